Source: an optimization exercise on an open RTL-to-GDS flow (aim: small area). Production flows keep margins and buffers that such runs may drop.
RTL that was checked went through simulation tests only; none was proved equivalent to the original.
Runs are listed by start time; runs that overlapped did not see each other's results, and the first one shown may already differ from the original design.
Some runs may be left out. An edit can pass the tests and still lose a function that they never use.
Only the layout flow was run in runs 6, 7, 20 and 21; the RTL was not checked for function there.
Power figures rest on the tool's default switching activity, not on a simulated workload.

<file path="flow/design.v">
`timescale 1ns / 1ps
module CPU(
	input clock,						
	input[15:0] d_datain,			 
	input enable,						
	input[15:0] i_datain,			 
	input reset,						
	input start,						
	output [7:0] d_addr,			
	output [15:0] d_dataout,	 
	output d_we,					
	output [7:0] i_addr			
    );
	parameter idle = 1'b0;
	parameter exec = 1'b1;
	reg[1:0]	state, next_state;
	parameter NOP = 5'b00000;
	parameter HALT = 5'b00001;
	parameter LOAD = 5'b00010;
	parameter STORE = 5'b00011;
	parameter LDIH = 5'b10000;
	parameter ADD = 5'b01000;
	parameter ADDI = 5'b01001;
	parameter ADDC = 5'b10001;
	parameter SUB = 5'b10010;
	parameter SUBI = 5'b10011;
	parameter SUBC = 5'b10100;
	parameter CMP = 5'b01100;
	parameter AND = 5'b01101;
	parameter OR = 5'b01110;
	parameter NOT = 5'b10111;
	parameter XOR = 5'b01111;
	parameter SLL = 5'b00100;
	parameter SRL = 5'b00110;
	parameter SLA = 5'b00101;
	parameter SRA = 5'b00111;
	parameter SLR = 5'b01010;
	parameter SRR = 5'b01011;
	parameter JUMP = 5'b11000;
	parameter JMPR = 5'b11001;
	parameter BZ = 5'b11010;
	parameter BNZ = 5'b11011;
	parameter BN = 5'b11100;
	parameter BNN = 5'b11101;
	parameter BC = 5'b11110;
	parameter BNC = 5'b11111;
	parameter INC = 5'b10101;
	parameter DEC = 5'b10110;
	reg[15:0] id_ir;
	reg[15:0] ex_ir;
	reg[15:0] mem_ir;
	reg[15:0] wb_ir;
	reg[15:0] reg_A;
	reg[15:0] reg_B;
	reg[15:0] reg_C;
	reg[15:0] reg_C1;
	reg[15:0] smdr;
	reg[15:0] smdr1;
	reg[2:0] flag;						 
	reg dw;
	reg[15:0] gr[0:7];
	reg[7:0] pc;
	assign i_addr = pc;
	assign d_we = dw;
	assign d_dataout = smdr1;
	assign d_addr = ((mem_ir[15:11] == LOAD)||(mem_ir[15:11] == STORE)) ? reg_C[7:0] : 8'b0000_0000;
	wire[15:0] mem_fwd = (mem_ir[15:11] == LOAD) ? d_datain : reg_C;
	wire[15:0] result;
	wire carry;
	reg[4:0] operation;
	always@(*)
	begin
		case(ex_ir[15:11])
			LOAD:operation <= 5'b00100;	 
			STORE:operation <= 5'b00000;	 
			LDIH:operation <= 5'b00000;	 
			ADD:operation <= 5'b00000;		 
			ADDI:operation <= 5'b00000;	 
			ADDC:operation <= 5'b00001;	 
			SUB:operation <= 5'b00010;		 
			SUBI:operation <= 5'b00010;	 
			SUBC:operation <= 5'b00011;	 
			INC:operation <= 5'b10000;		 
			DEC:operation <= 5'b10001;		 
			JUMP:operation <= 5'b00000;	 
			JMPR:operation <= 5'b00000;	 
			BZ:operation <= 5'b00000;		 
			BNZ:operation <= 5'b00000;		 
			BN:operation <= 5'b00000;		 
			BNN:operation <= 5'b00000;		 
			BC:operation <= 5'b00001;		 
			BNC:operation <= 5'b00001;		 
			CMP:operation <= 5'b00101;		 
			AND:operation <= 5'b00110;		 
			OR:operation <= 5'b00111;		 
			XOR:operation <= 5'b01000;		 
			NOT:operation <= 5'b01001;		 
			SLL:operation <= 5'b01010;		 
			SRL:operation <= 5'b01100;		 
			SLA:operation <= 5'b01011;		 
			SRA:operation <= 5'b01101;		 
			SLR:operation <= 5'b01110;		 
			SRR:operation <= 5'b01111;		 
			default: operation <= 5'b11111;
		endcase
	end
	ALU op(operation,reg_A,reg_B,flag[0],result,carry);
	always@(posedge clock or negedge reset)
	begin
		if(!reset)	state <= idle;
		else	state <= next_state;
	end
	always@(*)
	case(state)
		idle:
			if((enable == 1'b1)&&(start == 1'b1))	next_state <= exec;
			else	next_state <= idle;
		exec:
			if((enable == 1'b0)||(wb_ir[15:11] == HALT))	next_state <= idle;
			else	next_state <= exec;
		default:	next_state <= idle;
	endcase
	always@(posedge clock or negedge reset)
	begin
		if(!reset)
		begin
			id_ir <= 16'b0000_0000_0000_0000;
			pc <= 8'b0000_0000;
		end
		else if(state == exec)
		begin
			if((id_ir[15:11] == LOAD && i_datain[15:11] == ADD &&  (id_ir[10:8] == i_datain[2:0] || id_ir[10:8] == i_datain[6:4]))||
				(id_ir[15:11] == LOAD && i_datain[15:11] == ADDC && (id_ir[10:8] == i_datain[2:0] || id_ir[10:8] == i_datain[6:4]))||
				(id_ir[15:11] == LOAD && i_datain[15:11] == SUB && (id_ir[10:8] == i_datain[2:0] || id_ir[10:8] == i_datain[6:4]))||
				(id_ir[15:11] == LOAD && i_datain[15:11] == SUBC && (id_ir[10:8] == i_datain[2:0] || id_ir[10:8] == i_datain[6:4]))||
				(id_ir[15:11] == LOAD && i_datain[15:11] == OR && (id_ir[10:8] == i_datain[2:0] || id_ir[10:8] == i_datain[6:4]))||
				(id_ir[15:11] == LOAD && i_datain[15:11] == XOR && (id_ir[10:8] == i_datain[2:0] || id_ir[10:8] == i_datain[6:4]))||
				(id_ir[15:11] == LOAD && i_datain[15:11] == AND && (id_ir[10:8] == i_datain[2:0] || id_ir[10:8] == i_datain[6:4])))
			begin
				id_ir <= 16'b0000_0000_0000_0000;
				pc <= pc;
			end
			else if((id_ir[15:11] == LOAD && i_datain[15:11] == 	LOAD && id_ir[10:8] == i_datain[6:4])||
				(id_ir[15:11] == LOAD && i_datain[15:11] == STORE && id_ir[10:8] == i_datain[6:4])||
				(id_ir[15:11] == LOAD && i_datain[15:11] == INC && id_ir[10:8] == i_datain[6:4])||
				(id_ir[15:11] == LOAD && i_datain[15:11] == DEC && id_ir[10:8] == i_datain[6:4])||
				(id_ir[15:11] == LOAD && i_datain[15:11] == NOT && id_ir[10:8] == i_datain[6:4])||
				(id_ir[15:11] == LOAD && i_datain[15:11] == SLL && id_ir[10:8] == i_datain[6:4])||
				(id_ir[15:11] == LOAD && i_datain[15:11] == SRL && id_ir[10:8] == i_datain[6:4])||
				(id_ir[15:11] == LOAD && i_datain[15:11] == SLA && id_ir[10:8] == i_datain[6:4])||
				(id_ir[15:11] == LOAD && i_datain[15:11] == SRA && id_ir[10:8] == i_datain[6:4])||
				(id_ir[15:11] == LOAD && i_datain[15:11] == SLR && id_ir[10:8] == i_datain[6:4])||
				(id_ir[15:11] == LOAD && i_datain[15:11] == SRR && id_ir[10:8] == i_datain[6:4]))
				begin
				id_ir <= 16'b0000_0000_0000_0000;
				pc <= pc;
				end
			else if((id_ir[15:11] == LOAD && i_datain[15:11] == LDIH && id_ir[10:8] == i_datain[10:8])||
				(id_ir[15:11] == LOAD && i_datain[15:11] == ADDI && id_ir[10:8] == i_datain[10:8])||
				(id_ir[15:11] == LOAD && i_datain[15:11] == SUBI && id_ir[10:8] == i_datain[10:8]))
				begin
				id_ir <= 16'b0000_0000_0000_0000;
				pc <= pc;
				end
			else if(((mem_ir[15:11] == BZ) && (flag[1] == 1'b1))||
				((mem_ir[15:11] == BNZ) && (flag[1] == 1'b0))||
				((mem_ir[15:11] == BN) && (flag[2] == 1'b1))||
				((mem_ir[15:11] == BNN) && (flag[2] == 1'b0))||
				((mem_ir[15:11] == BC) && (flag[0] == 1'b1))||
				((mem_ir[15:11] == BNC) && (flag[0] == 1'b0))||
				(mem_ir[15:11] == JMPR)||(mem_ir[15:11] == JUMP))
				begin
				pc <= reg_C[7:0];
				id_ir <= i_datain;
				end
			else
				begin
				pc <= pc+1;
				id_ir <= i_datain;
				end
		end
	end
	always@(posedge clock or negedge reset)
	begin
		if(!reset)
		begin
			ex_ir <= 16'b0000_0000_0000_0000;
			reg_B <= 16'b0000_0000_0000_0000;
			reg_A <= 16'b0000_0000_0000_0000;
			smdr <= 16'b0000_0000_0000_0000;
		end
		else if(state == exec)
		begin
			ex_ir <= id_ir;
			if((id_ir[15:11] == BZ)||
				(id_ir[15:11] == BNZ)||
				(id_ir[15:11] == BC)||
				(id_ir[15:11] == BNC)||
				(id_ir[15:11] == BN)||
				(id_ir[15:11] == BNN)||
				(id_ir[15:11] == JMPR)||
				(id_ir[15:11] == LDIH)||
				(id_ir[15:11] == ADDI)||
				(id_ir[15:11] == SUBI))
				reg_A <= gr[id_ir[10:8]];
			else if(id_ir[15:11] == JUMP)
				reg_A <= 16'b0000_0000_0000_0000;
			else
				reg_A <= gr[id_ir[6:4]];
			if((id_ir[15:11] == LOAD)||
				(id_ir[15:11] == STORE)||
				(id_ir[15:11] == SLL)||
				(id_ir[15:11] == SRL)||
				(id_ir[15:11] == SLA)||
				(id_ir[15:11] == SRA)||
				(id_ir[15:11] == SLR)||
				(id_ir[15:11] == SRR))
				reg_B <= {12'b0000_0000_0000, id_ir[3:0]};
			else if((id_ir[15:11] == ADDI)||
				(id_ir[15:11] == SUBI)||
				(id_ir[15:11] == JUMP)||
				(id_ir[15:11] == JMPR)||
				(id_ir[15:11] == BZ)||
				(id_ir[15:11] == BNZ)||
				(id_ir[15:11] == BN)||
				(id_ir[15:11] == BNN)||
				(id_ir[15:11] == BC)||
				(id_ir[15:11] == BNC))
				reg_B <= {8'b0000_0000, id_ir[7:0]};
			else if(id_ir[15:11] == LDIH)
				reg_B <= {id_ir[7:0],8'b0000_0000};
			else if((id_ir[15:11] == ADD)||
				(id_ir[15:11] == ADDC)||
				(id_ir[15:11] == SUB)||
				(id_ir[15:11] == SUBC)||
				(id_ir[15:11] == CMP)||
				(id_ir[15:11] == AND)||
				(id_ir[15:11] == OR)||
				(id_ir[15:11] == XOR))
				reg_B <= gr[id_ir[2:0]];
			else
				reg_B <= 16'b0000_0000_0000_0000;
			if((id_ir[15:11] == ADD)||
				(id_ir[15:11] == ADDC)||
				(id_ir[15:11] == SUB)||
				(id_ir[15:11] == SUBC)||
				(id_ir[15:11] == CMP)||
				(id_ir[15:11] == AND)||
				(id_ir[15:11] == OR)||
				(id_ir[15:11] == NOT)||
				(id_ir[15:11] == XOR)||
				(id_ir[15:11] == INC)||
				(id_ir[15:11] == DEC)||
				(id_ir[15:11] == SLL)||
				(id_ir[15:11] == SRL)||
				(id_ir[15:11] == SLA)||
				(id_ir[15:11] == SRA)||
				(id_ir[15:11] == SLR)||
				(id_ir[15:11] == SRR))
				begin
					if(id_ir[6:4] == ex_ir[10:8])
						reg_A <= result;
					if(id_ir[6:4] == mem_ir[10:8])
						reg_A <= mem_fwd;
					if(id_ir[6:4] == wb_ir[10:8])
						reg_A <= reg_C1;
				end
			if((id_ir[15:11] == LDIH)||
				(id_ir[15:11] == SUBI)||
				(id_ir[15:11] == ADDI))
				begin
					if(id_ir[10:8] == ex_ir[10:8])
						reg_A <= result;
				end
			if((id_ir[15:11] == ADD)||
				(id_ir[15:11] == ADDC)||
				(id_ir[15:11] == SUB)||
				(id_ir[15:11] == SUBC)||
				(id_ir[15:11] == CMP)||
				(id_ir[15:11] == AND)||
				(id_ir[15:11] == OR)||
				(id_ir[15:11] == XOR))
				begin
					if(id_ir[3:0] == ex_ir[10:8])
						reg_B <= result;
					if(id_ir[3:0] == mem_ir[10:8])
						reg_B <= mem_fwd;
					if(id_ir[3:0] == wb_ir[10:8])
						reg_B <= reg_C1;
				end
			if(id_ir[15:11] == STORE)
				smdr <= gr[id_ir[10:8]];
			else
				smdr <= 16'b0000_0000_0000_0000;
		end
	end
	always@(posedge clock or negedge reset)
	begin
		if(!reset)
		begin
			mem_ir <= 16'b0000_0000_0000_0000;
			flag  <= 3'b000;
			reg_C <= 16'b0000_0000_0000_0000;
			dw <= 1'b0;
			smdr1 <= 16'b0000_0000_0000_0000;
		end
		else if(state == exec)
		begin
			mem_ir <= ex_ir;
			reg_C <= result;
			if(result == 16'b0000_0000_0000_0000)
				flag[1] <= 1'b1;
			else
				flag[1] <= 1'b0;
			if(result[15] == 1'b1)
				flag[2] <= 1'b1;
			else
				flag[2] <= 1'b0;
			if(ex_ir[15:11] == STORE)
				dw <= 1'b1;
			else
				dw <= 1'b0;
			if(ex_ir[15:11] == STORE)
				smdr1 <= smdr;
			else
				smdr1 <= 16'b0000_0000_0000_0000;
			if((ex_ir[15:11] == ADDC)||
				(ex_ir[15:11] == SUBC)||
				(ex_ir[15:11] == BC)||
				(ex_ir[15:11] == BNC)||
				(ex_ir[15:11] == CMP))
				flag[0] <= carry;
			else
				flag[0] <= 1'b0;
		end
	end
	always@(posedge clock or negedge reset)
	begin
		if(!reset)
		begin
			wb_ir <= 16'b0000_0000_0000_0000;
			reg_C1 <= 16'b0000_0000_0000_0000;
		end
		else if(state == exec)
		begin
			wb_ir <= mem_ir;
			if(mem_ir[15:11] == LOAD)
				reg_C1 <= d_datain;
			else
				reg_C1 <= reg_C;	
		end
	end
	always@(posedge clock)
	begin
		if(state == exec)
		begin
			if((wb_ir[15:11] == LOAD)||
				(wb_ir[15:11] == LDIH)||
				(wb_ir[15:11] == ADD)||
				(wb_ir[15:11] == ADDI)||
				(wb_ir[15:11] == ADDC)||
				(wb_ir[15:11] == SUB)||
				(wb_ir[15:11] == SUBI)||
				(wb_ir[15:11] == SUBC)||
				(wb_ir[15:11] == INC)||
				(wb_ir[15:11] == DEC)||
				(wb_ir[15:11] == AND)||
				(wb_ir[15:11] == OR)||
				(wb_ir[15:11] == NOT)||
				(wb_ir[15:11] == XOR)||
				(wb_ir[15:11] == SLL)||
				(wb_ir[15:11] == SRL)||
				(wb_ir[15:11] == SLA)||
				(wb_ir[15:11] == SRA)||
				(wb_ir[15:11] == SLR)||
				(wb_ir[15:11] == SRR))
				gr[wb_ir[10:8]] <= reg_C1;
			else;
		end
		else;
	end
endmodule
module ALU(
	input[4:0] select,
	input[15:0] in1,
	input[15:0] in2,
	input flag,									 
	output reg[15:0] out,
	output reg carry							 
	);
	reg[16:0] test;
	always@(*)
	begin
		carry = 1'b0;
		test = 17'b0;
		case(select)
			5'b00000:out = in1 + in2;		 
			5'b00001:							 
			begin
				test = in1 + in2 + flag;
				out = in1 + in2 + flag;
				if(test[16] == 1'b1)
					carry = 1'b1;
				else
					carry = 1'b0;
			end
			5'b00010:out = in1 - in2;		 
			5'b00011:							 
			begin
				if(in1 >= in2)
				begin
					out = in1 - in2;
					carry = 1'b0;
				end
				else
				begin
					out = in1 - in2;
					carry = 1'b1;
				end
			end
			5'b00100:out = in1;				 
			5'b00101:							 
			begin
				out = in1 - in2;
				if(in1 >= in2) carry = 1'b0;
				else carry = 1'b1;
			end
			5'b00110:out = in1 & in2;		 
			5'b00111:out = in1 | in2;		 
			5'b01000:out = in1 ^ in2;		 
			5'b01001:out = ~in1;				 
			5'b01010:out = in1 << in2;		 
			5'b01011:out = in1 << in2;		 
			5'b01100:out = in1 >> in2;		 
			5'b01101:							 
			begin
				if(in1[15] == 1'b0)
					out = in1 >> in2;
				else
					out = ~(~in1>>in2);
			end
			5'b01110:out = (in1 << in2) + (in1 >> (16 - in2)); 
			5'b01111:out = (in1 >> in2) + (in1 << (16 - in2)); 
			5'b10000:out = in1 + 1;		 
			5'b10001:out = in1 - 1;		 
			default:out = 0;
		endcase
	end
endmodule
</file>
<file path="flow/run.sh">
#!/bin/bash
# synth_recipe.tcl (not shown) runs the flow's synth.tcl, then flattens the netlist and writes it again
# the make line also repeats each setting of config.mk as NAME=value (left out here)
make -C /OpenROAD-flow-scripts/flow DESIGN_CONFIG=/design/flow/config.mk WORK_HOME=/design/flow/orfs CLKGATE_MAP_FILE= SYNTH_SCRIPT=/design/flow/synth_recipe.tcl finish
</file>
<file path="flow/config.mk">
export PLATFORM = sky130hd
export DESIGN_NAME = CPU
export DESIGN_NICKNAME = CPU
export VERILOG_FILES = /design/flow/design.v
export SDC_FILE = /design/flow/constraint.sdc
export NUM_CORES = 4
export LEC_CHECK = 0
export CAP_MARGIN = 20
export CORE_MARGIN = 2
export CORE_UTILIZATION = 40
export SLEW_MARGIN = 20
</file>
<file path="flow/constraint.sdc">
create_clock -name core_clock -period 10.0 [get_ports {clock}]
set_input_delay 2.0000 -clock core_clock [delete_from_list [all_inputs] [get_ports {clock}]]
set_output_delay 2.0000 -clock core_clock [all_outputs]
set_load 0.01 [all_outputs]
</file>
==> impl_metrics.yaml, run 1 <==
pwr:
  switching_share: 0.5351
  p_leak_nw: 10.05
  p_int_mw: 4.201
  ir_drop_uv: 199.9
  powerDensity_nw_per_um2: 339.2
  p_clk_frac: 0.114
  net-switching-power_mw: 4.835
  power_frac_seq: 0.221
  pwr-share-comb: 0.665
routing:
  viasPerCell: 6.690
  routed_wl_mm: 98.58
  routedWlPerCell_um: 29.64
  drc_errors: 0
  drt_iter0_markers: 2767
  dr.pass1.iters: 7
  via_count: 22252
  ant_nets: 0
clock_network:
  clkSlewWorstSetupHoldPaths_ns: 0.07
  cts_tree: "yes"
  htreeDepth: 1
  post_cts_buffers: 0
  cts.sinks: 276
  clk_latency_ns: 0.56
  clockRootBuffer: "clkbuf_16"
  numCtsBuffers: 27
  cts-hold-fix-buffers: 0
  clock_path_buffers: 3
  ctsResizeCount: 0
floorplan:
  dieArea_um2: 62760
  io_pins: 69
  rows: 90
  start_util: 0.4035
  core-area_um2: 60250
  fp.dieW_um: 250.5
  die_h_um: 250.5
logic_synthesis:
  syn_area_per_cell_um2: 9.484
  async_flop_share: 0.5362
  synthDistinctLibCells: 94
  yosys_warnings: 2
  synth_top_cell_by_area: "edfxtp_1"
  synth-edff-count: 128
  yosysSeqAreaShare: 0.3105
  ys_ff_latch: 276
  syn_area_um2: 24310
  postSynthCellCount: 2563
  synthTopCellsByArea: "edfxtp_1 16%, dfrtp_1 15%, mux4_2 13%"
  synth_commonest_cells: "233 x nor2_1, 200 x nand2_1, 153 x o21ai_0, 148 x dfrtp_1, 142 x a21oi_1"
  synthMostInstantiatedCell: "nor2_1"
  yosysTopAreaCellShare: 0.1581
  ys.flop_type: "dfrtp_1"
  synth_fp_nets: 2705
timing:
  setup_viol: 0
  finalClockSkew_ns: 0.02366
  final-hold-violation-count: 0
  fin_setup_tns_ns: 0
  finalCriticalPeriod_ns: 7.289
  worst_pin_slew_ns: 1.304
  max-slew-margin-rel: 0.1304
  drv_slew: 0
  timing.fmax_ghz: 0.1372
  rsz0062_at_grt: "no"
  fin_crit_sh: 0.7289
grt:
  grt_pass1_wl_mm: 144.2
  antenna_found_initial: 1
  first_global_vias: 21273
  grt_overflow_total: 0
  grt_max_degree: 76
  grtUsageTotal: 0.3059
setup_path:
  path_max_fanout: 33
  critPathCaptureType: "flop"
  cp.arrival_ns: 7.69
  required_ns: 10.40
  startpoint_type: "flop"
  r2r_cells: 22
  path_class: "reg -> reg"
placed_design:
  gp_congestion: 1.031
  port_buffers: 68
  hpwl_mm: 74.34
layout:
  postLayoutCoreUtil: 0.4422
  area_growth_pct: 9.595
  drive_gt1_frac: 0.1329
  finalNetCount: 2666
  antenna_cells: 0
  area.sequential_um2: 7557
  multi_input_area_um2: 15760
  num-fill-cells: 5762
hold_path:
  hp-class: "reg -> reg"
  hold_depth: 1
run:
  maxCapViolCount: 0
outcome:
  outcome: "finished clean"
-- critical path, stage by stage (launching register included) --
cell and delay (ns):
dfrtp_2 0.41, inv_1 0.06, buf_4 0.36, ha_1 0.38, nor3b_1 0.36, nor2_1 0.09
or3_1 0.58, or2_2 0.49, o32ai_1 0.36, ha_1 0.24, inv_1 0.06, fa_1 0.45
nor2b_1 0.16, o31a_1 0.25, o2111ai_1 0.22, nand3_1 0.18, nor4_1 0.06, a2111oi_0 0.56
nand3_1 0.13, a221oi_1 1.03, a221oi_1 0.25, a221oi_1 0.29, o221ai_1 0.14
-- power by group through the flow --
stage	Combinational, mW	Clock, mW	Sequential (mW)
after global routing	6.30	1.09	2.03
after CTS	5.82	1.05	1.98
after global placement	5.80	0	1.98
final	6.01	1.03	2.00
after floorplan	3.99	0	1.77
after detailed placement	5.80	0	2.00
-- path summary, 6_finish.rpt --
path	start	to	slack (ns)
max	reg_B[0]$_DFFE_PN0P_	reg_B[12]$_DFFE_PN0P_	2.71
min	smdr[3]$_DFFE_PN0P_	smdr[3]$_DFFE_PN0P_	0.49
max reg2reg	reg_B[0]$_DFFE_PN0P_	reg_B[12]$_DFFE_PN0P_	2.71
min reg2reg	smdr[3]$_DFFE_PN0P_	smdr[3]$_DFFE_PN0P_	0.49
max in group asynchronous	reset	reg_B[0]$_DFFE_PN0P_	6.74
min in group asynchronous	reset	id_ir[9]$_DFFE_PN0P_	1.38
-- per-stage QoR --
stage	power [mW]	setup slack (ns)	instances	cell area [µm²]	hold slack, ns
global placement	7.771	3.216	3276	25730	0.4711
floorplan	5.755	3.710	2563	24310	0.4556
global route	9.423	2.394	3326	26640	0.5113
detailed placement	7.796	3.047	3277	25760	0.4741
CTS	8.846	3.032	3326	26630	0.4975
finish	9.036	2.712	3326	26640	0.4945
-- cell families (layout without fill, tap and decap cells) --
kind of cell / after synthesis / after routing / share of synthesized area
muxes: 272 / 272 / 0.1835
adders and majority gates: 106 / 106 / 0.05641
buffers and inverters: 280 / 261 / 0.04499
AOI/OAI and AO/OA: 757 / 757 / 0.2128
and+or+nand+nor: 774 / 774 / 0.1564
xor gates and xnor gates: 98 / 98 / 0.03531
DFF: 276 / 276 / 0.3105
-- layout make-up --
| type | count | area share |
|---|---|---|
| multi-input combinational | 2007 | 0.5917 |
| clock buffer | 31 | 0.02593 |
| sequential | 276 | 0.2837 |
| inverter | 81 | 0.01141 |
| clock inverter | 18 | 0.006904 |
| tap | 782 | 0.03673 |
| timing repair buffer | 131 | 0.04363 |
-- layout by cell type, fill, tap and decap left out, drive strengths merged, types with 22 or more instances in the layout --
cell type / Yosys / final
xnor2: 47 / 47
nand2: 200 / 200
nand2b: 28 / 28
buf: 59 / 64
nor2: 235 / 235
nor3: 68 / 68
dfrtp: 148 / 148
mux2i: 106 / 106
clkdlybuf4s50: 0 / 67
o211ai: 38 / 38
o22ai: 43 / 43
a22o: 38 / 38
edfxtp: 128 / 128
a211oi: 51 / 51
nand3: 39 / 39
a21oi: 142 / 142
a31oi: 27 / 27
o21a: 22 / 22
mux4: 136 / 136
o21ai: 173 / 173
and2: 25 / 25
mux2: 30 / 30
ha: 100 / 100
xor2: 51 / 51
clkbuf: 140 / 31
inv: 80 / 84
nor4: 32 / 32
and3: 24 / 24
o2bb2ai: 24 / 24
-- flip-flops by register name, indices dropped and copies added, names as in the netlist --
signal and flops:
dw 1, ex_ir 8, flag 2, gr 128, id_ir 16, mem_ir 8
pc 8, reg_A 16, reg_B 16, reg_C 16, reg_C1 16, smdr 16
smdr1 16, state 1, wb_ir 8
-- per-layer routing --
metal,wire [µm],track usage
met5,11,0
met3,6694,0.02910
met2,46890,0.5121
met1,38650,0.3911
met4,6336,0.1672
==> run 2: changes to the inputs <==
==> flow/design.v (replaced) <==
`timescale 1ns / 1ps
module CPU(
	input clock,
	input [15:0] d_datain,
	input enable,
	input [15:0] i_datain,
	input reset,
	input start,
	output [7:0] d_addr,
	output [15:0] d_dataout,
	output d_we,
	output [7:0] i_addr
	);
	localparam [4:0] NOP = 5'b00000, HALT = 5'b00001, LOAD = 5'b00010, STORE = 5'b00011,
		LDIH = 5'b10000, ADD = 5'b01000, ADDI = 5'b01001, ADDC = 5'b10001, SUB = 5'b10010,
		SUBI = 5'b10011, SUBC = 5'b10100, CMP = 5'b01100, AND = 5'b01101, OR = 5'b01110,
		NOT = 5'b10111, XOR = 5'b01111, SLL = 5'b00100, SRL = 5'b00110, SLA = 5'b00101,
		SRA = 5'b00111, SLR = 5'b01010, SRR = 5'b01011, JUMP = 5'b11000, JMPR = 5'b11001,
		BZ = 5'b11010, BNZ = 5'b11011, BN = 5'b11100, BNN = 5'b11101, BC = 5'b11110,
		BNC = 5'b11111, INC = 5'b10101, DEC = 5'b10110;
	reg run;
	reg [7:0] pc;
	reg [7:0] id_hi, id_lo;
	reg [7:0] ex_hi, ex_lo;
	wire [15:0] id_ir = {id_hi, id_lo};
	wire [15:0] ex_ir = {ex_hi, ex_lo};
	reg [4:0] mem_op;
	reg [2:0] mem_r1;
	reg [15:0] reg_C;
	reg cf;
	reg [15:0] smdr1;
	reg wb_wr, wb_halt;
	reg [2:0] wb_r1;
	reg [15:0] reg_C1;
	reg p_wr;
	reg [2:0] p_r1;
	reg [15:0] reg_C2;
	reg [15:0] gr [0:7];
	wire mem_load  = (mem_op == LOAD);
	wire mem_store = (mem_op == STORE);
	wire zf = (reg_C == 16'd0);
	wire nf = reg_C[15];
	wire taken = (mem_op == JUMP) || (mem_op == JMPR) ||
		((mem_op == BZ) && zf) || ((mem_op == BNZ) && !zf) ||
		((mem_op == BN) && nf) || ((mem_op == BNN) && !nf) ||
		((mem_op == BC) && cf) || ((mem_op == BNC) && !cf);
	assign i_addr = pc;
	assign d_we = mem_store;
	assign d_addr = (mem_load || mem_store) ? reg_C[7:0] : 8'd0;
	assign d_dataout = mem_store ? smdr1 : 16'd0;
	wire mem_wr = (mem_op == LOAD) || (mem_op == LDIH) || (mem_op == ADD) ||
		(mem_op == ADDI) || (mem_op == ADDC) || (mem_op == SUB) || (mem_op == SUBI) ||
		(mem_op == SUBC) || (mem_op == INC) || (mem_op == DEC) || (mem_op == AND) ||
		(mem_op == OR) || (mem_op == NOT) || (mem_op == XOR) || (mem_op == SLL) ||
		(mem_op == SRL) || (mem_op == SLA) || (mem_op == SRA) || (mem_op == SLR) ||
		(mem_op == SRR);
	wire [4:0] iop = i_datain[15:11];
	wire [2:0] ld_r = id_ir[10:8];
	wire stall = (id_ir[15:11] == LOAD) && (
		(((iop == ADD) || (iop == ADDC) || (iop == SUB) || (iop == SUBC) ||
		  (iop == OR) || (iop == XOR) || (iop == AND)) &&
		 ((ld_r == i_datain[2:0]) || (ld_r == i_datain[6:4]))) ||
		(((iop == LOAD) || (iop == STORE) || (iop == INC) || (iop == DEC) ||
		  (iop == NOT) || (iop == SLL) || (iop == SRL) || (iop == SLA) ||
		  (iop == SRA) || (iop == SLR) || (iop == SRR)) &&
		 (ld_r == i_datain[6:4])) ||
		(((iop == LDIH) || (iop == ADDI) || (iop == SUBI)) &&
		 (ld_r == i_datain[10:8])));
	wire [4:0] op = ex_ir[15:11];
	wire [2:0] r1 = ex_ir[10:8];
	wire [2:0] r2 = ex_ir[6:4];
	wire [2:0] r3 = ex_ir[2:0];
	wire [3:0] f4 = ex_ir[3:0];
	wire [7:0] imm8 = ex_ir[7:0];
	wire op_br = (op == BZ) || (op == BNZ) || (op == BN) || (op == BNN) ||
		(op == BC) || (op == BNC) || (op == JMPR);
	wire op_imm = (op == LDIH) || (op == ADDI) || (op == SUBI);
	wire op_fwdA = (op == ADD) || (op == ADDC) || (op == SUB) || (op == SUBC) ||
		(op == CMP) || (op == AND) || (op == OR) || (op == NOT) || (op == XOR) ||
		(op == INC) || (op == DEC) || (op == SLL) || (op == SRL) || (op == SLA) ||
		(op == SRA) || (op == SLR) || (op == SRR);
	wire op_fwdB = (op == ADD) || (op == ADDC) || (op == SUB) || (op == SUBC) ||
		(op == CMP) || (op == AND) || (op == OR) || (op == XOR);
	wire [2:0] ra = (op_br || op_imm) ? r1 : r2;
	wire [2:0] rb = (op == STORE) ? r1 : r3;
	wire [15:0] gA = gr[ra];
	wire [15:0] gB = gr[rb];
	wire a_p = op_fwdA && (r2 == p_r1);
	wire a_w = op_fwdA && (r2 == wb_r1);
	wire a_m = (op_fwdA && (r2 == mem_r1)) || (op_imm && (r1 == mem_r1));
	wire [15:0] in1 = (op == JUMP) ? 16'd0 : a_p ? reg_C2 : a_w ? reg_C1 : a_m ? reg_C : gA;
	wire b_p = (f4 == {1'b0, p_r1});
	wire b_w = (f4 == {1'b0, wb_r1});
	wire b_m = (f4 == {1'b0, mem_r1});
	wire [15:0] fB = b_p ? reg_C2 : b_w ? reg_C1 : b_m ? reg_C : gB;
	reg [15:0] in2;
	always @(*) begin
		case (op)
			ADD, ADDC, SUB, SUBC, CMP, AND, OR, XOR: in2 = fB;
			STORE: in2 = {12'd0, f4};
			ADDI, SUBI, JUMP, JMPR, BZ, BNZ, BN, BNN, BC, BNC: in2 = {8'd0, imm8};
			LDIH: in2 = {imm8, 8'd0};
			INC, DEC: in2 = 16'd1;
			NOT: in2 = 16'hffff;
			default: in2 = 16'd0;
		endcase
	end
	wire op_sub = (op == SUB) || (op == SUBI) || (op == SUBC) || (op == CMP) || (op == DEC);
	wire op_addc = (op == ADDC) || (op == BC) || (op == BNC);
	wire [15:0] bx = op_sub ? ~in2 : in2;
	wire cin = op_sub | (op_addc & cf);
	wire [16:0] sum = {1'b0, in1} + {1'b0, bx} + {16'd0, cin};
	wire cf_next = op_addc ? sum[16] : ((op == SUBC) || (op == CMP)) ? !sum[16] : 1'b0;
	wire [3:0] k = f4;
	wire left = (op == SLL) || (op == SLA) || (op == SLR);
	wire [3:0] amt = left ? (4'd0 - k) : k;
	wire [31:0] rr = {in1, in1} >> amt;
	wire [15:0] rot = rr[15:0];
	reg [15:0] ge;
	integer i;
	always @(*)
		for (i = 0; i < 16; i = i + 1)
			ge[i] = (i >= k);
	wire [15:0] ger;
	genvar gi;
	generate
		for (gi = 0; gi < 16; gi = gi + 1) begin : g_rev
			assign ger[gi] = ge[15 - gi];
		end
	endgenerate
	reg [15:0] result;
	always @(*) begin
		case (op)
			LOAD, STORE, LDIH, ADD, ADDI, ADDC, SUB, SUBI, SUBC, CMP, INC, DEC,
			JUMP, JMPR, BZ, BNZ, BN, BNN, BC, BNC: result = sum[15:0];
			AND: result = in1 & in2;
			OR: result = in1 | in2;
			XOR, NOT: result = in1 ^ in2;
			SLL, SLA: result = rot & ge;
			SLR, SRR: result = rot;
			SRL: result = rot & ger;
			SRA: result = (rot & ger) | (~ger & {16{in1[15]}});
			default: result = 16'd0;
		endcase
	end
	always @(posedge clock or negedge reset) begin
		if (!reset)
			run <= 1'b0;
		else if (run)
			run <= enable && !wb_halt;
		else
			run <= enable && start;
	end
	always @(posedge clock or negedge reset) begin
		if (!reset) begin
			pc <= 8'd0;
			id_hi <= 8'd0;
			ex_hi <= 8'd0;
			mem_op <= 5'd0;
			mem_r1 <= 3'd0;
			reg_C <= 16'd0;
			wb_wr <= 1'b0;
			wb_halt <= 1'b0;
			wb_r1 <= 3'd0;
		end else if (run) begin
			if (stall)
				id_hi <= 8'd0;
			else begin
				id_hi <= i_datain[15:8];
				pc <= taken ? reg_C[7:0] : pc + 8'd1;
			end
			ex_hi <= id_hi;
			mem_op <= op;
			mem_r1 <= r1;
			reg_C <= result;
			wb_wr <= mem_wr;
			wb_halt <= (mem_op == HALT);
			wb_r1 <= mem_r1;
		end
	end
	always @(posedge clock) begin
		if (run) begin
			id_lo <= i_datain[7:0];
			ex_lo <= id_lo;
			cf <= cf_next;
			smdr1 <= gB;
			reg_C1 <= mem_load ? d_datain : reg_C;
			p_wr <= wb_wr;
			p_r1 <= wb_r1;
			reg_C2 <= reg_C1;
			if (p_wr)
				gr[p_r1] <= reg_C2;
		end
	end
endmodule
==> impl_metrics.yaml, run 2 <==
floorplan:
  dieArea_um2: 43120
  core-area_um2: 40920
  die_h_um: 207.7
  io_pins: 69
  fp.dieW_um: 207.7
  start_util: 0.4054
  rows: 74
layout:
  num-fill-cells: 3880
  final_common_cell: "nand2_1"
  fin_cells: 2292
  antenna_cells: 0
  largest_register_ff_count: 128
  drive_gt1_frac: 0.1256
  finalNetCount: 1826
  area_growth_pct: 13.80
  final_cell_mix: "273 x nand2_1, 197 x edfxtp_1, 129 x nand3_1"
pwr:
  switching_share: 0.4626
  p_clk_frac: 0.186
  net-switching-power_mw: 2.796
  power_frac_seq: 0.252
  total_power_mw: 6.044
  pwr-share-comb: 0.562
  p_leak_nw: 7.105
  powerDensity_nw_per_um2: 320.1
  p_int_mw: 3.248
  ir_drop_uv: 169.1
clock_network:
  clock_path_buffers: 3
  cts_tree: "yes"
  clk_latency_ns: 0.60
  ctsResizeCount: 0
  cts-hold-fix-buffers: 0
  post_cts_buffers: 0
  clockRootBuffer: "clkbuf_16"
  clkSlewWorstSetupHoldPaths_ns: 0.06
  cts.sinks: 251
  numCtsBuffers: 30
  htreeDepth: 1
setup_path:
  startpoint_type: "flop"
  r2r_slack_ns: 2.45
  critPathCaptureType: "flop"
  path_max_fanout: 35
  required_ns: 10.32
  reg2reg_to: "cf$_DFFE_PP_"
  r2r_cells: 26
  worstReg2RegStart: "ex_hi[5]$_DFFE_PN0P_"
  cp.arrival_ns: 7.88
  path_class: "reg -> reg"
  cp-startpoint: "ex_hi[5]$_DFFE_PN0P_"
timing:
  worst_pin_slew_ns: 1.310
  timing.fmax_ghz: 0.1324
  fin_setup_tns_ns: 0
  finalClockSkew_ns: 0.04669
  finalCriticalPeriod_ns: 7.555
  drv_slew: 0
  rsz0062_at_grt: "no"
  fin_ws_ns: 2.445
  max-slew-margin-rel: 0.1247
  fin_crit_sh: 0.7555
  setup_viol: 0
  final-hold-violation-count: 0
logic_synthesis:
  yosysSeqAreaShare: 0.4380
  synth_commonest_cells: "273 x nand2_1, 197 x edfxtp_1, 129 x nand3_1, 115 x o21ai_0, 90 x clkbuf_1"
  synth-edff-count: 197
  ys.flop_type: "edfxtp_1"
  syn_area_per_cell_um2: 9.702
  synth_top_cell_by_area: "edfxtp_1"
  synthDistinctLibCells: 95
  postSynthCellCount: 1710
  yosys_warnings: 1
  ys_ff_latch: 251
  syn_area_um2: 16590
  synthTopCellsByArea: "edfxtp_1 36%, dfrtp_1 8.1%, nand2_1 6.2%"
  yosysTopAreaCellShare: 0.3566
  synthMostInstantiatedCell: "nand2_1"
  async_flop_share: 0.2151
  synth_fp_nets: 1799
run:
  maxCapViolCount: 0
grt:
  grtUsageTotal: 0.2688
  grt_overflow_total: 0
  grt_max_degree: 58
  grt_pass1_wl_mm: 88.09
  first_global_vias: 13667
  antenna_found_initial: 2
hold_path:
  min_to: "ex_lo[2]$_DFFE_PP_"
  hold_depth: 0
  hold_path.startpoint: "id_lo[2]$_DFFE_PP_"
  hp-class: "reg -> reg"
routing:
  via_count: 14549
  viasPerCell: 6.348
  routedWlPerCell_um: 25.88
  routed_wl_mm: 59.31
  drt_iter0_markers: 1870
  ant_nets: 0
  drc_errors: 0
  dr.pass1.iters: 7
placed_design:
  dpl_worst_slack_ns: 2.585
  hpwl_mm: 41.49
  dp_cells: 2237
  port_buffers: 68
  gp_congestion: 0.9669
outcome:
  outcome: "finished clean"
[run 2: power by group through the flow]
stage	sequential [mW]	combinational (mW)	clock, mW
2_1_floorplan	1.42	2.34	0
3_3_place_gp	1.53	3.26	0
3_5_place_dp	1.53	3.29	0
4_1_cts	1.52	3.31	1.14
5_1_grt	1.54	3.64	1.18
6_report	1.52	3.39	1.13
[run 2: per-stage QoR]
stage	cell area (µm²)	util	hold slack, ns
2_1_floorplan	16590	-	0.4003
4_1_cts	18880	0.4613	0.4195
5_1_grt	18880	0.4613	0.4244
6_report	18880	0.4613	0.4204
3_5_place_dp	17870	0.4367	0.4045
3_3_place_gp	17870	0.4367	0.4047
[run 2: cell type report]
class / count / area (µm²) / area share
sequential: 251 / 7271 / 0.3851
tap: 532 / 665.6 / 0.03526
timing repair buffer: 116 / 1036 / 0.05487
clock inverter: 18 / 212.7 / 0.01127
clock buffer: 37 / 797.0 / 0.04222
inverter: 67 / 251.5 / 0.01332
multi-input combinational: 1271 / 8646 / 0.4579
[run 2: kinds of logic (layout without fill, tap and decap cells)]
kind of cell / count (synthesis) / after routing / share of synthesized area
AND/OR/NAND/NOR: 604 / 604 / 0.1698
multiplexers: 128 / 128 / 0.08975
flip-flops: 251 / 251 / 0.4380
adder cells (fa/ha/maj): 53 / 53 / 0.04088
AO/OA/AOI/OAI: 416 / 416 / 0.1769
buffers and inverters: 188 / 238 / 0.04759
XOR/XNOR: 70 / 70 / 0.03696
[run 2: how the worst max path moves through the flow]
stage / endpoint
after floorplan: cf$_DFFE_PP_
after global placement: cf$_DFFE_PP_
after detailed placement: cf$_DFFE_PP_
after CTS: cf$_DFFE_PP_
after global routing: cf$_DFFE_PP_
final: cf$_DFFE_PP_
[run 2: per-layer routing]
metal  global-route usage  vias up  routed length, µm
li1                     -     6406                  -
met1               0.3831     7140              24990
met2               0.4038      859              25720
met3              0.04629      144               5957
met5                    0        -                  0
met4               0.1130        0               2647
[run 2: critical path, stage by stage (launching register included)]
cell and delay [ns]:
dfrtp_1 0.98, or2_1 0.32, or3_1 0.52, mux2i_4 0.78, buf_4 0.47, nand2_1 0.11, nand3_1 0.09, nand2_1 0.05
o21ai_0 0.30, mux2i_1 0.12, o21ai_0 0.17, mux2_2 0.17, a221o_1 0.24, xor2_1 0.12, fa_1 0.46, inv_1 0.08
a21oi_1 0.09, o21bai_1 0.20, a21o_1 0.17, a31o_2 0.18, a41oi_1 0.15, a21oi_1 0.25, a31oi_1 0.15, o21ai_0 0.65
a211o_1 0.19, nand2_1 0.05, a32o_1 0.21
==> run 3: changes to the inputs <==
--- a/flow/config.mk
+++ b/flow/config.mk
@@ -9,3 +9,5 @@
 export CORE_MARGIN = 2
 export CORE_UTILIZATION = 40
+export CTS_BUF_LIST = sky130_fd_sc_hd__clkbuf_4
+export CTS_CLUSTER_SIZE = 30
 export SLEW_MARGIN = 20
==> impl_metrics.yaml, run 3 <==
pwr:
  powerDensity_nw_per_um2: 314.7
  ir_drop_uv: 147.7
  p_leak_nw: 7.181
  total_power_mw: 5.919
routing:
  routedWlPerCell_um: 25.17
  ant_nets: 0
  drt_iter0_markers: 1805
  routed_wl_mm: 59.55
  viasPerCell: 6.269
  dr.pass1.iters: 6
  via_count: 14832
  drc_errors: 0
clock_network:
  htreeDepth: 3
  clkSlewWorstSetupHoldPaths_ns: 0.06
  cts_tree: "yes"
  ctsResizeCount: 0
  cts-hold-fix-buffers: 0
  clockRootBuffer: "clkbuf_4"
  clk_latency_ns: 0.79
  clock_path_buffers: 3
  numCtsBuffers: 73
  cts.sinks: 251
  post_cts_buffers: 0
timing:
  final-hold-violation-count: 0
  fin_ws_ns: 2.445
  rsz0062_at_grt: "no"
  fin_hold_ws_ns: 0.3652
  setup_viol: 0
  finalCriticalPeriod_ns: 7.555
  timing.fmax_ghz: 0.1324
  worst_pin_slew_ns: 1.229
  fin_crit_sh: 0.7555
  max-slew-margin-rel: 0.1787
  drv_slew: 0
  finalClockSkew_ns: 0.07988
  fin_setup_tns_ns: 0
floorplan:
  io_pins: 69
  start_util: 0.4054
  fp.dieW_um: 207.7
  rows: 74
  die_h_um: 207.7
  dieArea_um2: 43120
  core-area_um2: 40920
logic_synthesis:
  async_flop_share: 0.2151
  ys.flop_type: "edfxtp_1"
  synthTopCellsByArea: "edfxtp_1 36%, dfrtp_1 8.1%, nand2_1 6.2%"
  syn_area_um2: 16590
  yosysSeqAreaShare: 0.4380
  syn_area_per_cell_um2: 9.702
  ys_ff_latch: 251
  postSynthCellCount: 1710
  synth-edff-count: 197
  yosysTopAreaCellShare: 0.3566
  synth_top_cell_by_area: "edfxtp_1"
  yosys_warnings: 1
  synth_commonest_cells: "273 x nand2_1, 197 x edfxtp_1, 129 x nand3_1, 115 x o21ai_0, 90 x clkbuf_1"
  synth_fp_nets: 1799
  synthDistinctLibCells: 95
  synthMostInstantiatedCell: "nand2_1"
setup_path:
  worstReg2RegStart: "ex_hi[5]$_DFFE_PN0P_"
  path_max_fanout: 35
  startpoint_type: "flop"
  cp_slowest_cell: "dfrtp_1"
  cp_top_family: "compound AO/OA/AOI/OAI gates"
  slowest_delay_ns: 0.99
  crit_buf_inv: 2
  required_ns: 10.53
  cp.arrival_ns: 8.08
  r2r_cells: 26
  path_class: "reg -> reg"
  reg2reg_to: "cf$_DFFE_PP_"
  critPathCaptureType: "flop"
  r2r_slack_ns: 2.44
outcome:
  outcome: "finished clean"
placed_design:
  port_buffers: 68
  place_area_um2: 17870
  dp_cells: 2237
  dpl_worst_slack_ns: 2.585
  gp_congestion: 0.9669
  hpwl_mm: 41.49
grt:
  grt_pass1_wl_mm: 88.42
  first_global_vias: 13937
  grt_busiest_layer: "met2"
  gr-usage-met1: 0.3789
  globalRouteMet2Util: 0.4030
  grt_max_degree: 58
  grtUsageTotal: 0.2716
  grt_overflow_total: 0
  grt_util_met3: 0.05915
  antenna_found_initial: 4
layout:
  final_cell_mix: "273 x nand2_1, 197 x edfxtp_1, 129 x nand3_1"
  postLayoutCoreUtil: 0.4596
  final_common_cell: "nand2_1"
  fin_area_um2: 18810
  drive_gt1_frac: 0.1578
  area_growth_pct: 13.38
  fin_cells: 2366
  largest_register_ff_count: 128
  finalNetCount: 1869
hold_path:
  hp-class: "reg -> reg"
  hold_depth: 0
  hold_path.startpoint: "id_lo[7]$_DFFE_PP_"
  min_to: "ex_lo[7]$_DFFE_PP_"
run:
  maxCapViolCount: 0
run 3: cell counts after synthesis:
Identical to the previous run, type by type.
run 3: report_power, final:
part	switching (mW)	internal [mW]
Sequential	0.234	1.29
Combinational	2.11	1.29
Clock	0.463	0.533
run 3: logic make-up (layout without fill, tap and decap cells):
family,after synthesis,count (layout),synth area share
mux,128,128,0.08975
buf+inv,188,310,0.04759
simple gates,604,604,0.1698
xor+xnor,70,70,0.03696
fa+ha+maj,53,53,0.04088
other cells,0,2,0
flops,251,251,0.4380
compound gates,416,416,0.1769
run 3: cell type report:
type | instances | area (µm²)
fillers | 3930 | 22120
multi-input cells | 1271 | 8646
flip-flops and latches | 251 | 7271
repair buffers | 116 | 1036
clock buffers | 105 | 788.3
well taps | 532 | 665.6
inverters | 67 | 251.5
clock inverters | 22 | 146.4
diodes | 2 | 5.005
run 3: worst max-delay path by stage:
stage	end	depth (start not counted)	slack (ns)	startpoint
global placement	cf$_DFFE_PP_	27	2.85	ex_hi[5]$_DFFE_PN0P_
detailed placement	cf$_DFFE_PP_	27	2.58	ex_hi[5]$_DFFE_PN0P_
finish	cf$_DFFE_PP_	26	2.44	ex_hi[5]$_DFFE_PN0P_
CTS	cf$_DFFE_PP_	26	2.62	ex_hi[5]$_DFFE_PN0P_
floorplan	cf$_DFFE_PP_	30	4.09	ex_hi[4]$_DFFE_PN0P_
global route	cf$_DFFE_PP_	26	1.88	ex_hi[5]$_DFFE_PN0P_
run 3: per-layer routing:
layer,wire (µm),vias to the layer above
li1,-,6535
met1,24530,7132
met3,6787,168
met5,13,-
met4,2578,2
met2,25640,995
run 3: worst reg2reg max path: stages, from the launching register on:
cell and delay (ns):
dfrtp_1 0.99, or2_1 0.33, or3_1 0.52, mux2i_4 0.80
buf_4 0.48, nand2_1 0.14, nand3_1 0.09, nand2_1 0.05
o21ai_0 0.34, mux2i_1 0.12, o21ai_0 0.16, mux2_2 0.17
a221o_1 0.24, xor2_1 0.11, fa_1 0.46, inv_1 0.09
a21oi_1 0.09, o21bai_1 0.20, a21o_1 0.16, a31o_2 0.18
a41oi_1 0.17, a21oi_1 0.25, a31oi_1 0.15, o21ai_0 0.61
a211o_1 0.19, nand2_1 0.05, a32o_1 0.21
==> run 4: changes to the inputs <==
--- a/flow/config.mk
+++ b/flow/config.mk
@@ -9,5 +9,6 @@
 export CORE_MARGIN = 2
 export CORE_UTILIZATION = 40
-export CTS_BUF_LIST = sky130_fd_sc_hd__clkbuf_4
+export CTS_BUF_LIST = sky130_fd_sc_hd__clkbuf_16
+export CTS_CLUSTER_DIAMETER = 60
 export CTS_CLUSTER_SIZE = 30
 export SLEW_MARGIN = 20
==> impl_metrics.yaml, run 4 <==
setup_path:
  reg2reg_to: "cf$_DFFE_PP_"
  required_ns: 10.34
  worstReg2RegStart: "ex_hi[5]$_DFFE_PN0P_"
  cp.arrival_ns: 7.94
  r2r_slack_ns: 2.40
  r2r_cells: 26
  critPathCaptureType: "flop"
  startpoint_type: "flop"
  path_class: "reg -> reg"
  path_max_fanout: 35
logic_synthesis:
  synthTopCellsByArea: "edfxtp_1 36%, dfrtp_1 8.1%, nand2_1 6.2%"
  synth_top_family_by_area: "compound AO/OA/AOI/OAI gates"
  yosys_warnings: 1
  ys_ff_latch: 251
  synth-edff-count: 197
  synth_compound_area_frac: 0.1769
  synth_top_cell_by_area: "edfxtp_1"
  syn_area_um2: 16590
  synth-adder-area-share: 0.04088
  synth_commonest_cells: "273 x nand2_1, 197 x edfxtp_1, 129 x nand3_1, 115 x o21ai_0, 90 x clkbuf_1"
  async_flop_share: 0.2151
  synth-xor-area-share: 0.03696
  yosys-mux-area-fraction: 0.08975
  synthDistinctLibCells: 95
  syn_area_per_cell_um2: 9.702
  yosysTopAreaCellShare: 0.3566
  synth_fp_nets: 1799
  synthMostInstantiatedCell: "nand2_1"
  ys.flop_type: "edfxtp_1"
  postSynthCellCount: 1710
  synth_simple_gate_area_frac: 0.1698
  yosysSeqAreaShare: 0.4380
grt:
  antenna_found_initial: 1
  grt_pass1_wl_mm: 87.14
  grt_overflow_total: 0
  grtUsageTotal: 0.2670
  first_global_vias: 13500
  grt_max_degree: 58
routing:
  viasPerCell: 6.268
  routedWlPerCell_um: 25.68
  top_layer_used: "met4"
  dr.pass1.iters: 7
  routed_wl_mm: 58.78
  via_count: 14348
  drc_errors: 0
  wl_met2_mm: 25.21
  wl_met1_mm: 24.62
  met3RoutedLength_mm: 6.087
  ant_nets: 0
  drt_iter0_markers: 1658
clock_network:
  cts_tree: "yes"
  htreeDepth: 1
  numCtsBuffers: 28
  clock_path_buffers: 3
  cts-hold-fix-buffers: 0
  cts.sinks: 251
  clockRootBuffer: "clkbuf_16"
  clk_latency_ns: 0.59
  post_cts_buffers: 0
  clkSlewWorstSetupHoldPaths_ns: 0.08
  ctsResizeCount: 0
timing:
  final-hold-violation-count: 0
  timing.fmax_ghz: 0.1316
  fin_setup_tns_ns: 0
  fin_ws_ns: 2.400
  finalClockSkew_ns: 0.02637
  setup_viol: 0
  finalCriticalPeriod_ns: 7.600
  max-slew-margin-rel: 0.1849
  worst_pin_slew_ns: 1.220
  fin_crit_sh: 0.7600
  drv_slew: 0
  rsz0062_at_grt: "no"
floorplan:
  rows: 74
  io_pins: 69
  start_util: 0.4054
  fp.dieW_um: 207.7
  dieArea_um2: 43120
  core-area_um2: 40920
  die_h_um: 207.7
layout:
  area.sequential_um2: 7271
  largest_register_ff_count: 128
  area_growth_pct: 14.15
  antenna_cells: 0
  final_common_cell: "nand2_1"
  drive_gt1_frac: 0.1281
  finalNetCount: 1824
  fin_area_um2: 18940
  num-fill-cells: 3860
  final_cell_mix: "273 x nand2_1, 197 x edfxtp_1, 129 x nand3_1"
  fin_cells: 2289
  multi_input_area_um2: 8646
placed_design:
  hpwl_mm: 41.49
  port_buffers: 68
  gp_congestion: 0.9669
  dp_cells: 2237
  dpl_worst_slack_ns: 2.585
  place_area_um2: 17870
hold_path:
  min_to: "ex_lo[3]$_DFFE_PP_"
  hp-class: "reg -> reg"
  hold_path.startpoint: "id_lo[3]$_DFFE_PP_"
  hold_depth: 0
pwr:
  ir_drop_uv: 149.4
  net-switching-power_mw: 2.875
  total_power_mw: 6.060
  pwr-share-comb: 0.558
  p_leak_nw: 7.129
  powerDensity_nw_per_um2: 320.0
  p_int_mw: 3.185
  switching_share: 0.4744
  power_frac_seq: 0.251
  p_clk_frac: 0.191
outcome:
  outcome: "finished clean"
run:
  maxCapViolCount: 0
-- run 4: cell counts after synthesis --
Identical to the previous run, type by type.
-- run 4: power groups by stage --
stage | logic [mW] | clock network (mW) | registers (mW)
CTS | 3.31 | 1.17 | 1.51
detailed placement | 3.29 | 0 | 1.53
floorplan | 2.34 | 0 | 1.42
global route | 3.64 | 1.20 | 1.54
finish | 3.38 | 1.16 | 1.52
global placement | 3.26 | 0 | 1.53
-- run 4: cells by family (layout without fill, tap and decap cells) --
family | after synthesis | after routing
compound gates | 416 | 416
xor+xnor | 70 | 70
fa+ha+maj | 53 | 53
buf+inv | 188 | 235
flops | 251 | 251
mux | 128 | 128
simple gates | 604 | 604
-- run 4: through the flow --
stage	hold slack [ns]	utilization
2_1_floorplan	0.4003	-
4_1_cts	0.4256	0.4627
3_5_place_dp	0.4045	0.4367
5_1_grt	0.4284	0.4627
6_report	0.4239	0.4627
3_3_place_gp	0.4047	0.4367
-- run 4: final cells by class --
cell class / count / share of cell area
Multi-Input combinational cell: 1271 / 0.4566
Clock inverter: 23 / 0.01804
Inverter: 67 / 0.01328
Timing Repair Buffer: 116 / 0.05471
Clock buffer: 29 / 0.03832
Sequential cell: 251 / 0.3839
Tap cell: 532 / 0.03515
-- run 4: metal layers --
layer,up-vias,GRT usage
met2,832,0.3987
met1,6977,0.3783
met4,0,0.1189
met3,137,0.04841
met5,-,0
li1,6402,-
-- run 4: worst max-delay path: stages, from the launching register on --
cell and delay [ns]:
dfrtp_1 0.99, or2_1 0.32, or3_1 0.52, mux2i_4 0.78, buf_4 0.47, nand2_1 0.10
nand3_1 0.09, nand2_1 0.05, o21ai_0 0.32, mux2i_1 0.12, o21ai_0 0.16, mux2_2 0.17
a221o_1 0.24, xor2_1 0.12, fa_1 0.46, inv_1 0.09, a21oi_1 0.09, o21bai_1 0.20
a21o_1 0.16, a31o_2 0.18, a41oi_1 0.16, a21oi_1 0.25, a31oi_1 0.15, o21ai_0 0.65
a211o_1 0.19, nand2_1 0.05, a32o_1 0.20
-- run 4: worst max-delay path by stage --
| stage | startpoint | to | cells after the start | slack (ns) |
|---|---|---|---|---|
| 6_report | ex_hi[5]$_DFFE_PN0P_ | cf$_DFFE_PP_ | 26 | 2.40 |
| 5_1_grt | ex_hi[5]$_DFFE_PN0P_ | cf$_DFFE_PP_ | 26 | 1.79 |
| 4_1_cts | ex_hi[5]$_DFFE_PN0P_ | cf$_DFFE_PP_ | 26 | 2.56 |
| 3_5_place_dp | ex_hi[5]$_DFFE_PN0P_ | cf$_DFFE_PP_ | 27 | 2.58 |
| 3_3_place_gp | ex_hi[5]$_DFFE_PN0P_ | cf$_DFFE_PP_ | 27 | 2.85 |
| 2_1_floorplan | ex_hi[4]$_DFFE_PN0P_ | cf$_DFFE_PP_ | 30 | 4.09 |
==> run 5: changes to the inputs <==
--- a/flow/config.mk
+++ b/flow/config.mk
@@ -9,6 +9,6 @@
 export CORE_MARGIN = 2
 export CORE_UTILIZATION = 40
-export CTS_BUF_LIST = sky130_fd_sc_hd__clkbuf_16
-export CTS_CLUSTER_DIAMETER = 60
-export CTS_CLUSTER_SIZE = 30
+export CTS_BUF_LIST = sky130_fd_sc_hd__clkbuf_8
+export CTS_CLUSTER_DIAMETER = 50
+export CTS_CLUSTER_SIZE = 20
 export SLEW_MARGIN = 20
==> impl_metrics.yaml, run 5 <==
grt:
  grt_overflow_total: 0
  grt_pass1_wl_mm: 88.18
  grtUsageTotal: 0.2707
  antenna_found_initial: 2
  grt_max_degree: 58
  first_global_vias: 13629
layout:
  final_common_cell: "nand2_1"
  area_growth_pct: 12.66
  antenna_cells: 0
  num-fill-cells: 3900
  drive_gt1_frac: 0.1335
  fin_area_um2: 18690
  fin_cells: 2300
  final_cell_mix: "273 x nand2_1, 197 x edfxtp_1, 129 x nand3_1"
  largest_register_ff_count: 128
  finalNetCount: 1831
  postLayoutCoreUtil: 0.4567
routing:
  wl_met1_mm: 25.14
  viasPerCell: 6.320
  ant_nets: 0
  routed_wl_mm: 59.47
  drt_iter0_markers: 1783
  routedWlPerCell_um: 25.86
  via_count: 14536
  wl_met2_mm: 25.61
  dr.pass1.iters: 6
  top_layer_used: "met5"
  met3RoutedLength_mm: 5.909
  drc_errors: 0
floorplan:
  io_pins: 69
  dieArea_um2: 43120
  fp.dieW_um: 207.7
  rows: 74
  die_h_um: 207.7
  core-area_um2: 40920
  start_util: 0.4054
timing:
  rsz0062_at_grt: "no"
  final-hold-violation-count: 0
  finalClockSkew_ns: 0.06494
  fin_setup_tns_ns: 0
  worst_pin_slew_ns: 1.213
  fin_crit_sh: 0.7595
  timing.fmax_ghz: 0.1317
  drv_slew: 0
  finalCriticalPeriod_ns: 7.595
  max-slew-margin-rel: 0.1894
  setup_viol: 0
clock_network:
  clk_latency_ns: 0.66
  htreeDepth: 2
  cts.sinks: 251
  cts-hold-fix-buffers: 0
  clock_path_buffers: 3
  clockRootBuffer: "clkbuf_8"
  post_cts_buffers: 0
  clkSlewWorstSetupHoldPaths_ns: 0.09
  cts_tree: "yes"
  ctsResizeCount: 0
  numCtsBuffers: 35
placed_design:
  place_area_um2: 17870
  dp_cells: 2237
  gp_congestion: 0.9669
  port_buffers: 68
  hpwl_mm: 41.49
setup_path:
  path_max_fanout: 35
  cp.arrival_ns: 7.98
  path_class: "reg -> reg"
  required_ns: 10.39
  slowest_delay_ns: 0.99
  cp-startpoint: "ex_hi[5]$_DFFE_PN0P_"
  endpoint: "cf$_DFFE_PP_"
  cp_slowest_cell: "dfrtp_1"
  startpoint_type: "flop"
  critPathCaptureType: "flop"
  reg2reg_to: "cf$_DFFE_PP_"
  r2r_slack_ns: 2.41
  worstReg2RegStart: "ex_hi[5]$_DFFE_PN0P_"
  r2r_cells: 26
logic_synthesis:
  syn_area_um2: 16590
  yosysTopAreaCellShare: 0.3566
  ys.flop_type: "edfxtp_1"
  postSynthCellCount: 1710
  synthMostInstantiatedCell: "nand2_1"
  synthDistinctLibCells: 95
  yosysSeqAreaShare: 0.4380
  synth-edff-count: 197
  synthTopCellsByArea: "edfxtp_1 36%, dfrtp_1 8.1%, nand2_1 6.2%"
  synth_commonest_cells: "273 x nand2_1, 197 x edfxtp_1, 129 x nand3_1, 115 x o21ai_0, 90 x clkbuf_1"
  synth_top_cell_by_area: "edfxtp_1"
  yosys_warnings: 1
  synth_fp_nets: 1799
  ys_ff_latch: 251
  syn_area_per_cell_um2: 9.702
  async_flop_share: 0.2151
pwr:
  p_clk_frac: 0.163
  ir_drop_uv: 146.6
  p_int_mw: 3.023
  power_frac_seq: 0.259
  powerDensity_nw_per_um2: 314.3
  p_leak_nw: 7.026
  switching_share: 0.4855
  net-switching-power_mw: 2.853
  pwr-share-comb: 0.579
run:
  maxCapViolCount: 0
hold_path:
  hp-class: "reg -> reg"
outcome:
  outcome: "finished clean"
run 5: cell counts after synthesis:
No cell type changed its count.
run 5: per-stage QoR:
| step | worst slack, ns | total power [mW] | hold WS (ns) |
|---|---|---|---|
| after floorplan | 4.088 | 3.758 | 0.4003 |
| after global placement | 2.854 | 4.789 | 0.4047 |
| after detailed placement | 2.585 | 4.827 | 0.4045 |
| after CTS | 2.546 | 5.797 | 0.4223 |
| after global routing | 1.789 | 6.186 | 0.4283 |
| final | 2.405 | 5.875 | 0.4231 |
run 5: layout make-up:
cell class                 count  area [µm²]  share of cell area
clock inverter                28       339.1             0.01814
clock buffer                  35       481.7             0.02577
sequential                   251        7271              0.3890
timing repair buffer         116        1036             0.05543
tap                          532       665.6             0.03561
multi-input combinational   1271        8646              0.4626
inverter                      67       251.5             0.01346
run 5: critical path: cells and delay by family, from the launching register on:
family / cells / cell delay, ns
adder cells (fa/ha/maj): 1 / 0.46
multiplexers: 3 / 1.09
AO/OA/AOI/OAI: 13 / 2.93
flip-flops: 1 / 0.99
XOR/XNOR: 1 / 0.12
buffers and inverters: 2 / 0.56
AND/OR/NAND/NOR: 6 / 1.14
run 5: worst min-delay path by stage:
stage          slack [ns]               start  cells past startpoint            endpoint
5_1_grt              0.43  id_lo[3]$_DFFE_PP_                      0  ex_lo[3]$_DFFE_PP_
2_1_floorplan        0.40  id_lo[0]$_DFFE_PP_                      0  ex_lo[0]$_DFFE_PP_
6_report             0.42  id_lo[3]$_DFFE_PP_                      0  ex_lo[3]$_DFFE_PP_
3_3_place_gp         0.40  id_lo[5]$_DFFE_PP_                      0  ex_lo[5]$_DFFE_PP_
3_5_place_dp         0.40  id_lo[7]$_DFFE_PP_                      0  ex_lo[7]$_DFFE_PP_
4_1_cts              0.42  id_lo[5]$_DFFE_PP_                      0  ex_lo[5]$_DFFE_PP_
run 5: layer usage:
| metal | vias up | global-route usage |
|---|---|---|
| li1 | 6412 | - |
| met5 | - | 0 |
| met2 | 863 | 0.4026 |
| met4 | 2 | 0.1235 |
| met3 | 163 | 0.05113 |
| met1 | 7096 | 0.3824 |
run 5: kinds of logic after synthesis:
family / Yosys count / share of synthesized area
simple gates: 604 / 0.1698
xor+xnor: 70 / 0.03696
buf+inv: 188 / 0.04759
compound gates: 416 / 0.1769
mux: 128 / 0.08975
fa+ha+maj: 53 / 0.04088
flops: 251 / 0.4380
run 5: power by group through the flow:
stage	combinational, mW	sequential [mW]	clock (mW)
2_1_floorplan	2.34	1.42	0
3_3_place_gp	3.26	1.53	0
3_5_place_dp	3.29	1.53	0
4_1_cts	3.31	1.51	0.973
5_1_grt	3.64	1.54	1.01
6_report	3.40	1.52	0.956
==> run 6: changes to the inputs <==
--- a/flow/design.v
+++ b/flow/design.v
@@ -82,16 +82,24 @@
 	wire op_fwdB = (op == ADD) || (op == ADDC) || (op == SUB) || (op == SUBC) ||
 		(op == CMP) || (op == AND) || (op == OR) || (op == XOR);
+	wire a_p = op_fwdA && (r2 == p_r1);
+	wire a_w = op_fwdA && (r2 == wb_r1) && !a_p;
+	wire a_m = ((op_fwdA && (r2 == mem_r1)) || (op_imm && (r1 == mem_r1))) && !a_p && !a_w;
+	wire a_g = (op != JUMP) && !a_p && !a_w && !a_m;
 	wire [2:0] ra = (op_br || op_imm) ? r1 : r2;
+	wire b_p = op_fwdB && (f4 == {1'b0, p_r1});
+	wire b_w = op_fwdB && (f4 == {1'b0, wb_r1}) && !b_p;
+	wire b_m = op_fwdB && (f4 == {1'b0, mem_r1}) && !b_p && !b_w;
+	wire b_g = !b_p && !b_w && !b_m;
 	wire [2:0] rb = (op == STORE) ? r1 : r3;
-	wire [15:0] gA = gr[ra];
-	wire [15:0] gB = gr[rb];
-	wire a_p = op_fwdA && (r2 == p_r1);
-	wire a_w = op_fwdA && (r2 == wb_r1);
-	wire a_m = (op_fwdA && (r2 == mem_r1)) || (op_imm && (r1 == mem_r1));
-	wire [15:0] in1 = (op == JUMP) ? 16'd0 : a_p ? reg_C2 : a_w ? reg_C1 : a_m ? reg_C : gA;
-	wire b_p = (f4 == {1'b0, p_r1});
-	wire b_w = (f4 == {1'b0, wb_r1});
-	wire b_m = (f4 == {1'b0, mem_r1});
-	wire [15:0] fB = b_p ? reg_C2 : b_w ? reg_C1 : b_m ? reg_C : gB;
+	reg [15:0] in1, fB;
+	integer j;
+	always @(*) begin
+		in1 = ({16{a_p}} & reg_C2) | ({16{a_w}} & reg_C1) | ({16{a_m}} & reg_C);
+		fB = ({16{b_p}} & reg_C2) | ({16{b_w}} & reg_C1) | ({16{b_m}} & reg_C);
+		for (j = 0; j < 8; j = j + 1) begin
+			in1 = in1 | ({16{a_g && (ra == j)}} & gr[j]);
+			fB = fB | ({16{b_g && (rb == j)}} & gr[j]);
+		end
+	end
 	reg [15:0] in2;
 	always @(*) begin
@@ -110,5 +118,15 @@
 	wire [15:0] bx = op_sub ? ~in2 : in2;
 	wire cin = op_sub | (op_addc & cf);
-	wire [16:0] sum = {1'b0, in1} + {1'b0, bx} + {16'd0, cin};
+	wire [15:0] pp = in1 ^ bx;
+	wire [15:0] gg = in1 & bx;
+	wire [16:0] cc;
+	assign cc[0] = cin;
+	genvar ci;
+	generate
+		for (ci = 0; ci < 16; ci = ci + 1) begin : g_rc
+			assign cc[ci + 1] = gg[ci] | (pp[ci] & cc[ci]);
+		end
+	endgenerate
+	wire [16:0] sum = {cc[16], pp ^ cc[15:0]};
 	wire cf_next = op_addc ? sum[16] : ((op == SUBC) || (op == CMP)) ? !sum[16] : 1'b0;
 	wire [3:0] k = f4;
@@ -129,4 +147,9 @@
 		end
 	endgenerate
+	wire shl = (op == SLL) || (op == SLA);
+	wire shr = (op == SRL) || (op == SRA);
+	wire [15:0] shm = shl ? ge : shr ? ger : 16'hffff;
+	wire [15:0] shf = ((op == SRA) && in1[15]) ? ~ger : 16'd0;
+	wire [15:0] shv = (rot & shm) | shf;
 	reg [15:0] result;
 	always @(*) begin
@@ -137,8 +160,5 @@
 			OR: result = in1 | in2;
 			XOR, NOT: result = in1 ^ in2;
-			SLL, SLA: result = rot & ge;
-			SLR, SRR: result = rot;
-			SRL: result = rot & ger;
-			SRA: result = (rot & ger) | (~ger & {16{in1[15]}});
+			SLL, SLA, SLR, SRR, SRL, SRA: result = shv;
 			default: result = 16'd0;
 		endcase
@@ -184,5 +204,5 @@
 			ex_lo <= id_lo;
 			cf <= cf_next;
-			smdr1 <= gB;
+			smdr1 <= fB;
 			reg_C1 <= mem_load ? d_datain : reg_C;
 			p_wr <= wb_wr;
==> flow/flow/run.sh (new file) <==
#!/bin/bash
# Own layout flow: the standard flow with three changes.
#  1. Synthesis is synth_recipe.tcl unchanged except that Yosys's abc pass runs
#     flow/abc_area.script (an area-oriented mapping). abc maps only the
#     combinational logic, after the flip-flops are mapped and named, so the
#     registers are those of the standard synthesis.
#  2. Port buffers are sky130_fd_sc_hd__buf_1 instead of the default buffer.
#  3. Clock tree: clkbuf_8 buffers, sinks clustered by 20, no dummy loads.
# Each tool's output goes to a log file in the work folder.
set -euo pipefail
W=$PWD
F=$W/flow

{
	head -n 1 "$W/synth_recipe.tcl"
	cat <<EOF
proc abc {args} {
	set i [lsearch \$args -script]
	if { \$i >= 0 } { set args [lreplace \$args \$i [expr {\$i + 1}] -script $F/abc_area.script] }
	yosys abc {*}\$args
}
EOF
	tail -n +2 "$W/synth_recipe.tcl"
} > "$W/own_synth.tcl"

make -C "$FLOW_HOME" DESIGN_CONFIG="$W/config.mk" WORK_HOME="$W/orfs" CLKGATE_MAP_FILE= \
	SYNTH_SCRIPT="$W/own_synth.tcl" synth > "$W/own_synth.log" 2>&1

bash "$W/standard.sh" \
	"BUFFER_PORTS_ARGS=-buffer_cell sky130_fd_sc_hd__buf_1" \
	"CTS_ARGS=-sink_clustering_enable -repair_clock_nets -buf_list sky130_fd_sc_hd__clkbuf_8 -sink_clustering_size 20 -sink_clustering_max_diameter 50 -dont_use_dummy_load" \
	finish > "$W/own_layout.log" 2>&1
==> flow/flow/abc_area.script (new file) <==
&get -n
&st
&dch -f
&nf -a -R 1000
&put
mfs2
strash
&get -n
&st
&dch -f
&nf -a -R 1000
&put
topo
stime -c
==> flow/standard.sh (new file) <==
#!/bin/bash
# synth_recipe.tcl (not shown) runs the flow's synth.tcl, then flattens the netlist and writes it again
# the make line also repeats each setting of config.mk as NAME=value (left out here)
make -C /OpenROAD-flow-scripts/flow DESIGN_CONFIG=/design/flow/config.mk WORK_HOME=/design/flow/orfs CLKGATE_MAP_FILE= SYNTH_SCRIPT=/design/flow/synth_recipe.tcl "${@:-finish}"
--- a/flow/config.mk
+++ b/flow/config.mk
@@ -9,6 +9,3 @@
 export CORE_MARGIN = 2
 export CORE_UTILIZATION = 40
-export CTS_BUF_LIST = sky130_fd_sc_hd__clkbuf_8
-export CTS_CLUSTER_DIAMETER = 50
-export CTS_CLUSTER_SIZE = 20
 export SLEW_MARGIN = 20
removed: flow/run.sh
==> impl_metrics.yaml, run 6 <==
setup_path:
  endpoint: "reg_C[15]$_DFFE_PN0P_"
  required_ns: 10.40
  reg2reg_to: "reg_C[15]$_DFFE_PN0P_"
  slowest_delay_ns: 0.47
  crit_buf_inv: 4
  r2r_cells: 39
  cp.arrival_ns: 10.22
  crit_top_cell: "fa_2"
  critPathCaptureType: "flop"
  startpoint_type: "flop"
  cp_slowest_cell: "dfrtp_2"
  worstReg2RegStart: "ex_hi[5]$_DFFE_PN0P_"
  cp_top_family: "adder cells"
  path_class: "reg -> reg"
  crit_cells: 39
  r2r_slack_ns: 0.19
  cp-startpoint: "ex_hi[5]$_DFFE_PN0P_"
  path_max_fanout: 17
grt:
  grt_pass1_wl_mm: 68.38
  antenna_found_initial: 0
  grt_max_degree: 61
  grt_overflow_total: 0
  first_global_vias: 11042
  grtUsageTotal: 0.2542
run:
  maxCapViolCount: 0
floorplan:
  core-area_um2: 33450
  rows: 67
  fp.dieW_um: 188.1
  io_pins: 69
  dieArea_um2: 35370
  start_util: 0.4052
  die_h_um: 188.1
layout:
  largest_register_ff_count: 128
  final_cell_mix: "197 x edfxtp_1, 136 x nand2_1, 82 x a222oi_1"
  final_common_cell: "edfxtp_1"
  area_growth_pct: 14.70
  finalNetCount: 1429
  drive_gt1_frac: 0.1173
  fin_area_um2: 15550
timing:
  timing.fmax_ghz: 0.1019
  finalClockSkew_ns: 0.1111
  fin_ws_ns: 0.1870
  max-slew-margin-rel: 0.3052
  setup_viol: 0
  final-hold-violation-count: 0
  finalCriticalPeriod_ns: 9.813
  fin_crit_sh: 0.9813
  drv_slew: 0
  fin_setup_tns_ns: 0
  fin_hold_ws_ns: 0.4003
  worst_pin_slew_ns: 1.042
  rsz0062_at_grt: "yes"
routing:
  routedWlPerCell_um: 25.39
  drt_iter0_markers: 1841
  ant_nets: 0
  via_count: 11310
  routed_wl_mm: 45.40
  drc_errors: 0
  viasPerCell: 6.326
  dr.pass1.iters: 14
logic_synthesis:
  synthTopCellsByArea: "edfxtp_1 44%, dfrtp_1 10%, a222oi_1 6.1%"
  async_flop_share: 0.2151
  yosysSeqAreaShare: 0.5361
  yosys_warnings: 1
  ys_ff_latch: 251
  synth_fp_nets: 1270
  synth_commonest_cells: "197 x edfxtp_1, 136 x nand2_1, 89 x nor2_1, 82 x a222oi_1, 73 x o21ai_0"
  ys.flop_type: "edfxtp_1"
  synth_top_cell_by_area: "edfxtp_1"
  synthMostInstantiatedCell: "edfxtp_1"
  syn_area_um2: 13550
  synthDistinctLibCells: 50
  yosysTopAreaCellShare: 0.4364
  postSynthCellCount: 1182
  synth-edff-count: 197
  syn_area_per_cell_um2: 11.47
clock_network:
  clockRootBuffer: "clkbuf_8"
  numCtsBuffers: 26
  cts-hold-fix-buffers: 0
  htreeDepth: 1
  clock_path_buffers: 3
  cts_tree: "yes"
  clk_latency_ns: 0.63
  cts.sinks: 251
  clkSlewWorstSetupHoldPaths_ns: 0.09
outcome:
  outcome: "finished clean"
placed_design:
  place_area_um2: 15120
  hpwl_mm: 30.27
  gp_congestion: 0.9123
  port_buffers: 68
  dpl_worst_slack_ns: 0.2380
pwr:
  powerDensity_nw_per_um2: 258.7
  ir_drop_uv: 126.0
  p_leak_nw: 5.512
  total_power_mw: 4.022
hold_path:
  hp-class: "reg -> reg"
[run 6: kinds of logic after synthesis]
logic type | count (synthesis) | synth area share
AOI/OAI and AO/OA | 342 | 0.1818
xor gates and xnor gates | 50 | 0.03231
adders and majority gates | 52 | 0.05686
buffers and inverters | 54 | 0.01495
DFF | 251 | 0.5361
muxes | 68 | 0.05372
and+or+nand+nor | 365 | 0.1243
[run 6: layer usage]
| layer | global-route usage | share of wire | vias to the layer above |
|---|---|---|---|
| met5 | 0 | 0 | - |
| met4 | 0.09146 | 0.037 | 0 |
| met3 | 0.05109 | 0.099 | 126 |
| met2 | 0.3940 | 0.45 | 705 |
| met1 | 0.3544 | 0.41 | 5476 |
| li1 | - | - | 5003 |
[run 6: stage by stage]
stage               cells    util
detailed placement   1753  0.4522
finish               1788  0.4648
global placement     1753  0.4522
CTS                  1779  0.4629
floorplan            1182       -
global route         1787  0.4647
[run 6: power breakdown]
part           total [mW]  switching, mW  internal, mW  leakage, nW
Sequential           1.54          0.236          1.30         2.44
Combinational        1.92           1.18         0.737         2.88
Clock               0.566          0.336         0.230        0.187
Total                4.02           1.75          2.27         5.51
[run 6: what timing repair did]
action | in CTS | in global routing
gates resized for setup | 0 | 1
setup endpoints to repair | 0 | 1
setup buffers | 0 | 8
[run 6: layout make-up]
type | instances | area [µm²]
fillers | 3088 | 17900
flip-flops and latches | 251 | 7277
clock buffers | 26 | 357.8
inverters | 54 | 211.5
diodes | 1 | 2.502
repair buffers | 131 | 726.9
multi-input cells | 877 | 6411
well taps | 448 | 560.5
[run 6: worst min-delay path by stage]
stage | from | end | cells after the start
4_1_cts | id_lo[4]$_DFFE_PP_ | ex_lo[4]$_DFFE_PP_ | 0
3_3_place_gp | id_lo[7]$_DFFE_PP_ | ex_lo[7]$_DFFE_PP_ | 0
5_1_grt | id_lo[4]$_DFFE_PP_ | ex_lo[4]$_DFFE_PP_ | 0
3_5_place_dp | id_lo[5]$_DFFE_PP_ | ex_lo[5]$_DFFE_PP_ | 0
2_1_floorplan | id_lo[0]$_DFFE_PP_ | ex_lo[0]$_DFFE_PP_ | 0
6_report | id_lo[4]$_DFFE_PP_ | ex_lo[4]$_DFFE_PP_ | 0
==> run 7: changes to the inputs <==
--- a/flow/design.v
+++ b/flow/design.v
@@ -73,31 +73,46 @@
 	wire [3:0] f4 = ex_ir[3:0];
 	wire [7:0] imm8 = ex_ir[7:0];
-	wire op_br = (op == BZ) || (op == BNZ) || (op == BN) || (op == BNN) ||
-		(op == BC) || (op == BNC) || (op == JMPR);
-	wire op_imm = (op == LDIH) || (op == ADDI) || (op == SUBI);
-	wire op_fwdA = (op == ADD) || (op == ADDC) || (op == SUB) || (op == SUBC) ||
-		(op == CMP) || (op == AND) || (op == OR) || (op == NOT) || (op == XOR) ||
-		(op == INC) || (op == DEC) || (op == SLL) || (op == SRL) || (op == SLA) ||
-		(op == SRA) || (op == SLR) || (op == SRR);
-	wire op_fwdB = (op == ADD) || (op == ADDC) || (op == SUB) || (op == SUBC) ||
-		(op == CMP) || (op == AND) || (op == OR) || (op == XOR);
-	wire a_p = op_fwdA && (r2 == p_r1);
-	wire a_w = op_fwdA && (r2 == wb_r1) && !a_p;
-	wire a_m = ((op_fwdA && (r2 == mem_r1)) || (op_imm && (r1 == mem_r1))) && !a_p && !a_w;
-	wire a_g = (op != JUMP) && !a_p && !a_w && !a_m;
-	wire [2:0] ra = (op_br || op_imm) ? r1 : r2;
-	wire b_p = op_fwdB && (f4 == {1'b0, p_r1});
-	wire b_w = op_fwdB && (f4 == {1'b0, wb_r1}) && !b_p;
-	wire b_m = op_fwdB && (f4 == {1'b0, mem_r1}) && !b_p && !b_w;
-	wire b_g = !b_p && !b_w && !b_m;
-	wire [2:0] rb = (op == STORE) ? r1 : r3;
+	wire [4:0] dop = id_ir[15:11];
+	wire [2:0] d1 = id_ir[10:8];
+	wire [2:0] d2 = id_ir[6:4];
+	wire [2:0] d3 = id_ir[2:0];
+	wire [3:0] d4 = id_ir[3:0];
+	wire d_br = (dop == BZ) || (dop == BNZ) || (dop == BN) || (dop == BNN) ||
+		(dop == BC) || (dop == BNC) || (dop == JMPR);
+	wire d_imm = (dop == LDIH) || (dop == ADDI) || (dop == SUBI);
+	wire d_fwdA = (dop == ADD) || (dop == ADDC) || (dop == SUB) || (dop == SUBC) ||
+		(dop == CMP) || (dop == AND) || (dop == OR) || (dop == NOT) || (dop == XOR) ||
+		(dop == INC) || (dop == DEC) || (dop == SLL) || (dop == SRL) || (dop == SLA) ||
+		(dop == SRA) || (dop == SLR) || (dop == SRR);
+	wire d_fwdB = (dop == ADD) || (dop == ADDC) || (dop == SUB) || (dop == SUBC) ||
+		(dop == CMP) || (dop == AND) || (dop == OR) || (dop == XOR);
+	wire na_p = d_fwdA && (d2 == wb_r1);
+	wire na_w = d_fwdA && (d2 == mem_r1) && !na_p;
+	wire na_m = ((d_fwdA && (d2 == r1)) || (d_imm && (d1 == r1))) && !na_p && !na_w;
+	wire na_g = (dop != JUMP) && !na_p && !na_w && !na_m;
+	wire [2:0] nra = (d_br || d_imm) ? d1 : d2;
+	wire nb_p = d_fwdB && (d4 == {1'b0, wb_r1});
+	wire nb_w = d_fwdB && (d4 == {1'b0, mem_r1}) && !nb_p;
+	wire nb_m = d_fwdB && (d4 == {1'b0, r1}) && !nb_p && !nb_w;
+	wire nb_g = !nb_p && !nb_w && !nb_m;
+	wire [2:0] nrb = (dop == STORE) ? d1 : d3;
+	reg [10:0] nselA, nselB;
+	integer j;
+	always @(*) begin
+		for (j = 0; j < 8; j = j + 1) begin
+			nselA[j] = na_g && (nra == j);
+			nselB[j] = nb_g && (nrb == j);
+		end
+		nselA[10:8] = {na_p, na_w, na_m};
+		nselB[10:8] = {nb_p, nb_w, nb_m};
+	end
+	reg [10:0] selA, selB;
 	reg [15:0] in1, fB;
-	integer j;
-	always @(*) begin
-		in1 = ({16{a_p}} & reg_C2) | ({16{a_w}} & reg_C1) | ({16{a_m}} & reg_C);
-		fB = ({16{b_p}} & reg_C2) | ({16{b_w}} & reg_C1) | ({16{b_m}} & reg_C);
+	always @(*) begin
+		in1 = ({16{selA[10]}} & reg_C2) | ({16{selA[9]}} & reg_C1) | ({16{selA[8]}} & reg_C);
+		fB = ({16{selB[10]}} & reg_C2) | ({16{selB[9]}} & reg_C1) | ({16{selB[8]}} & reg_C);
 		for (j = 0; j < 8; j = j + 1) begin
-			in1 = in1 | ({16{a_g && (ra == j)}} & gr[j]);
-			fB = fB | ({16{b_g && (rb == j)}} & gr[j]);
+			in1 = in1 | ({16{selA[j]}} & gr[j]);
+			fB = fB | ({16{selB[j]}} & gr[j]);
 		end
 	end
@@ -147,9 +162,4 @@
 		end
 	endgenerate
-	wire shl = (op == SLL) || (op == SLA);
-	wire shr = (op == SRL) || (op == SRA);
-	wire [15:0] shm = shl ? ge : shr ? ger : 16'hffff;
-	wire [15:0] shf = ((op == SRA) && in1[15]) ? ~ger : 16'd0;
-	wire [15:0] shv = (rot & shm) | shf;
 	reg [15:0] result;
 	always @(*) begin
@@ -160,5 +170,8 @@
 			OR: result = in1 | in2;
 			XOR, NOT: result = in1 ^ in2;
-			SLL, SLA, SLR, SRR, SRL, SRA: result = shv;
+			SLL, SLA: result = rot & ge;
+			SLR, SRR: result = rot;
+			SRL: result = rot & ger;
+			SRA: result = (rot & ger) | (~ger & {16{in1[15]}});
 			default: result = 16'd0;
 		endcase
@@ -203,4 +216,6 @@
 			id_lo <= i_datain[7:0];
 			ex_lo <= id_lo;
+			selA <= nselA;
+			selB <= nselB;
 			cf <= cf_next;
 			smdr1 <= fB;
--- a/flow/flow/run.sh
+++ b/flow/flow/run.sh
@@ -29,4 +29,4 @@
 bash "$W/standard.sh" \
 	"BUFFER_PORTS_ARGS=-buffer_cell sky130_fd_sc_hd__buf_1" \
-	"CTS_ARGS=-sink_clustering_enable -repair_clock_nets -buf_list sky130_fd_sc_hd__clkbuf_8 -sink_clustering_size 20 -sink_clustering_max_diameter 50 -dont_use_dummy_load" \
+	"CTS_ARGS=-sink_clustering_enable -repair_clock_nets -buf_list sky130_fd_sc_hd__clkbuf_8 -sink_clustering_size 16 -sink_clustering_max_diameter 40 -dont_use_dummy_load" \
 	finish > "$W/own_layout.log" 2>&1
--- a/flow/config.mk
+++ b/flow/config.mk
@@ -8,4 +8,4 @@
 export CAP_MARGIN = 20
 export CORE_MARGIN = 2
-export CORE_UTILIZATION = 40
+export CORE_UTILIZATION = 65
 export SLEW_MARGIN = 20
==> impl_metrics.yaml, run 7 <==
layout:
  final_common_cell: "edfxtp_1"
  drive_gt1_frac: 0.07732
  largest_register_ff_count: 128
  final_cell_mix: "219 x edfxtp_1, 107 x nand2_1, 85 x nor2_1"
  finalNetCount: 1448
  postLayoutCoreUtil: 0.7303
  area_growth_pct: 11.17
placed_design:
  hpwl_mm: 30.13
  gp_congestion: 0.9861
  port_buffers: 68
logic_synthesis:
  syn_area_um2: 14250
  syn_area_per_cell_um2: 11.88
  synth_commonest_cells: "219 x edfxtp_1, 107 x nand2_1, 87 x nor2_1, 76 x a22oi_1, 66 x a21oi_1"
  synth_top_cell_by_area: "edfxtp_1"
  synthMostInstantiatedCell: "edfxtp_1"
  yosysSeqAreaShare: 0.5564
  synth_fp_nets: 1287
  ys_ff_latch: 273
  yosysTopAreaCellShare: 0.4616
  postSynthCellCount: 1199
  synthTopCellsByArea: "edfxtp_1 46%, dfrtp_1 9.5%, a222oi_1 4.1%"
  async_flop_share: 0.1978
  synthDistinctLibCells: 56
  yosys_warnings: 1
  ys.flop_type: "edfxtp_1"
  synth-edff-count: 219
pwr:
  net-switching-power_mw: 1.353
  power_frac_seq: 0.456
  switching_share: 0.3782
  p_clk_frac: 0.195
  powerDensity_nw_per_um2: 225.9
  pwr-share-comb: 0.348
  ir_drop_uv: 150.2
  p_leak_nw: 5.520
  p_int_mw: 2.224
setup_path:
  cp.arrival_ns: 9.97
  critPathCaptureType: "flop"
  crit_top_cell: "fa_1"
  cp_slowest_cell: "edfxtp_1"
  path_max_fanout: 10
  startpoint_type: "flop"
  required_ns: 10.38
  path_class: "reg -> reg"
  slowest_delay_ns: 0.53
routing:
  viasPerCell: 7.237
  routedWlPerCell_um: 27.16
  drt_iter0_markers: 1868
  routed_wl_mm: 44.52
  drc_errors: 0
  dr.pass1.iters: 9
  ant_nets: 0
  via_count: 11862
timing:
  rsz0062_at_grt: "no"
  final-hold-violation-count: 0
  fin_hold_ws_ns: 0.4214
  max-slew-margin-rel: 0.2676
  fin_setup_tns_ns: 0
  timing.fmax_ghz: 0.1043
  fin_crit_sh: 0.9591
  finalCriticalPeriod_ns: 9.591
  drv_slew: 0
  finalClockSkew_ns: 0.06546
  setup_viol: 0
  worst_pin_slew_ns: 1.098
floorplan:
  die_h_um: 152.1
  io_pins: 69
  start_util: 0.6569
  rows: 54
  fp.dieW_um: 152.1
  dieArea_um2: 23120
  core-area_um2: 21690
grt:
  grtUsageTotal: 0.3778
  antenna_found_initial: 1
  first_global_vias: 11251
  grt_overflow_total: 0
  grt_pass1_wl_mm: 66.25
  grt_max_degree: 64
clock_network:
  cts-hold-fix-buffers: 0
  cts_tree: "yes"
  clk_latency_ns: 0.55
  cts.sinks: 273
  clkSlewWorstSetupHoldPaths_ns: 0.06
  clock_path_buffers: 3
  numCtsBuffers: 37
  htreeDepth: 2
  clockRootBuffer: "clkbuf_8"
run:
  maxCapViolCount: 0
outcome:
  outcome: "finished clean"
hold_path:
  hp-class: "reg -> reg"
[run 7: cell count changes in the layout (fill, tap and decap cells not counted), sizes merged, moves of 10 or more]
cell	previous run	this run
mux2i	30	19
a221o	1	14
a222oi	82	59
a22oi	30	76
nand2	136	107
nand4	3	21
o21ai	73	52
clkbuf	28	38
edfxtp	197	219
[run 7: timing repair]
action | CTS | global route
resized for setup | 0 | 6
endpoints found under the setup margin | 0 | 1
setup buffers | 0 | 1
[run 7: worst paths after layout]
kind | startpoint | end | slack [ns] | depth (start not counted)
setup / recovery | reg_C2[0]$_DFFE_PP_ | reg_C[15]$_DFFE_PN0P_ | 0.41 | 28
hold / removal | id_lo[7]$_DFFE_PP_ | ex_lo[7]$_DFFE_PP_ | 0.42 | 0
hold reg to reg | id_lo[7]$_DFFE_PP_ | ex_lo[7]$_DFFE_PP_ | 0.42 | 0
setup reg to reg | reg_C2[0]$_DFFE_PP_ | reg_C[15]$_DFFE_PN0P_ | 0.41 | 28
max in group asynchronous | reset | ex_hi[5]$_DFFE_PN0P_ | 7.63 | 2
min in group asynchronous | reset | reg_C[14]$_DFFE_PN0P_ | 1.38 | 1
[run 7: final cells by class]
class	count	area, µm²
inverter	60	225.2
antenna	1	2.502
timing repair buffer	122	661.9
fill	1531	5849
sequential	273	7934
multi-input combinational	866	6156
tap	280	350.3
clock buffer	37	509.2
[run 7: cells by family after synthesis]
group | synth area share
XOR/XNOR | 0.03258
adder cells (fa/ha/maj) | 0.05410
buffers and inverters | 0.01581
flip-flops | 0.5564
multiplexers | 0.03785
AND/OR/NAND/NOR | 0.1118
AO/OA/AOI/OAI | 0.1914
[run 7: power by group through the flow]
stage                     Clock [mW]  Combinational (mW)  Sequential (mW)
after floorplan                    0               0.757             1.61
after global placement             0                1.16             1.64
after detailed placement           0                1.20             1.65
after CTS                      0.706                1.21             1.62
after global routing           0.746                1.34             1.65
final                          0.699                1.25             1.63
[run 7: per-stage QoR]
| stage | cell area [µm²] | worst slack [ns] | total power, mW | cells |
|---|---|---|---|---|
| final | 15840 | 0.4090 | 3.577 | 1639 |
| after detailed placement | 15300 | 0.1674 | 2.848 | 1600 |
| after global routing | 15840 | 0.03634 | 3.735 | 1638 |
| after CTS | 15810 | 0.08760 | 3.539 | 1637 |
| after floorplan | 14250 | 0.3622 | 2.363 | 1199 |
| after global placement | 15290 | 0.4351 | 2.801 | 1600 |
[run 7: worst max-delay path: cells and delay by family (launching register included)]
| family | cells | cell delay, ns |
|---|---|---|
| flip-flops | 1 | 0.53 |
| AO/OA/AOI/OAI | 6 | 1.18 |
| adder cells (fa/ha/maj) | 16 | 7.02 |
| buffers and inverters | 3 | 0.26 |
| XOR/XNOR | 1 | 0.16 |
| AND/OR/NAND/NOR | 2 | 0.29 |
[run 7: layer usage]
layer  track usage  routed length [µm]
met1        0.5202               16020
met5             0                   0
met2        0.5699               19550
met4        0.2047                2741
met3       0.07958                6212
==> run 8: changes to the inputs <==
--- a/flow/design.v
+++ b/flow/design.v
@@ -73,46 +73,31 @@
 	wire [3:0] f4 = ex_ir[3:0];
 	wire [7:0] imm8 = ex_ir[7:0];
-	wire [4:0] dop = id_ir[15:11];
-	wire [2:0] d1 = id_ir[10:8];
-	wire [2:0] d2 = id_ir[6:4];
-	wire [2:0] d3 = id_ir[2:0];
-	wire [3:0] d4 = id_ir[3:0];
-	wire d_br = (dop == BZ) || (dop == BNZ) || (dop == BN) || (dop == BNN) ||
-		(dop == BC) || (dop == BNC) || (dop == JMPR);
-	wire d_imm = (dop == LDIH) || (dop == ADDI) || (dop == SUBI);
-	wire d_fwdA = (dop == ADD) || (dop == ADDC) || (dop == SUB) || (dop == SUBC) ||
-		(dop == CMP) || (dop == AND) || (dop == OR) || (dop == NOT) || (dop == XOR) ||
-		(dop == INC) || (dop == DEC) || (dop == SLL) || (dop == SRL) || (dop == SLA) ||
-		(dop == SRA) || (dop == SLR) || (dop == SRR);
-	wire d_fwdB = (dop == ADD) || (dop == ADDC) || (dop == SUB) || (dop == SUBC) ||
-		(dop == CMP) || (dop == AND) || (dop == OR) || (dop == XOR);
-	wire na_p = d_fwdA && (d2 == wb_r1);
-	wire na_w = d_fwdA && (d2 == mem_r1) && !na_p;
-	wire na_m = ((d_fwdA && (d2 == r1)) || (d_imm && (d1 == r1))) && !na_p && !na_w;
-	wire na_g = (dop != JUMP) && !na_p && !na_w && !na_m;
-	wire [2:0] nra = (d_br || d_imm) ? d1 : d2;
-	wire nb_p = d_fwdB && (d4 == {1'b0, wb_r1});
-	wire nb_w = d_fwdB && (d4 == {1'b0, mem_r1}) && !nb_p;
-	wire nb_m = d_fwdB && (d4 == {1'b0, r1}) && !nb_p && !nb_w;
-	wire nb_g = !nb_p && !nb_w && !nb_m;
-	wire [2:0] nrb = (dop == STORE) ? d1 : d3;
-	reg [10:0] nselA, nselB;
+	wire op_br = (op == BZ) || (op == BNZ) || (op == BN) || (op == BNN) ||
+		(op == BC) || (op == BNC) || (op == JMPR);
+	wire op_imm = (op == LDIH) || (op == ADDI) || (op == SUBI);
+	wire op_fwdA = (op == ADD) || (op == ADDC) || (op == SUB) || (op == SUBC) ||
+		(op == CMP) || (op == AND) || (op == OR) || (op == NOT) || (op == XOR) ||
+		(op == INC) || (op == DEC) || (op == SLL) || (op == SRL) || (op == SLA) ||
+		(op == SRA) || (op == SLR) || (op == SRR);
+	wire op_fwdB = (op == ADD) || (op == ADDC) || (op == SUB) || (op == SUBC) ||
+		(op == CMP) || (op == AND) || (op == OR) || (op == XOR);
+	wire a_p = op_fwdA && (r2 == p_r1);
+	wire a_w = op_fwdA && (r2 == wb_r1) && !a_p;
+	wire a_m = ((op_fwdA && (r2 == mem_r1)) || (op_imm && (r1 == mem_r1))) && !a_p && !a_w;
+	wire a_g = (op != JUMP) && !a_p && !a_w && !a_m;
+	wire [2:0] ra = (op_br || op_imm) ? r1 : r2;
+	wire b_p = op_fwdB && (f4 == {1'b0, p_r1});
+	wire b_w = op_fwdB && (f4 == {1'b0, wb_r1}) && !b_p;
+	wire b_m = op_fwdB && (f4 == {1'b0, mem_r1}) && !b_p && !b_w;
+	wire b_g = !b_p && !b_w && !b_m;
+	wire [2:0] rb = (op == STORE) ? r1 : r3;
+	reg [15:0] in1, fB;
 	integer j;
 	always @(*) begin
+		in1 = ({16{a_p}} & reg_C2) | ({16{a_w}} & reg_C1) | ({16{a_m}} & reg_C);
+		fB = ({16{b_p}} & reg_C2) | ({16{b_w}} & reg_C1) | ({16{b_m}} & reg_C);
 		for (j = 0; j < 8; j = j + 1) begin
-			nselA[j] = na_g && (nra == j);
-			nselB[j] = nb_g && (nrb == j);
-		end
-		nselA[10:8] = {na_p, na_w, na_m};
-		nselB[10:8] = {nb_p, nb_w, nb_m};
-	end
-	reg [10:0] selA, selB;
-	reg [15:0] in1, fB;
-	always @(*) begin
-		in1 = ({16{selA[10]}} & reg_C2) | ({16{selA[9]}} & reg_C1) | ({16{selA[8]}} & reg_C);
-		fB = ({16{selB[10]}} & reg_C2) | ({16{selB[9]}} & reg_C1) | ({16{selB[8]}} & reg_C);
-		for (j = 0; j < 8; j = j + 1) begin
-			in1 = in1 | ({16{selA[j]}} & gr[j]);
-			fB = fB | ({16{selB[j]}} & gr[j]);
+			in1 = in1 | ({16{a_g && (ra == j)}} & gr[j]);
+			fB = fB | ({16{b_g && (rb == j)}} & gr[j]);
 		end
 	end
@@ -124,6 +109,4 @@
 			ADDI, SUBI, JUMP, JMPR, BZ, BNZ, BN, BNN, BC, BNC: in2 = {8'd0, imm8};
 			LDIH: in2 = {imm8, 8'd0};
-			INC, DEC: in2 = 16'd1;
-			NOT: in2 = 16'hffff;
 			default: in2 = 16'd0;
 		endcase
@@ -132,5 +115,5 @@
 	wire op_addc = (op == ADDC) || (op == BC) || (op == BNC);
 	wire [15:0] bx = op_sub ? ~in2 : in2;
-	wire cin = op_sub | (op_addc & cf);
+	wire cin = (op_sub && (op != DEC)) || (op == INC) || (op_addc && cf);
 	wire [15:0] pp = in1 ^ bx;
 	wire [15:0] gg = in1 & bx;
@@ -162,4 +145,23 @@
 		end
 	endgenerate
+	wire shl = (op == SLL) || (op == SLA);
+	wire shr = (op == SRL) || (op == SRA);
+	wire [15:0] shm = shl ? ge : shr ? ger : 16'hffff;
+	wire [15:0] shf = ((op == SRA) && in1[15]) ? ~ger : 16'd0;
+	wire [15:0] shv = (rot & shm) | shf;
+	reg [3:0] tt;
+	always @(*) begin
+		case (op)
+			AND: tt = 4'b1000;
+			OR: tt = 4'b1110;
+			XOR: tt = 4'b0110;
+			default: tt = 4'b0011;	 
+		endcase
+	end
+	reg [15:0] lu;
+	integer li;
+	always @(*)
+		for (li = 0; li < 16; li = li + 1)
+			lu[li] = tt[{in1[li], in2[li]}];
 	reg [15:0] result;
 	always @(*) begin
@@ -167,11 +169,6 @@
 			LOAD, STORE, LDIH, ADD, ADDI, ADDC, SUB, SUBI, SUBC, CMP, INC, DEC,
 			JUMP, JMPR, BZ, BNZ, BN, BNN, BC, BNC: result = sum[15:0];
-			AND: result = in1 & in2;
-			OR: result = in1 | in2;
-			XOR, NOT: result = in1 ^ in2;
-			SLL, SLA: result = rot & ge;
-			SLR, SRR: result = rot;
-			SRL: result = rot & ger;
-			SRA: result = (rot & ger) | (~ger & {16{in1[15]}});
+			AND, OR, XOR, NOT: result = lu;
+			SLL, SLA, SLR, SRR, SRL, SRA: result = shv;
 			default: result = 16'd0;
 		endcase
@@ -216,6 +213,4 @@
 			id_lo <= i_datain[7:0];
 			ex_lo <= id_lo;
-			selA <= nselA;
-			selB <= nselB;
 			cf <= cf_next;
 			smdr1 <= fB;
--- a/flow/flow/run.sh
+++ b/flow/flow/run.sh
@@ -29,4 +29,4 @@
 bash "$W/standard.sh" \
 	"BUFFER_PORTS_ARGS=-buffer_cell sky130_fd_sc_hd__buf_1" \
-	"CTS_ARGS=-sink_clustering_enable -repair_clock_nets -buf_list sky130_fd_sc_hd__clkbuf_8 -sink_clustering_size 16 -sink_clustering_max_diameter 40 -dont_use_dummy_load" \
+	"CTS_ARGS=-sink_clustering_enable -repair_clock_nets -buf_list sky130_fd_sc_hd__clkbuf_8 -sink_clustering_size 20 -sink_clustering_max_diameter 50 -dont_use_dummy_load" \
 	finish > "$W/own_layout.log" 2>&1
--- a/flow/config.mk
+++ b/flow/config.mk
@@ -8,4 +8,5 @@
 export CAP_MARGIN = 20
 export CORE_MARGIN = 2
-export CORE_UTILIZATION = 65
+export CORE_UTILIZATION = 40
+export GPL_TIMING_DRIVEN = 0
 export SLEW_MARGIN = 20
==> impl_metrics.yaml, run 8 <==
outcome:
  outcome: "complete, but fails checks"
  so_faults: "setup timing"
logic_synthesis:
  syn_area_per_cell_um2: 11.64
  postSynthCellCount: 1138
  synthDistinctLibCells: 50
  yosys_warnings: 1
  synth_top_cell_by_area: "edfxtp_1"
  syn_area_um2: 13250
  synthTopCellsByArea: "edfxtp_1 45%, dfrtp_1 10%, a222oi_1 5.9%"
  synthMostInstantiatedCell: "edfxtp_1"
  synth-edff-count: 197
  async_flop_share: 0.2151
  synth_fp_nets: 1194
  yosysSeqAreaShare: 0.5486
  ys.flop_type: "edfxtp_1"
  ys_ff_latch: 251
  yosysTopAreaCellShare: 0.4466
  synth_commonest_cells: "197 x edfxtp_1, 117 x nor2_1, 80 x nand2_1, 78 x a222oi_1, 62 x a21oi_1"
setup_path:
  cp.arrival_ns: 10.58
  path_class: "reg -> reg"
  slowest_delay_ns: 0.52
  critPathCaptureType: "flop"
  cp_slowest_cell: "or4_4"
  startpoint_type: "flop"
  crit_top_cell: "fa_2"
  path_max_fanout: 9
  required_ns: 10.39
floorplan:
  io_pins: 69
  rows: 66
  die_h_um: 186.0
  start_util: 0.4071
  dieArea_um2: 34580
  fp.dieW_um: 186.0
  core-area_um2: 32540
layout:
  postLayoutCoreUtil: 0.4852
  area.sequential_um2: 7282
  num-fill-cells: 2942
  largest_register_ff_count: 128
  area_growth_pct: 19.18
  final_common_cell: "edfxtp_1"
  multi_input_area_um2: 6327
  antenna_cells: 0
  final_cell_mix: "197 x edfxtp_1, 94 x nor2_1, 78 x nand2_1, 78 x a222oi_1, 67 x buf_1"
  fin_area_um2: 15790
  fin_cells: 1770
  drive_gt1_frac: 0.1589
  finalNetCount: 1386
grt:
  grtUsageTotal: 0.2611
  first_global_vias: 10860
  grt_max_degree: 61
  grt_overflow_total: 0
  grt_pass1_wl_mm: 66.92
  antenna_found_initial: 0
clock_network:
  clkSlewWorstSetupHoldPaths_ns: 0.07
  clockRootBuffer: "clkbuf_8"
  cts.sinks: 251
  htreeDepth: 1
  numCtsBuffers: 29
  clk_latency_ns: 0.61
  clock_path_buffers: 3
  cts_tree: "yes"
routing:
  drc_errors: 0
  routed_wl_mm: 45.46
  via_count: 11415
  viasPerCell: 6.449
  drt_iter0_markers: 1895
  ant_nets: 0
  routedWlPerCell_um: 25.68
  dr.pass1.iters: 8
pwr:
  p_leak_nw: 5.488
  powerDensity_nw_per_um2: 263.4
  ir_drop_uv: 112.1
timing:
  final-hold-violation-count: 0
  timing.fmax_ghz: 0.09813
  finalClockSkew_ns: 0.09249
  finalCriticalPeriod_ns: 10.19
  fin_crit_sh: 1.019
  setup_viol: 1
  rsz0062_at_grt: "yes"
  drv_slew: 0
  fin_ws_ns: -0.1901
  max-slew-margin-rel: 0.2647
  worst_pin_slew_ns: 1.096
placed_design:
  dp_cells: 1678
  port_buffers: 68
  hpwl_mm: 29.63
  place_area_um2: 14780
  gp_congestion: 0.9049
hold_path:
  hp-class: "reg -> reg"
run:
  maxCapViolCount: 0
-- run 8: final timing paths --
kind	start	end	slack, ns	cells after the start
worst max-delay path	ex_hi[5]$_DFFE_PN0P_	reg_C[15]$_DFFE_PN0P_	-0.19	38
worst min-delay path	id_lo[3]$_DFFE_PP_	ex_lo[3]$_DFFE_PP_	0.42	0
worst max register to register	ex_hi[5]$_DFFE_PN0P_	reg_C[15]$_DFFE_PN0P_	-0.19	38
worst min register to register	id_lo[3]$_DFFE_PP_	ex_lo[3]$_DFFE_PP_	0.42	0
max in group asynchronous	reset	reg_C[13]$_DFFE_PN0P_	7.85	2
min in group asynchronous	reset	id_hi[1]$_DFFE_PN0P_	1.43	1
-- run 8: kinds of logic (layout without fill, tap and decap cells) --
kind of cell / after synthesis / after routing / synth area share
and+or+nand+nor: 351 / 352 / 0.1239
adders and majority gates: 20 / 20 / 0.02796
muxes: 74 / 74 / 0.05838
DFF: 251 / 251 / 0.5486
buffers and inverters: 33 / 222 / 0.009352
xor gates and xnor gates: 50 / 50 / 0.03306
AOI/OAI and AO/OA: 359 / 359 / 0.1987
-- run 8: layout make-up --
| type | count | share of cell area |
|---|---|---|
| flip-flops and latches | 251 | 0.4613 |
| inverters | 33 | 0.008164 |
| multi-input cells | 855 | 0.4008 |
| repair buffers | 160 | 0.06936 |
| well taps | 442 | 0.03503 |
| clock buffers | 29 | 0.02529 |
-- run 8: repair_timing --
action,in CTS,in global routing
setup buffers,49,12
endpoints found under the hold margin,0,0
hold buffers,0,0
resized for setup,18,12
pin swaps,38,28
cloned,1,0
endpoints found under the setup margin,8,3
-- run 8: metrics by stage --
stage          total power [mW]  hold WS (ns)  setup slack, ns   TNS, ns
4_1_cts                   4.077        0.4227         -0.07612  -0.07612
3_5_place_dp              3.370        0.4057           -2.041    -9.553
3_3_place_gp              3.300        0.4018           -3.068    -17.89
2_1_floorplan             2.706        0.4003          -0.5404   -0.9955
6_report                  4.158        0.4189          -0.1901   -0.1901
5_1_grt                   4.369        0.4306          -0.4173   -0.7574
-- run 8: worst max-delay path: cells and delay by family (launching register included) --
kind                       cells  cell delay, ns
AOI/OAI and AO/OA              7            1.26
xor gates and xnor gates       1            0.16
adders and majority gates     16            5.94
buffers and inverters          5            0.46
DFF                            1            0.45
and+or+nand+nor                9            1.67
-- run 8: power breakdown --
group / total, mW / internal, mW / switching [mW] / leakage (nW)
clock: 0.594 / 0.255 / 0.340 / 0.209
combinational: 2.02 / 0.787 / 1.24 / 2.84
sequential: 1.54 / 1.30 / 0.240 / 2.44
total: 4.16 / 2.34 / 1.82 / 5.49
-- run 8: metal layers --
layer / vias up / share of wire / GRT usage
met2: 784 / 0.44 / 0.4021
met4: 0 / 0.046 / 0.1140
met1: 5496 / 0.40 / 0.3664
met3: 132 / 0.11 / 0.04011
li1: 5003 / - / -
met5: - / 0 / 0
==> run 9: changes to the inputs <==
--- a/flow/flow/run.sh
+++ b/flow/flow/run.sh
@@ -30,3 +30,3 @@
 	"BUFFER_PORTS_ARGS=-buffer_cell sky130_fd_sc_hd__buf_1" \
 	"CTS_ARGS=-sink_clustering_enable -repair_clock_nets -buf_list sky130_fd_sc_hd__clkbuf_8 -sink_clustering_size 20 -sink_clustering_max_diameter 50 -dont_use_dummy_load" \
-	finish > "$W/own_layout.log" 2>&1
+	"REMOVE_ABC_BUFFERS=1" finish > "$W/own_layout.log" 2>&1
==> impl_metrics.yaml, run 9 <==
setup_path:
  cp.arrival_ns: 10.88
  cp-startpoint: "ex_hi[6]$_DFFE_PN0P_"
  worstReg2RegStart: "ex_hi[6]$_DFFE_PN0P_"
  path_class: "reg -> reg"
  slowest_delay_ns: 0.55
  required_ns: 10.42
  crit_top_cell: "fa_2"
  path_max_fanout: 4
  cp_slowest_cell: "or4_4"
  startpoint_type: "flop"
  critPathCaptureType: "flop"
pwr:
  powerDensity_nw_per_um2: 264.1
  p_leak_nw: 5.600
  ir_drop_uv: 122.4
logic_synthesis:
  yosysTopAreaCellShare: 0.4466
  yosys_warnings: 1
  synth_commonest_cells: "197 x edfxtp_1, 117 x nor2_1, 80 x nand2_1, 78 x a222oi_1, 62 x a21oi_1"
  synth_top_cell_by_area: "edfxtp_1"
  synthDistinctLibCells: 50
  synthTopCellsByArea: "edfxtp_1 45%, dfrtp_1 10%, a222oi_1 5.9%"
  yosysSeqAreaShare: 0.5486
  async_flop_share: 0.2151
  ys.flop_type: "edfxtp_1"
  synth-edff-count: 197
  synthMostInstantiatedCell: "edfxtp_1"
  syn_area_um2: 13250
  syn_area_per_cell_um2: 11.64
  ys_ff_latch: 251
  postSynthCellCount: 1138
floorplan:
  dieArea_um2: 34580
  die_h_um: 186.0
  start_util: 0.4071
  io_pins: 69
  fp.dieW_um: 186.0
  rows: 66
  core-area_um2: 32540
layout:
  final_cell_mix: "197 x edfxtp_1, 94 x nor2_1, 78 x a222oi_1"
  final_common_cell: "edfxtp_1"
  area_growth_pct: 20.90
  drive_gt1_frac: 0.1706
  antenna_cells: 0
  finalNetCount: 1400
  postLayoutCoreUtil: 0.4922
  largest_register_ff_count: 128
timing:
  finalCriticalPeriod_ns: 10.46
  fin_crit_sh: 1.046
  finalClockSkew_ns: 0.1128
  setup_viol: 3
  drv_slew: 0
  rsz0062_at_grt: "yes"
  max-slew-margin-rel: 0.2306
  final-hold-violation-count: 0
  fin_ws_ns: -0.4575
  timing.fmax_ghz: 0.09563
  worst_pin_slew_ns: 1.147
routing:
  routed_wl_mm: 46.53
  drt_iter0_markers: 2046
  routedWlPerCell_um: 26.08
  drc_errors: 0
  viasPerCell: 6.516
  ant_nets: 0
  via_count: 11625
  dr.pass1.iters: 10
grt:
  first_global_vias: 11171
  grtUsageTotal: 0.2719
  grt_pass1_wl_mm: 69.88
  antenna_found_initial: 0
  grt_max_degree: 54
  grt_overflow_total: 0
clock_network:
  cts.sinks: 251
  cts-hold-fix-buffers: 0
  htreeDepth: 1
  numCtsBuffers: 28
  clock_path_buffers: 3
  clockRootBuffer: "clkbuf_8"
  clk_latency_ns: 0.64
  clkSlewWorstSetupHoldPaths_ns: 0.08
  cts_tree: "yes"
outcome:
  outcome: "complete, but fails checks"
  so_faults: "setup timing"
placed_design:
  port_buffers: 68
  gp_congestion: 0.9036
  dpl_worst_slack_ns: -3.350
  hpwl_mm: 31.62
hold_path:
  hold_path.startpoint: "reg_C1[13]$_DFFE_PP_"
  hp-class: "reg -> reg"
run:
  maxCapViolCount: 0
==> run 9: what timing repair did <==
action                                  CTS  global route
setup buffers                            49             9
resized for setup                        82            11
gates cloned                              1             0
hold endpoints to repair                  0             0
endpoints found under the setup margin    9             4
pin swaps                                44            38
==> run 9: through the flow <==
stage	total power, mW	hold slack, ns	setup TNS (ns)	std cells	cell area, µm²
floorplan	2.627	0.4003	-18.29	1138	13250
global placement	3.223	0.4025	-128.46	1648	14050
detailed placement	3.356	0.4062	-19.10	1698	14850
CTS	4.138	0.4214	-0.7564	1776	15900
global route	4.451	0.4281	-1.936	1784	16010
finish	4.229	0.4130	-0.9936	1784	16010
==> run 9: worst max-delay path: cells and delay by family (launching register included) <==
family | cells | cell delay (ns)
AO/OA/AOI/OAI | 5 | 0.45
AND/OR/NAND/NOR | 14 | 2.62
buffers and inverters | 6 | 0.63
flip-flops | 1 | 0.48
adder cells (fa/ha/maj) | 16 | 6.11
==> run 9: power breakdown <==
part / internal [mW] / switching [mW]
combinational: 0.838 / 1.26
sequential: 1.30 / 0.246
clock: 0.246 / 0.341
==> run 9: cell families (layout without fill, tap and decap cells) <==
kind of cell | count (synthesis) | count (layout) | share of synthesized area
flip-flops | 251 | 251 | 0.5486
buffers and inverters | 33 | 236 | 0.009352
AO/OA/AOI/OAI | 359 | 359 | 0.1987
XOR/XNOR | 50 | 50 | 0.03306
AND/OR/NAND/NOR | 351 | 352 | 0.1239
adder cells (fa/ha/maj) | 20 | 20 | 0.02796
multiplexers | 74 | 74 | 0.05838
==> run 9: path summary, 6_finish.rpt <==
path                                          to  slack [ns]  depth (start not counted)
min in group asynchronous   reg_C[7]$_DFFE_PN0P_        1.31                          1
hold reg to reg             reg_C2[13]$_DFFE_PP_        0.41                          0
setup / recovery           reg_C[15]$_DFFE_PN0P_       -0.46                         41
hold / removal              reg_C2[13]$_DFFE_PP_        0.41                          0
setup reg to reg           reg_C[15]$_DFFE_PN0P_       -0.46                         41
max in group asynchronous      pc[5]$_DFFE_PN0P_        7.94                          3
==> run 9: per-layer routing <==
metal  track usage  part of all wire  vias up
met2        0.4268              0.45      830
met3       0.04754              0.12      174
met5             0                 0        -
li1              -                 -     5027
met1        0.3729              0.39     5594
met4        0.1134             0.047        0
==> run 9: cell type report <==
| type | instances | area, µm² |
|---|---|---|
| clock buffer | 28 | 385.4 |
| timing repair buffer | 175 | 1306 |
| tap | 442 | 553.0 |
| inverter | 33 | 127.6 |
| sequential | 251 | 7282 |
| fill | 2908 | 16520 |
| multi-input combinational | 855 | 6359 |
==> run 10: changes to the inputs <==
--- a/flow/flow/run.sh
+++ b/flow/flow/run.sh
@@ -30,3 +30,3 @@
 	"BUFFER_PORTS_ARGS=-buffer_cell sky130_fd_sc_hd__buf_1" \
 	"CTS_ARGS=-sink_clustering_enable -repair_clock_nets -buf_list sky130_fd_sc_hd__clkbuf_8 -sink_clustering_size 20 -sink_clustering_max_diameter 50 -dont_use_dummy_load" \
-	"REMOVE_ABC_BUFFERS=1" finish > "$W/own_layout.log" 2>&1
+	finish > "$W/own_layout.log" 2>&1
--- a/flow/config.mk
+++ b/flow/config.mk
@@ -9,4 +9,3 @@
 export CORE_MARGIN = 2
 export CORE_UTILIZATION = 40
-export GPL_TIMING_DRIVEN = 0
 export SLEW_MARGIN = 20
==> impl_metrics.yaml, run 10 <==
outcome:
  outcome: "finished clean"
grt:
  grt_max_degree: 74
  grt_pass1_wl_mm: 67.90
  first_global_vias: 10883
  grtUsageTotal: 0.2644
  antenna_found_initial: 3
  grt_overflow_total: 0
pwr:
  ir_drop_uv: 111.4
  p_int_mw: 2.323
  power_frac_seq: 0.369
  p_clk_frac: 0.145
  powerDensity_nw_per_um2: 267.9
  switching_share: 0.4355
  net-switching-power_mw: 1.792
  p_leak_nw: 5.339
  pwr-share-comb: 0.486
logic_synthesis:
  ys.flop_type: "edfxtp_1"
  synth_fp_nets: 1194
  ys_ff_latch: 251
  async_flop_share: 0.2151
  syn_area_per_cell_um2: 11.64
  synthTopCellsByArea: "edfxtp_1 45%, dfrtp_1 10%, a222oi_1 5.9%"
  synth-xor-area-share: 0.03306
  synthMostInstantiatedCell: "edfxtp_1"
  yosys-mux-area-fraction: 0.05838
  yosysTopAreaCellShare: 0.4466
  synth_top_family_by_area: "compound AO/OA/AOI/OAI gates"
  yosys_warnings: 1
  syn_area_um2: 13250
  synth_top_cell_by_area: "edfxtp_1"
  synth_commonest_cells: "197 x edfxtp_1, 117 x nor2_1, 80 x nand2_1, 78 x a222oi_1, 62 x a21oi_1"
  synth-edff-count: 197
  postSynthCellCount: 1138
  synthDistinctLibCells: 50
  yosysSeqAreaShare: 0.5486
  synth_compound_area_frac: 0.1987
  synth_simple_gate_area_frac: 0.1239
  synth-adder-area-share: 0.02796
timing:
  fin_ws_ns: 0.2404
  finalCriticalPeriod_ns: 9.760
  setup_viol: 0
  worst_pin_slew_ns: 1.042
  fin_crit_sh: 0.9760
  final-hold-violation-count: 0
  finalClockSkew_ns: 0.1199
  max-slew-margin-rel: 0.3007
  fin_hold_ws_ns: 0.4175
  drv_slew: 0
  rsz0062_at_grt: "yes"
  timing.fmax_ghz: 0.1025
setup_path:
  required_ns: 10.36
  path_max_fanout: 4
  cp_slowest_cell: "or4_4"
  r2r_slack_ns: 0.24
  r2r_cells: 36
  cp.arrival_ns: 10.12
  cp-startpoint: "ex_hi[5]$_DFFE_PN0P_"
  reg2reg_to: "reg_C[15]$_DFFE_PN0P_"
  critPathCaptureType: "flop"
  slowest_delay_ns: 0.55
  crit_top_cell: "fa_2"
  worstReg2RegStart: "ex_hi[5]$_DFFE_PN0P_"
  endpoint: "reg_C[15]$_DFFE_PN0P_"
  startpoint_type: "flop"
  path_class: "reg -> reg"
layout:
  final_common_cell: "edfxtp_1"
  largest_register_ff_count: 128
  area_growth_pct: 15.98
  final_cell_mix: "197 x edfxtp_1, 108 x nor2_1, 79 x nand2_1"
  finalNetCount: 1371
  drive_gt1_frac: 0.1302
placed_design:
  port_buffers: 68
  dpl_worst_slack_ns: -0.04702
  hpwl_mm: 30.16
  gp_congestion: 0.9382
routing:
  via_count: 11327
  routed_wl_mm: 45.45
  viasPerCell: 6.450
  routedWlPerCell_um: 25.88
  wl_met2_mm: 20.15
  met3RoutedLength_mm: 5.104
  drt_iter0_markers: 1910
  ant_nets: 0
  wl_met1_mm: 18.17
  top_layer_used: "met4"
  dr.pass1.iters: 8
  drc_errors: 0
floorplan:
  die_h_um: 186.0
  fp.dieW_um: 186.0
  start_util: 0.4071
  rows: 66
  io_pins: 69
  dieArea_um2: 34580
  core-area_um2: 32540
clock_network:
  htreeDepth: 1
  clkSlewWorstSetupHoldPaths_ns: 0.08
  cts.sinks: 251
  clockRootBuffer: "clkbuf_8"
  cts_tree: "yes"
  numCtsBuffers: 29
  clock_path_buffers: 3
  clk_latency_ns: 0.63
hold_path:
  hp-class: "reg -> reg"
run:
  maxCapViolCount: 0
==> run 10: cell counts after synthesis <==
Identical to the previous run, type by type.
==> run 10: per-layer routing <==
metal  track usage  vias up
met4        0.1178        0
met1        0.3644     5467
met3       0.05165      135
li1              -     4961
met5             0        -
met2        0.4055      764
==> run 10: final cells by class <==
cell class	instances	area [µm²]
flip-flops and latches	251	7277
well taps	442	553.0
diodes	1	2.502
fillers	3026	17170
clock buffers	29	399.1
inverters	33	127.6
repair buffers	146	843.3
multi-input cells	854	6160
==> run 10: critical path, delay by kind of cell (launching register included) <==
kind	cells	cell delay, ns
adder cells (fa/ha/maj)	16	5.72
AO/OA/AOI/OAI	5	0.54
AND/OR/NAND/NOR	11	2.48
flip-flops	1	0.44
buffers and inverters	4	0.36
==> run 10: metrics by stage <==
stage	setup TNS, ns	cell area, µm²	util	power (mW)	instances
3_3_place_gp	0	14830	0.4557	3.432	1715
2_1_floorplan	-0.9955	13470	-	2.706	1138
3_5_place_dp	-0.04702	14840	0.4561	3.462	1716
6_report	0	15360	0.4722	4.116	1756
4_1_cts	0	15280	0.4696	4.070	1750
5_1_grt	-0.1040	15360	0.4721	4.344	1755
==> run 10: cell families after synthesis <==
family,Yosys count
multiplexers,74
adder cells (fa/ha/maj),20
buffers and inverters,33
AND/OR/NAND/NOR,351
AO/OA/AOI/OAI,359
flip-flops,251
XOR/XNOR,50
==> run 10: timing repair <==
| action | in CTS | in global routing |
|---|---|---|
| hold buffers | 0 | 0 |
| buffers inserted | 5 | 4 |
| endpoints found under the setup margin | 1 | 3 |
| resized for setup | 1 | 6 |
| pin swaps | 17 | 8 |
| gates cloned | 0 | 0 |
==> run 10: worst min path at each step <==
stage | start | endpoint | slack [ns] | cells past startpoint
finish | id_lo[3]$_DFFE_PP_ | ex_lo[3]$_DFFE_PP_ | 0.42 | 0
detailed placement | id_lo[7]$_DFFE_PP_ | ex_lo[7]$_DFFE_PP_ | 0.41 | 0
CTS | id_lo[3]$_DFFE_PP_ | ex_lo[3]$_DFFE_PP_ | 0.42 | 0
floorplan | id_lo[0]$_DFFE_PP_ | ex_lo[0]$_DFFE_PP_ | 0.40 | 0
global route | id_lo[3]$_DFFE_PP_ | ex_lo[3]$_DFFE_PP_ | 0.42 | 0
global placement | id_lo[7]$_DFFE_PP_ | ex_lo[7]$_DFFE_PP_ | 0.40 | 0
==> run 10: power groups by stage <==
stage	clock [mW]	sequential (mW)	combinational, mW
6_report	0.597	1.52	2.00
5_1_grt	0.644	1.54	2.17
4_1_cts	0.610	1.51	1.95
3_5_place_dp	0	1.53	1.93
3_3_place_gp	0	1.53	1.90
2_1_floorplan	0	1.46	1.24
==> run 11: changes to the inputs <==
--- a/flow/flow/run.sh
+++ b/flow/flow/run.sh
@@ -29,4 +29,4 @@
 bash "$W/standard.sh" \
 	"BUFFER_PORTS_ARGS=-buffer_cell sky130_fd_sc_hd__buf_1" \
-	"CTS_ARGS=-sink_clustering_enable -repair_clock_nets -buf_list sky130_fd_sc_hd__clkbuf_8 -sink_clustering_size 20 -sink_clustering_max_diameter 50 -dont_use_dummy_load" \
+	"CTS_ARGS=-sink_clustering_enable -repair_clock_nets -buf_list sky130_fd_sc_hd__clkbuf_8 -sink_clustering_size 20 -sink_clustering_max_diameter 70 -dont_use_dummy_load" \
 	finish > "$W/own_layout.log" 2>&1
==> impl_metrics.yaml, run 11 <==
placed_design:
  hpwl_mm: 30.16
  place_area_um2: 14840
  port_buffers: 68
  gp_congestion: 0.9382
logic_synthesis:
  synth_top_family_by_area: "compound AO/OA/AOI/OAI gates"
  syn_area_per_cell_um2: 11.64
  async_flop_share: 0.2151
  synth-edff-count: 197
  yosysSeqAreaShare: 0.5486
  synth_top_cell_by_area: "edfxtp_1"
  yosys_warnings: 1
  synth_commonest_cells: "197 x edfxtp_1, 117 x nor2_1, 80 x nand2_1, 78 x a222oi_1, 62 x a21oi_1"
  synth_simple_gate_area_frac: 0.1239
  synth-adder-area-share: 0.02796
  syn_area_um2: 13250
  synthMostInstantiatedCell: "edfxtp_1"
  ys.flop_type: "edfxtp_1"
  postSynthCellCount: 1138
  synth_fp_nets: 1194
  yosysTopAreaCellShare: 0.4466
  yosys-mux-area-fraction: 0.05838
  synth_compound_area_frac: 0.1987
  synthTopCellsByArea: "edfxtp_1 45%, dfrtp_1 10%, a222oi_1 5.9%"
  ys_ff_latch: 251
  synthDistinctLibCells: 50
  synth-xor-area-share: 0.03306
setup_path:
  required_ns: 10.36
  slowest_delay_ns: 0.55
  worstReg2RegStart: "ex_hi[5]$_DFFE_PN0P_"
  crit_top_cell: "fa_2"
  cp_slowest_cell: "or4_4"
  cp.arrival_ns: 10.13
  path_max_fanout: 4
  cp-startpoint: "ex_hi[5]$_DFFE_PN0P_"
  path_class: "reg -> reg"
  crit_buf_inv: 4
  cp_top_family: "adder cells"
  critPathCaptureType: "flop"
  startpoint_type: "flop"
clock_network:
  cts_tree: "yes"
  cts-hold-fix-buffers: 0
  clockRootBuffer: "clkbuf_8"
  htreeDepth: 1
  numCtsBuffers: 20
  clkSlewWorstSetupHoldPaths_ns: 0.12
  clock_path_buffers: 3
  cts.sinks: 251
  clk_latency_ns: 0.58
grt:
  grt_util_met3: 0.04989
  first_global_vias: 10785
  gr-usage-met1: 0.3640
  antenna_found_initial: 3
  grtUsageTotal: 0.2637
  grt_overflow_total: 0
  grt_busiest_layer: "met2"
  globalRouteMet2Util: 0.4013
  grt_pass1_wl_mm: 67.66
  grt_max_degree: 74
run:
  maxCapViolCount: 0
layout:
  multi_input_area_um2: 6160
  final_cell_mix: "197 x edfxtp_1, 108 x nor2_1, 79 x nand2_1"
  fin_area_um2: 15230
  area_growth_pct: 14.99
  final_common_cell: "edfxtp_1"
  area.sequential_um2: 7277
  finalNetCount: 1361
  largest_register_ff_count: 128
  drive_gt1_frac: 0.1236
  num-fill-cells: 3032
floorplan:
  core-area_um2: 32540
  fp.dieW_um: 186.0
  io_pins: 69
  die_h_um: 186.0
  dieArea_um2: 34580
  start_util: 0.4071
  rows: 66
outcome:
  outcome: "finished clean"
routing:
  ant_nets: 0
  via_count: 11286
  drc_errors: 0
  routedWlPerCell_um: 25.96
  dr.pass1.iters: 14
  routed_wl_mm: 45.32
  drt_iter0_markers: 1847
  viasPerCell: 6.464
timing:
  final-hold-violation-count: 0
  max-slew-margin-rel: 0.2959
  fin_crit_sh: 0.9762
  finalCriticalPeriod_ns: 9.762
  timing.fmax_ghz: 0.1024
  worst_pin_slew_ns: 1.049
  drv_slew: 0
  finalClockSkew_ns: 0.05124
  rsz0062_at_grt: "yes"
  setup_viol: 0
hold_path:
  hold_path.startpoint: "id_lo[7]$_DFFE_PP_"
  hp-class: "reg -> reg"
pwr:
  powerDensity_nw_per_um2: 264.0
  total_power_mw: 4.022
  ir_drop_uv: 166.1
  p_leak_nw: 5.270
## run 11: cell count changes in the layout (fill, tap and decap cells not counted), sizes merged
| cell | previous run | this run |
|---|---|---|
| clkbuf | 30 | 21 |
| buf | 145 | 144 |
## run 11: final cells by class
class | count | share of cell area
flip-flops and latches | 251 | 0.4778
diodes | 1 | 0.0001643
repair buffers | 145 | 0.05488
clock buffers | 20 | 0.01807
well taps | 442 | 0.03631
multi-input cells | 854 | 0.4044
inverters | 33 | 0.008379
## run 11: through the flow
step / util / setup slack, ns / hold slack [ns] / cells / setup TNS, ns
after floorplan: - / -0.5404 / 0.4003 / 1138 / -0.9955
after global placement: 0.4557 / 0.09375 / 0.4009 / 1715 / 0
after detailed placement: 0.4561 / -0.04702 / 0.4065 / 1716 / -0.04702
after CTS: 0.4658 / 0.02073 / 0.4160 / 1741 / 0
after global routing: 0.4680 / -0.1422 / 0.4202 / 1745 / -0.1422
final: 0.4681 / 0.2378 / 0.4157 / 1746 / 0
## run 11: what timing repair did
action                                  CTS  global route
setup buffers                             5             3
endpoints found under the setup margin    1             3
pin swaps                                17             8
cloned                                    0             0
resized for setup                         1             6
## run 11: path summary, 6_finish.rpt
check / to / slack, ns / cells after the start
max: reg_C[15]$_DFFE_PN0P_ / 0.24 / 36
min: ex_lo[7]$_DFFE_PP_ / 0.42 / 0
max reg2reg: reg_C[15]$_DFFE_PN0P_ / 0.24 / 36
min reg2reg: ex_lo[7]$_DFFE_PP_ / 0.42 / 0
max in group asynchronous: ex_hi[4]$_DFFE_PN0P_ / 7.84 / 2
min in group asynchronous: id_hi[1]$_DFFE_PN0P_ / 1.58 / 2
## run 11: metal layers
metal / part of all wire / wire (µm)
met1: 0.40 / 18150
met4: 0.052 / 2338
met5: 0 / 0
met3: 0.11 / 5103
met2: 0.44 / 19730
## run 11: power by group
part / switching (mW) / total (mW) / internal (mW)
clock network: 0.328 / 0.508 / 0.180
registers: 0.221 / 1.52 / 1.30
logic: 1.23 / 2.00 / 0.767
## run 11: logic make-up after synthesis
kind of cell             after synthesis
flip-flops                           251
buffers and inverters                 33
adder cells (fa/ha/maj)               20
AO/OA/AOI/OAI                        359
multiplexers                          74
AND/OR/NAND/NOR                      351
XOR/XNOR                              50
==> run 12: changes to the inputs <==
--- a/flow/design.v
+++ b/flow/design.v
@@ -118,13 +118,8 @@
 	wire [15:0] pp = in1 ^ bx;
 	wire [15:0] gg = in1 & bx;
-	wire [16:0] cc;
-	assign cc[0] = cin;
-	genvar ci;
-	generate
-		for (ci = 0; ci < 16; ci = ci + 1) begin : g_rc
-			assign cc[ci + 1] = gg[ci] | (pp[ci] & cc[ci]);
-		end
-	endgenerate
-	wire [16:0] sum = {cc[16], pp ^ cc[15:0]};
+	wire [8:0] sum_lo = {1'b0, in1[7:0]} + {1'b0, bx[7:0]} + {8'd0, cin};
+	wire [8:0] sum_h0 = {1'b0, in1[15:8]} + {1'b0, bx[15:8]};
+	wire [8:0] sum_h1 = {1'b0, in1[15:8]} + {1'b0, bx[15:8]} + 9'd1;
+	wire [16:0] sum = {sum_lo[8] ? sum_h1 : sum_h0, sum_lo[7:0]};
 	wire cf_next = op_addc ? sum[16] : ((op == SUBC) || (op == CMP)) ? !sum[16] : 1'b0;
 	wire [3:0] k = f4;
--- a/flow/flow/run.sh
+++ b/flow/flow/run.sh
@@ -29,4 +29,4 @@
 bash "$W/standard.sh" \
 	"BUFFER_PORTS_ARGS=-buffer_cell sky130_fd_sc_hd__buf_1" \
-	"CTS_ARGS=-sink_clustering_enable -repair_clock_nets -buf_list sky130_fd_sc_hd__clkbuf_8 -sink_clustering_size 20 -sink_clustering_max_diameter 70 -dont_use_dummy_load" \
+	"CTS_ARGS=-sink_clustering_enable -repair_clock_nets -buf_list sky130_fd_sc_hd__clkbuf_8 -sink_clustering_size 20 -sink_clustering_max_diameter 50 -dont_use_dummy_load" \
 	finish > "$W/own_layout.log" 2>&1
==> impl_metrics.yaml, run 12 <==
layout:
  num-fill-cells: 3131
  area_growth_pct: 11.92
  final_cell_mix: "197 x edfxtp_1, 136 x nand2_1, 112 x nor2_1"
  finalNetCount: 1426
  drive_gt1_frac: 0.06520
  antenna_cells: 0
  area.sequential_um2: 7271
  fin_cells: 1813
  fin_area_um2: 15220
  largest_register_ff_count: 128
  final_common_cell: "edfxtp_1"
  multi_input_area_um2: 6315
pwr:
  p_int_mw: 2.429
  total_power_mw: 4.467
  powerDensity_nw_per_um2: 293.5
  p_clk_frac: 0.132
  net-switching-power_mw: 2.038
  switching_share: 0.4562
  p_leak_nw: 5.320
  power_frac_seq: 0.353
  ir_drop_uv: 128.3
  pwr-share-comb: 0.515
logic_synthesis:
  yosysSeqAreaShare: 0.5343
  synth_commonest_cells: "197 x edfxtp_1, 136 x nand2_1, 113 x nor2_1, 82 x a21oi_1, 81 x a222oi_1"
  ys_ff_latch: 251
  ys.flop_type: "edfxtp_1"
  yosysTopAreaCellShare: 0.4350
  syn_area_per_cell_um2: 11.08
  async_flop_share: 0.2151
  synth_fp_nets: 1286
  syn_area_um2: 13600
  yosys_warnings: 1
  synth_top_cell_by_area: "edfxtp_1"
  postSynthCellCount: 1227
  synthDistinctLibCells: 51
  synthMostInstantiatedCell: "edfxtp_1"
  synthTopCellsByArea: "edfxtp_1 43%, dfrtp_1 9.9%, a222oi_1 6.0%"
  synth-edff-count: 197
floorplan:
  die_h_um: 188.4
  io_pins: 69
  rows: 67
  fp.dieW_um: 188.4
  dieArea_um2: 35490
  start_util: 0.4056
  core-area_um2: 33530
clock_network:
  cts.sinks: 251
  ctsResizeCount: 0
  clkSlewWorstSetupHoldPaths_ns: 0.08
  post_cts_buffers: 0
  clockRootBuffer: "clkbuf_8"
  cts-hold-fix-buffers: 0
  numCtsBuffers: 29
  cts_tree: "yes"
  htreeDepth: 1
  clk_latency_ns: 0.65
  clock_path_buffers: 3
grt:
  grtUsageTotal: 0.2592
  first_global_vias: 10906
  grt_pass1_wl_mm: 69.42
  grt_overflow_total: 0
  antenna_found_initial: 0
  grt_max_degree: 72
routing:
  routedWlPerCell_um: 25.84
  dr.pass1.iters: 11
  routed_wl_mm: 46.84
  via_count: 11793
  viasPerCell: 6.505
  ant_nets: 0
  drc_errors: 0
  drt_iter0_markers: 1891
timing:
  timing.fmax_ghz: 0.1218
  max-slew-margin-rel: 0.2462
  fin_ws_ns: 1.790
  finalCriticalPeriod_ns: 8.210
  final-hold-violation-count: 0
  drv_slew: 0
  fin_setup_tns_ns: 0
  setup_viol: 0
  fin_crit_sh: 0.8210
  finalClockSkew_ns: 0.09891
  rsz0062_at_grt: "no"
  worst_pin_slew_ns: 1.125
placed_design:
  hpwl_mm: 31.93
  port_buffers: 68
  place_area_um2: 14820
  gp_congestion: 1.009
  dpl_worst_slack_ns: 2.019
  dp_cells: 1784
setup_path:
  r2r_slack_ns: 1.79
  startpoint_type: "flop"
  critPathCaptureType: "flop"
  cp.arrival_ns: 8.51
  cp_slowest_cell: "nor2_1"
  slowest_delay_ns: 0.84
  path_max_fanout: 19
  path_class: "reg -> reg"
  required_ns: 10.30
  crit_top_cell: "a21o_1"
run:
  maxCapViolCount: 0
outcome:
  outcome: "finished clean"
hold_path:
  hp-class: "reg -> reg"
run 12: cell types whose count changed after synthesis, sizes merged, moves of 11 or more:
cell   before  now
nand2      80  136
mux2i      48   32
xnor2      24   38
ha          4   20
a21oi      62   82
a21o        1   12
fa         16    3
run 12: per-layer routing:
metal	vias to the layer above	share of wire	global-route usage
li1	5175	-	-
met1	5512	0.40	0.3716
met3	161	0.13	0.04787
met2	945	0.42	0.3785
met4	0	0.053	0.1253
met5	-	0	0
run 12: final cells by class:
class | instances | area share
Inverter | 30 | 0.007398
Timing Repair Buffer | 109 | 0.03707
Multi-Input combinational cell | 946 | 0.4148
Tap cell | 448 | 0.03682
Sequential cell | 251 | 0.4776
Clock buffer | 29 | 0.02622
run 12: through the flow:
step	util	hold slack, ns
detailed placement	0.4418	0.4072
finish	0.4540	0.3971
global route	0.4540	0.4075
CTS	0.4537	0.3978
global placement	0.4415	0.4017
floorplan	-	0.4003
run 12: final timing paths:
check	startpoint	endpoint	cells past startpoint
max reg2reg	ex_hi[7]$_DFFE_PN0P_	cf$_DFFE_PP_	27
min reg2reg	id_lo[0]$_DFFE_PP_	ex_lo[0]$_DFFE_PP_	0
max	ex_hi[7]$_DFFE_PN0P_	cf$_DFFE_PP_	27
min	id_lo[0]$_DFFE_PP_	ex_lo[0]$_DFFE_PP_	0
min in group asynchronous	reset	id_hi[1]$_DFFE_PN0P_	2
max in group asynchronous	reset	reg_C[7]$_DFFE_PN0P_	2
run 12: kinds of logic after synthesis:
family / synth area share
AO/OA/AOI/OAI: 0.1998
XOR/XNOR: 0.04637
adder cells (fa/ha/maj): 0.02282
buffers and inverters: 0.008280
flip-flops: 0.5343
multiplexers: 0.05336
AND/OR/NAND/NOR: 0.1351
run 12: power by group through the flow:
stage	sequential (mW)	combinational (mW)	clock (mW)
finish	1.58	2.30	0.590
global route	1.59	2.49	0.644
CTS	1.57	2.24	0.605
detailed placement	1.59	2.23	0
global placement	1.59	2.22	0
floorplan	1.47	1.59	0
run 12: critical path: cells and delay by family, from the launching register on:
kind | cells | cell delay (ns)
adder cells (fa/ha/maj) | 2 | 0.86
AND/OR/NAND/NOR | 15 | 4.35
flip-flops | 1 | 0.59
multiplexers | 1 | 0.35
AO/OA/AOI/OAI | 6 | 0.96
buffers and inverters | 2 | 0.53
XOR/XNOR | 1 | 0.25
==> run 13: changes to the inputs <==
--- a/flow/design.v
+++ b/flow/design.v
@@ -118,8 +118,13 @@
 	wire [15:0] pp = in1 ^ bx;
 	wire [15:0] gg = in1 & bx;
-	wire [8:0] sum_lo = {1'b0, in1[7:0]} + {1'b0, bx[7:0]} + {8'd0, cin};
-	wire [8:0] sum_h0 = {1'b0, in1[15:8]} + {1'b0, bx[15:8]};
-	wire [8:0] sum_h1 = {1'b0, in1[15:8]} + {1'b0, bx[15:8]} + 9'd1;
-	wire [16:0] sum = {sum_lo[8] ? sum_h1 : sum_h0, sum_lo[7:0]};
+	wire [16:0] cc;
+	assign cc[0] = cin;
+	genvar ci;
+	generate
+		for (ci = 0; ci < 16; ci = ci + 1) begin : g_rc
+			assign cc[ci + 1] = gg[ci] | (pp[ci] & cc[ci]);
+		end
+	endgenerate
+	wire [16:0] sum = {cc[16], pp ^ cc[15:0]};
 	wire cf_next = op_addc ? sum[16] : ((op == SUBC) || (op == CMP)) ? !sum[16] : 1'b0;
 	wire [3:0] k = f4;
--- a/flow/flow/run.sh
+++ b/flow/flow/run.sh
@@ -30,3 +30,3 @@
 	"BUFFER_PORTS_ARGS=-buffer_cell sky130_fd_sc_hd__buf_1" \
 	"CTS_ARGS=-sink_clustering_enable -repair_clock_nets -buf_list sky130_fd_sc_hd__clkbuf_8 -sink_clustering_size 20 -sink_clustering_max_diameter 50 -dont_use_dummy_load" \
-	finish > "$W/own_layout.log" 2>&1
+	"RECOVER_POWER=100" finish > "$W/own_layout.log" 2>&1
==> impl_metrics.yaml, run 13 <==
setup_path:
  critPathCaptureType: "flop"
  r2r_cells: 38
  path_max_fanout: 4
  cp_slowest_cell: "or4_4"
  r2r_slack_ns: 0.26
  startpoint_type: "flop"
  cp.arrival_ns: 10.12
  slowest_delay_ns: 0.55
  path_class: "reg -> reg"
  crit_top_cell: "fa_2"
  cp-startpoint: "ex_hi[5]$_DFFE_PN0P_"
  required_ns: 10.37
  worstReg2RegStart: "ex_hi[5]$_DFFE_PN0P_"
logic_synthesis:
  synth_fp_nets: 1194
  ys_ff_latch: 251
  synthMostInstantiatedCell: "edfxtp_1"
  ys.flop_type: "edfxtp_1"
  syn_area_um2: 13250
  postSynthCellCount: 1138
  synthTopCellsByArea: "edfxtp_1 45%, dfrtp_1 10%, a222oi_1 5.9%"
  yosysSeqAreaShare: 0.5486
  synth_top_cell_by_area: "edfxtp_1"
  synthDistinctLibCells: 50
  yosys_warnings: 1
  yosysTopAreaCellShare: 0.4466
  async_flop_share: 0.2151
  synth-edff-count: 197
  synth_commonest_cells: "197 x edfxtp_1, 117 x nor2_1, 80 x nand2_1, 78 x a222oi_1, 62 x a21oi_1"
  syn_area_per_cell_um2: 11.64
floorplan:
  die_h_um: 186.0
  start_util: 0.4071
  core-area_um2: 32540
  fp.dieW_um: 186.0
  rows: 66
  dieArea_um2: 34580
  io_pins: 69
timing:
  finalCriticalPeriod_ns: 9.744
  final-hold-violation-count: 0
  fin_crit_sh: 0.9744
  setup_viol: 0
  rsz0062_at_grt: "yes"
  drv_slew: 71
  finalClockSkew_ns: 0.1171
  worst_pin_slew_ns: 3.276
  timing.fmax_ghz: 0.1026
  max-slew-margin-rel: -1.184
routing:
  drt_iter0_markers: 2014
  ant_nets: 0
  dr.pass1.iters: 10
  drc_errors: 0
  routedWlPerCell_um: 25.92
  viasPerCell: 6.459
  via_count: 11342
  routed_wl_mm: 45.52
layout:
  drive_gt1_frac: 0.1203
  num-fill-cells: 3034
  final_cell_mix: "197 x edfxtp_1, 108 x nor2_1, 79 x nand2_1"
  area_growth_pct: 15.58
  final_common_cell: "edfxtp_1"
  fin_area_um2: 15310
  finalNetCount: 1371
  largest_register_ff_count: 128
pwr:
  ir_drop_uv: 111.2
  p_leak_nw: 5.295
  powerDensity_nw_per_um2: 269.1
  total_power_mw: 4.119
grt:
  grtUsageTotal: 0.2644
  grt_overflow_total: 0
  antenna_found_initial: 3
  grt_max_degree: 74
  grt_pass1_wl_mm: 67.90
  first_global_vias: 10883
clock_network:
  clkSlewWorstSetupHoldPaths_ns: 0.08
  cts.sinks: 251
  cts_tree: "yes"
  htreeDepth: 1
  clock_path_buffers: 3
  clk_latency_ns: 0.63
  cts-hold-fix-buffers: 0
  numCtsBuffers: 29
  clockRootBuffer: "clkbuf_8"
hold_path:
  hold_path.startpoint: "id_lo[3]$_DFFE_PP_"
  hp-class: "reg -> reg"
  hold_depth: 0
outcome:
  so_faults: "capacitance limit, slew limit"
  outcome: "complete, but fails checks"
placed_design:
  hpwl_mm: 30.16
  place_area_um2: 14840
  port_buffers: 68
  gp_congestion: 0.9382
run:
  maxCapViolCount: 3
==> run 13: where the power goes <==
| part | switching [mW] | internal, mW |
|---|---|---|
| clock | 0.344 | 0.255 |
| sequential | 0.218 | 1.30 |
| combinational | 1.23 | 0.768 |
| total | 1.80 | 2.32 |
==> run 13: final timing paths <==
path                                    endpoint
max in group asynchronous          run$_DFF_PN0_
max reg2reg                reg_C[15]$_DFFE_PN0P_
min in group asynchronous   reg_C[1]$_DFFE_PN0P_
max                        reg_C[15]$_DFFE_PN0P_
min reg2reg                   ex_lo[3]$_DFFE_PP_
min                           ex_lo[3]$_DFFE_PP_
==> run 13: critical path, delay by kind of cell (launching register included) <==
family,cells,cell delay (ns)
AO/OA/AOI/OAI,5,0.50
adder cells (fa/ha/maj),16,5.71
buffers and inverters,4,0.36
flip-flops,1,0.44
AND/OR/NAND/NOR,13,2.51
==> run 13: layer usage <==
| layer | global-route usage | routed length, µm |
|---|---|---|
| met1 | 0.3644 | 18030 |
| met5 | 0 | 0 |
| met2 | 0.4055 | 20170 |
| met3 | 0.05165 | 5330 |
| met4 | 0.1178 | 1996 |
==> run 13: stage by stage <==
| step | util | setup WS, ns | TNS [ns] | hold slack (ns) | cells |
|---|---|---|---|---|---|
| after global routing | 0.4704 | -0.1040 | -0.1040 | 0.4247 | 1755 |
| after detailed placement | 0.4561 | -0.04702 | -0.04702 | 0.4065 | 1716 |
| after floorplan | - | -0.5404 | -0.9955 | 0.4003 | 1138 |
| after CTS | 0.4696 | 0.04234 | 0 | 0.4200 | 1750 |
| after global placement | 0.4557 | 0.09375 | 0 | 0.4009 | 1715 |
| final | 0.4705 | 0.2561 | 0 | 0.4175 | 1756 |
==> run 13: what timing repair did <==
item / 4_1_cts / 5_1_grt
endpoints found under the setup margin: 1 / 3
setup buffers: 5 / 4
pin swaps: 17 / 8
resized for setup: 1 / 6
==> run 13: logic make-up (layout without fill, tap and decap cells) <==
family / after synthesis / in the layout / synth area share
adder cells (fa/ha/maj): 20 / 20 / 0.02796
AND/OR/NAND/NOR: 351 / 351 / 0.1239
flip-flops: 251 / 251 / 0.5486
AO/OA/AOI/OAI: 359 / 359 / 0.1987
buffers and inverters: 33 / 208 / 0.009352
other: 0 / 1 / 0
XOR/XNOR: 50 / 50 / 0.03306
multiplexers: 74 / 74 / 0.05838
==> run 13: layout make-up <==
| cell class | instances | area [µm²] | share of cell area |
|---|---|---|---|
| Clock buffer | 29 | 399.1 | 0.02607 |
| Inverter | 33 | 127.6 | 0.008337 |
| Sequential cell | 251 | 7277 | 0.4754 |
| Timing Repair Buffer | 146 | 805.8 | 0.05264 |
| Antenna cell | 1 | 2.502 | 0.0001635 |
| Multi-Input combinational cell | 854 | 6143 | 0.4013 |
| Tap cell | 442 | 553.0 | 0.03613 |
==> run 14: changes to the inputs <==
--- a/flow/flow/run.sh
+++ b/flow/flow/run.sh
@@ -30,3 +30,3 @@
 	"BUFFER_PORTS_ARGS=-buffer_cell sky130_fd_sc_hd__buf_1" \
 	"CTS_ARGS=-sink_clustering_enable -repair_clock_nets -buf_list sky130_fd_sc_hd__clkbuf_8 -sink_clustering_size 20 -sink_clustering_max_diameter 50 -dont_use_dummy_load" \
-	"RECOVER_POWER=100" finish > "$W/own_layout.log" 2>&1
+	finish > "$W/own_layout.log" 2>&1
--- a/flow/config.mk
+++ b/flow/config.mk
@@ -6,6 +6,6 @@
 export NUM_CORES = 4
 export LEC_CHECK = 0
-export CAP_MARGIN = 20
+export CAP_MARGIN = 0
 export CORE_MARGIN = 2
 export CORE_UTILIZATION = 40
-export SLEW_MARGIN = 20
+export SLEW_MARGIN = 0
==> impl_metrics.yaml, run 14 <==
logic_synthesis:
  synthTopCellsByArea: "edfxtp_1 45%, dfrtp_1 10%, a222oi_1 5.9%"
  syn_area_um2: 13250
  yosysTopAreaCellShare: 0.4466
  synthMostInstantiatedCell: "edfxtp_1"
  postSynthCellCount: 1138
  synth_commonest_cells: "197 x edfxtp_1, 117 x nor2_1, 80 x nand2_1, 78 x a222oi_1, 62 x a21oi_1"
  synth_top_cell_by_area: "edfxtp_1"
  synth_fp_nets: 1194
  async_flop_share: 0.2151
  yosys_warnings: 1
  synth-edff-count: 197
  syn_area_per_cell_um2: 11.64
  synthDistinctLibCells: 50
  ys.flop_type: "edfxtp_1"
  ys_ff_latch: 251
  yosysSeqAreaShare: 0.5486
timing:
  max-slew-margin-rel: 0.1111
  fin_crit_sh: 0.9750
  fin_setup_tns_ns: 0
  finalClockSkew_ns: 0.1223
  drv_slew: 0
  final-hold-violation-count: 0
  setup_viol: 0
  finalCriticalPeriod_ns: 9.750
  worst_pin_slew_ns: 1.324
  rsz0062_at_grt: "yes"
  timing.fmax_ghz: 0.1026
clock_network:
  cts_tree: "yes"
  clock_path_buffers: 3
  htreeDepth: 1
  clk_latency_ns: 0.63
  cts.sinks: 251
  clockRootBuffer: "clkbuf_8"
  numCtsBuffers: 27
  clkSlewWorstSetupHoldPaths_ns: 0.08
layout:
  finalNetCount: 1365
  num-fill-cells: 3028
  largest_register_ff_count: 128
  final_common_cell: "edfxtp_1"
  postLayoutCoreUtil: 0.4700
  area_growth_pct: 15.45
  drive_gt1_frac: 0.1262
  final_cell_mix: "197 x edfxtp_1, 108 x nor2_1, 79 x nand2_1"
  fin_cells: 1750
placed_design:
  dp_cells: 1715
  port_buffers: 68
  hpwl_mm: 30.19
  gp_congestion: 0.9382
grt:
  gr-usage-met1: 0.3596
  first_global_vias: 10813
  grt_max_degree: 74
  antenna_found_initial: 1
  grt_busiest_layer: "met2"
  grt_pass1_wl_mm: 67.21
  grtUsageTotal: 0.2623
  grt_util_met3: 0.05400
  globalRouteMet2Util: 0.4012
  grt_overflow_total: 0
setup_path:
  crit_top_cell: "fa_2"
  reg2reg_to: "reg_C[15]$_DFFE_PN0P_"
  required_ns: 10.36
  crit_cells: 37
  cp_top_family: "adder cells"
  startpoint_type: "flop"
  path_class: "reg -> reg"
  cp_slowest_cell: "dfrtp_2"
  cp.arrival_ns: 10.11
  path_max_fanout: 5
  r2r_cells: 37
  r2r_slack_ns: 0.25
  crit_buf_inv: 3
  endpoint: "reg_C[15]$_DFFE_PN0P_"
  cp-startpoint: "ex_hi[6]$_DFFE_PN0P_"
  worstReg2RegStart: "ex_hi[6]$_DFFE_PN0P_"
  critPathCaptureType: "flop"
  slowest_delay_ns: 0.46
floorplan:
  rows: 66
  io_pins: 69
  core-area_um2: 32540
  dieArea_um2: 34580
  start_util: 0.4071
  die_h_um: 186.0
  fp.dieW_um: 186.0
pwr:
  powerDensity_nw_per_um2: 266.8
  ir_drop_uv: 155.2
  total_power_mw: 4.080
  p_leak_nw: 5.304
routing:
  routed_wl_mm: 45.27
  dr.pass1.iters: 10
  routedWlPerCell_um: 25.87
  ant_nets: 0
  drc_errors: 0
  viasPerCell: 6.458
  drt_iter0_markers: 1712
  via_count: 11302
outcome:
  outcome: "finished clean"
run:
  maxCapViolCount: 0
hold_path:
  hp-class: "reg -> reg"
==> run 14: what timing repair did <==
item                                    in CTS  in global routing
pin swaps                                   16                 12
endpoints found under the setup margin       1                  3
buffers inserted                             5                  2
gates cloned                                 0                  0
hold buffers                                 0                  0
resized for setup                            1                  8
==> run 14: worst min path at each step <==
stage                             from                  to  slack, ns  depth (start not counted)
global route        id_lo[3]$_DFFE_PP_  ex_lo[3]$_DFFE_PP_       0.42                          0
global placement    id_lo[7]$_DFFE_PP_  ex_lo[7]$_DFFE_PP_       0.40                          0
CTS                 id_lo[7]$_DFFE_PP_  ex_lo[7]$_DFFE_PP_       0.42                          0
detailed placement  id_lo[1]$_DFFE_PP_  ex_lo[1]$_DFFE_PP_       0.41                          0
finish              id_lo[1]$_DFFE_PP_  ex_lo[1]$_DFFE_PP_       0.42                          0
floorplan           id_lo[0]$_DFFE_PP_  ex_lo[0]$_DFFE_PP_       0.40                          0
==> run 14: metrics by stage <==
stage	instance area, µm²	hold WS, ns	setup WS [ns]
6_report	15290	0.4153	0.2497
2_1_floorplan	13470	0.4003	-0.5404
5_1_grt	15290	0.4246	-0.07121
3_5_place_dp	14830	0.4080	-0.05858
4_1_cts	15240	0.4171	0.004507
3_3_place_gp	14830	0.4009	0.09375
==> run 14: layout make-up <==
type	count	area (µm²)	share of cell area
tap	442	553.0	0.03616
timing repair buffer	142	812.0	0.05310
inverter	33	127.6	0.008346
sequential	251	7277	0.4759
antenna	1	2.502	0.0001636
multi-input combinational	854	6148	0.4021
clock buffer	27	371.6	0.02430
==> run 14: logic make-up after synthesis <==
| group | Yosys count | synth area share |
|---|---|---|
| simple gates | 351 | 0.1239 |
| fa+ha+maj | 20 | 0.02796 |
| buf+inv | 33 | 0.009352 |
| flops | 251 | 0.5486 |
| xor+xnor | 50 | 0.03306 |
| compound gates | 359 | 0.1987 |
| mux | 74 | 0.05838 |
==> run 14: metal layers <==
| layer | share of wire | vias up | wire length (µm) |
|---|---|---|---|
| li1 | - | 4949 | - |
| met1 | 0.40 | 5438 | 18290 |
| met2 | 0.44 | 777 | 19820 |
| met3 | 0.11 | 138 | 5032 |
| met4 | 0.047 | 0 | 2135 |
| met5 | 0 | - | 0 |
==> run 14: power by group <==
| group | internal, mW | switching (mW) | total, mW |
|---|---|---|---|
| sequential | 1.30 | 0.220 | 1.52 |
| combinational | 0.765 | 1.22 | 1.99 |
| clock | 0.238 | 0.333 | 0.571 |
==> run 15: changes to the inputs <==
--- a/flow/design.v
+++ b/flow/design.v
@@ -118,13 +118,8 @@
 	wire [15:0] pp = in1 ^ bx;
 	wire [15:0] gg = in1 & bx;
-	wire [16:0] cc;
-	assign cc[0] = cin;
-	genvar ci;
-	generate
-		for (ci = 0; ci < 16; ci = ci + 1) begin : g_rc
-			assign cc[ci + 1] = gg[ci] | (pp[ci] & cc[ci]);
-		end
-	endgenerate
-	wire [16:0] sum = {cc[16], pp ^ cc[15:0]};
+	wire [8:0] sum_lo = {1'b0, in1[7:0]} + {1'b0, bx[7:0]} + {8'd0, cin};
+	wire [8:0] sum_h0 = {1'b0, in1[15:8]} + {1'b0, bx[15:8]};
+	wire [8:0] sum_h1 = {1'b0, in1[15:8]} + {1'b0, bx[15:8]} + 9'd1;
+	wire [16:0] sum = {sum_lo[8] ? sum_h1 : sum_h0, sum_lo[7:0]};
 	wire cf_next = op_addc ? sum[16] : ((op == SUBC) || (op == CMP)) ? !sum[16] : 1'b0;
 	wire [3:0] k = f4;
--- a/flow/flow/run.sh
+++ b/flow/flow/run.sh
@@ -29,4 +29,4 @@
 bash "$W/standard.sh" \
 	"BUFFER_PORTS_ARGS=-buffer_cell sky130_fd_sc_hd__buf_1" \
-	"CTS_ARGS=-sink_clustering_enable -repair_clock_nets -buf_list sky130_fd_sc_hd__clkbuf_8 -sink_clustering_size 20 -sink_clustering_max_diameter 50 -dont_use_dummy_load" \
+	"CTS_ARGS=-sink_clustering_enable -repair_clock_nets -buf_list sky130_fd_sc_hd__clkbuf_8 -sink_clustering_size 20 -sink_clustering_max_diameter 70 -dont_use_dummy_load" \
 	finish > "$W/own_layout.log" 2>&1
--- a/flow/config.mk
+++ b/flow/config.mk
@@ -8,4 +8,4 @@
 export CAP_MARGIN = 0
 export CORE_MARGIN = 2
-export CORE_UTILIZATION = 40
+export CORE_UTILIZATION = 50
 export SLEW_MARGIN = 0
==> impl_metrics.yaml, run 15 <==
placed_design:
  gp_congestion: 0.9793
  dpl_worst_slack_ns: 2.224
  place_area_um2: 14690
  hpwl_mm: 32.26
  port_buffers: 68
logic_synthesis:
  synth_top_cell_by_area: "edfxtp_1"
  ys_ff_latch: 251
  synth_commonest_cells: "197 x edfxtp_1, 136 x nand2_1, 113 x nor2_1, 82 x a21oi_1, 81 x a222oi_1"
  synthTopCellsByArea: "edfxtp_1 43%, dfrtp_1 9.9%, a222oi_1 6.0%"
  synthDistinctLibCells: 51
  yosysTopAreaCellShare: 0.4350
  synth_fp_nets: 1286
  yosysSeqAreaShare: 0.5343
  yosys-mux-area-fraction: 0.05336
  synth-edff-count: 197
  synth_simple_gate_area_frac: 0.1351
  syn_area_per_cell_um2: 11.08
  ys.flop_type: "edfxtp_1"
  postSynthCellCount: 1227
  async_flop_share: 0.2151
  synth_top_family_by_area: "compound AO/OA/AOI/OAI gates"
  synth-xor-area-share: 0.04637
  yosys_warnings: 1
  synth_compound_area_frac: 0.1998
  synth-adder-area-share: 0.02282
  synthMostInstantiatedCell: "edfxtp_1"
  syn_area_um2: 13600
timing:
  finalClockSkew_ns: 0.1091
  drv_slew: 0
  fin_setup_tns_ns: 0
  rsz0062_at_grt: "no"
  fin_hold_ws_ns: 0.4263
  final-hold-violation-count: 0
  max-slew-margin-rel: 0.1701
  fin_crit_sh: 0.8067
  fin_ws_ns: 1.933
  timing.fmax_ghz: 0.1240
  finalCriticalPeriod_ns: 8.067
  setup_viol: 0
  worst_pin_slew_ns: 1.237
layout:
  multi_input_area_um2: 6296
  postLayoutCoreUtil: 0.5582
  finalNetCount: 1419
  area_growth_pct: 10.00
  drive_gt1_frac: 0.05817
  num-fill-cells: 2398
  largest_register_ff_count: 128
  area.sequential_um2: 7271
  final_common_cell: "edfxtp_1"
  final_cell_mix: "197 x edfxtp_1, 136 x nand2_1, 112 x nor2_1"
  fin_area_um2: 14960
  antenna_cells: 0
floorplan:
  dieArea_um2: 28540
  die_h_um: 168.9
  io_pins: 69
  core-area_um2: 26800
  start_util: 0.5075
  fp.dieW_um: 168.9
  rows: 60
hold_path:
  min_to: "ex_lo[0]$_DFFE_PP_"
  hold_path.startpoint: "id_lo[0]$_DFFE_PP_"
  hold_depth: 0
  hp-class: "reg -> reg"
setup_path:
  path_class: "reg -> reg"
  required_ns: 10.25
  crit_buf_inv: 2
  r2r_slack_ns: 1.93
  slowest_delay_ns: 0.85
  cp_slowest_cell: "nor2_1"
  reg2reg_to: "cf$_DFFE_PP_"
  cp_top_family: "simple AND/OR/NAND/NOR gates"
  path_max_fanout: 19
  critPathCaptureType: "flop"
  crit_top_cell: "a21o_1"
  cp.arrival_ns: 8.31
  r2r_cells: 28
  worstReg2RegStart: "ex_hi[4]$_DFFE_PN0P_"
  startpoint_type: "flop"
clock_network:
  clockRootBuffer: "clkbuf_8"
  clk_latency_ns: 0.59
  cts_tree: "yes"
  cts.sinks: 251
  clock_path_buffers: 3
  clkSlewWorstSetupHoldPaths_ns: 0.11
  htreeDepth: 1
  ctsResizeCount: 0
  numCtsBuffers: 20
  cts-hold-fix-buffers: 0
  post_cts_buffers: 0
routing:
  dr.pass1.iters: 9
  viasPerCell: 6.892
  drt_iter0_markers: 2257
  via_count: 11709
  drc_errors: 0
  ant_nets: 0
  routed_wl_mm: 47.47
  routedWlPerCell_um: 27.94
grt:
  grt_max_degree: 70
  grt_pass1_wl_mm: 69.96
  grtUsageTotal: 0.3302
  antenna_found_initial: 0
  first_global_vias: 10750
  grt_overflow_total: 0
pwr:
  p_leak_nw: 5.253
  powerDensity_nw_per_um2: 295.0
  ir_drop_uv: 167.4
run:
  maxCapViolCount: 0
outcome:
  outcome: "finished clean"
[run 15: cell types whose count changed after synthesis, moves of 5 or more]
cell and change:
nand2_1 +56, a22o_1 -10, a221oi_1 -8, a21oi_1 +20
nand2b_1 -6, xor2_1 +8, xnor2_1 +14, mux2i_1 -16
ha_1 +16, o32ai_1 -5, a21o_1 +11, o21ai_0 +8
fa_1 -13, mux2_1 +10
[run 15: worst register-to-register path: cells and delay by family (launching register included)]
family                     cells  cell delay [ns]
AOI/OAI and AO/OA              7             1.42
xor gates and xnor gates       2             0.31
adders and majority gates      2             0.82
buffers and inverters          2             0.48
DFF                            1             0.68
muxes                          1             0.33
and+or+nand+nor               14             3.73
[run 15: area by class of cell]
type                       instances  share of cell area
sequential                       251              0.4860
multi-input combinational        946              0.4208
timing repair buffer             111             0.03872
tap                              341             0.02852
clock buffer                      20             0.01840
inverter                          30            0.007527
[run 15: power breakdown]
group          leakage (nW)  switching (mW)  internal (mW)
clock                 0.144           0.326          0.179
sequential             2.44           0.259           1.30
combinational          2.67            1.47          0.875
total                  5.25            2.06           2.36
[run 15: kinds of logic after synthesis]
family / after synthesis
adders and majority gates: 23
and+or+nand+nor: 401
muxes: 68
xor gates and xnor gates: 72
AOI/OAI and AO/OA: 382
DFF: 251
buffers and inverters: 30
[run 15: per-stage QoR]
step	power, mW	cells
global placement	3.834	1679
global route	4.654	1699
finish	4.413	1699
floorplan	3.056	1227
detailed placement	3.840	1679
CTS	4.347	1699
[run 15: worst max path at each step]
stage                         start           end  slack (ns)  cells past startpoint
2_1_floorplan  ex_hi[7]$_DFFE_PN0P_  cf$_DFFE_PP_        1.50                     26
3_3_place_gp   ex_hi[7]$_DFFE_PN0P_  cf$_DFFE_PP_        2.42                     28
3_5_place_dp   ex_hi[4]$_DFFE_PN0P_  cf$_DFFE_PP_        2.22                     28
4_1_cts        ex_hi[4]$_DFFE_PN0P_  cf$_DFFE_PP_        2.13                     28
5_1_grt        ex_hi[4]$_DFFE_PN0P_  cf$_DFFE_PP_        1.26                     28
6_report       ex_hi[4]$_DFFE_PN0P_  cf$_DFFE_PP_        1.93                     28
[run 15: metal layers]
| layer | vias up | share of wire | global-route usage |
|---|---|---|---|
| met3 | 114 | 0.12 | 0.05752 |
| met4 | 0 | 0.044 | 0.1428 |
| met1 | 5550 | 0.42 | 0.4890 |
| li1 | 5159 | - | - |
| met2 | 886 | 0.42 | 0.4779 |
| met5 | - | 0 | 0 |
==> run 16: changes to the inputs <==
--- a/flow/config.mk
+++ b/flow/config.mk
@@ -6,6 +6,6 @@
 export NUM_CORES = 4
 export LEC_CHECK = 0
-export CAP_MARGIN = 0
+export CAP_MARGIN = 20
 export CORE_MARGIN = 2
-export CORE_UTILIZATION = 50
-export SLEW_MARGIN = 0
+export CORE_UTILIZATION = 40
+export SLEW_MARGIN = 20
==> impl_metrics.yaml, run 16 <==
grt:
  grt_overflow_total: 0
  grtUsageTotal: 0.2592
  grt_max_degree: 72
  first_global_vias: 10863
  antenna_found_initial: 0
  grt_pass1_wl_mm: 69.55
routing:
  routed_wl_mm: 46.82
  dr.pass1.iters: 14
  via_count: 11688
  drt_iter0_markers: 2131
  routedWlPerCell_um: 25.92
  ant_nets: 0
  viasPerCell: 6.472
  drc_errors: 0
timing:
  fin_setup_tns_ns: 0
  finalCriticalPeriod_ns: 8.227
  worst_pin_slew_ns: 1.110
  max-slew-margin-rel: 0.2565
  fin_crit_sh: 0.8227
  rsz0062_at_grt: "no"
  finalClockSkew_ns: 0.08055
  setup_viol: 0
  drv_slew: 0
  final-hold-violation-count: 0
  timing.fmax_ghz: 0.1215
logic_synthesis:
  postSynthCellCount: 1227
  async_flop_share: 0.2151
  syn_area_per_cell_um2: 11.08
  yosys_warnings: 1
  synth-adder-area-share: 0.02282
  synthTopCellsByArea: "edfxtp_1 43%, dfrtp_1 9.9%, a222oi_1 6.0%"
  yosysSeqAreaShare: 0.5343
  ys.flop_type: "edfxtp_1"
  synth-xor-area-share: 0.04637
  synth-edff-count: 197
  synth_top_cell_by_area: "edfxtp_1"
  synthMostInstantiatedCell: "edfxtp_1"
  ys_ff_latch: 251
  synth_compound_area_frac: 0.1998
  synth_top_family_by_area: "compound AO/OA/AOI/OAI gates"
  syn_area_um2: 13600
  yosysTopAreaCellShare: 0.4350
  synth_commonest_cells: "197 x edfxtp_1, 136 x nand2_1, 113 x nor2_1, 82 x a21oi_1, 81 x a222oi_1"
  yosys-mux-area-fraction: 0.05336
  synthDistinctLibCells: 51
  synth_simple_gate_area_frac: 0.1351
  synth_fp_nets: 1286
floorplan:
  io_pins: 69
  rows: 67
  start_util: 0.4056
  dieArea_um2: 35490
  core-area_um2: 33530
  die_h_um: 188.4
  fp.dieW_um: 188.4
clock_network:
  clockRootBuffer: "clkbuf_8"
  cts-hold-fix-buffers: 0
  post_cts_buffers: 0
  clkSlewWorstSetupHoldPaths_ns: 0.08
  cts.sinks: 251
  clk_latency_ns: 0.59
  ctsResizeCount: 0
  htreeDepth: 1
  clock_path_buffers: 3
  numCtsBuffers: 22
  cts_tree: "yes"
placed_design:
  place_area_um2: 14820
  port_buffers: 68
  gp_congestion: 1.009
  hpwl_mm: 31.93
  dp_cells: 1784
setup_path:
  path_max_fanout: 19
  cp.arrival_ns: 8.49
  critPathCaptureType: "flop"
  path_class: "reg -> reg"
  required_ns: 10.26
  startpoint_type: "flop"
layout:
  area_growth_pct: 11.21
  final_cell_mix: "197 x edfxtp_1, 136 x nand2_1, 112 x nor2_1"
  fin_area_um2: 15130
  final_common_cell: "edfxtp_1"
  drive_gt1_frac: 0.06038
  largest_register_ff_count: 128
  fin_cells: 1806
  postLayoutCoreUtil: 0.4511
  antenna_cells: 0
  finalNetCount: 1419
pwr:
  total_power_mw: 4.393
  powerDensity_nw_per_um2: 290.4
  p_leak_nw: 5.269
  ir_drop_uv: 125.1
outcome:
  outcome: "finished clean"
run:
  maxCapViolCount: 0
hold_path:
  hp-class: "reg -> reg"
-- run 16: cell type report --
cell class	count	area (µm²)
clock buffers	22	302.8
fillers	3123	18410
inverters	30	112.6
multi-input cells	946	6315
flip-flops and latches	251	7271
well taps	448	560.5
repair buffers	109	564.3
-- run 16: where the power goes --
part	switching, mW	leakage [nW]	internal (mW)
registers	0.271	2.44	1.30
logic	1.43	2.67	0.871
clock network	0.324	0.158	0.196
-- run 16: stage by stage --
step,setup WS [ns],hold slack [ns]
final,1.773,0.4242
after detailed placement,2.019,0.4072
after floorplan,1.501,0.4003
after global routing,1.197,0.4353
after CTS,1.920,0.4282
after global placement,2.325,0.4017
-- run 16: worst max-delay path: stages, from the launching register on --
cell      delay (ns)
dfrtp_1         0.59
nand2b_1        0.30
nor2_1          0.82
nand2_1         0.20
and4_1          0.29
nor4_2          0.27
buf_4           0.31
nor3_2          0.09
buf_4           0.22
nor4_1          0.37
nand2b_1        0.19
nor2_1          0.58
a222oi_1        0.21
and3_1          0.31
fa_1            0.48
fa_1            0.39
nor2b_1         0.16
o21ai_0         0.09
nand2b_1        0.13
a21o_1          0.14
a21o_1          0.16
a21o_1          0.13
a21o_1          0.23
nand3_1         0.16
nor3_1          0.34
nand4_1         0.17
xor2_1          0.25
mux2_1          0.36
-- run 16: layer usage --
metal / track usage / share of wire / vias up
met3: 0.05010 / 0.12 / 144
met4: 0.1166 / 0.054 / 0
met2: 0.3823 / 0.42 / 834
li1: - / - / 5160
met1: 0.3705 / 0.41 / 5550
met5: 0 / 0 / -
-- run 16: final timing paths --
kind | start | endpoint | slack (ns) | cells past startpoint
min reg2reg | id_lo[3]$_DFFE_PP_ | ex_lo[3]$_DFFE_PP_ | 0.42 | 0
min | id_lo[3]$_DFFE_PP_ | ex_lo[3]$_DFFE_PP_ | 0.42 | 0
max reg2reg | ex_hi[7]$_DFFE_PN0P_ | cf$_DFFE_PP_ | 1.77 | 27
max | ex_hi[7]$_DFFE_PN0P_ | cf$_DFFE_PP_ | 1.77 | 27
max in group asynchronous | reset | reg_C[7]$_DFFE_PN0P_ | 7.87 | 2
min in group asynchronous | reset | id_hi[2]$_DFFE_PN0P_ | 1.56 | 2
-- run 16: kinds of logic after synthesis --
kind of cell,count (synthesis)
XOR/XNOR,72
adder cells (fa/ha/maj),23
buffers and inverters,30
flip-flops,251
multiplexers,68
AND/OR/NAND/NOR,401
AO/OA/AOI/OAI,382
==> run 17: changes to the inputs <==
--- a/flow/config.mk
+++ b/flow/config.mk
@@ -6,6 +6,6 @@
 export NUM_CORES = 4
 export LEC_CHECK = 0
-export CAP_MARGIN = 20
+export CAP_MARGIN = 0
 export CORE_MARGIN = 2
 export CORE_UTILIZATION = 40
-export SLEW_MARGIN = 20
+export SLEW_MARGIN = 0
==> impl_metrics.yaml, run 17 <==
pwr:
  p_int_mw: 2.362
  pwr-share-comb: 0.526
  switching_share: 0.4629
  p_clk_frac: 0.116
  power_frac_seq: 0.358
  ir_drop_uv: 145.6
  powerDensity_nw_per_um2: 291.4
  p_leak_nw: 5.251
  net-switching-power_mw: 2.036
setup_path:
  path_max_fanout: 19
  r2r_slack_ns: 1.74
  r2r_cells: 27
  startpoint_type: "flop"
  reg2reg_to: "cf$_DFFE_PP_"
  critPathCaptureType: "flop"
  cp-startpoint: "ex_hi[4]$_DFFE_PN0P_"
  worstReg2RegStart: "ex_hi[4]$_DFFE_PN0P_"
  required_ns: 10.27
  path_class: "reg -> reg"
  endpoint: "cf$_DFFE_PP_"
  cp.arrival_ns: 8.54
logic_synthesis:
  synth_top_family_by_area: "compound AO/OA/AOI/OAI gates"
  synth-edff-count: 197
  synth_compound_area_frac: 0.1998
  synth_top_cell_by_area: "edfxtp_1"
  postSynthCellCount: 1227
  synthTopCellsByArea: "edfxtp_1 43%, dfrtp_1 9.9%, a222oi_1 6.0%"
  synth-adder-area-share: 0.02282
  ys_ff_latch: 251
  synth_commonest_cells: "197 x edfxtp_1, 136 x nand2_1, 113 x nor2_1, 82 x a21oi_1, 81 x a222oi_1"
  synthDistinctLibCells: 51
  yosysSeqAreaShare: 0.5343
  async_flop_share: 0.2151
  ys.flop_type: "edfxtp_1"
  syn_area_um2: 13600
  yosys_warnings: 1
  synth-xor-area-share: 0.04637
  yosys-mux-area-fraction: 0.05336
  yosysTopAreaCellShare: 0.4350
  syn_area_per_cell_um2: 11.08
  synth_simple_gate_area_frac: 0.1351
  synth_fp_nets: 1286
  synthMostInstantiatedCell: "edfxtp_1"
outcome:
  outcome: "finished clean"
timing:
  timing.fmax_ghz: 0.1210
  setup_viol: 0
  max-slew-margin-rel: 0.1488
  fin_setup_tns_ns: 0
  drv_slew: 0
  final-hold-violation-count: 0
  rsz0062_at_grt: "no"
  finalCriticalPeriod_ns: 8.265
  finalClockSkew_ns: 0.08572
  worst_pin_slew_ns: 1.268
  fin_crit_sh: 0.8265
clock_network:
  post_cts_buffers: 0
  clk_latency_ns: 0.60
  clockRootBuffer: "clkbuf_8"
  numCtsBuffers: 21
  htreeDepth: 1
  cts.sinks: 251
  ctsResizeCount: 0
  clkSlewWorstSetupHoldPaths_ns: 0.09
  cts_tree: "yes"
  cts-hold-fix-buffers: 0
  clock_path_buffers: 3
run:
  maxCapViolCount: 0
grt:
  grt_overflow_total: 0
  antenna_found_initial: 1
  grt_pass1_wl_mm: 69.99
  grtUsageTotal: 0.2606
  grt_max_degree: 72
  first_global_vias: 11023
layout:
  area_growth_pct: 10.99
  finalNetCount: 1418
  largest_register_ff_count: 128
  fin_area_um2: 15100
  final_cell_mix: "197 x edfxtp_1, 136 x nand2_1, 112 x nor2_1"
  final_common_cell: "edfxtp_1"
  drive_gt1_frac: 0.05748
routing:
  ant_nets: 0
  routedWlPerCell_um: 26.00
  viasPerCell: 6.541
  routed_wl_mm: 46.96
  drc_errors: 0
  drt_iter0_markers: 2005
  dr.pass1.iters: 11
  via_count: 11813
floorplan:
  io_pins: 69
  rows: 67
  fp.dieW_um: 188.4
  core-area_um2: 33530
  die_h_um: 188.4
  dieArea_um2: 35490
  start_util: 0.4056
placed_design:
  gp_congestion: 1.009
  port_buffers: 68
  place_area_um2: 14800
  hpwl_mm: 32.01
hold_path:
  hold_depth: 0
  hp-class: "reg -> reg"
-- run 17: logic make-up (layout without fill, tap and decap cells) --
logic type / after synthesis / count (layout)
buf+inv: 30 / 160
fa+ha+maj: 23 / 23
compound gates: 382 / 382
xor+xnor: 72 / 72
other cells: 0 / 1
simple gates: 401 / 401
mux: 68 / 68
flops: 251 / 251
-- run 17: worst max-delay path, cell delays in order (launching register included) --
cell      delay [ns]
dfrtp_1         0.67
nand2b_1        0.21
nor2_1          0.87
nand2_1         0.19
and4_1          0.29
nor4_2          0.28
buf_4           0.31
nor3_2          0.09
buf_4           0.22
nor4_1          0.36
nand2b_1        0.19
nor2_1          0.60
a222oi_1        0.19
and3_1          0.30
fa_1            0.47
fa_1            0.39
nor2b_1         0.15
o21ai_0         0.11
nand2b_1        0.13
a21o_1          0.13
a21o_1          0.15
a21o_1          0.13
a21o_1          0.23
nand3_1         0.16
nor3_1          0.34
nand4_1         0.17
xor2_1          0.28
mux2_1          0.35
-- run 17: area by class of cell --
class	count	area (µm²)
sequential	251	7271
multi-input combinational	946	6296
tap	448	560.5
fill	3180	18440
clock buffer	21	289.0
antenna	1	2.502
inverter	30	112.6
timing repair buffer	109	564.3
-- run 17: through the flow --
step / hold slack (ns) / setup slack [ns] / power (mW) / utilization / std cells
after floorplan: 0.4003 / 1.501 / 3.056 / - / 1227
after global placement: 0.4017 / 2.325 / 3.808 / 0.4415 / 1784
after detailed placement: 0.4045 / 2.011 / 3.819 / 0.4415 / 1784
after CTS: 0.4295 / 1.936 / 4.339 / 0.4501 / 1805
after global routing: 0.4433 / 1.273 / 4.649 / 0.4501 / 1805
final: 0.4258 / 1.735 / 4.398 / 0.4502 / 1806
-- run 17: worst min path at each step --
stage / slack, ns / end / from
after global routing: 0.44 / ex_lo[3]$_DFFE_PP_ / id_lo[3]$_DFFE_PP_
after floorplan: 0.40 / ex_lo[0]$_DFFE_PP_ / id_lo[0]$_DFFE_PP_
after detailed placement: 0.40 / ex_lo[0]$_DFFE_PP_ / id_lo[0]$_DFFE_PP_
final: 0.43 / ex_lo[3]$_DFFE_PP_ / id_lo[3]$_DFFE_PP_
after global placement: 0.40 / ex_lo[1]$_DFFE_PP_ / id_lo[1]$_DFFE_PP_
after CTS: 0.43 / ex_lo[3]$_DFFE_PP_ / id_lo[3]$_DFFE_PP_
-- run 17: routing by layer --
| layer | wire length (µm) | global-route usage | vias up | part of all wire |
|---|---|---|---|---|
| li1 | - | - | 5159 | - |
| met1 | 19320 | 0.3741 | 5641 | 0.41 |
| met2 | 19770 | 0.3822 | 847 | 0.42 |
| met3 | 5254 | 0.04582 | 166 | 0.11 |
| met4 | 2610 | 0.1256 | 0 | 0.056 |
| met5 | 0 | 0 | - | 0 |
-- run 17: power groups by stage --
stage | registers (mW) | logic [mW] | clock network, mW
5_1_grt | 1.59 | 2.50 | 0.556
4_1_cts | 1.57 | 2.25 | 0.523
3_5_place_dp | 1.59 | 2.23 | 0
2_1_floorplan | 1.47 | 1.59 | 0
3_3_place_gp | 1.59 | 2.22 | 0
6_report | 1.58 | 2.31 | 0.509
==> run 18: changes to the inputs <==
==> flow/flow/abc_area.script (replaced) <==
&get -n
&st
&dch -f
&nf -a -R 1000
&put
mfs2
strash
&get -n
&st
&dch -f
&nf -a -R 1000
&put
buffer -c
topo
stime -c
upsize -c
dnsize -c
==> impl_metrics.yaml, run 18 <==
floorplan:
  fp.dieW_um: 191.0
  rows: 68
  core-area_um2: 34460
  start_util: 0.4058
  die_h_um: 191.0
  io_pins: 69
  dieArea_um2: 36470
grt:
  first_global_vias: 11178
  grt_pass1_wl_mm: 71.82
  grtUsageTotal: 0.2622
  antenna_found_initial: 2
  grt_overflow_total: 0
  grt_max_degree: 71
placed_design:
  dpl_worst_slack_ns: 1.916
  hpwl_mm: 32.88
  place_area_um2: 14840
  gp_congestion: 0.9746
  port_buffers: 68
routing:
  routed_wl_mm: 47.86
  drc_errors: 0
  viasPerCell: 6.570
  ant_nets: 0
  dr.pass1.iters: 14
  via_count: 11892
  drt_iter0_markers: 2246
  routedWlPerCell_um: 26.44
setup_path:
  slowest_delay_ns: 0.87
  path_class: "reg -> reg"
  cp_top_family: "simple AND/OR/NAND/NOR gates"
  startpoint_type: "flop"
  reg2reg_to: "cf$_DFFE_PP_"
  required_ns: 10.27
  crit_buf_inv: 3
  worstReg2RegStart: "ex_hi[4]$_DFFE_PN0P_"
  r2r_slack_ns: 1.53
  r2r_cells: 28
  crit_top_cell: "a21o_1"
  cp_slowest_cell: "nor2_1"
  critPathCaptureType: "flop"
  cp.arrival_ns: 8.74
  path_max_fanout: 19
logic_synthesis:
  ys.flop_type: "edfxtp_1"
  yosys_warnings: 1
  async_flop_share: 0.2151
  synthTopCellsByArea: "edfxtp_1 42%, dfrtp_1 9.7%, a222oi_1 5.8%"
  syn_area_um2: 13980
  synth_commonest_cells: "197 x edfxtp_1, 136 x nand2_1, 112 x nor2_1, 82 x a21oi_1, 81 x a222oi_1"
  postSynthCellCount: 1308
  synth_top_cell_by_area: "edfxtp_1"
  synthMostInstantiatedCell: "edfxtp_1"
  synth_fp_nets: 1367
  syn_area_per_cell_um2: 10.69
  yosysSeqAreaShare: 0.5197
  yosysTopAreaCellShare: 0.4230
  ys_ff_latch: 251
  synthDistinctLibCells: 64
  synth-edff-count: 197
layout:
  largest_register_ff_count: 128
  fin_area_um2: 15100
  num-fill-cells: 3289
  postLayoutCoreUtil: 0.4383
  antenna_cells: 0
  final_cell_mix: "197 x edfxtp_1, 136 x nand2_1, 111 x nor2_1"
  final_common_cell: "edfxtp_1"
  area_growth_pct: 8.017
  finalNetCount: 1416
  drive_gt1_frac: 0.08856
clock_network:
  ctsResizeCount: 0
  htreeDepth: 1
  clk_latency_ns: 0.59
  numCtsBuffers: 19
  clockRootBuffer: "clkbuf_8"
  cts.sinks: 251
  clock_path_buffers: 3
  clkSlewWorstSetupHoldPaths_ns: 0.08
  cts_tree: "yes"
  cts-hold-fix-buffers: 0
  post_cts_buffers: 0
pwr:
  powerDensity_nw_per_um2: 293.3
  p_clk_frac: 0.113
  ir_drop_uv: 112.6
  pwr-share-comb: 0.534
  switching_share: 0.4643
  p_int_mw: 2.373
  p_leak_nw: 5.376
  power_frac_seq: 0.352
  net-switching-power_mw: 2.057
run:
  maxCapViolCount: 0
timing:
  finalCriticalPeriod_ns: 8.470
  finalClockSkew_ns: 0.07915
  drv_slew: 0
  fin_setup_tns_ns: 0
  fin_crit_sh: 0.8470
  final-hold-violation-count: 0
  fin_ws_ns: 1.530
  timing.fmax_ghz: 0.1181
  rsz0062_at_grt: "no"
  worst_pin_slew_ns: 1.260
  max-slew-margin-rel: 0.1539
  setup_viol: 0
hold_path:
  min_to: "ex_lo[3]$_DFFE_PP_"
  hold_depth: 0
  hold_path.startpoint: "id_lo[3]$_DFFE_PP_"
  hp-class: "reg -> reg"
outcome:
  outcome: "finished clean"
[run 18: cell types whose count changed after synthesis, sizes merged]
cell	delta
clkbuf	+63
clkinv	-30
buf	+18
inv	+30
[run 18: cell families (layout without fill, tap and decap cells)]
group | after synthesis | after routing | synth area share
adder cells (fa/ha/maj) | 23 | 23 | 0.02219
AO/OA/AOI/OAI | 382 | 382 | 0.1957
buffers and inverters | 111 | 158 | 0.03141
multiplexers | 68 | 68 | 0.05190
flip-flops | 251 | 251 | 0.5197
AND/OR/NAND/NOR | 401 | 401 | 0.1340
XOR/XNOR | 72 | 72 | 0.04510
[run 18: how the worst max path moves through the flow]
stage,to,cells after the start,from,slack (ns)
3_3_place_gp,cf$_DFFE_PP_,30,ex_hi[4]$_DFFE_PN0P_,2.17
4_1_cts,cf$_DFFE_PP_,28,ex_hi[4]$_DFFE_PN0P_,1.84
3_5_place_dp,cf$_DFFE_PP_,28,ex_hi[7]$_DFFE_PN0P_,1.92
2_1_floorplan,cf$_DFFE_PP_,28,ex_hi[4]$_DFFE_PN0P_,3.80
6_report,cf$_DFFE_PP_,28,ex_hi[4]$_DFFE_PN0P_,1.53
5_1_grt,cf$_DFFE_PP_,28,ex_hi[4]$_DFFE_PN0P_,1.19
[run 18: power groups by stage]
| stage | Sequential, mW | Combinational, mW | Clock [mW] |
|---|---|---|---|
| 4_1_cts | 1.55 | 2.30 | 0.511 |
| 3_3_place_gp | 1.57 | 2.27 | 0 |
| 6_report | 1.56 | 2.37 | 0.503 |
| 5_1_grt | 1.58 | 2.57 | 0.543 |
| 3_5_place_dp | 1.57 | 2.28 | 0 |
| 2_1_floorplan | 1.44 | 1.68 | 0 |
[run 18: worst reg2reg max path, delay by kind of cell (launching register included)]
kind | cells | cell delay [ns]
compound gates | 7 | 0.88
xor+xnor | 1 | 0.25
fa+ha+maj | 2 | 0.89
buf+inv | 3 | 0.85
flops | 1 | 0.68
mux | 1 | 0.36
simple gates | 14 | 4.32
[run 18: stage by stage]
stage / hold slack [ns] / power, mW / cells
2_1_floorplan: 0.4003 / 3.125 / 1308
3_3_place_gp: 0.4042 / 3.843 / 1791
3_5_place_dp: 0.4045 / 3.854 / 1791
4_1_cts: 0.4398 / 4.363 / 1810
5_1_grt: 0.4428 / 4.687 / 1810
6_report: 0.4326 / 4.430 / 1810
[run 18: area by class of cell]
class | count | area, µm² | area share
timing repair buffer | 109 | 564.3 | 0.03736
sequential | 251 | 7271 | 0.4814
inverter | 30 | 112.6 | 0.007455
clock buffer | 19 | 261.5 | 0.01731
tap | 455 | 569.3 | 0.03769
multi-input combinational | 946 | 6326 | 0.4188
[run 18: routing by layer]
layer	up-vias	global-route usage	share of wire
met3	187	0.04149	0.11
li1	5152	-	-
met1	5674	0.3711	0.41
met5	-	0	0.00048
met4	4	0.1348	0.063
met2	875	0.3880	0.42
==> run 19: changes to the inputs <==
==> flow/flow/abc_area.script (replaced) <==
&get -n
&st
&dch -f
&nf -a -R 1000
&put
mfs2
strash
&get -n
&st
&dch -f
&nf -a -R 1000
&put
mfs2
strash
&get -n
&st
&dch -f
&nf -a -R 1000
&put
topo
stime -c
==> impl_metrics.yaml, run 19 <==
outcome:
  outcome: "finished clean"
logic_synthesis:
  synth-edff-count: 197
  ys_ff_latch: 251
  synth_compound_area_frac: 0.2021
  synth-xor-area-share: 0.04438
  synth_commonest_cells: "197 x edfxtp_1, 139 x nand2_1, 119 x nor2_1, 94 x a21oi_1, 88 x a222oi_1"
  synthTopCellsByArea: "edfxtp_1 43%, dfrtp_1 9.9%, a222oi_1 6.5%"
  postSynthCellCount: 1235
  synth_top_family_by_area: "compound AO/OA/AOI/OAI gates"
  synth_simple_gate_area_frac: 0.1334
  syn_area_per_cell_um2: 11.03
  synth-adder-area-share: 0.02279
  synthMostInstantiatedCell: "edfxtp_1"
  async_flop_share: 0.2151
  syn_area_um2: 13620
  yosys_warnings: 1
  synth_fp_nets: 1294
  synth_top_cell_by_area: "edfxtp_1"
  yosys-mux-area-fraction: 0.05513
  synthDistinctLibCells: 55
  ys.flop_type: "edfxtp_1"
  yosysTopAreaCellShare: 0.4344
  yosysSeqAreaShare: 0.5336
pwr:
  total_power_mw: 4.491
  ir_drop_uv: 129.4
  p_leak_nw: 5.284
  powerDensity_nw_per_um2: 296.5
setup_path:
  path_max_fanout: 22
  cp_slowest_cell: "nor3_2"
  path_class: "reg -> reg"
  required_ns: 10.25
  startpoint_type: "flop"
  slowest_delay_ns: 0.80
  critPathCaptureType: "flop"
  cp.arrival_ns: 9.17
  crit_top_cell: "nand2_1"
layout:
  drive_gt1_frac: 0.05999
  finalNetCount: 1428
  fin_area_um2: 15140
  largest_register_ff_count: 128
  fin_cells: 1815
  final_common_cell: "edfxtp_1"
  antenna_cells: 0
  final_cell_mix: "197 x edfxtp_1, 139 x nand2_1, 119 x nor2_1"
  area_growth_pct: 11.20
timing:
  worst_pin_slew_ns: 1.316
  timing.fmax_ghz: 0.1121
  setup_viol: 0
  fin_setup_tns_ns: 0
  max-slew-margin-rel: 0.1166
  rsz0062_at_grt: "no"
  finalCriticalPeriod_ns: 8.920
  drv_slew: 0
  finalClockSkew_ns: 0.1138
  final-hold-violation-count: 0
  fin_crit_sh: 0.8920
floorplan:
  rows: 67
  fp.dieW_um: 188.5
  core-area_um2: 33530
  dieArea_um2: 35540
  die_h_um: 188.5
  start_util: 0.4061
  io_pins: 69
routing:
  viasPerCell: 6.530
  routed_wl_mm: 47.24
  drt_iter0_markers: 1936
  via_count: 11852
  routedWlPerCell_um: 26.03
  dr.pass1.iters: 10
  drc_errors: 0
  ant_nets: 0
placed_design:
  place_area_um2: 14840
  dp_cells: 1793
  hpwl_mm: 32.26
  port_buffers: 68
  gp_congestion: 0.9667
grt:
  grt_overflow_total: 0
  grt_pass1_wl_mm: 70.59
  first_global_vias: 11240
  antenna_found_initial: 0
  grt_max_degree: 70
  grtUsageTotal: 0.2616
clock_network:
  cts-hold-fix-buffers: 0
  clkSlewWorstSetupHoldPaths_ns: 0.12
  numCtsBuffers: 22
  cts_tree: "yes"
  clk_latency_ns: 0.60
  ctsResizeCount: 0
  clock_path_buffers: 3
  cts.sinks: 251
  htreeDepth: 1
  clockRootBuffer: "clkbuf_8"
  post_cts_buffers: 0
run:
  maxCapViolCount: 0
hold_path:
  hp-class: "reg -> reg"
[run 19: area by class of cell]
type	count	area (µm²)
clock buffer	22	302.8
fill	3202	18390
inverter	31	116.4
multi-input combinational	953	6321
sequential	251	7271
tap	448	560.5
timing repair buffer	110	571.8
[run 19: worst max-delay path: cells and delay by family, from the launching register on]
family          cells  cell delay (ns)
simple gates       21             4.40
compound gates      8             1.23
fa+ha+maj           2             0.96
flops               1             0.78
buf+inv             3             0.73
mux                 1             0.34
xor+xnor            1             0.17
[run 19: power by group]
part	total [mW]	internal [mW]	switching, mW	leakage, nW
sequential	1.57	1.31	0.266	2.44
clock	0.525	0.197	0.328	0.158
combinational	2.39	0.910	1.48	2.68
total	4.49	2.41	2.08	5.28
[run 19: routing by layer]
metal / GRT usage / wire length [µm]
met5: 0 / 0
met4: 0.1436 / 2763
met3: 0.05550 / 5381
met2: 0.3876 / 20100
met1: 0.3583 / 18990
[run 19: final timing paths]
check / start / endpoint / slack [ns] / depth (start not counted)
hold / removal: id_lo[3]$_DFFE_PP_ / ex_lo[3]$_DFFE_PP_ / 0.39 / 0
setup / recovery: ex_hi[4]$_DFFE_PN0P_ / cf$_DFFE_PP_ / 1.08 / 36
hold reg to reg: id_lo[3]$_DFFE_PP_ / ex_lo[3]$_DFFE_PP_ / 0.39 / 0
max in group asynchronous: reset / reg_C[15]$_DFFE_PN0P_ / 7.80 / 2
setup reg to reg: ex_hi[4]$_DFFE_PN0P_ / cf$_DFFE_PP_ / 1.08 / 36
min in group asynchronous: reset / pc[6]$_DFFE_PN0P_ / 1.58 / 2
[run 19: per-stage QoR]
step | hold slack [ns] | setup WS, ns | util
2_1_floorplan | 0.4003 | 1.128 | -
3_3_place_gp | 0.4019 | 1.812 | 0.4426
3_5_place_dp | 0.4054 | 1.422 | 0.4426
4_1_cts | 0.4000 | 1.293 | 0.4516
5_1_grt | 0.4157 | 0.4030 | 0.4516
6_report | 0.3874 | 1.080 | 0.4516
[run 19: logic make-up (layout without fill, tap and decap cells)]
group                      Yosys count  count (layout)
and+or+nand+nor                    403             403
AOI/OAI and AO/OA                  388             388
DFF                                251             251
muxes                               70              70
xor gates and xnor gates            69              69
buffers and inverters               31             163
adders and majority gates           23              23
==> run 20: changes to the inputs <==
--- a/flow/design.v
+++ b/flow/design.v
@@ -116,10 +116,8 @@
 	wire [15:0] bx = op_sub ? ~in2 : in2;
 	wire cin = (op_sub && (op != DEC)) || (op == INC) || (op_addc && cf);
-	wire [15:0] pp = in1 ^ bx;
-	wire [15:0] gg = in1 & bx;
-	wire [8:0] sum_lo = {1'b0, in1[7:0]} + {1'b0, bx[7:0]} + {8'd0, cin};
-	wire [8:0] sum_h0 = {1'b0, in1[15:8]} + {1'b0, bx[15:8]};
-	wire [8:0] sum_h1 = {1'b0, in1[15:8]} + {1'b0, bx[15:8]} + 9'd1;
-	wire [16:0] sum = {sum_lo[8] ? sum_h1 : sum_h0, sum_lo[7:0]};
+	wire [10:0] sum_lo = {1'b0, in1[9:0]} + {1'b0, bx[9:0]} + {10'd0, cin};
+	wire [6:0] sum_h0 = {1'b0, in1[15:10]} + {1'b0, bx[15:10]};
+	wire [6:0] sum_h1 = {1'b0, in1[15:10]} + {1'b0, bx[15:10]} + 7'd1;
+	wire [16:0] sum = {sum_lo[10] ? sum_h1 : sum_h0, sum_lo[9:0]};
 	wire cf_next = op_addc ? sum[16] : ((op == SUBC) || (op == CMP)) ? !sum[16] : 1'b0;
 	wire [3:0] k = f4;
==> flow/flow/abc_area.script (replaced) <==
&get -n
&st
&dch -f
&nf -a -R 1000
&put
mfs2
strash
&get -n
&st
&dch -f
&nf -a -R 1000
&put
topo
stime -c
==> impl_metrics.yaml, run 20 <==
timing:
  timing.fmax_ghz: 0.1281
  rsz0062_at_grt: "no"
  max-slew-margin-rel: 0.1341
  finalCriticalPeriod_ns: 7.805
  fin_setup_tns_ns: 0
  worst_pin_slew_ns: 1.294
  fin_crit_sh: 0.7805
  setup_viol: 0
  drv_slew: 0
  final-hold-violation-count: 0
  finalClockSkew_ns: 0.1039
logic_synthesis:
  synthDistinctLibCells: 51
  ys_ff_latch: 251
  synth_fp_nets: 1262
  yosysTopAreaCellShare: 0.4358
  synth_top_cell_by_area: "edfxtp_1"
  synthTopCellsByArea: "edfxtp_1 44%, dfrtp_1 10%, a222oi_1 5.9%"
  async_flop_share: 0.2151
  yosysSeqAreaShare: 0.5353
  syn_area_um2: 13570
  postSynthCellCount: 1203
  synthMostInstantiatedCell: "edfxtp_1"
  synth-edff-count: 197
  ys.flop_type: "edfxtp_1"
  yosys_warnings: 1
  syn_area_per_cell_um2: 11.28
  synth_commonest_cells: "197 x edfxtp_1, 109 x nor2_1, 102 x nand2_1, 87 x a21oi_1, 80 x a222oi_1"
setup_path:
  reg2reg_to: "reg_C[13]$_DFFE_PN0P_"
  cp.arrival_ns: 8.18
  critPathCaptureType: "flop"
  required_ns: 10.37
  slowest_delay_ns: 0.78
  path_max_fanout: 19
  cp_top_family: "simple AND/OR/NAND/NOR gates"
  path_class: "reg -> reg"
  r2r_slack_ns: 2.20
  crit_cells: 31
  endpoint: "reg_C[13]$_DFFE_PN0P_"
  crit_buf_inv: 2
  crit_top_cell: "nand2_1"
  worstReg2RegStart: "ex_hi[7]$_DFFE_PN0P_"
  cp-startpoint: "ex_hi[7]$_DFFE_PN0P_"
  cp_slowest_cell: "nor4b_2"
  startpoint_type: "flop"
  r2r_cells: 31
routing:
  dr.pass1.iters: 10
  routedWlPerCell_um: 25.50
  drc_errors: 0
  routed_wl_mm: 45.68
  ant_nets: 0
  via_count: 11557
  drt_iter0_markers: 1985
  viasPerCell: 6.453
clock_network:
  numCtsBuffers: 20
  clk_latency_ns: 0.58
  clock_path_buffers: 3
  cts-hold-fix-buffers: 0
  htreeDepth: 1
  cts.sinks: 251
  ctsResizeCount: 0
  clkSlewWorstSetupHoldPaths_ns: 0.07
  clockRootBuffer: "clkbuf_8"
  cts_tree: "yes"
  post_cts_buffers: 0
grt:
  antenna_found_initial: 2
  grt_pass1_wl_mm: 68.30
  first_global_vias: 10856
  grt_max_degree: 84
  grt_overflow_total: 0
  grtUsageTotal: 0.2541
placed_design:
  gp_congestion: 0.9562
  port_buffers: 68
  hpwl_mm: 30.92
  place_area_um2: 14880
hold_path:
  hp-class: "reg -> reg"
layout:
  finalNetCount: 1402
  area_growth_pct: 11.68
  final_cell_mix: "197 x edfxtp_1, 109 x nor2_1, 102 x nand2_1"
  largest_register_ff_count: 128
  drive_gt1_frac: 0.06711
  fin_area_um2: 15160
  final_common_cell: "edfxtp_1"
pwr:
  powerDensity_nw_per_um2: 291.6
  p_leak_nw: 5.168
  total_power_mw: 4.420
  ir_drop_uv: 154.8
floorplan:
  start_util: 0.4058
  die_h_um: 188.2
  rows: 67
  core-area_um2: 33450
  dieArea_um2: 35420
  fp.dieW_um: 188.2
  io_pins: 69
run:
  maxCapViolCount: 0
outcome:
  outcome: "finished clean"
## run 20: layout make-up
class	count	area, µm²
fillers	3080	18290
flip-flops and latches	251	7271
multi-input cells	928	6326
repair buffers	118	631.9
well taps	448	560.5
clock buffers	20	275.3
inverters	24	90.09
diodes	2	5.005
## run 20: through the flow
stage               cells    util  hold slack (ns)  setup WS (ns)
floorplan            1203       -           0.4003          1.559
global placement     1769  0.4448           0.4029          2.773
detailed placement   1769  0.4448           0.4045          2.527
CTS                  1789  0.4531           0.4284          2.373
global route         1789  0.4531           0.4384          1.766
finish               1791  0.4532           0.4244          2.195
## run 20: where the power goes
part           internal, mW  total, mW  switching [mW]  leakage, nW
Clock                 0.180      0.500           0.320        0.144
Combinational         0.909       2.37            1.47         2.60
Sequential             1.31       1.55           0.238         2.43
Total                  2.40       4.42            2.02         5.17
## run 20: worst min path at each step
stage | to | from | cells after the start | slack, ns
2_1_floorplan | ex_lo[0]$_DFFE_PP_ | id_lo[0]$_DFFE_PP_ | 0 | 0.40
3_3_place_gp | ex_lo[7]$_DFFE_PP_ | id_lo[7]$_DFFE_PP_ | 0 | 0.40
3_5_place_dp | ex_lo[6]$_DFFE_PP_ | id_lo[6]$_DFFE_PP_ | 0 | 0.40
4_1_cts | ex_lo[3]$_DFFE_PP_ | id_lo[3]$_DFFE_PP_ | 0 | 0.43
5_1_grt | ex_lo[1]$_DFFE_PP_ | id_lo[1]$_DFFE_PP_ | 0 | 0.44
6_report | ex_lo[3]$_DFFE_PP_ | id_lo[3]$_DFFE_PP_ | 0 | 0.42
## run 20: routing by layer
metal	up-vias	routed length, µm	GRT usage
li1	5124	-	-
met1	5552	18660	0.3592
met2	757	20110	0.3877
met3	124	4983	0.04377
met4	0	1920	0.1051
met5	-	0	0
## run 20: cell families after synthesis
family / count (synthesis) / share of synthesized area
AO/OA/AOI/OAI: 388 / 0.2010
AND/OR/NAND/NOR: 375 / 0.1319
flip-flops: 251 / 0.5353
multiplexers: 74 / 0.05835
XOR/XNOR: 68 / 0.04387
buffers and inverters: 24 / 0.006637
adder cells (fa/ha/maj): 23 / 0.02286
## run 20: worst reg2reg max path: cells and delay by family, from the launching register on
kind | cells | cell delay [ns]
AO/OA/AOI/OAI | 12 | 1.86
XOR/XNOR | 2 | 0.36
adder cells (fa/ha/maj) | 2 | 0.86
buffers and inverters | 2 | 0.44
flip-flops | 1 | 0.68
AND/OR/NAND/NOR | 13 | 3.44
==> run 21: changes to the inputs <==
--- a/flow/design.v
+++ b/flow/design.v
@@ -116,8 +116,8 @@
 	wire [15:0] bx = op_sub ? ~in2 : in2;
 	wire cin = (op_sub && (op != DEC)) || (op == INC) || (op_addc && cf);
-	wire [10:0] sum_lo = {1'b0, in1[9:0]} + {1'b0, bx[9:0]} + {10'd0, cin};
-	wire [6:0] sum_h0 = {1'b0, in1[15:10]} + {1'b0, bx[15:10]};
-	wire [6:0] sum_h1 = {1'b0, in1[15:10]} + {1'b0, bx[15:10]} + 7'd1;
-	wire [16:0] sum = {sum_lo[10] ? sum_h1 : sum_h0, sum_lo[9:0]};
+	wire [11:0] sum_lo = {1'b0, in1[10:0]} + {1'b0, bx[10:0]} + {11'd0, cin};
+	wire [5:0] sum_h0 = {1'b0, in1[15:11]} + {1'b0, bx[15:11]};
+	wire [5:0] sum_h1 = {1'b0, in1[15:11]} + {1'b0, bx[15:11]} + 6'd1;
+	wire [16:0] sum = {sum_lo[11] ? sum_h1 : sum_h0, sum_lo[10:0]};
 	wire cf_next = op_addc ? sum[16] : ((op == SUBC) || (op == CMP)) ? !sum[16] : 1'b0;
 	wire [3:0] k = f4;
==> impl_metrics.yaml, run 21 <==
grt:
  grt_pass1_wl_mm: 69.42
  antenna_found_initial: 1
  grt_overflow_total: 0
  grt_max_degree: 84
  first_global_vias: 10878
  grtUsageTotal: 0.2585
logic_synthesis:
  yosys_warnings: 1
  yosysSeqAreaShare: 0.5353
  syn_area_per_cell_um2: 11.27
  async_flop_share: 0.2151
  synth_top_cell_by_area: "edfxtp_1"
  synthDistinctLibCells: 54
  postSynthCellCount: 1205
  yosysTopAreaCellShare: 0.4357
  syn_area_um2: 13580
  ys.flop_type: "edfxtp_1"
  ys_ff_latch: 251
  synth_fp_nets: 1264
  synthTopCellsByArea: "edfxtp_1 44%, dfrtp_1 10%, a222oi_1 6.2%"
  synth-edff-count: 197
  synthMostInstantiatedCell: "edfxtp_1"
  synth_commonest_cells: "197 x edfxtp_1, 119 x nand2_1, 102 x nor2_1, 84 x a222oi_1, 77 x a21oi_1"
clock_network:
  clockRootBuffer: "clkbuf_8"
  cts.sinks: 251
  cts_tree: "yes"
  ctsResizeCount: 0
  clk_latency_ns: 0.58
  cts-hold-fix-buffers: 0
  post_cts_buffers: 0
  htreeDepth: 1
  numCtsBuffers: 21
  clock_path_buffers: 3
  clkSlewWorstSetupHoldPaths_ns: 0.08
setup_path:
  path_max_fanout: 24
  cp.arrival_ns: 9.21
  required_ns: 10.30
  startpoint_type: "flop"
  reg2reg_to: "cf$_DFFE_PP_"
  critPathCaptureType: "flop"
  cp_slowest_cell: "dfrtp_1"
  slowest_delay_ns: 0.78
  r2r_cells: 33
  r2r_slack_ns: 1.09
  path_class: "reg -> reg"
  worstReg2RegStart: "ex_hi[7]$_DFFE_PN0P_"
layout:
  fin_area_um2: 15110
  area.sequential_um2: 7271
  num-fill-cells: 3065
  final_common_cell: "edfxtp_1"
  finalNetCount: 1398
  largest_register_ff_count: 128
  area_growth_pct: 11.26
  multi_input_area_um2: 6271
  fin_cells: 1785
  final_cell_mix: "197 x edfxtp_1, 119 x nand2_1, 102 x nor2_1"
  antenna_cells: 0
  drive_gt1_frac: 0.06208
timing:
  final-hold-violation-count: 0
  rsz0062_at_grt: "no"
  fin_setup_tns_ns: 0
  max-slew-margin-rel: 0.2206
  finalClockSkew_ns: 0.08272
  fin_crit_sh: 0.8907
  finalCriticalPeriod_ns: 8.907
  timing.fmax_ghz: 0.1123
  worst_pin_slew_ns: 1.163
  setup_viol: 0
  drv_slew: 0
routing:
  routedWlPerCell_um: 25.73
  ant_nets: 0
  via_count: 11471
  routed_wl_mm: 45.92
  viasPerCell: 6.426
  drc_errors: 0
  drt_iter0_markers: 1981
  dr.pass1.iters: 13
hold_path:
  hp-class: "reg -> reg"
  min_to: "ex_lo[2]$_DFFE_PP_"
  hold_depth: 0
  hold_path.startpoint: "id_lo[2]$_DFFE_PP_"
floorplan:
  fp.dieW_um: 188.2
  start_util: 0.4059
  rows: 67
  die_h_um: 188.2
  io_pins: 69
  dieArea_um2: 35430
  core-area_um2: 33450
placed_design:
  hpwl_mm: 31.61
  gp_congestion: 0.9508
  place_area_um2: 14820
  dp_cells: 1764
  port_buffers: 68
pwr:
  ir_drop_uv: 153.0
  p_leak_nw: 5.234
  powerDensity_nw_per_um2: 256.9
outcome:
  outcome: "finished clean"
run:
  maxCapViolCount: 0
[run 21: final cells by class]
class	instances	area share
Sequential cell	251	0.4813
Multi-Input combinational cell	918	0.4151
Timing Repair Buffer	111	0.03835
Tap cell	448	0.03711
Clock buffer	21	0.01913
Inverter	36	0.008946
[run 21: critical path: cells and delay by family (launching register included)]
| family | cells | cell delay (ns) |
|---|---|---|
| muxes | 1 | 0.36 |
| buffers and inverters | 1 | 0.23 |
| xor gates and xnor gates | 2 | 0.43 |
| AOI/OAI and AO/OA | 14 | 2.87 |
| adders and majority gates | 1 | 0.45 |
| DFF | 1 | 0.78 |
| and+or+nand+nor | 14 | 3.52 |
[run 21: metrics by stage]
step / setup WS (ns) / util / hold slack [ns] / power (mW)
after floorplan: 1.824 / - / 0.4003 / 2.693
after global placement: 1.433 / 0.4430 / 0.4031 / 3.338
after detailed placement: 1.226 / 0.4430 / 0.4045 / 3.340
after CTS: 1.168 / 0.4516 / 0.4270 / 3.859
after global routing: 0.4292 / 0.4516 / 0.4449 / 4.127
final: 1.093 / 0.4516 / 0.4254 / 3.881
[run 21: report_power, final]
group,switching [mW],internal (mW),leakage [nW]
Clock,0.327,0.188,0.151
Sequential,0.234,1.29,2.44
Combinational,1.13,0.707,2.64
[run 21: layer usage]
metal | GRT usage | up-vias | part of all wire
met5 | 0 | - | 0
li1 | - | 5121 | -
met4 | 0.1057 | 0 | 0.047
met3 | 0.05178 | 144 | 0.10
met2 | 0.3936 | 755 | 0.44
met1 | 0.3622 | 5451 | 0.42
[run 21: worst max-delay path by stage]
stage	startpoint	to
3_5_place_dp	ex_hi[7]$_DFFE_PN0P_	cf$_DFFE_PP_
6_report	ex_hi[7]$_DFFE_PN0P_	cf$_DFFE_PP_
5_1_grt	ex_hi[7]$_DFFE_PN0P_	cf$_DFFE_PP_
2_1_floorplan	ex_hi[7]$_DFFE_PN0P_	cf$_DFFE_PP_
4_1_cts	ex_hi[7]$_DFFE_PN0P_	cf$_DFFE_PP_
3_3_place_gp	ex_hi[7]$_DFFE_PN0P_	cf$_DFFE_PP_
[run 21: kinds of logic after synthesis]
family,after synthesis,synth area share
flops,251,0.5353
mux,73,0.05640
simple gates,380,0.1315
xor+xnor,70,0.04516
buf+inv,36,0.009953
fa+ha+maj,23,0.02286
compound gates,372,0.1989

## separate check: timing with driven ports
No port has a modelled driver above. Below, the same layouts with a new extraction and two added sets of constraints.
Step 1 (the two cells are an assumption about what drives the block):
set clk [get_ports {clock}]
set_driving_cell -lib_cell sky130_fd_sc_hd__clkbuf_16 $clk
set_driving_cell -lib_cell sky130_fd_sc_hd__buf_2 [delete_from_list [all_inputs] $clk]
Step 2 times the ports against the registers' clock, not the clock port: input delays grow and output delays shrink by t, the midpoint of the rising clock arrivals with the driver on.
a / b / c = ideal / step 1 / step 2; a / b = the first two.
run	t, ns	setup WS [ns]	worst setup path after step 2	latest minus earliest clock arrival (ns)	worst register clock-pin slew, ns
run 1	0.605	2.711 / 2.711 / 2.711	register to register	0.025 / 0.025	0.07 / 0.07
run 2	0.639	2.445 / 2.445 / 2.445	register to register	0.046 / 0.046	0.07 / 0.07
run 3	0.804	2.445 / 2.445 / 2.445	register to register	0.080 / 0.080	0.07 / 0.07
run 4	0.633	2.400 / 2.400 / 2.400	register to register	0.027 / 0.027	0.08 / 0.08
run 5	0.681	2.405 / 2.405 / 2.405	register to register	0.068 / 0.069	0.10 / 0.10
run 6	0.619	0.187 / 0.187 / 0.187	register to register	0.111 / 0.111	0.12 / 0.12
run 7	0.566	0.409 / 0.409 / 0.409	register to register	0.066 / 0.066	0.08 / 0.08
run 8	0.616	-0.190 / -0.190 / -0.190	register to register	0.092 / 0.092	0.09 / 0.09
run 9	0.631	-0.457 / -0.457 / -0.457	register to register	0.113 / 0.113	0.10 / 0.10
run 10	0.621	0.240 / 0.240 / 0.240	register to register	0.120 / 0.120	0.10 / 0.10
run 11	0.598	0.238 / 0.238 / 0.238	register to register	0.051 / 0.052	0.12 / 0.12
run 12	0.647	1.790 / 1.790 / 1.790	register to register	0.099 / 0.100	0.11 / 0.11
run 13	0.623	0.256 / 0.256 / 0.256	register to register	0.117 / 0.117	0.10 / 0.10
run 14	0.618	0.250 / 0.250 / 0.250	register to register	0.122 / 0.123	0.11 / 0.11
run 15	0.589	1.933 / 1.933 / 1.933	register to register	0.109 / 0.109	0.12 / 0.12
run 16	0.603	1.773 / 1.773 / 1.773	register to register	0.081 / 0.081	0.11 / 0.11
run 17	0.604	1.735 / 1.735 / 1.735	register to register	0.086 / 0.085	0.11 / 0.11
run 18	0.593	1.530 / 1.530 / 1.530	register to register	0.079 / 0.080	0.12 / 0.12
run 19	0.596	1.080 / 1.080 / 1.080	register to register	0.114 / 0.113	0.12 / 0.12
run 20	0.580	2.195 / 2.195 / 2.195	register to register	0.104 / 0.104	0.12 / 0.12
run 21	0.587	1.093 / 1.093 / 1.093	register to register	0.082 / 0.083	0.12 / 0.12
